Context: an optimization exercise on an open-source flow, tuned for small area. The choices shown serve that exercise and are no tape-out recipe.
In this exercise RTL edits were held to simulation tests only and were not proved equivalent to the original.
Order is by start time. A run may have started before the one above it ended, and the first run may already hold edits.
The series may have gaps, and a smaller design here may also do less where the tests do not look.
The clock cells of runs 11 to 18 come from the design's own scripts or RTL, not from TritonCTS.
The flow treats the clock pin as an ideal source. Dropping or thinning the clock tree relies on that and would not hold on a real chip.
No activity file was given, so power comes from the tool's default toggle rates.

==> design/flow/design.v <==
`timescale 1ns / 1ps
module UART_RX #(
parameter  Baud_rate = 115200,  
parameter  clk_frq = 100000000,   
parameter  data_depth = 36   
) 
(
    input  wire clk,              
    input  wire rst,             
    input  wire [3:0] data_bits,  
    input  wire [1:0] stop_bits,  
    input  wire [1:0] parity,     
    output reg  [data_depth*8-1:0] receive_data,  
	 output reg  [data_depth*8-1:0] receive_data_,  
    output reg  [5:0] receive_data_bytes,        
    output reg  [data_depth-1:0] receive_data_check,  
	 output reg  receive_data_check_all,  
    output reg  RX_interrupt,               
    input  wire RX_interrupt_clear,         
    input  wire RX                           
    ); 
    localparam  Baud_rate_division_factor = clk_frq/Baud_rate; 
    localparam  Baud_rate_division_factor_2 = clk_frq/Baud_rate/2;   
    localparam  RX_complete = 3; 
    reg  [3:0] sig_rx;
    always @ (posedge clk )  
    begin  
        if(~rst) sig_rx <= 4'b1111;
        else sig_rx <= {sig_rx[2:0],RX};
    end
    reg [6:0] sig_maoci;
    always @ (posedge clk)  
    begin
        if(~rst) sig_maoci <= 7'b1111111;
        else sig_maoci <= {sig_maoci[5:0],sig_rx[3]};
    end
    wire [2:0] sig_maoci_sum;
    assign sig_maoci_sum = sig_maoci[0] + sig_maoci[1] + sig_maoci[2] +sig_maoci[3]+sig_maoci[4]+sig_maoci[5]+sig_maoci[6];
    wire RX_signal;
    assign RX_signal = (sig_maoci_sum >= 4)? 1'b1:1'b0;
    reg [15:0] counter; 
    reg [5:0]  RX_data_bytes_counter;
    reg [3:0]  RX_data_bits_counter; 
    reg [3:0]  RX_stop_bits_counter; 
    reg        RX_busy;
	 reg        RX_interrupt_;
     reg [2:0] RX_state;
    localparam                     RX_IDLE               = 0, 
                                   RX_START_BIT_DETECTED = 1, 
                                   RX_START_BIT          = 2, 
                                   RX_DATA_BITS          = 3,  
                                   RX_PARITY_BIT         = 4,  
                                   RX_STOP_BIT           = 5; 
    reg [7:0] RX_once_data;
    reg       RX_once_parity_bit;
    wire check_bit; 
    assign check_bit = RX_once_data[0] + RX_once_data[1] + RX_once_data[2] + RX_once_data[3] + RX_once_data[4] + RX_once_data[5] + RX_once_data[6] + RX_once_data[7];
    always @ (posedge clk ) 
    begin
        if(~rst)
        begin
            counter <= 0;
            RX_data_bytes_counter <= 0;
            RX_data_bits_counter  <= 0;
            RX_stop_bits_counter  <= 0;
            RX_state <= RX_IDLE;
            RX_busy <= 0;
            receive_data <= 0;
				receive_data_ <= 0;
            receive_data_bytes <= 0;
            receive_data_check <= 0;
				receive_data_check_all <= 1;
            RX_interrupt <= 0;
				RX_interrupt_ <=0;
        end
        else  if(RX_busy)
        begin
            if(counter == Baud_rate_division_factor - 1)
                counter <= 0;
            else
                counter <= counter + 1;
            if(counter == Baud_rate_division_factor_2-1)
            begin
                if(RX_state == RX_START_BIT_DETECTED) 
                    RX_state <= RX_START_BIT;
                else if(RX_state == RX_START_BIT)
                begin
                    RX_data_bits_counter <= 0; 
                    RX_data_bytes_counter <= RX_data_bytes_counter+1; 
                    RX_state <= RX_DATA_BITS;
                end
                else if(RX_state == RX_DATA_BITS)
                begin
                    if(RX_data_bits_counter == data_bits - 1) 
                    begin
                        RX_data_bits_counter <= 0;
                        if( parity == 2'b01 || parity == 2'b10 )  
                            RX_state <= RX_PARITY_BIT;
                        else
                        begin
                            RX_state <= RX_STOP_BIT;
                            RX_stop_bits_counter  <= 0;
                        end
                    end
                    else
                    begin
                        RX_data_bits_counter <= RX_data_bits_counter + 1; 
                        RX_state <= RX_DATA_BITS;
                    end
                end
                else if(RX_state == RX_PARITY_BIT)
                begin
                    RX_state <= RX_STOP_BIT;
                    RX_stop_bits_counter  <= 0;
                end
                else if(RX_state == RX_STOP_BIT)
                begin
                   RX_stop_bits_counter <= RX_stop_bits_counter + 1;
                   if(RX_stop_bits_counter == RX_complete) 
                   begin
                        RX_busy <= 1'b0; 
                        RX_state <= RX_IDLE; 
								receive_data_ <= receive_data << (data_depth - receive_data_bytes)*8; 
                        RX_interrupt_ <= 1'b1;
                   end
                end
            end
            else  if(counter == Baud_rate_division_factor_2)
            begin
                if(RX_state == RX_DATA_BITS) 
                begin
                    RX_once_data[RX_data_bits_counter] <= RX_signal; 
                end
                else if(RX_state == RX_PARITY_BIT)
                begin
                    RX_once_parity_bit <= RX_signal;
                end
                else if(RX_state == RX_STOP_BIT && RX_stop_bits_counter == 0)
                begin
                    receive_data <= {receive_data[data_depth*8-9 : 0],RX_once_data[7:0]};  
                    receive_data_bytes <= RX_data_bytes_counter;
                    if(parity == 2'b00 || (parity == 2'b01 && RX_once_parity_bit == check_bit) || (parity == 2'b10 && RX_once_parity_bit == ~check_bit) )  
						  begin
                        receive_data_check <= {receive_data_check[data_depth-2 : 0],1'b1};
								receive_data_check_all <= receive_data_check_all && 1'b1;
						  end
                    else                                                                                                                                  
						  begin
                        receive_data_check <= {receive_data_check[data_depth-2 : 0],1'b0};
								receive_data_check_all <= receive_data_check_all && 1'b0;
						  end
                end
            end
            if(RX_state == RX_STOP_BIT) 
            begin
                if(RX_signal == 1'b0)
                begin
                    counter <= 0;
                    RX_state <= RX_START_BIT_DETECTED;
                end
            end
        end
        else  
        begin
            if(RX_state == RX_IDLE && RX_signal == 1'b0) 
            begin
                RX_busy <= 1'b1; 
                RX_data_bytes_counter <= 0;
                RX_data_bits_counter  <= 0;
                receive_data <= 0; 
					 receive_data_ <= 0;
                receive_data_bytes <= 0;
                receive_data_check <= 0;
					 receive_data_check_all <= 1;
                RX_once_data <= 0;  
                RX_once_parity_bit <= 0;  
                counter <= 0;
                RX_state <= RX_START_BIT_DETECTED;
                RX_interrupt <= 0;
					 RX_interrupt_ <= 0;
            end
            else
            begin
					 if(RX_interrupt_ == 1)
					 begin
						RX_interrupt <= 1;
						RX_interrupt_ <= 0;
					 end
					 else
					 begin
						 if(RX_interrupt_clear == 1) 
							  RX_interrupt <= 0;
						 else 
							  RX_interrupt <= RX_interrupt;
					 end
            end
        end
    end
endmodule
`timescale 1ns / 1ps
`timescale 1ns / 1ps
module UART_TX #(
parameter  Baud_rate = 115200,  
parameter  clk_frq = 100000000,   
parameter  data_depth = 36   
) 
(
    input  wire clk,              
    input  wire rst,             
    input  wire [3:0] data_bits,  
    input  wire [1:0] stop_bits,  
    input  wire [1:0] parity,     
    input  wire [data_depth*8-1:0] send_data,  
    input  wire [5:0] send_data_bytes,         
    output wire  TX_ready,                    
    input  wire start_TX,                    
    output reg  TX                          
    ); 
    localparam  Baud_rate_division_factor = clk_frq/Baud_rate;
    localparam  Baud_rate_division_factor_2 = clk_frq/Baud_rate/2;
    reg [15:0] counter;  
    reg [5:0]  send_data_bytes_counter;
    reg [3:0]  send_data_bits_counter; 
    reg [3:0]  send_stop_bits_counter; 
    reg        TX_busy;
    assign TX_ready = ~TX_busy;
    reg [2:0] send_state;
    localparam                     SEND_IDLE       = 0, 
                                   SEND_START_BIT  = 1, 
                                   SEND_DATA_BITS  = 2,  
                                   SEND_PARITY_BIT = 3,  
                                   SEND_STOP_BIT   = 4; 
    always @ (posedge clk) 
    begin
        if(~rst) 
        begin
            counter <= 0;
            send_data_bytes_counter <= 0;
            send_data_bits_counter  <= 0;
            send_stop_bits_counter  <= 0;
            send_state <= SEND_IDLE;
            TX_busy <= 0;
        end
        else  if(TX_busy)
        begin
            if(counter == Baud_rate_division_factor - 1)
                counter <= 0;
            else
                counter <= counter + 1;
            if(counter == 1)
            begin
                if(send_state == SEND_IDLE) 
                    send_state <= SEND_START_BIT;
                else if(send_state == SEND_START_BIT)
                begin
                    send_data_bits_counter <= 0; 
                    send_state <= SEND_DATA_BITS;
                end
                else if(send_state == SEND_DATA_BITS)
                begin
                    if(send_data_bits_counter == data_bits - 1) 
                    begin
                        send_data_bits_counter <= 0;
                        if( parity == 2'b01 || parity == 2'b10 ) 
                            send_state <= SEND_PARITY_BIT;
                        else
                        begin
                            send_state <= SEND_STOP_BIT;
                            send_stop_bits_counter  <= 0;
                        end
                    end
                    else
                    begin
                        send_data_bits_counter <= send_data_bits_counter + 1; 
                        send_state <= SEND_DATA_BITS;
                    end
                end
                else if(send_state == SEND_PARITY_BIT)
                begin
                    send_state <= SEND_STOP_BIT;
                    send_stop_bits_counter  <= 0;
                end
                else if(send_state == SEND_STOP_BIT)
                begin
                    if(stop_bits == 2'b00) 
                    begin
                        if(send_data_bytes_counter == send_data_bytes - 1)
                        begin
                            send_data_bytes_counter <= 0;
                            send_state <= SEND_IDLE;
                            TX_busy <= 1'b0;  
                        end
                        else
                        begin
                            send_data_bytes_counter <= send_data_bytes_counter + 1;
                            send_state <= SEND_START_BIT;
                        end
                    end
                    else if(stop_bits == 2'b01) 
                    begin
                        send_stop_bits_counter <= send_stop_bits_counter + 1;
                    end
                    else if(stop_bits == 2'b10) 
                    begin
                        if(send_stop_bits_counter == 1)
                        begin
                            if(send_data_bytes_counter == send_data_bytes - 1)
                            begin
                                send_data_bytes_counter <= 0;
                                send_state <= SEND_IDLE;
                                TX_busy <= 1'b0;  
                            end
                            else
                            begin
                                send_data_bytes_counter <= send_data_bytes_counter + 1;
                                send_state <= SEND_START_BIT;
                            end
                        end
                        else 
                            send_stop_bits_counter <= send_stop_bits_counter + 1;
                    end
                end
            end
            else if (counter == Baud_rate_division_factor_2 && stop_bits == 2'b01 && send_stop_bits_counter == 1)  
            begin
                counter <= 0;
                send_stop_bits_counter <= 0;
                if(send_data_bytes_counter == send_data_bytes - 1)
                begin
                    send_data_bytes_counter <= 0;
                    send_state <= SEND_IDLE;
                    TX_busy <= 1'b0;  
                end
                else
                begin
                    send_data_bytes_counter <= send_data_bytes_counter + 1;
                    send_state <= SEND_IDLE;
                end
            end
        end
        else  
        begin
            if(start_TX == 1'b1)
            begin
                TX_busy <= 1'b1; 
                send_data_bytes_counter <= 0;
                send_data_bits_counter  <= 0;
                counter <= 0;
                send_state <= SEND_IDLE;
            end
        end
    end
    wire [9:0] send_start_once_addr;
    assign send_start_once_addr = {send_data_bytes - send_data_bytes_counter - 1,3'b000};
    reg check_bit;
    always @(*) 
    begin
      case(data_bits)
      4'h5:check_bit = send_data[send_start_once_addr] + send_data[send_start_once_addr + 1] + send_data[send_start_once_addr + 2] +send_data[send_start_once_addr + 3]
    + send_data[send_start_once_addr + 4] ;
      4'h6:check_bit = send_data[send_start_once_addr] + send_data[send_start_once_addr + 1] + send_data[send_start_once_addr + 2] +send_data[send_start_once_addr + 3]
    + send_data[send_start_once_addr + 4] + send_data[send_start_once_addr + 5] ;
      4'h7:check_bit = send_data[send_start_once_addr] + send_data[send_start_once_addr + 1] + send_data[send_start_once_addr + 2] +send_data[send_start_once_addr + 3]
    + send_data[send_start_once_addr + 4] + send_data[send_start_once_addr + 5] +send_data[send_start_once_addr + 6];
      4'h8:check_bit = send_data[send_start_once_addr] + send_data[send_start_once_addr + 1] + send_data[send_start_once_addr + 2] +send_data[send_start_once_addr + 3]
    + send_data[send_start_once_addr + 4] + send_data[send_start_once_addr + 5] +send_data[send_start_once_addr + 6] +send_data[send_start_once_addr + 7];
      default: check_bit = send_data[send_start_once_addr] + send_data[send_start_once_addr + 1] + send_data[send_start_once_addr + 2] +send_data[send_start_once_addr + 3]
    + send_data[send_start_once_addr + 4] + send_data[send_start_once_addr + 5] +send_data[send_start_once_addr + 6] +send_data[send_start_once_addr + 7];
      endcase
    end
    always @ (*)  
    begin
        if(~rst)
        begin
            TX = 1;
        end
        else 
        case(send_state)
            SEND_IDLE: begin                 
                TX = 1;
            end
            SEND_START_BIT: begin            
                TX = 0;  
            end
            SEND_DATA_BITS: begin           
                TX = send_data[send_start_once_addr + send_data_bits_counter];
            end
            SEND_PARITY_BIT:begin           
                if(parity == 2'b01)  
                    TX = check_bit;
                else                
                    TX = ~check_bit;
            end
            SEND_STOP_BIT: begin            
                TX = 1;  
            end
            default: begin
                TX = 1;
            end
        endcase
    end
endmodule
`timescale 1ns / 1ps
module process
#(
    parameter uart_data_depth = 12
)
(
	input clk,
	input rst_n,
    input tx_ready,
	output reg start_tx,
	output reg [uart_data_depth*8-1:0] send_data,
	output reg [5:0] send_data_bytes,
	input [uart_data_depth*8-1:0] receive_data,
	input RX_interrupt,
	output reg RX_interrupt_clear,
    input spi_ready,
    output reg spi_dir,
    output reg spi_start,
    output reg [23:0] spi_data_tx,
    output reg [7:0] spi_data_depth
);
localparam              PROCESS_RESET    = 0, 
                        UART_DEBUG       = 1;
wire [7:0] rx_byte [uart_data_depth-1:0];
genvar i;
generate 
    for(i=1;i<=uart_data_depth;i=i+1) 
    begin: rx_byte_gen
        assign rx_byte[i-1][7:0]=receive_data[i*8-1-:8];
    end
endgenerate
reg [1:0] process_state;
reg spi_wait;
always @(posedge clk)
if(!rst_n)
begin
    process_state<=PROCESS_RESET;
    RX_interrupt_clear<=0;
    spi_start<=0;
    start_tx<=0;
    spi_wait<=0;
end
else
case(process_state)
PROCESS_RESET:
begin
    RX_interrupt_clear<=0;
    spi_start<=0;
    spi_wait<=0;
    if(rst_n)
        process_state<=UART_DEBUG;   
end
UART_DEBUG:
begin
    if(RX_interrupt)
    begin
        if((rx_byte[10] == 8'h55) && (rx_byte[9] == 8'h5D) 
        && (rx_byte[1] == 8'h0D) && (rx_byte[0] == 8'h0A))  
        begin
            case(rx_byte[8])
            8'h01:  
            if(spi_ready)  
            begin
                spi_dir<=0;
                spi_data_depth<=14;
                spi_data_tx<={rx_byte[7],rx_byte[6]};
                spi_start<=1;   
            end
            8'h02:  
            if(spi_ready)  
            begin
                spi_dir<=0;
                spi_data_depth<=23;
                spi_data_tx<={rx_byte[7],rx_byte[6],rx_byte[5]};
                spi_start<=1;   
            end
            8'hAA: 
            if(tx_ready)  
            begin
                send_data<= 80'h45504741204F4B210D0A; 
                send_data_bytes<=10;
                start_tx<=1;
            end
            endcase
        end
        else if(tx_ready)  
        begin
            send_data<= 64'h6572726F72210D0A;  
            send_data_bytes<=8;
            start_tx<=1;
        end
        RX_interrupt_clear<=1;
    end
    else
    begin
        spi_start<=0;
        RX_interrupt_clear<=0;
        start_tx<=0;
    end 
    if(spi_wait&&spi_ready)  
    begin
        spi_wait<=0;
        spi_start<=1;
    end   
end
endcase
endmodule
`timescale 1ns / 1ps
module spi_master_modify #(
    parameter clk_div=10,
    parameter data_depth=32,
    parameter rx_head_depth=6
)
(
    input clk,
    input rst_n,
    input spi_start,
    input spi_dir,  
    input [7:0] spi_data_depth,
    input spi_miso,
    input [data_depth-1:0] spi_data_tx,
    output reg [data_depth-1:0] spi_data_rx,
    output reg spi_ready,
    output reg spi_sclk,
    output reg spi_read_finish, 
    output reg spi_mosi,
    output reg spi_le
);
reg spi_dir_reg;
reg [data_depth-1:0] spi_data_tx_reg;
reg [2:0] spi_state;
reg [7:0] spi_bit_cnt;
reg [15:0] clk_div_cnt;
reg [1:0] spi_ssc_cnt;
localparam                  SPI_IDLE        = 0, 
                            SPI_SSC         = 1,
                            SPI_WRITE_CLOCK_HIGH  = 2, 
                            SPI_WRITE_CLOCK_LOW  = 3, 
                            SPI_READ_CLOCK_HIGH  = 4, 
                            SPI_READ_CLOCK_LOW  = 5;
always @(posedge clk)
begin
    if(!rst_n)
    begin
        spi_le<=1;
        spi_sclk<=0;
        spi_mosi<=0;
        spi_state<=SPI_IDLE;
        spi_ready<=1;
        spi_read_finish<=0;
        spi_bit_cnt<=0;
        spi_ssc_cnt<=2'd0;
        clk_div_cnt<=0;
    end
    else if(spi_ready) 
    begin
        if(spi_start)
        begin
            spi_ready<=0;
            spi_le<=0;
            spi_dir_reg<=spi_dir;
            spi_data_tx_reg<=spi_data_tx;
            spi_ssc_cnt<=2'd0;
            spi_state<=SPI_SSC;
        end
    end
    else 
    begin
        if(clk_div_cnt!=clk_div-1)
            clk_div_cnt<=clk_div_cnt+1'b1;
        else
        begin
            clk_div_cnt<=0;
            case(spi_state)
            SPI_IDLE:
            begin
                spi_ready<=1;
                spi_le<=1;
                spi_read_finish<=0;
                spi_bit_cnt<=0;
                spi_sclk<=0;
                spi_mosi<=0;
                spi_state<=SPI_IDLE;
            end
            SPI_SSC:
            begin
                spi_sclk<=0;
                if(spi_ssc_cnt==2'd3)
                begin
                    spi_mosi <= 1'd0;
                    spi_ssc_cnt <= 2'd0;      
                    spi_state<=SPI_WRITE_CLOCK_HIGH;          
                end
                else
                if(spi_ssc_cnt==2'd2)
                begin
                    spi_mosi <= 1'd0;
                    spi_ssc_cnt <= spi_ssc_cnt+1'd1;     
                    spi_state<=SPI_SSC;            
                end
                else
                begin
                    spi_mosi <= 1'd1;
                    spi_ssc_cnt <= spi_ssc_cnt+1'd1;     
                    spi_state<=SPI_SSC;              
                end
            end
            SPI_WRITE_CLOCK_HIGH:
            begin
                spi_sclk<=1;
                spi_mosi<=spi_data_tx_reg[spi_data_depth-spi_bit_cnt-1];
                spi_state<=SPI_WRITE_CLOCK_LOW;
            end
            SPI_WRITE_CLOCK_LOW:
            begin
                spi_bit_cnt<=spi_bit_cnt+1'b1;
                spi_sclk<=1'b0;
                if(spi_dir_reg) 
                    if(spi_bit_cnt==rx_head_depth-1)
                        spi_state<=SPI_READ_CLOCK_HIGH;
                    else
                        spi_state<=SPI_WRITE_CLOCK_HIGH;
                else 
                    if(spi_bit_cnt==spi_data_depth-1) 
                    begin
                        spi_state<=SPI_IDLE;
                    end
                    else
                        spi_state<=SPI_WRITE_CLOCK_HIGH;
            end
            SPI_READ_CLOCK_HIGH:
            begin
                spi_sclk<=1;
                spi_state<=SPI_READ_CLOCK_LOW;
            end
            SPI_READ_CLOCK_LOW:
            begin
                spi_bit_cnt<=spi_bit_cnt+1'b1;
                spi_sclk<=1'b0;
                spi_data_rx[spi_data_depth-spi_bit_cnt-1]<=spi_miso;
                if(spi_bit_cnt==spi_data_depth-1) 
                begin
                    spi_state<=SPI_IDLE;
                    spi_read_finish<=1;
                end
                else
                    spi_state<=SPI_READ_CLOCK_HIGH;
            end
            endcase
        end
    end
end
endmodule
`timescale 1ns / 1ps
module uart2rffe_top
(
    input clk,
    input rst_n,
    input  FPGA_RX,
	output FPGA_TX,
    output spi_clk_rffe,
    output spi_sdo_rffe,
    output spi_le_rffe
);
parameter spi_data_depth_max = 24;  
parameter spi_clk_div = 5;   
wire spi_start;
wire spi_ready;
wire spi_dir;
wire [7:0] spi_data_depth;
wire [spi_data_depth_max-1:0] spi_data_tx;
spi_master_modify #(
    .clk_div(spi_clk_div),
    .data_depth(spi_data_depth_max)
)
rffe_spi(
    .clk(clk),
    .rst_n(rst_n),
    .spi_start(spi_start),
    .spi_dir(spi_dir),
    .spi_data_depth(spi_data_depth),
    .spi_miso(1'b0),
    .spi_data_tx(spi_data_tx),
    .spi_data_rx(),
    .spi_ready(spi_ready),
    .spi_sclk(spi_clk_rffe),
    .spi_read_finish(),
    .spi_mosi(spi_sdo_rffe),
    .spi_le(spi_le_rffe)
);
parameter  Baud_rate = 115200;
parameter  clk_frq = 50000000;  
parameter  data_depth = 12;   
parameter  data_bits = 8;
parameter  stop_bits = 2'b00;
parameter  parity = 2'b00;
wire [data_depth*8-1:0] send_data;
wire [5:0] send_data_bytes;
wire TX_ready;
wire start_TX;
UART_TX #(
    .Baud_rate(Baud_rate),
    .clk_frq(clk_frq),
    .data_depth(data_depth)
)
TX (
    .clk(clk),
    .rst(rst_n),
    .data_bits(data_bits),
    .stop_bits(stop_bits),
    .parity(parity),
    .send_data(send_data),
    .send_data_bytes(send_data_bytes),
    .TX_ready(TX_ready),
    .start_TX(start_TX),
    .TX(FPGA_TX)
);
wire [data_depth*8-1:0] receive_data;
wire [data_depth*8-1:0] receive_data_;
wire [5:0] receive_data_bytes;
wire [data_depth-1:0] receive_data_check;
wire receive_data_check_all;
wire RX_interrupt;
wire RX_interrupt_clear;
UART_RX #(
    .Baud_rate(Baud_rate),
    .clk_frq(clk_frq),
    .data_depth(data_depth)
)
RX(
    .clk(clk),
    .rst(rst_n),
    .data_bits(data_bits),
    .stop_bits(stop_bits),
    .parity(parity),
    .receive_data(receive_data),
    .receive_data_(receive_data_),
    .receive_data_bytes(receive_data_bytes),
    .receive_data_check(receive_data_check),
    .receive_data_check_all(receive_data_check_all),
    .RX_interrupt(RX_interrupt),
    .RX_interrupt_clear(RX_interrupt_clear),
    .RX(FPGA_RX)
);
process process(
    .clk(clk),
    .rst_n(rst_n),
    .tx_ready(TX_ready),
    .start_tx(start_TX),
    .send_data(send_data),
    .send_data_bytes(send_data_bytes),
    .RX_interrupt(RX_interrupt),
    .RX_interrupt_clear(RX_interrupt_clear),
    .receive_data(receive_data),
    .spi_ready(spi_ready),
    .spi_dir(spi_dir),
    .spi_start(spi_start),
    .spi_data_tx(spi_data_tx),
    .spi_data_depth(spi_data_depth)
);
endmodule
==> design/flow/run.sh <==
#!/bin/bash
# synth_recipe.tcl (not shown) runs the flow's synth.tcl, then flattens the netlist and writes it again
# the make line also repeats each setting of config.mk as NAME=value (left out here)
make -C /OpenROAD-flow-scripts/flow DESIGN_CONFIG=/design/flow/config.mk WORK_HOME=/design/flow/orfs CLKGATE_MAP_FILE= SYNTH_SCRIPT=/design/flow/synth_recipe.tcl finish
==> design/flow/config.mk <==
export PLATFORM = sky130hd
export DESIGN_NAME = uart2rffe_top
export DESIGN_NICKNAME = uart2rffe_top
export VERILOG_FILES = /design/flow/design.v
export SDC_FILE = /design/flow/constraint.sdc
export NUM_CORES = 4
export LEC_CHECK = 0
export CAP_MARGIN = 20
export CORE_MARGIN = 2
export CORE_UTILIZATION = 40
export PLACE_DENSITY = 0.6
export SLEW_MARGIN = 20
==> design/flow/constraint.sdc <==
create_clock -name core_clock -period 20.0 [get_ports {clk}]
set_input_delay 4.0000 -clock core_clock [delete_from_list [all_inputs] [get_ports {clk}]]
set_output_delay 4.0000 -clock core_clock [all_outputs]
set_load 0.01 [all_outputs]
==> run notes, run 1 <==
----------------------------------------------------
[Floorplanning]
  Horizontal extent of the die ... 181.6 microns
  Count of pins on the block boundary ... 7
  Core Region ... 0.03131 sq mm
  Effective utilization at floorplan ... 40.28%
  DIE AREA ... 0.03297 sq mm
  Number of cell rows ... 65
  Die height ... 181.6 microns

[Detailed routing]
  Residual DRC count ... 0
  Wire length per cell after detailed routing ... 14.01 microns
  Vias ... 9601
  Via density per instance ... 5.406
  Remaining number of nets flagged by the antenna check after routing ... 0
  Initial drt markers ... 592
  Final WL ... 24.89 mm
  First-pass DRT Iterations ... 5

[Layout]
  Most common cell after layout, fill and taps aside ... sky130_fd_sc_hd__dfxtp_1
  Total inserted antenna cells ... 0
  Most frequent cells in the layout ... sky130_fd_sc_hd__dfxtp_1, sky130_fd_sc_hd__nand2_1, sky130_fd_sc_hd__nor2b_1
  Design area ... 0.01384 sq mm
  Post-layout net count ... 1391
  Growth of design area from synthesis to finish ... 9.712%
  Number of flip-flops in the largest register ... 88
  Final-layout fill cell count ... 3014
  Layout cells sized above 1 ... 5.822%

[Global route]
  Maximum number of pins on one net before global-route repair ... 114
  Overall Global Routing Usage ... 15.02%
  Via count of the first global-routing pass ... 8988
  Antenna violations before repair ... 0
  Wire length of the first global-routing pass ... 43.07 mm
  Aggregate global routing overflow ... 0

[Power]
  Clock Power Share ... 48.1%
  Switching power ... 0.2280 mW
  Internal power ... 0.8558 mW
  Worst IR drop on VDD ... 0.05762 mV
  Leak Pwr ... 4.895 nW
  Logic gate share of total power ... 2.8%
  Proportion of total power due to net switching ... 21.04%
  Pwr per Cell Area ... 78.32 mW/mm^2
  Sequential Power Share ... 49.0%

[Clock network]
  # clock sinks ... 256
  Number of buffers on the longest clock path ... 3
  Clock Latency Late Sink ... 550 ps
  CTS tree ... yes
  Cell at the root of the clock tree ... sky130_fd_sc_hd__clkbuf_16
  Count of H-tree levels built during CTS ... 1
  Post-CTS setup repair buffer count ... 0
  Post-CTS Resized ... 0
  # hold bufs at CTS ... 0
  Number of buffers created by CTS ... 29
  Worst-path clk slew ... 60 ps

[Timing]
  Final Hold Violating Endpoints ... 0
  Minimum hold slack ... 411.4 ps
  Number of max-slew violations in the final report ... 0
  Final-report setup violation count ... 0
  Upper clock frequency limit ... 107.2 MHz
  Final critical path time including I/O delays and setup ... 9327 ps
  Final period utilization ... 46.64%
  Unrepaired setup endpoints after global routing ... no
  Final TNS setup ... 0 ps
  Slew @ Worst Pin ... 1054 ps
  Post-layout worst setup margin ... 10670 ps
  Worst clock skew on the final layout ... 27.04 ps
  Rel. slew slack ... 29.29%

[Synth]
  Post-synthesis net count ... 1433
  Unique masters post-synth ... 82
  EDFF count, synth ... 60
  Synthesized netlist cell count ... 1393
  Leading register cell type out of synthesis ... sky130_fd_sc_hd__dfxtp_1
  Post-synthesis async set-or-reset flop share ... 0%
  Synth warnings ... 6
  Syn avg cell area ... 9.055 sq um
  Portion of the post-synthesis area used by sequential elements ... 45.39%
  Cell Area, Synth ... 0.01261 sq mm
  Register bit total from synthesis ... 256

[Critical path]
  Highest net fanout along the worst path ... 62
  Family with the most delay on the worst path ... buffers and inverters
  Worst Path Arrival ... 5330 ps
  Critical-path cell with the highest stage delay ... sky130_fd_sc_hd__buf_4
  Critical path launch point type ... primary input
  Endpoint type of the worst setup path ... primary output
  Chain of cells forming the critical path ... buf_4, nor2b_1, o221ai_1, clkdlybuf4s50_1
  Largest stage delay on the critical path ... 500 ps
  CP Class ... primary input to primary output
  Critical path data required time ... 16000 ps
  Crit path buf inv count ... 2

[Status]
  Status ... no timing/DRC/antenna violations

[Place]
  Placed instance area ... 0.01289 sq mm
  Worst slack at placement ... 10650 ps
  Routability congestion estimate from global placement ... 0.8034
  Dpl hpwl ... 16.10 mm
  Quantity of I/O buffers inserted on ports ... 6

[Job]
  Number of max-cap violations ... 0

[Min path]
  Class of the most critical hold timing path ... flop to flop

----------------------------------------------------
[layer usage]
layer	routed length, microns	vias to the layer above	GRT usage, %
met5	0	-	0
met4	439	0	3.935
met3	747	37	1.966
met2	11790	122	25.58
met1	11920	4530	20.16
li1	-	4912	-
[cells in the mapped netlist, types with 4 or more instances]
| library cell | instances | area (sq um) |
|---|---|---|
| sky130_fd_sc_hd__a21boi_0 | 11 | 82.58 |
| sky130_fd_sc_hd__a21o_1 | 7 | 52.55 |
| sky130_fd_sc_hd__a21oi_1 | 59 | 295.3 |
| sky130_fd_sc_hd__a22oi_1 | 88 | 660.6 |
| sky130_fd_sc_hd__a22oi_2 | 4 | 50.05 |
| sky130_fd_sc_hd__a31oi_1 | 10 | 62.56 |
| sky130_fd_sc_hd__and2_1 | 13 | 81.33 |
| sky130_fd_sc_hd__and3_1 | 19 | 118.9 |
| sky130_fd_sc_hd__and4_1 | 6 | 52.55 |
| sky130_fd_sc_hd__buf_1 | 5 | 18.77 |
| sky130_fd_sc_hd__buf_2 | 5 | 25.02 |
| sky130_fd_sc_hd__clkbuf_1 | 73 | 274.0 |
| sky130_fd_sc_hd__dfxtp_1 | 196 | 3924 |
| sky130_fd_sc_hd__edfxtp_1 | 60 | 1802 |
| sky130_fd_sc_hd__ha_1 | 35 | 437.9 |
| sky130_fd_sc_hd__inv_1 | 43 | 161.4 |
| sky130_fd_sc_hd__mux2i_1 | 14 | 140.1 |
| sky130_fd_sc_hd__nand2_1 | 146 | 548.0 |
| sky130_fd_sc_hd__nand2b_1 | 20 | 125.1 |
| sky130_fd_sc_hd__nand3_1 | 59 | 295.3 |
| sky130_fd_sc_hd__nand3b_1 | 12 | 90.09 |
| sky130_fd_sc_hd__nand4_1 | 22 | 137.6 |
| sky130_fd_sc_hd__nand4b_1 | 6 | 52.55 |
| sky130_fd_sc_hd__nor2_1 | 92 | 345.3 |
| sky130_fd_sc_hd__nor2b_1 | 114 | 713.2 |
| sky130_fd_sc_hd__nor3_1 | 35 | 175.2 |
| sky130_fd_sc_hd__nor3b_1 | 4 | 30.03 |
| sky130_fd_sc_hd__nor4_1 | 9 | 56.30 |
| sky130_fd_sc_hd__nor4b_1 | 9 | 78.83 |
| sky130_fd_sc_hd__nor4bb_1 | 4 | 40.04 |
| sky130_fd_sc_hd__o211a_1 | 13 | 130.1 |
| sky130_fd_sc_hd__o211ai_1 | 8 | 60.06 |
| sky130_fd_sc_hd__o21a_1 | 5 | 37.54 |
| sky130_fd_sc_hd__o21ai_0 | 58 | 290.3 |
| sky130_fd_sc_hd__o31ai_1 | 4 | 30.03 |
| sky130_fd_sc_hd__or2_2 | 5 | 31.28 |
| sky130_fd_sc_hd__or3_1 | 10 | 62.56 |
| sky130_fd_sc_hd__xnor2_1 | 23 | 201.4 |
| sky130_fd_sc_hd__xor2_1 | 19 | 166.4 |
[cell families after synthesis]
family	share of synthesized area, %
AND/OR/NAND/NOR	25.14
AO/OA/AOI/OAI	16.83
flip-flops	45.39
buffers and inverters	4.156
XOR/XNOR	3.224
adder cells (fa/ha/maj)	3.789
multiplexers	1.468
[power groups by stage]
stage / Clock (mW) / Combinational, mW / Sequential (mW)
after floorplan: 0 / 0.0254 / 0.541
after global placement: 0 / 0.0307 / 0.543
after detailed placement: 0 / 0.0312 / 0.543
after CTS: 0.536 / 0.0312 / 0.531
after global routing: 0.556 / 0.0347 / 0.531
final: 0.522 / 0.0308 / 0.531
[worst register-to-register path: stages, from the launching register on]
cell and delay, ps:
sky130_fd_sc_hd__dfxtp_1 310, sky130_fd_sc_hd__ha_1 280, sky130_fd_sc_hd__inv_1 60, sky130_fd_sc_hd__fa_1 420
sky130_fd_sc_hd__fa_1 370, sky130_fd_sc_hd__inv_1 60, sky130_fd_sc_hd__ha_1 210, sky130_fd_sc_hd__and3b_1 170
sky130_fd_sc_hd__or3_1 320, sky130_fd_sc_hd__and2_1 260, sky130_fd_sc_hd__nor3_1 430, sky130_fd_sc_hd__a21oi_1 120
sky130_fd_sc_hd__nor2b_1 570
[per-stage QoR]
stage                     util (%)  power, mW  std cells
after global placement       41.12     0.5733       1720
final                        44.20      1.084       1776
after detailed placement     41.17     0.5738       1722
after global routing         44.20      1.122       1776
after floorplan                  -     0.5666       1393
after CTS                    44.20      1.099       1776
[path summary, 6_finish.rpt]
kind	start	endpoint	slack [ps]	cells after the start
worst max-delay path	rst_n	FPGA_TX	10670	4
worst min-delay path	RX.sig_rx[0]$_SDFF_PN1_	RX.sig_rx[1]$_SDFF_PN1_	410	1
worst max register to register	RX.sig_maoci[0]$_SDFF_PN1_	RX.RX_once_data[2]$_SDFFCE_PN0P_	16040	12
worst min register to register	RX.sig_rx[0]$_SDFF_PN1_	RX.sig_rx[1]$_SDFF_PN1_	410	1
[area by class of cell]
type | instances | area [sq um] | share of cell area, %
flip-flops and latches | 256 | 5725 | 41.37
well taps | 402 | 503.0 | 3.635
repair buffers | 14 | 117.6 | 0.8499
clock inverters | 13 | 146.4 | 1.058
clock buffers | 41 | 800.8 | 5.787
multi-input cells | 1006 | 6380 | 46.10
inverters | 44 | 165.2 | 1.193
==> run 2, diff against run 1 <==
==> design/flow/design.v (replaced) <==
`timescale 1ns / 1ps
module uart2rffe_top
(
    input  clk,
    input  rst_n,
    input  FPGA_RX,
    output FPGA_TX,
    output spi_clk_rffe,
    output spi_sdo_rffe,
    output spi_le_rffe
);
reg [10:0] rxs;
always @(posedge clk)
    if (!rst_n) rxs <= 11'h7ff;
    else        rxs <= {rxs[9:0], FPGA_RX};
wire [2:0] ones = rxs[4] + rxs[5] + rxs[6] + rxs[7] + rxs[8] + rxs[9] + rxs[10];
wire rxd = (ones >= 3'd4);
localparam R_S3 = 4'd3, R_IDLE = 4'd4, R_LOCK = 4'd5, R_SBD = 4'd6, R_START = 4'd7, R_D0 = 4'd8;
reg [3:0] pos;
reg [8:0] rc;        
reg [1:0] ist;       
reg [3:0] n;         
reg [63:0] F;        
reg [2:0] z;         
reg P;               
wire rtick  = (rc == 9'd433);            
wire rsamp  = (rc == 9'd0);              
wire ridle  = (pos[3:1] == 3'b010);      
wire instop = (pos[3:2] == 2'b00);
wire rstart = (pos == R_IDLE) && !rxd;
wire done   = rtick && (pos == R_S3);
always @(posedge clk) begin
    if (!rst_n) begin
        pos <= R_IDLE;
        ist <= 2'd0;
        n   <= 4'd0;
    end else begin
        if (!rxd && (instop || pos == R_IDLE))
            pos <= (done) ? R_LOCK : R_SBD;
        else if (rtick && !ridle)
            pos <= pos + 4'd1;
        if (rstart)
            n <= 4'd0;
        else if (rtick && pos == R_START && n != 4'd11)
            n <= n + 4'd1;
        if (rstart)            ist <= 2'd0;
        else if (done)         ist <= 2'd1;
        else if (ist == 2'd1)  ist <= 2'd2;
        else if (ist == 2'd2)  ist <= 2'd3;
        else                   ist <= 2'd0;
    end
end
always @(posedge clk)
    if (!rxd && (instop || pos == R_IDLE)) rc <= 9'd217;
    else if (rtick)                        rc <= 9'd0;
    else                                   rc <= rc + 9'd1;
wire [7:0] b7 = F[7:0];
always @(posedge clk)
    if (rsamp && pos[3]) begin
        F <= {rxd, F[63:1]};
        if (pos == R_D0) begin
            P <= (z == 3'd5);
            z <= (b7 == 8'h01) ? 3'd1 :
                 (b7 == 8'h02) ? 3'd2 :
                 (b7 == 8'hAA) ? 3'd3 :
                 (b7 == 8'h55) ? 3'd4 :
                 (b7 == 8'h5D && z == 3'd4) ? 3'd5 : 3'd0;
        end
    end
wire act   = ist[1];
wire valid = (n == 4'd11) && P && (F[63:56] == 8'h0A) && (F[55:48] == 8'h0D);
wire [1:0] cmd = z[2] ? 2'd0 : z[1:0];
reg sbusy, spend;
reg [2:0] pres;
reg [5:0] d;         
wire m23 = (cmd == 2'd2);
wire spi_go = act && valid && (cmd == 2'd1 || cmd == 2'd2) && !sbusy;
always @(posedge clk) begin
    if (!rst_n) begin
        sbusy <= 1'b0;
        spend <= 1'b0;
    end else begin
        spend <= spi_go;
        if (!sbusy) begin
            if (spend) sbusy <= 1'b1;
        end else if (pres == 3'd4 && d == (m23 ? 6'd0 : 6'd16))
            sbusy <= 1'b0;
    end
    pres <= (sbusy && pres != 3'd4) ? pres + 3'd1 : 3'd0;
    if (!sbusy) d <= m23 ? 6'd50 : 6'd48;
    else if (pres == 3'd4) d <= d - 6'd1;
end
wire [22:0] W = {F[6:0], F[15:8], F[23:16]};
wire wbit  = W[d[5:1]];
wire ssc12 = m23 ? (d == 6'd49 || d == 6'd48) : (d == 6'd47 || d == 6'd46);
wire datap = m23 ? (d <= 6'd45) : (d <= 6'd43);
assign spi_le_rffe  = !sbusy;
assign spi_clk_rffe = sbusy && datap && d[0];
assign spi_sdo_rffe = sbusy && (ssc12 || (datap && wbit));
localparam T_STOP = 4'd0, T_IDLE = 4'd1, T_PEND = 4'd2, T_PRE = 4'd6, T_START = 4'd7;
reg [3:0] q;
reg [3:0] p;         
reg [8:0] tc;        
wire ttick = (tc == 9'd433);
wire tx_ready = (q == T_IDLE) || (q == T_PEND);
wire tx_go = act && tx_ready && (!valid || cmd == 2'd3);
always @(posedge clk) begin
    if (!rst_n)
        q <= T_IDLE;
    else if (q == T_IDLE) begin
        if (tx_go) q <= T_PEND;
    end else if (q == T_PEND)
        q <= T_PRE;
    else if (ttick) begin
        if (q == T_STOP) q <= (p == 4'd0) ? T_IDLE : T_START;
        else             q <= q + 4'd1;
    end
    if (tx_go)
        p <= valid ? 4'd14 : 4'd7;
    else if (ttick && q == T_STOP)
        p <= (p == 4'd8) ? 4'd2 : p - 4'd1;
    if (q == T_PEND)  tc <= 9'd432;
    else if (ttick)   tc <= 9'd0;
    else              tc <= tc + 9'd1;
end
reg [7:0] ch;
always @(*)
    case (p)
    4'd0:  ch = 8'h0A;
    4'd1:  ch = 8'h0D;
    4'd2:  ch = 8'h21;
    4'd3:  ch = 8'h72;
    4'd4:  ch = 8'h6F;
    4'd5:  ch = 8'h72;
    4'd6:  ch = 8'h72;
    4'd7:  ch = 8'h65;
    4'd8:  ch = 8'h4B;
    4'd9:  ch = 8'h4F;
    4'd10: ch = 8'h20;
    4'd11: ch = 8'h41;
    4'd12: ch = 8'h47;
    4'd13: ch = 8'h50;
    4'd14: ch = 8'h45;
    default: ch = 8'hxx;
    endcase
wire txb = (q == T_START) ? 1'b0 : q[3] ? ch[q[2:0]] : 1'b1;
assign FPGA_TX = !rst_n || txb;
endmodule
==> run notes, run 2 <==
----------------------------------------------------
[Status]
  Status ... no timing/DRC/antenna violations

[Synth]
  Leading post-synthesis cells by instance count ... sky130_fd_sc_hd__edfxtp_1, sky130_fd_sc_hd__dfxtp_1, sky130_fd_sc_hd__nor2_1, sky130_fd_sc_hd__inv_1, sky130_fd_sc_hd__nand2_1
  Cell taking the most area after synthesis ... sky130_fd_sc_hd__edfxtp_1
  Syn avg cell area ... 12.24 sq um (+35%)
  Cell Area, Synth ... 0.005827 sq mm (-54%)
  Synth warnings ... 1 (-5)
  Leading register cell type out of synthesis ... sky130_fd_sc_hd__edfxtp_1
  Cell types with the largest area share after synthesis ... sky130_fd_sc_hd__edfxtp_1, sky130_fd_sc_hd__dfxtp_1, sky130_fd_sc_hd__ha_1
  Portion of the post-synthesis area used by sequential elements ... 59.09% (+14 points)
  Library cell with the highest instance count after synthesis ... sky130_fd_sc_hd__edfxtp_1
  Post-synthesis net count ... 512 (-64%)
  Unique masters post-synth ... 61 (-26%)
  Synthesized netlist cell count ... 476 (-66%)
  Register bit total from synthesis ... 133 (-48%)
  EDFF count, synth ... 78 (+30%)
  Post-synthesis async set-or-reset flop share ... 0% (unchanged)
  Area share of the largest cell type after synthesis ... 40.20% (+9.1 points)

[Layout]
  Most flop-heavy register ... F
  Final-layout fill cell count ... 1268 (-58%)
  Total inserted antenna cells ... 0 (unchanged)
  Number of flip-flops in the largest register ... 64 (-27%)
  Layout cells sized above 1 ... 9.581% (+3.8 points)
  Post-layout net count ... 525 (-62%)
  Growth of design area from synthesis to finish ... 14.60%
  Most frequent cells in the layout ... sky130_fd_sc_hd__edfxtp_1, sky130_fd_sc_hd__dfxtp_1, sky130_fd_sc_hd__nor2_1
  Final cell utilization of the core ... 46.47% (+2.3 points)
  Largest registers ranked by flip-flop count ... F: 64 flops, rxs: 11 flops
  Most common cell after layout, fill and taps aside ... sky130_fd_sc_hd__edfxtp_1

[Detailed routing]
  Via density per instance ... 5.108 (-5.5%)
  Wire length per cell after detailed routing ... 13.85 microns (-1.2%)
  Vias ... 3499 (-64%)
  First-pass DRT Iterations ... 4 (-1)
  Final WL ... 9.485 mm (-62%)
  Initial drt markers ... 319 (-46%)
  Remaining number of nets flagged by the antenna check after routing ... 0 (unchanged)
  Residual DRC count ... 0 (unchanged)

[Floorplanning]
  Effective utilization at floorplan ... 40.55% (+0.27 points)
  Core Region ... 0.01437 sq mm (-54%)
  Die height ... 124.7 microns (-31%)
  Count of pins on the block boundary ... 7 (unchanged)
  DIE AREA ... 0.01555 sq mm (-53%)
  Number of cell rows ... 44 (-32%)
  Horizontal extent of the die ... 124.7 microns (-31%)

[Timing]
  Worst clock skew on the final layout ... 6.035 ps (-21.00 ps)
  Upper clock frequency limit ... 104.4 MHz (-2.6%)
  Final period utilization ... 47.88% (+1.2 points)
  Number of max-slew violations in the final report ... 0 (unchanged)
  Final Hold Violating Endpoints ... 0 (unchanged)
  Final TNS setup ... 0 ps (unchanged)
  Unrepaired setup endpoints after global routing ... no
  Slew @ Worst Pin ... 802.7 ps (-250.9 ps)
  Final critical path time including I/O delays and setup ... 9577 ps (+249.5 ps)
  Rel. slew slack ... 46.03% (+17 points)
  Final-report setup violation count ... 0 (unchanged)

[Power]
  Sum of internal, switching and leakage power ... 0.6498 mW (-40%)
  Pwr per Cell Area ... 97.31 mW/mm^2 (+24%)
  Worst IR drop on VDD ... 0.05393 mV (-6.4%)
  Leak Pwr ... 2.534 nW (-48%)

[Global route]
  Via count of the first global-routing pass ... 3551 (-60%)
  Overall Global Routing Usage ... 13.32% (-1.7 points)
  Wire length of the first global-routing pass ... 16.75 mm (-61%)
  Antenna violations before repair ... 0 (unchanged)
  Aggregate global routing overflow ... 0 (unchanged)
  Maximum number of pins on one net before global-route repair ... 66 (-42%)

[Critical path]
  Highest net fanout along the worst path ... 23 (-63%)
  Chain of cells forming the critical path ... clkdlybuf4s50_1, nand2_1, clkdlybuf4s50_1
  Critical path launch point type ... primary input
  CP Class ... primary input to primary output
  Endpoint of the most critical register-to-register path ... n[3]$_SDFFE_PP0P_
  Beginning of the critical path ... rst_n
  Largest stage delay on the critical path ... 960 ps (+460 ps)
  Endpoint of the most critical setup path ... FPGA_TX
  Length in cells of the worst reg-to-reg path ... 9 (-3)
  Critical path data required time ... 16000 ps (about the same)
  Reg-to-Reg Start ... rxs[4]$_SDFF_PN1_
  Endpoint type of the worst setup path ... primary output
  Reg2Reg Setup Slack ... 16960 ps (+920 ps)
  Most repeated library cell on the critical path ... sky130_fd_sc_hd__clkdlybuf4s50_1
  Worst Path Arrival ... 5580 ps (+250 ps)
  Critical-path cell with the highest stage delay ... sky130_fd_sc_hd__clkdlybuf4s50_1

[Clock network]
  Number of buffers on the longest clock path ... 2 (-1)
  Clock Latency Late Sink ... 410 ps (-140 ps)
  CTS tree ... yes
  # clock sinks ... 133 (-48%)
  Worst-path clk slew ... 60 ps (about the same)
  Number of buffers created by CTS ... 17 (-41%)
  Cell at the root of the clock tree ... sky130_fd_sc_hd__clkbuf_16
  Post-CTS Resized ... 0 (unchanged)
  Post-CTS setup repair buffer count ... 0 (unchanged)
  # hold bufs at CTS ... 0 (unchanged)
  Count of H-tree levels built during CTS ... 4 (+3)

[Place]
  Routability congestion estimate from global placement ... 0.7911 (-1.5%)
  Dpl hpwl ... 6.277 mm (-61%)
  Quantity of I/O buffers inserted on ports ... 6 (unchanged)

[Min path]
  Class of the most critical hold timing path ... flop to flop
  Hold Path Depth ... 1 (unchanged)

[Job]
  Number of max-cap violations ... 0 (unchanged)

----------------------------------------------------
==> run 2: layer usage <==
metal,track usage [%],routed length (microns)
met2,20.35,4395
met5,0,0
met3,4.467,258
met4,5.684,146
met1,17.34,4684
==> run 2: power by group <==
part / total [mW] / switching [mW] / internal, mW / leakage [nW]
Combinational: 0.0233 / 0.0111 / 0.0122 / 1.14
Sequential: 0.307 / 0.0106 / 0.297 / 1.11
Clock: 0.319 / 0.112 / 0.207 / 0.289
Total: 0.650 / 0.134 / 0.516 / 2.53
==> run 2: how the worst min path moves through the flow <==
stage	startpoint	end	slack [ps]
2_1_floorplan	rxs[0]$_SDFF_PN1_	rxs[1]$_SDFF_PN1_	390
3_3_place_gp	rxs[3]$_SDFF_PN1_	rxs[4]$_SDFF_PN1_	390
3_5_place_dp	rxs[1]$_SDFF_PN1_	rxs[2]$_SDFF_PN1_	390
4_1_cts	rxs[1]$_SDFF_PN1_	rxs[2]$_SDFF_PN1_	410
5_1_grt	F[42]$_DFFE_PP_	F[41]$_DFFE_PP_	420
6_report	rxs[1]$_SDFF_PN1_	rxs[2]$_SDFF_PN1_	400
==> run 2: final cells by class <==
cell class	instances	area [sq um]	share of cell area [%]
multi-input combinational	297	2202	32.98
timing repair buffer	7	67.56	1.012
sequential	133	3443	51.56
clock inverter	13	181.4	2.717
inverter	33	123.9	1.855
tap	184	230.2	3.448
clock buffer	18	429.2	6.427
==> run 2: critical path, delay by kind of cell <==
kind / cells / cell delay (ps)
buf+inv: 2 / 1470
simple gates: 1 / 110
==> run 2: logic make-up (layout without fill, tap and decap cells) <==
logic type | Yosys count | after routing | share of synthesized area (%)
xor+xnor | 24 | 24 | 3.608
simple gates | 151 | 151 | 13.91
fa+ha+maj | 33 | 33 | 7.344
mux | 18 | 18 | 4.681
compound gates | 71 | 71 | 8.224
flops | 133 | 133 | 59.09
buf+inv | 46 | 71 | 3.135
==> run 2: per-stage QoR <==
| step | hold WS (ps) | std cells | setup WS, ps | cell area [sq um] |
|---|---|---|---|---|
| floorplan | 386.3 | 476 | 11650 | 5827 |
| global placement | 392.1 | 654 | 10420 | 6067 |
| detailed placement | 393.2 | 654 | 10380 | 6067 |
| CTS | 406.7 | 685 | 10380 | 6678 |
| global route | 417.0 | 685 | 10300 | 6678 |
| finish | 404.7 | 685 | 10420 | 6678 |
==> run 3, diff against run 2 <==
--- a/design/flow/config.mk
+++ b/design/flow/config.mk
@@ -10,2 +10,5 @@
 export CORE_UTILIZATION = 40
+export CTS_BUF_LIST = sky130_fd_sc_hd__clkbuf_4
+export CTS_CLUSTER_DIAMETER = 200
+export CTS_CLUSTER_SIZE = 50
 export PLACE_DENSITY = 0.6
==> run notes, run 3 <==
----------------------------------------------------
[Critical path]
  Worst Path Arrival ... 5580 ps (about the same)
  Levels on crit path ... 3 (unchanged)
  Endpoint type of the worst setup path ... primary output
  Length in cells of the worst reg-to-reg path ... 9 (unchanged)
  Most repeated library cell on the critical path ... sky130_fd_sc_hd__clkdlybuf4s50_1
  Critical path launch point type ... primary input
  Largest stage delay on the critical path ... 960 ps (about the same)
  Critical-path cell with the highest stage delay ... sky130_fd_sc_hd__clkdlybuf4s50_1
  Family with the most delay on the worst path ... buffers and inverters
  Critical path data required time ... 16000 ps (about the same)
  Chain of cells forming the critical path ... clkdlybuf4s50_1, nand2_1, clkdlybuf4s50_1
  Highest net fanout along the worst path ... 23 (unchanged)
  Crit path buf inv count ... 2 (unchanged)
  CP Class ... primary input to primary output

[Clock network]
  Post-CTS Resized ... 0 (unchanged)
  Number of buffers created by CTS ... 17 (unchanged)
  Number of buffers on the longest clock path ... 2 (unchanged)
  Cell at the root of the clock tree ... sky130_fd_sc_hd__clkbuf_4
  Count of H-tree levels built during CTS ... 4 (unchanged)
  # clock sinks ... 133 (unchanged)
  CTS tree ... yes
  Worst-path clk slew ... 110 ps (+50 ps)
  Post-CTS setup repair buffer count ... 0 (unchanged)
  Clock Latency Late Sink ... 510 ps (+100 ps)
  # hold bufs at CTS ... 0 (unchanged)

[Floorplanning]
  DIE AREA ... 0.01555 sq mm (unchanged)
  Horizontal extent of the die ... 124.7 microns (unchanged)
  Die height ... 124.7 microns (unchanged)
  Core Region ... 0.01437 sq mm (unchanged)
  Effective utilization at floorplan ... 40.55% (unchanged)
  Number of cell rows ... 44 (unchanged)
  Count of pins on the block boundary ... 7 (unchanged)

[Layout]
  Most frequent cells in the layout ... sky130_fd_sc_hd__edfxtp_1, sky130_fd_sc_hd__dfxtp_1, sky130_fd_sc_hd__nor2_1
  Design area ... 0.006384 sq mm (-4.4%)
  Post-layout net count ... 525 (unchanged)
  Growth of design area from synthesis to finish ... 9.555%
  Total inserted antenna cells ... 0 (unchanged)
  Final-layout fill cell count ... 1312 (+3.5%)
  Multi-input combinational cell area ... 0.002202 sq mm (unchanged)
  Largest registers ranked by flip-flop count ... F: 64 flops, rxs: 11 flops
  Layout cells sized above 1 ... 9.780% (+0.20 points)
  Most flop-heavy register ... F
  Sequential cell area ... 0.003443 sq mm (unchanged)
  Number of flip-flops in the largest register ... 64 (unchanged)
  Most common cell after layout, fill and taps aside ... sky130_fd_sc_hd__edfxtp_1

[Detailed routing]
  Vias ... 3472 (-0.77%)
  Initial drt markers ... 273 (-14%)
  Via density per instance ... 5.069 (-0.77%)
  Residual DRC count ... 0 (unchanged)
  First-pass DRT Iterations ... 6 (+2)
  Remaining number of nets flagged by the antenna check after routing ... 0 (unchanged)
  Wire length per cell after detailed routing ... 13.72 microns (-0.89%)
  Final WL ... 9.401 mm (-0.89%)

[Timing]
  Upper clock frequency limit ... 104.4 MHz (about the same)
  Post-layout worst setup margin ... 10420 ps (-3.200 ps)
  Final Hold Violating Endpoints ... 0 (unchanged)
  Number of max-slew violations in the final report ... 0 (unchanged)
  Minimum hold slack ... 418.0 ps (+13.28 ps)
  Worst clock skew on the final layout ... 22.20 ps (+16.16 ps)
  Final-report setup violation count ... 0 (unchanged)
  Rel. slew slack ... 46.53% (+0.50 points)
  Unrepaired setup endpoints after global routing ... no
  Final TNS setup ... 0 ps (unchanged)
  Slew @ Worst Pin ... 795.2 ps (-7.498 ps)
  Final critical path time including I/O delays and setup ... 9580 ps (+3.200 ps)
  Final period utilization ... 47.90% (about the same)

[Synth]
  EDFF count, synth ... 78 (unchanged)
  Portion of the post-synthesis area used by sequential elements ... 59.09% (unchanged)
  Cell Area, Synth ... 0.005827 sq mm (unchanged)
  Cell taking the most area after synthesis ... sky130_fd_sc_hd__edfxtp_1
  Synthesized netlist cell count ... 476 (unchanged)
  Post-synthesis async set-or-reset flop share ... 0% (unchanged)
  Leading register cell type out of synthesis ... sky130_fd_sc_hd__edfxtp_1
  Leading post-synthesis cells by instance count ... sky130_fd_sc_hd__edfxtp_1, sky130_fd_sc_hd__dfxtp_1, sky130_fd_sc_hd__nor2_1, sky130_fd_sc_hd__inv_1, sky130_fd_sc_hd__nand2_1
  Unique masters post-synth ... 61 (unchanged)
  Syn avg cell area ... 12.24 sq um (unchanged)
  Area share of the largest cell type after synthesis ... 40.20% (unchanged)
  Cell types with the largest area share after synthesis ... sky130_fd_sc_hd__edfxtp_1, sky130_fd_sc_hd__dfxtp_1, sky130_fd_sc_hd__ha_1
  Register bit total from synthesis ... 133 (unchanged)
  Post-synthesis net count ... 512 (unchanged)
  Synth warnings ... 1 (unchanged)
  Library cell with the highest instance count after synthesis ... sky130_fd_sc_hd__edfxtp_1

[Power]
  Leak Pwr ... 2.406 nW (-5.0%)
  Pwr per Cell Area ... 82.45 mW/mm^2 (-15%)
  Sum of internal, switching and leakage power ... 0.5263 mW (-19%)
  Worst IR drop on VDD ... 0.02760 mV (-49%)

[Global route]
  Aggregate global routing overflow ... 0 (unchanged)
  Via count of the first global-routing pass ... 3507 (-1.2%)
  Antenna violations before repair ... 0 (unchanged)
  Overall Global Routing Usage ... 13.22% (-0.10 points)
  Maximum number of pins on one net before global-route repair ... 66 (unchanged)
  Wire length of the first global-routing pass ... 16.68 mm (-0.45%)

[Status]
  Status ... no timing/DRC/antenna violations

[Place]
  Routability congestion estimate from global placement ... 0.7911 (unchanged)
  Dpl hpwl ... 6.277 mm (unchanged)
  Placed instance area ... 0.006067 sq mm (unchanged)
  Worst slack at placement ... 10380 ps (unchanged)
  Quantity of I/O buffers inserted on ports ... 6 (unchanged)

[Job]
  Number of max-cap violations ... 0 (unchanged)

[Min path]
  Class of the most critical hold timing path ... flop to flop
  Hold Path Depth ... 1 (unchanged)

----------------------------------------------------
## run 3: cell types whose count changed in the layout (fill, tap and decap cells not counted)
cell,before,now
sky130_fd_sc_hd__clkbuf_4,0,18
sky130_fd_sc_hd__clkbuf_1,1,0
sky130_fd_sc_hd__clkbuf_16,17,0
## run 3: stage by stage
stage	util [%]	cells
global placement	42.22	654
finish	44.43	685
detailed placement	42.22	654
CTS	44.43	685
floorplan	-	476
global route	44.43	685
## run 3: area by class of cell
class                           count  area share [%]
Timing Repair Buffer                7           1.058
Multi-Input combinational cell    297           34.50
Clock buffer                       18           2.117
Sequential cell                   133           53.94
Tap cell                          184           3.606
Clock inverter                     13           2.842
Inverter                           33           1.940
## run 3: power by group
| group | leakage, nW | internal [mW] | total (mW) | switching (mW) |
|---|---|---|---|---|
| logic | 1.14 | 0.0122 | 0.0234 | 0.0112 |
| clock network | 0.161 | 0.0996 | 0.196 | 0.0965 |
| registers | 1.11 | 0.296 | 0.307 | 0.0108 |
| total | 2.41 | 0.408 | 0.526 | 0.118 |
## run 3: cell families after synthesis
kind of cell	count (synthesis)	share of synthesized area, %
buf+inv	46	3.135
xor+xnor	24	3.608
compound gates	71	8.224
simple gates	151	13.91
fa+ha+maj	33	7.344
mux	18	4.681
flops	133	59.09
## run 3: final timing paths
check / from / endpoint / slack, ps
max: rst_n / FPGA_TX / 10420
min reg2reg: rxs[1]$_SDFF_PN1_ / rxs[2]$_SDFF_PN1_ / 420
max reg2reg: rxs[4]$_SDFF_PN1_ / n[0]$_SDFFE_PP0P_ / 16960
min: rxs[1]$_SDFF_PN1_ / rxs[2]$_SDFF_PN1_ / 420
## run 3: routing by layer
layer	part of all wire (%)	vias up	track usage (%)
met5	0	-	0
met4	1.4	0	4.296
met3	2.9	12	4.811
met2	46	38	20.15
met1	50	1676	17.57
li1	-	1746	-
==> run 4, diff against run 3 <==
--- a/design/flow/config.mk
+++ b/design/flow/config.mk
@@ -9,7 +9,7 @@
 export CORE_MARGIN = 2
-export CORE_UTILIZATION = 40
-export CTS_BUF_LIST = sky130_fd_sc_hd__clkbuf_4
-export CTS_CLUSTER_DIAMETER = 200
-export CTS_CLUSTER_SIZE = 50
-export PLACE_DENSITY = 0.6
+export CORE_UTILIZATION = 60
+export CTS_BUF_LIST = sky130_fd_sc_hd__clkbuf_8
+export CTS_CLUSTER_DIAMETER = 100
+export CTS_CLUSTER_SIZE = 30
+export PLACE_DENSITY = 0.7
 export SLEW_MARGIN = 20
==> run notes, run 4 <==
----------------------------------------------------
[Status]
  Status ... no timing/DRC/antenna violations

[Global route]
  Maximum number of pins on one net before global-route repair ... 66 (unchanged)
  Antenna violations before repair ... 0 (unchanged)
  Aggregate global routing overflow ... 0 (unchanged)
  Via count of the first global-routing pass ... 3413 (-2.7%)
  Overall Global Routing Usage ... 19.89% (+6.7 points)
  Wire length of the first global-routing pass ... 16.01 mm (-4.0%)

[Detailed routing]
  Final WL ... 9.241 mm (-1.7%)
  Wire length per cell after detailed routing ... 14.65 microns (+6.7%)
  Remaining number of nets flagged by the antenna check after routing ... 0 (unchanged)
  Vias ... 3513 (+1.2%)
  First-pass DRT Iterations ... 5 (-1)
  Residual DRC count ... 0 (unchanged)
  Initial drt markers ... 220 (-19%)
  Via density per instance ... 5.567 (+9.8%)

[Synth]
  Post-synthesis net count ... 512 (unchanged)
  Unique masters post-synth ... 61 (unchanged)
  Leading register cell type out of synthesis ... sky130_fd_sc_hd__edfxtp_1
  Area share of the largest cell type after synthesis ... 40.20% (unchanged)
  EDFF count, synth ... 78 (unchanged)
  Register bit total from synthesis ... 133 (unchanged)
  Portion of the post-synthesis area used by sequential elements ... 59.09% (unchanged)
  Synthesized netlist cell count ... 476 (unchanged)
  Leading post-synthesis cells by instance count ... sky130_fd_sc_hd__edfxtp_1, sky130_fd_sc_hd__dfxtp_1, sky130_fd_sc_hd__nor2_1, sky130_fd_sc_hd__inv_1, sky130_fd_sc_hd__nand2_1
  Cell Area, Synth ... 0.005827 sq mm (unchanged)
  Synth warnings ... 1 (unchanged)
  Library cell with the highest instance count after synthesis ... sky130_fd_sc_hd__edfxtp_1
  Syn avg cell area ... 12.24 sq um (unchanged)
  Cell types with the largest area share after synthesis ... sky130_fd_sc_hd__edfxtp_1, sky130_fd_sc_hd__dfxtp_1, sky130_fd_sc_hd__ha_1
  Cell taking the most area after synthesis ... sky130_fd_sc_hd__edfxtp_1
  Post-synthesis async set-or-reset flop share ... 0% (unchanged)

[Timing]
  Rel. slew slack ... 48.79% (+2.3 points)
  Final TNS setup ... 0 ps (unchanged)
  Worst clock skew on the final layout ... 9.109 ps (-13.09 ps)
  Final critical path time including I/O delays and setup ... 9587 ps (+7.000 ps)
  Final Hold Violating Endpoints ... 0 (unchanged)
  Upper clock frequency limit ... 104.3 MHz (about the same)
  Final period utilization ... 47.93% (about the same)
  Number of max-slew violations in the final report ... 0 (unchanged)
  Unrepaired setup endpoints after global routing ... no
  Post-layout worst setup margin ... 10410 ps (-7.000 ps)
  Minimum hold slack ... 416.4 ps (-1.587 ps)
  Slew @ Worst Pin ... 761.7 ps (-33.55 ps)
  Final-report setup violation count ... 0 (unchanged)

[Job]
  Number of max-cap violations ... 0 (unchanged)

[Place]
  Placed instance area ... 0.005998 sq mm (-1.1%)
  Cell total after placement ... 599 (-8.4%)
  Dpl hpwl ... 6.166 mm (-1.8%)
  Quantity of I/O buffers inserted on ports ... 6 (unchanged)
  Worst slack at placement ... 10430 ps (+53.60 ps)
  Routability congestion estimate from global placement ... 0.8313 (+5.1%)

[Layout]
  Most frequent cells in the layout ... sky130_fd_sc_hd__edfxtp_1, sky130_fd_sc_hd__dfxtp_1, sky130_fd_sc_hd__nor2_1
  Most common cell after layout, fill and taps aside ... sky130_fd_sc_hd__edfxtp_1
  Growth of design area from synthesis to finish ... 9.019%
  Final-layout fill cell count ... 695 (-47%)
  Layout cells sized above 1 ... 10.16% (+0.38 points)
  Number of flip-flops in the largest register ... 64 (unchanged)
  Most flop-heavy register ... F
  Design area ... 0.006352 sq mm (-0.49%)
  Total inserted antenna cells ... 0 (unchanged)
  Largest registers ranked by flip-flop count ... F: 64 flops, rxs: 11 flops
  Non-filler cells in the finished layout ... 631 (-7.9%)
  Post-layout net count ... 525 (unchanged)

[Critical path]
  Highest net fanout along the worst path ... 23 (unchanged)
  Chain of cells forming the critical path ... clkdlybuf4s50_1, nand2_1, clkdlybuf4s50_1
  Length in cells of the worst reg-to-reg path ... 9 (unchanged)
  Critical-path cell with the highest stage delay ... sky130_fd_sc_hd__clkdlybuf4s50_1
  Endpoint type of the worst setup path ... primary output
  Critical path launch point type ... primary input
  CP Class ... primary input to primary output
  Reg2Reg Setup Slack ... 17000 ps (+40 ps)
  Critical path data required time ... 16000 ps (about the same)
  Worst Path Arrival ... 5590 ps (about the same)
  Endpoint of the most critical register-to-register path ... n[2]$_SDFFE_PP0P_
  Reg-to-Reg Start ... rxs[4]$_SDFF_PN1_
  Largest stage delay on the critical path ... 960 ps (about the same)
  Most repeated library cell on the critical path ... sky130_fd_sc_hd__clkdlybuf4s50_1

[Min path]
  Origin of the worst min-delay path ... rxs[2]$_SDFF_PN1_
  Hold Path Depth ... 1 (unchanged)
  Class of the most critical hold timing path ... flop to flop
  Worst hold path endpoint ... rxs[3]$_SDFF_PN1_

[Clock network]
  Post-CTS Resized ... 0 (unchanged)
  Worst-path clk slew ... 80 ps (-30 ps)
  # clock sinks ... 133 (unchanged)
  # hold bufs at CTS ... 0 (unchanged)
  CTS tree ... yes
  Number of buffers on the longest clock path ... 2 (unchanged)
  Cell at the root of the clock tree ... sky130_fd_sc_hd__clkbuf_8
  Count of H-tree levels built during CTS ... 4 (unchanged)
  Post-CTS setup repair buffer count ... 0 (unchanged)
  Clock Latency Late Sink ... 430 ps (-80 ps)
  Number of buffers created by CTS ... 17 (unchanged)

[Floorplanning]
  Count of pins on the block boundary ... 7 (unchanged)
  Die height ... 102.5 microns (-18%)
  Effective utilization at floorplan ... 62.47% (+22 points)
  Number of cell rows ... 35 (-20%)
  DIE AREA ... 0.01052 sq mm (-32%)
  Core Region ... 0.009328 sq mm (-35%)
  Horizontal extent of the die ... 102.5 microns (-18%)

[Power]
  Worst IR drop on VDD ... 0.08948 mV (+220%)
  Pwr per Cell Area ... 83.26 mW/mm^2 (+0.99%)
  Leak Pwr ... 2.421 nW (+0.60%)

----------------------------------------------------
-- run 4: through the flow --
stage	utilization [%]	total power, mW
after floorplan	-	0.3295
after global placement	64.31	0.3341
after detailed placement	64.31	0.3364
after CTS	68.10	0.5347
after global routing	68.10	0.5510
final	68.10	0.5289
-- run 4: logic make-up (layout without fill, tap and decap cells) --
logic type	after synthesis	after routing	share of synthesized area, %
compound gates	71	71	8.224
xor+xnor	24	24	3.608
fa+ha+maj	33	33	7.344
buf+inv	46	72	3.135
flops	133	133	59.09
mux	18	18	4.681
simple gates	151	151	13.91
-- run 4: area by class of cell --
class	count	area [sq um]	share of cell area, %
multi-input combinational	297	2202	34.67
clock inverter	15	120.1	1.891
timing repair buffer	7	67.56	1.064
sequential	133	3443	54.21
tap	129	161.4	2.541
clock buffer	17	234.0	3.683
inverter	33	123.9	1.950
-- run 4: critical path, delay by kind of cell --
family,cells,cell delay (ps)
and+or+nand+nor,1,110
buffers and inverters,2,1480
-- run 4: metal layers --
metal	share of wire (%)	track usage (%)	up-vias
met2	47	30.77	64
li1	-	-	1739
met4	1.1	7.385	0
met1	49	27.25	1702
met3	3.5	5.288	8
met5	0	0	-
-- run 4: how the worst max path moves through the flow --
stage,startpoint,endpoint
3_3_place_gp,rst_n,FPGA_TX
3_5_place_dp,rst_n,FPGA_TX
6_report,rst_n,FPGA_TX
5_1_grt,rst_n,FPGA_TX
2_1_floorplan,rst_n,FPGA_TX
4_1_cts,rst_n,FPGA_TX
-- run 4: power by group --
group          internal, mW  switching (mW)
registers             0.296          0.0107
logic                0.0124          0.0111
clock network        0.0886           0.110
total                 0.397           0.132
==> run 5, diff against run 4 <==
--- a/design/flow/design.v
+++ b/design/flow/design.v
@@ -25,4 +25,8 @@
 reg P;               
-wire rtick  = (rc == 9'd433);            
-wire rsamp  = (rc == 9'd0);              
+localparam [8:0] U0 = 9'h055, U217 = 9'h0fa, U432 = 9'h115, U433 = 9'h02a;
+function [8:0] lfsr(input [8:0] s);
+    lfsr = {s[7:0], s[8] ^ s[4]};
+endfunction
+wire rtick  = (rc == U433);              
+wire rsamp  = (rc == U0);                
 wire ridle  = (pos[3:1] == 3'b010);      
@@ -53,5 +57,5 @@
 always @(posedge clk)
-    if (!rxd && (instop || pos == R_IDLE)) rc <= 9'd217;
-    else if (rtick)                        rc <= 9'd0;
-    else                                   rc <= rc + 9'd1;
+    if (!rxd && (instop || pos == R_IDLE)) rc <= U217;
+    else if (rtick)                        rc <= U0;
+    else                                   rc <= lfsr(rc);
 wire [7:0] b7 = F[7:0];
@@ -103,3 +107,3 @@
 reg [8:0] tc;        
-wire ttick = (tc == 9'd433);
+wire ttick = (tc == U433);
 wire tx_ready = (q == T_IDLE) || (q == T_PEND);
@@ -121,5 +125,5 @@
         p <= (p == 4'd8) ? 4'd2 : p - 4'd1;
-    if (q == T_PEND)  tc <= 9'd432;
-    else if (ttick)   tc <= 9'd0;
-    else              tc <= tc + 9'd1;
+    if (q == T_PEND)  tc <= U432;
+    else if (ttick)   tc <= U0;
+    else              tc <= lfsr(tc);
 end
==> design/flow/flow/run.sh (new file) <==
#!/bin/bash
# The standard layout, with clock tree synthesis told not to add dummy loads
# for balancing. Make's full output goes to standard_flow.log; ORFS keeps each
# step's own log under orfs/logs/.
set -euo pipefail
export CTS_ARGS="-sink_clustering_enable -repair_clock_nets -sink_clustering_size 50 -sink_clustering_max_diameter 200 -buf_list sky130_fd_sc_hd__clkbuf_4 -dont_use_dummy_load"
bash standard.sh > standard_flow.log 2>&1
==> design/flow/standard.sh (new file) <==
#!/bin/bash
# synth_recipe.tcl (not shown) runs the flow's synth.tcl, then flattens the netlist and writes it again
# the make line also repeats each setting of config.mk as NAME=value (left out here)
make -C /OpenROAD-flow-scripts/flow DESIGN_CONFIG=/design/flow/config.mk WORK_HOME=/design/flow/orfs CLKGATE_MAP_FILE= SYNTH_SCRIPT=/design/flow/synth_recipe.tcl "${@:-finish}"
--- a/design/flow/config.mk
+++ b/design/flow/config.mk
@@ -9,7 +9,7 @@
 export CORE_MARGIN = 2
-export CORE_UTILIZATION = 60
-export CTS_BUF_LIST = sky130_fd_sc_hd__clkbuf_8
-export CTS_CLUSTER_DIAMETER = 100
-export CTS_CLUSTER_SIZE = 30
-export PLACE_DENSITY = 0.7
+export CORE_UTILIZATION = 40
+export CTS_BUF_LIST = sky130_fd_sc_hd__clkbuf_4
+export CTS_CLUSTER_DIAMETER = 200
+export CTS_CLUSTER_SIZE = 50
+export PLACE_DENSITY = 0.6
 export SLEW_MARGIN = 20
removed: design/flow/run.sh
==> run notes, run 5 <==
----------------------------------------------------
[Status]
  Status ... no timing/DRC/antenna violations

[Layout]
  Multi-input combinational cell area ... 0.001969 sq mm (-11%)
  Growth of design area from synthesis to finish ... 6.761%
  Total inserted antenna cells ... 0 (unchanged)
  Largest registers ranked by flip-flop count ... F: 64 flops, rxs: 11 flops
  Sequential cell area ... 0.003443 sq mm (unchanged)
  Post-layout net count ... 480 (-8.6%)
  Final-layout fill cell count ... 1294 (+86%)
  Number of flip-flops in the largest register ... 64 (unchanged)
  Layout cells sized above 1 ... 11.63% (+1.5 points)
  Most frequent cells in the layout ... sky130_fd_sc_hd__edfxtp_1, sky130_fd_sc_hd__dfxtp_1, sky130_fd_sc_hd__nor2_1
  Most flop-heavy register ... F
  Most common cell after layout, fill and taps aside ... sky130_fd_sc_hd__edfxtp_1

[Synth]
  Cell types with the largest area share after synthesis ... sky130_fd_sc_hd__edfxtp_1, sky130_fd_sc_hd__dfxtp_1, sky130_fd_sc_hd__ha_1
  Register bit total from synthesis ... 133 (unchanged)
  Unique masters post-synth ... 64 (+4.9%)
  Library cell with the highest instance count after synthesis ... sky130_fd_sc_hd__edfxtp_1
  Leading register cell type out of synthesis ... sky130_fd_sc_hd__edfxtp_1
  Area share of the largest cell type after synthesis ... 42.05% (+1.9 points)
  EDFF count, synth ... 78 (unchanged)
  Portion of the post-synthesis area used by sequential elements ... 61.81% (+2.7 points)
  Syn avg cell area ... 12.86 sq um (+5.1%)
  Post-synthesis net count ... 464 (-9.4%)
  Post-synthesis async set-or-reset flop share ... 0% (unchanged)
  Cell Area, Synth ... 0.005570 sq mm (-4.4%)
  Cell taking the most area after synthesis ... sky130_fd_sc_hd__edfxtp_1
  Leading post-synthesis cells by instance count ... sky130_fd_sc_hd__edfxtp_1, sky130_fd_sc_hd__dfxtp_1, sky130_fd_sc_hd__nor2_1, sky130_fd_sc_hd__inv_1, sky130_fd_sc_hd__ha_1
  Synth warnings ... 1 (unchanged)
  Synthesized netlist cell count ... 433 (-9.0%)

[Timing]
  Final period utilization ... 47.72% (-0.22 points)
  Final-report setup violation count ... 0 (unchanged)
  Number of max-slew violations in the final report ... 0 (unchanged)
  Rel. slew slack ... 46.91% (-1.9 points)
  Upper clock frequency limit ... 104.8 MHz (+0.46%)
  Final Hold Violating Endpoints ... 0 (unchanged)
  Final TNS setup ... 0 ps (unchanged)
  Slew @ Worst Pin ... 796.3 ps (+34.68 ps)
  Final critical path time including I/O delays and setup ... 9543 ps (-43.70 ps)
  Unrepaired setup endpoints after global routing ... no
  Worst clock skew on the final layout ... 33.90 ps (+24.79 ps)

[Min path]
  Class of the most critical hold timing path ... flop to flop

[Clock network]
  # clock sinks ... 133 (unchanged)
  Post-CTS Resized ... 0 (unchanged)
  Cell at the root of the clock tree ... sky130_fd_sc_hd__clkbuf_4
  Number of buffers on the longest clock path ... 2 (unchanged)
  Number of buffers created by CTS ... 17 (unchanged)
  # hold bufs at CTS ... 0 (unchanged)
  CTS tree ... yes
  Count of H-tree levels built during CTS ... 4 (unchanged)
  Post-CTS setup repair buffer count ... 0 (unchanged)
  Worst-path clk slew ... 100 ps (+20 ps)
  Clock Latency Late Sink ... 520 ps (+90 ps)

[Power]
  Pwr per Cell Area ... 73.40 mW/mm^2 (-12%)
  Sum of internal, switching and leakage power ... 0.4365 mW (-17%)
  Worst IR drop on VDD ... 0.05595 mV (-37%)
  Leak Pwr ... 2.103 nW (-13%)

[Critical path]
  Reg2Reg Setup Slack ... 16890 ps (-110 ps)
  Critical path data required time ... 16000 ps (about the same)
  Length in cells of the worst reg-to-reg path ... 11 (+2)
  Endpoint of the most critical register-to-register path ... pos[0]$_SDFFE_PN0P_
  Endpoint of the most critical setup path ... FPGA_TX
  Highest net fanout along the worst path ... 17 (-26%)
  Critical path launch point type ... primary input
  Worst Path Arrival ... 5540 ps (-50 ps)
  Endpoint type of the worst setup path ... primary output
  Reg-to-Reg Start ... rxs[4]$_SDFF_PN1_
  Beginning of the critical path ... rst_n
  CP Class ... primary input to primary output

[Floorplanning]
  Count of pins on the block boundary ... 7 (unchanged)
  Horizontal extent of the die ... 122.0 microns (+19%)
  Effective utilization at floorplan ... 40.60% (-22 points)
  Die height ... 122.0 microns (+19%)
  DIE AREA ... 0.01489 sq mm (+42%)
  Core Region ... 0.01372 sq mm (+47%)
  Number of cell rows ... 43 (+23%)

[Global route]
  Overall Global Routing Usage ... 13.20% (-6.7 points)
  Maximum number of pins on one net before global-route repair ... 66 (unchanged)
  Via count of the first global-routing pass ... 3176 (-6.9%)
  Aggregate global routing overflow ... 0 (unchanged)
  Wire length of the first global-routing pass ... 15.14 mm (-5.4%)
  Antenna violations before repair ... 0 (unchanged)

[Detailed routing]
  First-pass DRT Iterations ... 4 (-1)
  Final WL ... 8.782 mm (-5.0%)
  Remaining number of nets flagged by the antenna check after routing ... 0 (unchanged)
  Residual DRC count ... 0 (unchanged)
  Wire length per cell after detailed routing ... 14.01 microns (-4.4%)
  Vias ... 3202 (-8.9%)
  Initial drt markers ... 289 (+31%)
  Via density per instance ... 5.107 (-8.3%)

[Place]
  Dpl hpwl ... 5.855 mm (-5.0%)
  Routability congestion estimate from global placement ... 0.8170 (-1.7%)
  Quantity of I/O buffers inserted on ports ... 6 (unchanged)

[Job]
  Number of max-cap violations ... 0 (unchanged)

----------------------------------------------------
==> run 5: changes by cell type in the layout (fill, tap and decap cells not counted), moves of 6 or more <==
cell / change
sky130_fd_sc_hd__clkbuf_4: +17
sky130_fd_sc_hd__clkbuf_8: -17
sky130_fd_sc_hd__or2_2: +10
sky130_fd_sc_hd__nand2_1: -8
sky130_fd_sc_hd__inv_6: -7
sky130_fd_sc_hd__nor3_1: +7
sky130_fd_sc_hd__o21ai_0: -7
sky130_fd_sc_hd__inv_1: -6
sky130_fd_sc_hd__nand3_1: -6
sky130_fd_sc_hd__nor2_1: -6
sky130_fd_sc_hd__xnor2_1: -6
==> run 5: per-layer routing <==
metal,GRT usage [%],up-vias,routed length [microns]
li1,-,1583,-
met1,18.19,1564,4411
met2,18.96,46,3900
met3,4.775,9,365
met4,5.172,0,105
met5,0,-,0
==> run 5: through the flow <==
stage          hold slack [ps]  util, %  setup WS [ps]  instances  area (sq um)
2_1_floorplan            386.3        -          11550        433          5570
3_3_place_gp             392.6    42.38          10500        609          5814
3_5_place_dp             396.1    42.42          10430        610          5819
4_1_cts                  399.3    43.35          10400        627          5947
5_1_grt                  414.1    43.35          10310        627          5947
6_report                 398.0    43.35          10460        627          5947
==> run 5: final cells by class <==
| cell class | count | share of cell area [%] |
|---|---|---|
| clock buffers | 17 | 2.146 |
| inverters | 29 | 1.830 |
| multi-input cells | 260 | 33.12 |
| flip-flops and latches | 133 | 57.90 |
| well taps | 180 | 3.787 |
| repair buffers | 8 | 1.220 |
==> run 5: critical path, cell delays in order <==
cell and delay [ps]:
sky130_fd_sc_hd__clkdlybuf4s50_1 810, sky130_fd_sc_hd__o21ai_0 210, sky130_fd_sc_hd__clkdlybuf4s50_1 520
==> run 5: cells by family after synthesis <==
kind of cell | after synthesis | share of synthesized area [%]
and+or+nand+nor | 144 | 14.69
muxes | 19 | 5.144
buffers and inverters | 40 | 2.942
AOI/OAI and AO/OA | 55 | 6.649
xor gates and xnor gates | 14 | 2.201
adders and majority gates | 28 | 6.559
DFF | 133 | 61.82
==> run 5: worst min-delay path by stage <==
stage / start / to / slack, ps / cells after the start
2_1_floorplan: rxs[0]$_SDFF_PN1_ / rxs[1]$_SDFF_PN1_ / 390 / 1
3_3_place_gp: rxs[3]$_SDFF_PN1_ / rxs[4]$_SDFF_PN1_ / 390 / 1
3_5_place_dp: rxs[3]$_SDFF_PN1_ / rxs[4]$_SDFF_PN1_ / 400 / 1
4_1_cts: rxs[3]$_SDFF_PN1_ / rxs[4]$_SDFF_PN1_ / 400 / 1
5_1_grt: rxs[3]$_SDFF_PN1_ / rxs[4]$_SDFF_PN1_ / 410 / 1
6_report: rxs[3]$_SDFF_PN1_ / rxs[4]$_SDFF_PN1_ / 400 / 1
==> run 5: power breakdown <==
part	leakage [nW]	total, mW	switching [mW]	internal [mW]
clock network	0.0782	0.117	0.0783	0.0389
registers	1.12	0.305	0.00809	0.296
logic	0.903	0.0148	0.00489	0.00990
total	2.10	0.436	0.0913	0.345
==> run 6, diff against run 5 <==
==> design/flow/flow/run.sh (replaced) <==
#!/bin/bash
# The standard layout, with clock tree synthesis told not to add dummy loads
# for balancing. Make's full output goes to standard_flow.log; ORFS keeps each
# step's own log under orfs/logs/.
set -euo pipefail
export CTS_ARGS="-sink_clustering_enable -repair_clock_nets -sink_clustering_size 50 -sink_clustering_max_diameter 200 -buf_list sky130_fd_sc_hd__clkbuf_8 -dont_use_dummy_load"
bash standard.sh > standard_flow.log 2>&1
--- a/design/flow/config.mk
+++ b/design/flow/config.mk
@@ -10,3 +10,3 @@
 export CORE_UTILIZATION = 40
-export CTS_BUF_LIST = sky130_fd_sc_hd__clkbuf_4
+export CTS_BUF_LIST = sky130_fd_sc_hd__clkbuf_8
 export CTS_CLUSTER_DIAMETER = 200
==> run notes, run 6 <==
----------------------------------------------------
[Status]
  Status ... no timing/DRC/antenna violations

[Detailed routing]
  Wire length per cell after detailed routing ... 14.02 microns (about the same)
  Via density per instance ... 5.086 (-0.41%)
  M1 WL ... 4.308 mm (-2.3%)
  Initial drt markers ... 316 (+9.3%)
  Met2 WL ... 3.995 mm (+2.4%)
  Residual DRC count ... 0 (unchanged)
  Final WL ... 8.788 mm (about the same)
  First-pass DRT Iterations ... 4 (unchanged)
  Vias ... 3189 (-0.41%)
  Met3 wire length ... 384 microns (+5.2%)
  Highest routed metal layer ... met4
  Remaining number of nets flagged by the antenna check after routing ... 0 (unchanged)

[Layout]
  Layout cells sized above 1 ... 11.63% (unchanged)
  Post-layout net count ... 480 (unchanged)
  Design area ... 0.006053 sq mm (+1.8%)
  Most frequent cells in the layout ... sky130_fd_sc_hd__edfxtp_1, sky130_fd_sc_hd__dfxtp_1, sky130_fd_sc_hd__nor2_1
  Most common cell after layout, fill and taps aside ... sky130_fd_sc_hd__edfxtp_1
  Non-filler cells in the finished layout ... 627 (unchanged)
  Final cell utilization of the core ... 44.12% (+0.78 points)
  Number of flip-flops in the largest register ... 64 (unchanged)
  Most flop-heavy register ... F
  Largest registers ranked by flip-flop count ... F: 64 flops, rxs: 11 flops
  Total inserted antenna cells ... 0 (unchanged)
  Final-layout fill cell count ... 1271 (-1.8%)
  Growth of design area from synthesis to finish ... 8.670%

[Synth]
  Portion of the post-synthesis area used by sequential elements ... 61.81% (unchanged)
  Area share of the largest cell type after synthesis ... 42.05% (unchanged)
  EDFF count, synth ... 78 (unchanged)
  Syn avg cell area ... 12.86 sq um (unchanged)
  Leading register cell type out of synthesis ... sky130_fd_sc_hd__edfxtp_1
  Synth warnings ... 1 (unchanged)
  Cell Area, Synth ... 0.005570 sq mm (unchanged)
  Cell taking the most area after synthesis ... sky130_fd_sc_hd__edfxtp_1
  Register bit total from synthesis ... 133 (unchanged)
  Post-synthesis async set-or-reset flop share ... 0% (unchanged)
  Synthesized netlist cell count ... 433 (unchanged)
  Post-synthesis net count ... 464 (unchanged)
  Leading post-synthesis cells by instance count ... sky130_fd_sc_hd__edfxtp_1, sky130_fd_sc_hd__dfxtp_1, sky130_fd_sc_hd__nor2_1, sky130_fd_sc_hd__inv_1, sky130_fd_sc_hd__ha_1
  Unique masters post-synth ... 64 (unchanged)
  Cell types with the largest area share after synthesis ... sky130_fd_sc_hd__edfxtp_1, sky130_fd_sc_hd__dfxtp_1, sky130_fd_sc_hd__ha_1
  Library cell with the highest instance count after synthesis ... sky130_fd_sc_hd__edfxtp_1

[Clock network]
  Worst-path clk slew ... 60 ps (-40 ps)
  Count of H-tree levels built during CTS ... 4 (unchanged)
  Post-CTS setup repair buffer count ... 0 (unchanged)
  Clock Latency Late Sink ... 430 ps (-90 ps)
  Number of buffers created by CTS ... 17 (unchanged)
  CTS tree ... yes
  Post-CTS Resized ... 0 (unchanged)
  # clock sinks ... 133 (unchanged)
  Number of buffers on the longest clock path ... 2 (unchanged)
  # hold bufs at CTS ... 0 (unchanged)
  Cell at the root of the clock tree ... sky130_fd_sc_hd__clkbuf_8

[Timing]
  Unrepaired setup endpoints after global routing ... no
  Upper clock frequency limit ... 104.7 MHz (-0.13%)
  Final critical path time including I/O delays and setup ... 9555 ps (+12.20 ps)
  Slew @ Worst Pin ... 799.0 ps (+2.666 ps)
  Final Hold Violating Endpoints ... 0 (unchanged)
  Number of max-slew violations in the final report ... 0 (unchanged)
  Final-report setup violation count ... 0 (unchanged)
  Final period utilization ... 47.78% (+0.061 points)
  Worst clock skew on the final layout ... 18.86 ps (-15.04 ps)
  Final TNS setup ... 0 ps (unchanged)
  Rel. slew slack ... 46.73% (-0.18 points)

[Global route]
  Via count of the first global-routing pass ... 3182 (+0.19%)
  Wire length of the first global-routing pass ... 15.20 mm (+0.41%)
  Antenna violations before repair ... 0 (unchanged)
  Aggregate global routing overflow ... 0 (unchanged)
  Overall Global Routing Usage ... 13.30% (+0.10 points)
  Maximum number of pins on one net before global-route repair ... 66 (unchanged)

[Critical path]
  Most repeated library cell on the critical path ... sky130_fd_sc_hd__clkdlybuf4s50_1
  Worst Path Arrival ... 5560 ps (+20 ps)
  Critical path launch point type ... primary input
  CP Class ... primary input to primary output
  Highest net fanout along the worst path ... 17 (unchanged)
  Critical path data required time ... 16000 ps (about the same)
  Reg2Reg Setup Slack ... 16880 ps (about the same)
  Critical-path cell with the highest stage delay ... sky130_fd_sc_hd__clkdlybuf4s50_1
  Endpoint type of the worst setup path ... primary output
  Largest stage delay on the critical path ... 820 ps (about the same)
  Chain of cells forming the critical path ... clkdlybuf4s50_1, o21ai_0, clkdlybuf4s50_1

[Place]
  Placed instance area ... 0.005819 sq mm (unchanged)
  Routability congestion estimate from global placement ... 0.8170 (unchanged)
  Dpl hpwl ... 5.855 mm (unchanged)
  Quantity of I/O buffers inserted on ports ... 6 (unchanged)
  Cell total after placement ... 610 (unchanged)

[Job]
  Number of max-cap violations ... 0 (unchanged)

[Floorplanning]
  Core Region ... 0.01372 sq mm (unchanged)
  Effective utilization at floorplan ... 40.60% (unchanged)
  Die height ... 122.0 microns (unchanged)
  Number of cell rows ... 43 (unchanged)
  Count of pins on the block boundary ... 7 (unchanged)
  Horizontal extent of the die ... 122.0 microns (unchanged)
  DIE AREA ... 0.01489 sq mm (unchanged)

[Power]
  Worst IR drop on VDD ... 0.06666 mV (+19%)
  Pwr per Cell Area ... 79.05 mW/mm^2 (+7.7%)
  Leak Pwr ... 2.147 nW (+2.1%)

[Min path]
  Class of the most critical hold timing path ... flop to flop

----------------------------------------------------
## run 6: changes by cell type in the layout (fill, tap and decap cells not counted)
cell                       previous run  this run
sky130_fd_sc_hd__clkbuf_4            17         0
sky130_fd_sc_hd__clkbuf_8             0        17
## run 6: layout make-up
type / instances / area, sq um / share of cell area, %
sequential: 133 / 3443 / 56.88
multi-input combinational: 260 / 1969 / 32.53
clock buffer: 17 / 234.0 / 3.865
tap: 180 / 225.2 / 3.721
inverter: 29 / 108.9 / 1.798
timing repair buffer: 8 / 72.57 / 1.199
## run 6: cells by family (layout without fill, tap and decap cells)
group / Yosys count / count (layout) / share of synthesized area (%)
adders and majority gates: 28 / 28 / 6.559
DFF: 133 / 133 / 61.82
AOI/OAI and AO/OA: 55 / 55 / 6.649
xor gates and xnor gates: 14 / 14 / 2.201
muxes: 19 / 19 / 5.144
and+or+nand+nor: 144 / 144 / 14.69
buffers and inverters: 40 / 54 / 2.942
## run 6: path summary, 6_finish.rpt
| kind | start | cells past startpoint | to |
|---|---|---|---|
| min | rxs[3]$_SDFF_PN1_ | 1 | rxs[4]$_SDFF_PN1_ |
| min reg2reg | rxs[3]$_SDFF_PN1_ | 1 | rxs[4]$_SDFF_PN1_ |
| max reg2reg | rxs[4]$_SDFF_PN1_ | 11 | pos[0]$_SDFFE_PN0P_ |
| max | rst_n | 3 | FPGA_TX |
## run 6: per-layer routing
layer	vias to the layer above	track usage [%]
li1	1579	-
met1	1557	18.22
met2	46	19.17
met3	7	4.775
met4	0	5.388
met5	-	0
## run 6: power by group
| group | internal [mW] | switching, mW |
|---|---|---|
| sequential | 0.297 | 0.00818 |
| combinational | 0.00990 | 0.00483 |
| clock | 0.0746 | 0.0840 |
## run 6: worst max-delay path, delay by kind of cell
kind,cells,cell delay [ps]
AOI/OAI and AO/OA,1,210
buffers and inverters,2,1340
## run 6: per-stage QoR
stage | setup slack (ps) | hold slack, ps | power, mW
after floorplan | 11550 | 386.3 | 0.3209
after global placement | 10500 | 392.6 | 0.3247
after detailed placement | 10430 | 396.1 | 0.3259
after CTS | 10400 | 400.1 | 0.4854
after global routing | 10310 | 412.1 | 0.4977
final | 10440 | 396.1 | 0.4785
==> run 7, diff against run 6 <==
==> design/flow/flow/run.sh (replaced) <==
#!/bin/bash
# The standard layout, with clock tree synthesis told not to add dummy loads
# for balancing. Make's full output goes to standard_flow.log; ORFS keeps each
# step's own log under orfs/logs/.
set -euo pipefail
export CTS_ARGS='-sink_clustering_enable -repair_clock_nets -sink_clustering_size 50 -sink_clustering_max_diameter 200 -buf_list {sky130_fd_sc_hd__clkbuf_4 sky130_fd_sc_hd__clkbuf_8} -dont_use_dummy_load'
bash standard.sh > standard_flow.log 2>&1
==> run notes, run 7 <==
----------------------------------------------------
[Status]
  Status ... no timing/DRC/antenna violations

[Detailed routing]
  Initial drt markers ... 316 (unchanged)
  Vias ... 3189 (unchanged)
  Remaining number of nets flagged by the antenna check after routing ... 0 (unchanged)
  Via density per instance ... 5.086 (unchanged)
  Wire length per cell after detailed routing ... 14.02 microns (unchanged)
  First-pass DRT Iterations ... 4 (unchanged)
  Final WL ... 8.788 mm (unchanged)
  Residual DRC count ... 0 (unchanged)

[Clock network]
  Clock Latency Late Sink ... 430 ps (about the same)
  Worst-path clk slew ... 60 ps (about the same)
  Post-CTS Resized ... 0 (unchanged)
  # clock sinks ... 133 (unchanged)
  Number of buffers on the longest clock path ... 2 (unchanged)
  Post-CTS setup repair buffer count ... 0 (unchanged)
  Number of buffers created by CTS ... 17 (unchanged)
  Cell at the root of the clock tree ... sky130_fd_sc_hd__clkbuf_8
  Count of H-tree levels built during CTS ... 4 (unchanged)
  # hold bufs at CTS ... 0 (unchanged)
  CTS tree ... yes

[Floorplanning]
  DIE AREA ... 0.01489 sq mm (unchanged)
  Die height ... 122.0 microns (unchanged)
  Effective utilization at floorplan ... 40.60% (unchanged)
  Horizontal extent of the die ... 122.0 microns (unchanged)
  Count of pins on the block boundary ... 7 (unchanged)
  Core Region ... 0.01372 sq mm (unchanged)
  Number of cell rows ... 43 (unchanged)

[Timing]
  Minimum hold slack ... 396.1 ps (unchanged)
  Final critical path time including I/O delays and setup ... 9555 ps (unchanged)
  Number of max-slew violations in the final report ... 0 (unchanged)
  Upper clock frequency limit ... 104.7 MHz (unchanged)
  Unrepaired setup endpoints after global routing ... no
  Slew @ Worst Pin ... 799.0 ps (unchanged)
  Final TNS setup ... 0 ps (unchanged)
  Final-report setup violation count ... 0 (unchanged)
  Rel. slew slack ... 46.73% (unchanged)
  Final Hold Violating Endpoints ... 0 (unchanged)
  Worst clock skew on the final layout ... 18.86 ps (unchanged)
  Final period utilization ... 47.78% (unchanged)

[Layout]
  Layout cells sized above 1 ... 11.63% (unchanged)
  Most frequent cells in the layout ... sky130_fd_sc_hd__edfxtp_1, sky130_fd_sc_hd__dfxtp_1, sky130_fd_sc_hd__nor2_1
  Most flop-heavy register ... F
  Non-filler cells in the finished layout ... 627 (unchanged)
  Total inserted antenna cells ... 0 (unchanged)
  Most common cell after layout, fill and taps aside ... sky130_fd_sc_hd__edfxtp_1
  Post-layout net count ... 480 (unchanged)
  Number of flip-flops in the largest register ... 64 (unchanged)
  Final cell utilization of the core ... 44.12% (unchanged)
  Growth of design area from synthesis to finish ... 8.670% (unchanged)
  Largest registers ranked by flip-flop count ... F: 64 flops, rxs: 11 flops

[Critical path]
  Reg2Reg Setup Slack ... 16880 ps (about the same)
  Highest net fanout along the worst path ... 17 (unchanged)
  CP Class ... primary input to primary output
  Endpoint of the most critical register-to-register path ... pos[0]$_SDFFE_PN0P_
  Worst Path Arrival ... 5560 ps (about the same)
  Endpoint type of the worst setup path ... primary output
  Critical path data required time ... 16000 ps (about the same)
  Length in cells of the worst reg-to-reg path ... 11 (unchanged)
  Reg-to-Reg Start ... rxs[4]$_SDFF_PN1_
  Critical path launch point type ... primary input

[Place]
  Dpl hpwl ... 5.855 mm (unchanged)
  Cell total after placement ... 610 (unchanged)
  Routability congestion estimate from global placement ... 0.8170 (unchanged)
  Quantity of I/O buffers inserted on ports ... 6 (unchanged)

[Global route]
  Aggregate global routing overflow ... 0 (unchanged)
  Antenna violations before repair ... 0 (unchanged)
  Maximum number of pins on one net before global-route repair ... 66 (unchanged)
  Overall Global Routing Usage ... 13.30% (unchanged)
  Wire length of the first global-routing pass ... 15.20 mm (unchanged)
  Via count of the first global-routing pass ... 3182 (unchanged)

[Synth]
  EDFF count, synth ... 78 (unchanged)
  Post-synthesis net count ... 464 (unchanged)
  Synth warnings ... 1 (unchanged)
  Cell types with the largest area share after synthesis ... sky130_fd_sc_hd__edfxtp_1, sky130_fd_sc_hd__dfxtp_1, sky130_fd_sc_hd__ha_1
  Unique masters post-synth ... 64 (unchanged)
  Register bit total from synthesis ... 133 (unchanged)
  Portion of the post-synthesis area used by sequential elements ... 61.81% (unchanged)
  Post-synthesis async set-or-reset flop share ... 0% (unchanged)
  Syn avg cell area ... 12.86 sq um (unchanged)
  Synthesized netlist cell count ... 433 (unchanged)
  Leading register cell type out of synthesis ... sky130_fd_sc_hd__edfxtp_1
  Cell Area, Synth ... 0.005570 sq mm (unchanged)
  Leading post-synthesis cells by instance count ... sky130_fd_sc_hd__edfxtp_1, sky130_fd_sc_hd__dfxtp_1, sky130_fd_sc_hd__nor2_1, sky130_fd_sc_hd__inv_1, sky130_fd_sc_hd__ha_1
  Cell taking the most area after synthesis ... sky130_fd_sc_hd__edfxtp_1
  Area share of the largest cell type after synthesis ... 42.05% (unchanged)
  Library cell with the highest instance count after synthesis ... sky130_fd_sc_hd__edfxtp_1

[Min path]
  Origin of the worst min-delay path ... rxs[3]$_SDFF_PN1_
  Class of the most critical hold timing path ... flop to flop
  Worst hold path endpoint ... rxs[4]$_SDFF_PN1_
  Hold Path Depth ... 1 (unchanged)

[Power]
  Leak Pwr ... 2.147 nW (unchanged)
  Pwr per Cell Area ... 79.05 mW/mm^2 (unchanged)
  Worst IR drop on VDD ... 0.06666 mV (unchanged)

[Job]
  Number of max-cap violations ... 0 (unchanged)

----------------------------------------------------
## run 7: cell counts after synthesis
Identical to the previous run, type by type.
## run 7: area by class of cell
type / instances / area, sq um
timing repair buffer: 8 / 72.57
tap: 180 / 225.2
fill: 1271 / 7666
inverter: 29 / 108.9
clock buffer: 17 / 234.0
sequential: 133 / 3443
multi-input combinational: 260 / 1969
## run 7: kinds of logic after synthesis
| logic type | after synthesis | share of synthesized area, % |
|---|---|---|
| AOI/OAI and AO/OA | 55 | 6.649 |
| muxes | 19 | 5.144 |
| DFF | 133 | 61.82 |
| xor gates and xnor gates | 14 | 2.201 |
| and+or+nand+nor | 144 | 14.69 |
| buffers and inverters | 40 | 2.942 |
| adders and majority gates | 28 | 6.559 |
## run 7: per-layer routing
metal | share of wire, % | wire length (microns) | vias to the layer above | GRT usage, %
met5 | 0 | 0 | - | 0
met4 | 1.1 | 99 | 0 | 5.388
met3 | 4.4 | 384 | 7 | 4.775
met2 | 45 | 3995 | 46 | 19.17
met1 | 49 | 4308 | 1557 | 18.22
li1 | - | - | 1579 | -
## run 7: worst max-delay path by stage
stage          startpoint  endpoint  cells past startpoint
2_1_floorplan       rst_n   FPGA_TX                      2
3_3_place_gp        rst_n   FPGA_TX                      3
3_5_place_dp        rst_n   FPGA_TX                      3
4_1_cts             rst_n   FPGA_TX                      3
5_1_grt             rst_n   FPGA_TX                      3
6_report            rst_n   FPGA_TX                      3
## run 7: stage by stage
stage | worst slack [ps] | cell area [sq um] | total power, mW
6_report | 10440 | 6053 | 0.4785
5_1_grt | 10310 | 6053 | 0.4977
4_1_cts | 10400 | 6053 | 0.4854
3_5_place_dp | 10430 | 5819 | 0.3259
3_3_place_gp | 10500 | 5814 | 0.3247
2_1_floorplan | 11550 | 5570 | 0.3209
## run 7: worst max-delay path, stage by stage
cell and delay, ps:
sky130_fd_sc_hd__clkdlybuf4s50_1 820, sky130_fd_sc_hd__o21ai_0 210, sky130_fd_sc_hd__clkdlybuf4s50_1 520
## run 7: report_power, final
part	switching, mW	leakage [nW]	internal, mW
Sequential	0.00818	1.12	0.297
Clock	0.0840	0.122	0.0746
Combinational	0.00483	0.903	0.00990
==> run 8, diff against run 7 <==
==> design/flow/flow/run.sh (replaced) <==
#!/bin/bash
# The standard layout, with clock tree synthesis told not to add dummy loads
# for balancing. Make's full output goes to standard_flow.log; ORFS keeps each
# step's own log under orfs/logs/.
set -euo pipefail
export CTS_ARGS='-sink_clustering_enable -repair_clock_nets -sink_clustering_size 50 -sink_clustering_max_diameter 200 -root_buf sky130_fd_sc_hd__clkbuf_16 -buf_list sky130_fd_sc_hd__clkbuf_4 -dont_use_dummy_load'
bash standard.sh > standard_flow.log 2>&1
--- a/design/flow/config.mk
+++ b/design/flow/config.mk
@@ -10,3 +10,3 @@
 export CORE_UTILIZATION = 40
-export CTS_BUF_LIST = sky130_fd_sc_hd__clkbuf_8
+export CTS_BUF_LIST = sky130_fd_sc_hd__clkbuf_4
 export CTS_CLUSTER_DIAMETER = 200
==> run notes, run 8 <==
----------------------------------------------------
[Synth]
  Cell taking the most area after synthesis ... sky130_fd_sc_hd__edfxtp_1
  Area share of the largest cell type after synthesis ... 42.05% (unchanged)
  Cell Area, Synth ... 0.005570 sq mm (unchanged)
  Register bit total from synthesis ... 133 (unchanged)
  Syn avg cell area ... 12.86 sq um (unchanged)
  Post-synthesis net count ... 464 (unchanged)
  Leading post-synthesis cells by instance count ... sky130_fd_sc_hd__edfxtp_1, sky130_fd_sc_hd__dfxtp_1, sky130_fd_sc_hd__nor2_1, sky130_fd_sc_hd__inv_1, sky130_fd_sc_hd__ha_1
  Leading register cell type out of synthesis ... sky130_fd_sc_hd__edfxtp_1
  Cell types with the largest area share after synthesis ... sky130_fd_sc_hd__edfxtp_1, sky130_fd_sc_hd__dfxtp_1, sky130_fd_sc_hd__ha_1
  Synthesized netlist cell count ... 433 (unchanged)
  Post-synthesis async set-or-reset flop share ... 0% (unchanged)
  Synth warnings ... 1 (unchanged)
  EDFF count, synth ... 78 (unchanged)
  Unique masters post-synth ... 64 (unchanged)
  Library cell with the highest instance count after synthesis ... sky130_fd_sc_hd__edfxtp_1
  Portion of the post-synthesis area used by sequential elements ... 61.81% (unchanged)

[Timing]
  Final-report setup violation count ... 0 (unchanged)
  Final TNS setup ... 0 ps (unchanged)
  Final Hold Violating Endpoints ... 0 (unchanged)
  Worst clock skew on the final layout ... 32.02 ps (+13.15 ps)
  Rel. slew slack ... 46.25% (-0.48 points)
  Unrepaired setup endpoints after global routing ... no
  Post-layout worst setup margin ... 10460 ps (+10.60 ps)
  Final critical path time including I/O delays and setup ... 9545 ps (-10.60 ps)
  Slew @ Worst Pin ... 806.2 ps (+7.220 ps)
  Number of max-slew violations in the final report ... 0 (unchanged)
  Final period utilization ... 47.72% (-0.053 points)
  Upper clock frequency limit ... 104.8 MHz (+0.11%)

[Floorplanning]
  DIE AREA ... 0.01489 sq mm (unchanged)
  Horizontal extent of the die ... 122.0 microns (unchanged)
  Core Region ... 0.01372 sq mm (unchanged)
  Number of cell rows ... 43 (unchanged)
  Effective utilization at floorplan ... 40.60% (unchanged)
  Count of pins on the block boundary ... 7 (unchanged)
  Die height ... 122.0 microns (unchanged)

[Layout]
  Post-layout net count ... 480 (unchanged)
  Largest registers ranked by flip-flop count ... F: 64 flops, rxs: 11 flops
  Most frequent cells in the layout ... sky130_fd_sc_hd__edfxtp_1, sky130_fd_sc_hd__dfxtp_1, sky130_fd_sc_hd__nor2_1
  Growth of design area from synthesis to finish ... 7.075%
  Layout cells sized above 1 ... 11.63% (unchanged)
  Most flop-heavy register ... F
  Final-layout fill cell count ... 1294 (+1.8%)
  Total inserted antenna cells ... 0 (unchanged)
  Most common cell after layout, fill and taps aside ... sky130_fd_sc_hd__edfxtp_1
  Number of flip-flops in the largest register ... 64 (unchanged)

[Power]
  Logic gate share of total power ... 3.3% (+0.2 points)
  Switching power ... 0.09098 mW (-6.2%)
  Clock Power Share ... 28.0% (-5.2 points)
  Leak Pwr ... 2.111 nW (-1.7%)
  Worst IR drop on VDD ... 0.05611 mV (-16%)
  Proportion of total power due to net switching ... 20.50% (+0.23 points)
  Pwr per Cell Area ... 74.41 mW/mm^2 (-5.9%)
  Internal power ... 0.3528 mW (-7.5%)
  Sequential Power Share ... 68.6% (+4.8 points)

[Min path]
  Worst hold path endpoint ... rxs[4]$_SDFF_PN1_
  Class of the most critical hold timing path ... flop to flop
  Hold Path Depth ... 1 (unchanged)
  Origin of the worst min-delay path ... rxs[3]$_SDFF_PN1_

[Place]
  Quantity of I/O buffers inserted on ports ... 6 (unchanged)
  Worst slack at placement ... 10430 ps (unchanged)
  Dpl hpwl ... 5.855 mm (unchanged)
  Routability congestion estimate from global placement ... 0.8170 (unchanged)

[Detailed routing]
  Final WL ... 8.785 mm (about the same)
  Remaining number of nets flagged by the antenna check after routing ... 0 (unchanged)
  Vias ... 3199 (+0.31%)
  Residual DRC count ... 0 (unchanged)
  Wire length per cell after detailed routing ... 14.01 microns (about the same)
  Via density per instance ... 5.102 (+0.31%)
  Initial drt markers ... 346 (+9.5%)
  First-pass DRT Iterations ... 4 (unchanged)

[Clock network]
  # clock sinks ... 133 (unchanged)
  Post-CTS setup repair buffer count ... 0 (unchanged)
  Worst-path clk slew ... 100 ps (+40 ps)
  Clock Latency Late Sink ... 360 ps (-70 ps)
  Post-CTS Resized ... 0 (unchanged)
  # hold bufs at CTS ... 0 (unchanged)
  CTS tree ... yes
  Count of H-tree levels built during CTS ... 4 (unchanged)
  Cell at the root of the clock tree ... sky130_fd_sc_hd__clkbuf_16
  Number of buffers created by CTS ... 17 (unchanged)
  Number of buffers on the longest clock path ... 2 (unchanged)

[Critical path]
  Reg2Reg Setup Slack ... 16880 ps (about the same)
  CP Class ... primary input to primary output
  Critical path data required time ... 16000 ps (about the same)
  Endpoint of the most critical register-to-register path ... pos[0]$_SDFFE_PN0P_
  Worst Path Arrival ... 5540 ps (-20 ps)
  Beginning of the critical path ... rst_n
  Critical path launch point type ... primary input
  Reg-to-Reg Start ... rxs[4]$_SDFF_PN1_
  Endpoint type of the worst setup path ... primary output
  Length in cells of the worst reg-to-reg path ... 11 (unchanged)
  Highest net fanout along the worst path ... 17 (unchanged)

[Status]
  Status ... no timing/DRC/antenna violations

[Global route]
  Overall Global Routing Usage ... 13.18% (-0.12 points)
  Maximum number of pins on one net before global-route repair ... 66 (unchanged)
  Via count of the first global-routing pass ... 3172 (-0.31%)
  Wire length of the first global-routing pass ... 15.14 mm (-0.41%)
  Antenna violations before repair ... 0 (unchanged)
  Aggregate global routing overflow ... 0 (unchanged)

[Job]
  Number of max-cap violations ... 0 (unchanged)

----------------------------------------------------
==> run 8: cell type report <==
cell class                 count  area (sq um)  area share (%)
sequential                   133          3443           57.73
multi-input combinational    260          1969           33.02
tap                          180         225.2           3.776
clock buffer                  17         145.1           2.433
inverter                      29         108.9           1.825
timing repair buffer           8         72.57           1.217
==> run 8: logic make-up after synthesis <==
family,after synthesis,share of synthesized area [%]
AOI/OAI and AO/OA,55,6.649
DFF,133,61.82
muxes,19,5.144
and+or+nand+nor,144,14.69
buffers and inverters,40,2.942
xor gates and xnor gates,14,2.201
adders and majority gates,28,6.559
==> run 8: power groups by stage <==
stage,logic [mW],clock network [mW],registers (mW)
3_5_place_dp,0.0148,0,0.311
5_1_grt,0.0166,0.141,0.306
4_1_cts,0.0150,0.132,0.305
2_1_floorplan,0.0126,0,0.308
6_report,0.0148,0.124,0.305
3_3_place_gp,0.0144,0,0.310
==> run 8: through the flow <==
| step | util (%) | instances | hold slack, ps | area (sq um) | power, mW |
|---|---|---|---|---|---|
| finish | 43.47 | 627 | 397.8 | 5964 | 0.4438 |
| detailed placement | 42.42 | 610 | 396.1 | 5819 | 0.3259 |
| global placement | 42.38 | 609 | 392.6 | 5814 | 0.3247 |
| global route | 43.47 | 627 | 413.6 | 5964 | 0.4636 |
| CTS | 43.47 | 627 | 398.8 | 5964 | 0.4514 |
| floorplan | - | 433 | 386.3 | 5570 | 0.3209 |
==> run 8: worst max-delay path by stage <==
| stage | slack, ps | end | cells after the start |
|---|---|---|---|
| after floorplan | 11550 | FPGA_TX | 2 |
| after global routing | 10310 | FPGA_TX | 3 |
| final | 10460 | FPGA_TX | 3 |
| after detailed placement | 10430 | FPGA_TX | 3 |
| after CTS | 10400 | FPGA_TX | 3 |
| after global placement | 10500 | FPGA_TX | 3 |
==> run 8: critical path, stage by stage <==
cell and delay [ps]:
sky130_fd_sc_hd__clkdlybuf4s50_1 810, sky130_fd_sc_hd__o21ai_0 210, sky130_fd_sc_hd__clkdlybuf4s50_1 520
==> run 8: per-layer routing <==
layer | wire [microns] | global-route usage [%] | share of wire, % | up-vias
li1 | - | - | - | 1583
met4 | 59 | 5.172 | 0.67 | 0
met3 | 333 | 4.635 | 3.8 | 5
met1 | 4442 | 18.22 | 51 | 1565
met5 | 0 | 0 | 0 | -
met2 | 3950 | 18.96 | 45 | 46
==> run 9, diff against run 8 <==
==> design/flow/flow/run.sh (replaced) <==
#!/bin/bash
# The standard layout, with clock tree synthesis told not to add dummy loads
# for balancing. Make's full output goes to standard_flow.log; ORFS keeps each
# step's own log under orfs/logs/.
set -euo pipefail
export CTS_ARGS='-sink_clustering_enable -repair_clock_nets -sink_clustering_size 50 -sink_clustering_max_diameter 200 -root_buf sky130_fd_sc_hd__clkbuf_8 -buf_list sky130_fd_sc_hd__clkbuf_4 -dont_use_dummy_load'
bash standard.sh > standard_flow.log 2>&1
==> run notes, run 9 <==
----------------------------------------------------
[Critical path]
  Worst Path Arrival ... 5550 ps (about the same)
  Reg-to-Reg Start ... rxs[4]$_SDFF_PN1_
  Reg2Reg Setup Slack ... 16880 ps (about the same)
  Beginning of the critical path ... rst_n
  Endpoint of the most critical setup path ... FPGA_TX
  Endpoint of the most critical register-to-register path ... pos[0]$_SDFFE_PN0P_
  Critical path data required time ... 16000 ps (about the same)
  Highest net fanout along the worst path ... 17 (unchanged)
  Length in cells of the worst reg-to-reg path ... 11 (unchanged)
  CP Class ... primary input to primary output
  Critical path launch point type ... primary input
  Endpoint type of the worst setup path ... primary output

[Synth]
  Portion of the post-synthesis area used by sequential elements ... 61.81% (unchanged)
  Post-synthesis async set-or-reset flop share ... 0% (unchanged)
  Unique masters post-synth ... 64 (unchanged)
  Cell taking the most area after synthesis ... sky130_fd_sc_hd__edfxtp_1
  Leading post-synthesis cells by instance count ... sky130_fd_sc_hd__edfxtp_1, sky130_fd_sc_hd__dfxtp_1, sky130_fd_sc_hd__nor2_1, sky130_fd_sc_hd__inv_1, sky130_fd_sc_hd__ha_1
  Syn avg cell area ... 12.86 sq um (unchanged)
  Cell Area, Synth ... 0.005570 sq mm (unchanged)
  Leading register cell type out of synthesis ... sky130_fd_sc_hd__edfxtp_1
  Synth warnings ... 1 (unchanged)
  Post-synthesis net count ... 464 (unchanged)
  Area share of the largest cell type after synthesis ... 42.05% (unchanged)
  Synthesized netlist cell count ... 433 (unchanged)
  Library cell with the highest instance count after synthesis ... sky130_fd_sc_hd__edfxtp_1
  Register bit total from synthesis ... 133 (unchanged)
  Cell types with the largest area share after synthesis ... sky130_fd_sc_hd__edfxtp_1, sky130_fd_sc_hd__dfxtp_1, sky130_fd_sc_hd__ha_1
  EDFF count, synth ... 78 (unchanged)

[Detailed routing]
  Via density per instance ... 5.100 (about the same)
  First-pass DRT Iterations ... 4 (unchanged)
  Residual DRC count ... 0 (unchanged)
  Remaining number of nets flagged by the antenna check after routing ... 0 (unchanged)
  Vias ... 3198 (-0.031%)
  Final WL ... 8.774 mm (-0.13%)
  Wire length per cell after detailed routing ... 13.99 microns (-0.13%)
  Initial drt markers ... 343 (-0.87%)

[Layout]
  Final cell utilization of the core ... 43.39% (-0.082 points)
  Total inserted antenna cells ... 0 (unchanged)
  Growth of design area from synthesis to finish ... 6.873%
  Most frequent cells in the layout ... sky130_fd_sc_hd__edfxtp_1, sky130_fd_sc_hd__dfxtp_1, sky130_fd_sc_hd__nor2_1
  Most common cell after layout, fill and taps aside ... sky130_fd_sc_hd__edfxtp_1
  Most flop-heavy register ... F
  Design area ... 0.005953 sq mm (-0.19%)
  Largest registers ranked by flip-flop count ... F: 64 flops, rxs: 11 flops
  Number of flip-flops in the largest register ... 64 (unchanged)
  Layout cells sized above 1 ... 11.63% (unchanged)
  Post-layout net count ... 480 (unchanged)

[Clock network]
  Clock Latency Late Sink ... 410 ps (+50 ps)
  Count of H-tree levels built during CTS ... 4 (unchanged)
  Worst-path clk slew ... 100 ps (about the same)
  # hold bufs at CTS ... 0 (unchanged)
  # clock sinks ... 133 (unchanged)
  Number of buffers on the longest clock path ... 2 (unchanged)
  Number of buffers created by CTS ... 17 (unchanged)
  Cell at the root of the clock tree ... sky130_fd_sc_hd__clkbuf_8
  CTS tree ... yes
  Post-CTS setup repair buffer count ... 0 (unchanged)
  Post-CTS Resized ... 0 (unchanged)

[Timing]
  Final Hold Violating Endpoints ... 0 (unchanged)
  Final critical path time including I/O delays and setup ... 9546 ps (+1.300 ps)
  Final-report setup violation count ... 0 (unchanged)
  Upper clock frequency limit ... 104.8 MHz (about the same)
  Worst clock skew on the final layout ... 33.16 ps (+1.143 ps)
  Final TNS setup ... 0 ps (unchanged)
  Rel. slew slack ... 46.28% (about the same)
  Final period utilization ... 47.73% (about the same)
  Number of max-slew violations in the final report ... 0 (unchanged)
  Slew @ Worst Pin ... 805.8 ps (-0.4697 ps)
  Unrepaired setup endpoints after global routing ... no

[Global route]
  Maximum number of pins on one net before global-route repair ... 66 (unchanged)
  Antenna violations before repair ... 0 (unchanged)
  Wire length of the first global-routing pass ... 15.14 mm (unchanged)
  Via count of the first global-routing pass ... 3172 (unchanged)
  Overall Global Routing Usage ... 13.18% (unchanged)
  Aggregate global routing overflow ... 0 (unchanged)

[Place]
  Placed instance area ... 0.005819 sq mm (unchanged)
  Dpl hpwl ... 5.855 mm (unchanged)
  Quantity of I/O buffers inserted on ports ... 6 (unchanged)
  Routability congestion estimate from global placement ... 0.8170 (unchanged)

[Min path]
  Class of the most critical hold timing path ... flop to flop
  Hold Path Depth ... 1 (unchanged)

[Floorplanning]
  DIE AREA ... 0.01489 sq mm (unchanged)
  Count of pins on the block boundary ... 7 (unchanged)
  Core Region ... 0.01372 sq mm (unchanged)
  Number of cell rows ... 43 (unchanged)
  Effective utilization at floorplan ... 40.60% (unchanged)
  Die height ... 122.0 microns (unchanged)
  Horizontal extent of the die ... 122.0 microns (unchanged)

[Power]
  Pwr per Cell Area ... 73.78 mW/mm^2 (-0.85%)
  Worst IR drop on VDD ... 0.05605 mV (about the same)
  Leak Pwr ... 2.106 nW (-0.24%)

[Status]
  Status ... no timing/DRC/antenna violations

[Job]
  Number of max-cap violations ... 0 (unchanged)

----------------------------------------------------
-- run 9: cell counts after synthesis --
No cell type changed its count.
-- run 9: final cells by class --
| cell class | instances | area, sq um |
|---|---|---|
| fill | 1294 | 7766 |
| sequential | 133 | 3443 |
| multi-input combinational | 260 | 1969 |
| tap | 180 | 225.2 |
| clock buffer | 17 | 133.9 |
| inverter | 29 | 108.9 |
| timing repair buffer | 8 | 72.57 |
-- run 9: how the worst min path moves through the flow --
stage,startpoint,to,slack (ps)
global placement,rxs[3]$_SDFF_PN1_,rxs[4]$_SDFF_PN1_,390
CTS,rxs[3]$_SDFF_PN1_,rxs[4]$_SDFF_PN1_,400
global route,rxs[3]$_SDFF_PN1_,rxs[4]$_SDFF_PN1_,410
finish,rxs[3]$_SDFF_PN1_,rxs[4]$_SDFF_PN1_,400
detailed placement,rxs[3]$_SDFF_PN1_,rxs[4]$_SDFF_PN1_,400
floorplan,rxs[0]$_SDFF_PN1_,rxs[1]$_SDFF_PN1_,390
-- run 9: through the flow --
| stage | power (mW) | instances | setup slack, ps | hold slack, ps |
|---|---|---|---|---|
| after CTS | 0.4463 | 627 | 10400 | 399.0 |
| after floorplan | 0.3209 | 433 | 11550 | 386.3 |
| after detailed placement | 0.3259 | 610 | 10430 | 396.1 |
| after global placement | 0.3247 | 609 | 10500 | 392.6 |
| final | 0.4392 | 627 | 10450 | 398.0 |
| after global routing | 0.4585 | 627 | 10310 | 413.7 |
-- run 9: cells by family (layout without fill, tap and decap cells) --
logic type | after synthesis | count (layout) | share of synthesized area, %
adder cells (fa/ha/maj) | 28 | 28 | 6.559
XOR/XNOR | 14 | 14 | 2.201
flip-flops | 133 | 133 | 61.82
AO/OA/AOI/OAI | 55 | 55 | 6.649
AND/OR/NAND/NOR | 144 | 144 | 14.69
multiplexers | 19 | 19 | 5.144
buffers and inverters | 40 | 54 | 2.942
-- run 9: routing by layer --
metal	vias to the layer above	routed length [microns]	global-route usage [%]
met5	-	0	0
met4	0	106	5.172
met3	9	351	4.635
met2	43	3890	18.96
met1	1563	4425	18.22
li1	1583	-	-
-- run 9: power breakdown --
group,internal [mW],switching (mW),total [mW]
clock network,0.0417,0.0781,0.120
logic,0.00990,0.00489,0.0148
registers,0.296,0.00810,0.305
total,0.348,0.0911,0.439
-- run 9: critical path, stage by stage --
cell and delay (ps):
sky130_fd_sc_hd__clkdlybuf4s50_1 810, sky130_fd_sc_hd__o21ai_0 210, sky130_fd_sc_hd__clkdlybuf4s50_1 520
==> run 10, diff against run 9 <==
==> design/flow/flow/run.sh (replaced) <==
#!/bin/bash
# The standard layout, with clock tree synthesis told not to add dummy loads
# for balancing. Make's full output goes to standard_flow.log; ORFS keeps each
# step's own log under orfs/logs/.
set -euo pipefail
export CTS_ARGS='-sink_clustering_enable -repair_clock_nets -sink_clustering_size 40 -sink_clustering_max_diameter 300 -sink_clustering_levels 1 -buf_list sky130_fd_sc_hd__clkbuf_8 -dont_use_dummy_load'
bash standard.sh > standard_flow.log 2>&1
==> run notes, run 10 <==
----------------------------------------------------
[Synth]
  Leading post-synthesis cells by instance count ... sky130_fd_sc_hd__edfxtp_1, sky130_fd_sc_hd__dfxtp_1, sky130_fd_sc_hd__nor2_1, sky130_fd_sc_hd__inv_1, sky130_fd_sc_hd__ha_1
  Cell types with the largest area share after synthesis ... sky130_fd_sc_hd__edfxtp_1, sky130_fd_sc_hd__dfxtp_1, sky130_fd_sc_hd__ha_1
  Unique masters post-synth ... 64 (unchanged)
  Post-synthesis async set-or-reset flop share ... 0% (unchanged)
  Cell Area, Synth ... 0.005570 sq mm (unchanged)
  Synthesized netlist cell count ... 433 (unchanged)
  Portion of the post-synthesis area used by sequential elements ... 61.81% (unchanged)
  Register bit total from synthesis ... 133 (unchanged)
  Cell taking the most area after synthesis ... sky130_fd_sc_hd__edfxtp_1
  Leading register cell type out of synthesis ... sky130_fd_sc_hd__edfxtp_1
  Library cell with the highest instance count after synthesis ... sky130_fd_sc_hd__edfxtp_1
  Syn avg cell area ... 12.86 sq um (unchanged)
  Post-synthesis net count ... 464 (unchanged)
  Synth warnings ... 1 (unchanged)
  Area share of the largest cell type after synthesis ... 42.05% (unchanged)
  EDFF count, synth ... 78 (unchanged)

[Global route]
  Maximum number of pins on one net before global-route repair ... 66 (unchanged)
  Antenna violations before repair ... 0 (unchanged)
  Wire length of the first global-routing pass ... 15.20 mm (+0.41%)
  Via count of the first global-routing pass ... 3182 (+0.32%)
  Overall Global Routing Usage ... 13.30% (+0.12 points)
  Aggregate global routing overflow ... 0 (unchanged)

[Critical path]
  Critical path launch point type ... primary input
  CP Class ... primary input to primary output
  Critical-path cell with the highest stage delay ... sky130_fd_sc_hd__clkdlybuf4s50_1
  Chain of cells forming the critical path ... clkdlybuf4s50_1, o21ai_0, clkdlybuf4s50_1
  Critical path data required time ... 16000 ps (about the same)
  Most repeated library cell on the critical path ... sky130_fd_sc_hd__clkdlybuf4s50_1
  Crit path buf inv count ... 2 (unchanged)
  Largest stage delay on the critical path ... 820 ps (about the same)
  Worst Path Arrival ... 5560 ps (about the same)
  Highest net fanout along the worst path ... 17 (unchanged)
  Endpoint type of the worst setup path ... primary output
  Family with the most delay on the worst path ... buffers and inverters

[Clock network]
  Number of buffers on the longest clock path ... 2 (unchanged)
  Count of H-tree levels built during CTS ... 4 (unchanged)
  # clock sinks ... 133 (unchanged)
  Post-CTS setup repair buffer count ... 0 (unchanged)
  Worst-path clk slew ... 60 ps (-40 ps)
  # hold bufs at CTS ... 0 (unchanged)
  Clock Latency Late Sink ... 430 ps (+20 ps)
  Cell at the root of the clock tree ... sky130_fd_sc_hd__clkbuf_8
  CTS tree ... yes
  Number of buffers created by CTS ... 17 (unchanged)
  Post-CTS Resized ... 0 (unchanged)

[Layout]
  Non-filler cells in the finished layout ... 627 (unchanged)
  Largest registers ranked by flip-flop count ... F: 64 flops, rxs: 11 flops
  Most common cell after layout, fill and taps aside ... sky130_fd_sc_hd__edfxtp_1
  Post-layout net count ... 480 (unchanged)
  Most flop-heavy register ... F
  Final cell utilization of the core ... 44.12% (+0.73 points)
  Layout cells sized above 1 ... 11.63% (unchanged)
  Growth of design area from synthesis to finish ... 8.670%
  Number of flip-flops in the largest register ... 64 (unchanged)
  Most frequent cells in the layout ... sky130_fd_sc_hd__edfxtp_1, sky130_fd_sc_hd__dfxtp_1, sky130_fd_sc_hd__nor2_1
  Design area ... 0.006053 sq mm (+1.7%)
  Total inserted antenna cells ... 0 (unchanged)

[Timing]
  Worst clock skew on the final layout ... 18.86 ps (-14.30 ps)
  Minimum hold slack ... 396.1 ps (-1.824 ps)
  Upper clock frequency limit ... 104.7 MHz (about the same)
  Unrepaired setup endpoints after global routing ... no
  Number of max-slew violations in the final report ... 0 (unchanged)
  Post-layout worst setup margin ... 10440 ps (-9.300 ps)
  Final Hold Violating Endpoints ... 0 (unchanged)
  Final period utilization ... 47.78% (about the same)
  Rel. slew slack ... 46.73% (+0.45 points)
  Final critical path time including I/O delays and setup ... 9555 ps (+9.300 ps)
  Slew @ Worst Pin ... 799.0 ps (-6.750 ps)
  Final-report setup violation count ... 0 (unchanged)
  Final TNS setup ... 0 ps (unchanged)

[Place]
  Routability congestion estimate from global placement ... 0.8170 (unchanged)
  Cell total after placement ... 610 (unchanged)
  Placed instance area ... 0.005819 sq mm (unchanged)
  Dpl hpwl ... 5.855 mm (unchanged)
  Worst slack at placement ... 10430 ps (unchanged)
  Quantity of I/O buffers inserted on ports ... 6 (unchanged)

[Floorplanning]
  Effective utilization at floorplan ... 40.60% (unchanged)
  Count of pins on the block boundary ... 7 (unchanged)
  Number of cell rows ... 43 (unchanged)
  Die height ... 122.0 microns (unchanged)
  Horizontal extent of the die ... 122.0 microns (unchanged)
  DIE AREA ... 0.01489 sq mm (unchanged)
  Core Region ... 0.01372 sq mm (unchanged)

[Detailed routing]
  Final WL ... 8.788 mm (+0.16%)
  First-pass DRT Iterations ... 4 (unchanged)
  Wire length per cell after detailed routing ... 14.02 microns (+0.16%)
  Residual DRC count ... 0 (unchanged)
  Vias ... 3189 (-0.28%)
  Via density per instance ... 5.086 (-0.28%)
  Remaining number of nets flagged by the antenna check after routing ... 0 (unchanged)
  Initial drt markers ... 316 (-7.9%)

[Status]
  Status ... no timing/DRC/antenna violations

[Job]
  Number of max-cap violations ... 0 (unchanged)

[Min path]
  Class of the most critical hold timing path ... flop to flop

[Power]
  Leak Pwr ... 2.147 nW (+2.0%)
  Sum of internal, switching and leakage power ... 0.4785 mW (+8.9%)
  Pwr per Cell Area ... 79.05 mW/mm^2 (+7.1%)
  Worst IR drop on VDD ... 0.06666 mV (+19%)

----------------------------------------------------
## run 10: cell type report
cell class	instances	area, sq um
timing repair buffer	8	72.57
fill	1271	7666
sequential	133	3443
tap	180	225.2
clock buffer	17	234.0
inverter	29	108.9
multi-input combinational	260	1969
## run 10: path summary, 6_finish.rpt
check / from / end / slack (ps) / depth (start not counted)
min reg2reg: rxs[3]$_SDFF_PN1_ / rxs[4]$_SDFF_PN1_ / 400 / 1
min: rxs[3]$_SDFF_PN1_ / rxs[4]$_SDFF_PN1_ / 400 / 1
max reg2reg: rxs[4]$_SDFF_PN1_ / pos[0]$_SDFFE_PN0P_ / 16880 / 11
max: rst_n / FPGA_TX / 10440 / 3
## run 10: cells by family after synthesis
group | synth area share [%]
DFF | 61.82
muxes | 5.144
AOI/OAI and AO/OA | 6.649
adders and majority gates | 6.559
and+or+nand+nor | 14.69
buffers and inverters | 2.942
xor gates and xnor gates | 2.201
## run 10: power breakdown
| group | total, mW | internal (mW) | switching (mW) |
|---|---|---|---|
| clock | 0.159 | 0.0746 | 0.0840 |
| combinational | 0.0147 | 0.00990 | 0.00483 |
| sequential | 0.305 | 0.297 | 0.00818 |
| total | 0.479 | 0.382 | 0.0970 |
## run 10: metal layers
| layer | global-route usage [%] | up-vias | share of wire [%] |
|---|---|---|---|
| met4 | 5.388 | 0 | 1.1 |
| met5 | 0 | - | 0 |
| met2 | 19.17 | 46 | 45 |
| met1 | 18.22 | 1557 | 49 |
| li1 | - | 1579 | - |
| met3 | 4.775 | 7 | 4.4 |
==> run 11, diff against run 10 <==
==> design/flow/flow/run.sh (replaced) <==
#!/bin/bash
# The standard layout, except the clock tree: after ORFS's clock tree synthesis,
# flow/clock_tree.tcl replaces its tree with a smaller one (a root buffer and one
# buffer per group of nearby flip-flops). Make's full output goes to
# standard_flow.log; ORFS keeps each step's log under orfs/logs/.
set -euo pipefail
export POST_CTS_TCL="$PWD/flow/clock_tree.tcl"
export CTS_TREE_GROUPS="${CTS_TREE_GROUPS:-8}"
export CTS_LEAF_BUF="${CTS_LEAF_BUF:-sky130_fd_sc_hd__clkbuf_8}"
bash standard.sh > standard_flow.log 2>&1
==> design/flow/flow/clock_tree.tcl (new file) <==
# Replace the clock tree that clock_tree_synthesis built with a two-level tree:
# clk -> one root buffer -> one leaf buffer per group of flip-flops, the groups
# made by splitting the flip-flops in halves by position, alternating x and y.
set db [ord::get_db]
set block [[$db getChip] getBlock]
set root_master [$db findMaster sky130_fd_sc_hd__clkbuf_4]
set leaf_master [$db findMaster $::env(CTS_LEAF_BUF)]
set ngroups $::env(CTS_TREE_GROUPS)

set clk_net [$block findNet clk]
set sinks {}
set old_insts {}
set old_nets {}
set todo [list $clk_net]
while {[llength $todo] > 0} {
  set net [lindex $todo 0]
  set todo [lrange $todo 1 end]
  foreach it [$net getITerms] {
    if {[$it isOutputSignal]} { continue }
    set inst [$it getInst]
    set mname [[$inst getMaster] getName]
    if {[string match "sky130_fd_sc_hd__clkbuf_*" $mname] || [string match "sky130_fd_sc_hd__clkinv*" $mname] || [string match "clkload*" [$inst getName]]} {
      lappend old_insts $inst
      foreach o [$inst getITerms] {
        if {[$o isOutputSignal] && [$o getNet] != "NULL"} {
          lappend old_nets [$o getNet]
          lappend todo [$o getNet]
        }
      }
    } else {
      lappend sinks $it
    }
  }
}
puts "clock_tree.tcl: [llength $sinks] sinks, removing [llength $old_insts] buffers"
foreach it $sinks { $it disconnect }
foreach inst $old_insts { odb::dbInst_destroy $inst }
foreach net $old_nets { odb::dbNet_destroy $net }

proc sink_xy {it} {
  set b [[$it getInst] getBBox]
  return [list [expr {([$b xMin] + [$b xMax]) / 2}] [expr {([$b yMin] + [$b yMax]) / 2}]]
}
proc split_groups {items n axis} {
  if {$n <= 1} { return [list $items] }
  set keyed {}
  foreach it $items { lappend keyed [list [lindex [sink_xy $it] $axis] $it] }
  set sorted {}
  foreach k [lsort -integer -index 0 $keyed] { lappend sorted [lindex $k 1] }
  set h [expr {[llength $sorted] / 2}]
  set a [lrange $sorted 0 [expr {$h - 1}]]
  set b [lrange $sorted $h end]
  set nax [expr {1 - $axis}]
  return [concat [split_groups $a [expr {$n / 2}] $nax] [split_groups $b [expr {$n / 2}] $nax]]
}
proc place_at {inst x y} {
  $inst setLocation [expr {int($x)}] [expr {int($y)}]
  $inst setPlacementStatus PLACED
}

set groups [split_groups $sinks $ngroups 0]
set root [odb::dbInst_create $block $root_master clktree_root]
[$root findITerm A] connect $clk_net
set root_net [odb::dbNet_create $block clktree_root_net]
$root_net setSigType CLOCK
[$root findITerm X] connect $root_net
set sx 0; set sy 0; set sn 0
set i 0
foreach g $groups {
  set leaf [odb::dbInst_create $block $leaf_master clktree_leaf_$i]
  set net [odb::dbNet_create $block clktree_leaf_net_$i]
  $net setSigType CLOCK
  [$leaf findITerm A] connect $root_net
  [$leaf findITerm X] connect $net
  set gx 0; set gy 0
  foreach it $g {
    $it connect $net
    lassign [sink_xy $it] x y
    set gx [expr {$gx + $x}]; set gy [expr {$gy + $y}]
  }
  set gx [expr {$gx / [llength $g]}]; set gy [expr {$gy / [llength $g]}]
  place_at $leaf $gx $gy
  set sx [expr {$sx + $gx}]; set sy [expr {$sy + $gy}]; incr sn
  puts "clock_tree.tcl: leaf $i drives [llength $g] flip-flops at ($gx, $gy)"
  incr i
}
place_at $root [expr {$sx / $sn}] [expr {$sy / $sn}]
$clk_net setSigType CLOCK

detailed_placement
check_placement -verbose
estimate_parasitics -placement
report_clock_skew
repair_timing -hold -hold_margin 0.1
detailed_placement
check_placement -verbose
estimate_parasitics -placement
report_clock_skew
report_worst_slack -min
report_worst_slack -max
--- a/design/flow/config.mk
+++ b/design/flow/config.mk
@@ -10,5 +10,2 @@
 export CORE_UTILIZATION = 40
-export CTS_BUF_LIST = sky130_fd_sc_hd__clkbuf_4
-export CTS_CLUSTER_DIAMETER = 200
-export CTS_CLUSTER_SIZE = 50
 export PLACE_DENSITY = 0.6
==> run notes, run 11 <==
----------------------------------------------------
[Power]
  Logic gate share of total power ... 3.4% (+0.3 points)
  Switching power ... 0.08743 mW (-9.9%)
  Worst IR drop on VDD ... 0.05504 mV (-17%)
  Clock Power Share ... 26.1% (-7.1 points)
  Pwr per Cell Area ... 72.74 mW/mm^2 (-8.0%)
  Sum of internal, switching and leakage power ... 0.4319 mW (-9.7%)
  Leak Pwr ... 2.087 nW (-2.8%)
  Internal power ... 0.3444 mW (-9.7%)
  Proportion of total power due to net switching ... 20.25% (-0.026 points)
  Sequential Power Share ... 70.5% (+6.7 points)

[Global route]
  Wire length of the first global-routing pass ... 15.03 mm (-1.1%)
  Antenna violations before repair ... 0 (unchanged)
  Maximum number of pins on one net before global-route repair ... 66 (unchanged)
  Via count of the first global-routing pass ... 3122 (-1.9%)
  Overall Global Routing Usage ... 12.28% (-1.0 points)
  Aggregate global routing overflow ... 0 (unchanged)

[Min path]
  Class of the most critical hold timing path ... flop to flop

[Synth]
  Synth warnings ... 1 (unchanged)
  Library cell with the highest instance count after synthesis ... sky130_fd_sc_hd__edfxtp_1
  Portion of the post-synthesis area used by sequential elements ... 61.81% (unchanged)
  Cell taking the most area after synthesis ... sky130_fd_sc_hd__edfxtp_1
  Syn avg cell area ... 12.86 sq um (unchanged)
  Leading post-synthesis cells by instance count ... sky130_fd_sc_hd__edfxtp_1, sky130_fd_sc_hd__dfxtp_1, sky130_fd_sc_hd__nor2_1, sky130_fd_sc_hd__inv_1, sky130_fd_sc_hd__ha_1
  Leading register cell type out of synthesis ... sky130_fd_sc_hd__edfxtp_1
  Cell types with the largest area share after synthesis ... sky130_fd_sc_hd__edfxtp_1, sky130_fd_sc_hd__dfxtp_1, sky130_fd_sc_hd__ha_1
  Register bit total from synthesis ... 133 (unchanged)
  Area share of the largest cell type after synthesis ... 42.05% (unchanged)
  Unique masters post-synth ... 64 (unchanged)
  Post-synthesis async set-or-reset flop share ... 0% (unchanged)
  EDFF count, synth ... 78 (unchanged)
  Cell Area, Synth ... 0.005570 sq mm (unchanged)
  Post-synthesis net count ... 464 (unchanged)
  Synthesized netlist cell count ... 433 (unchanged)

[Floorplanning]
  Number of cell rows ... 43 (unchanged)
  Core Region ... 0.01372 sq mm (unchanged)
  Horizontal extent of the die ... 122.0 microns (unchanged)
  Die height ... 122.0 microns (unchanged)
  DIE AREA ... 0.01489 sq mm (unchanged)
  Count of pins on the block boundary ... 7 (unchanged)
  Effective utilization at floorplan ... 40.60% (unchanged)

[Layout]
  Design area ... 0.005937 sq mm (-1.9%)
  Number of flip-flops in the largest register ... 64 (unchanged)
  Growth of design area from synthesis to finish ... 6.581%
  Post-layout net count ... 472 (-1.7%)
  Most flop-heavy register ... F
  Sequential cell area ... 0.003443 sq mm (unchanged)
  Final-layout fill cell count ... 1274 (+0.24%)
  Final cell utilization of the core ... 43.27% (-0.85 points)
  Largest registers ranked by flip-flop count ... F: 64 flops, rxs: 11 flops
  Most frequent cells in the layout ... sky130_fd_sc_hd__edfxtp_1, sky130_fd_sc_hd__dfxtp_1, sky130_fd_sc_hd__nor2_1
  Multi-input combinational cell area ... 0.001969 sq mm (unchanged)
  Layout cells sized above 1 ... 10.02% (-1.6 points)
  Most common cell after layout, fill and taps aside ... sky130_fd_sc_hd__edfxtp_1
  Total inserted antenna cells ... 0 (unchanged)

[Timing]
  Unrepaired setup endpoints after global routing ... no
  Final-report setup violation count ... 0 (unchanged)
  Number of max-slew violations in the final report ... 0 (unchanged)
  Final TNS setup ... 0 ps (unchanged)
  Final critical path time including I/O delays and setup ... 9546 ps (-9.500 ps)
  Rel. slew slack ... 47.00% (+0.27 points)
  Worst clock skew on the final layout ... 14.39 ps (-4.469 ps)
  Upper clock frequency limit ... 104.8 MHz (+0.10%)
  Slew @ Worst Pin ... 795.0 ps (-4.046 ps)
  Final Hold Violating Endpoints ... 0 (unchanged)
  Final period utilization ... 47.73% (about the same)

[Clock network]
  Clock Latency Late Sink ... 480 ps (+50 ps)
  Worst-path clk slew ... 90 ps (+30 ps)
  # clock sinks ... 133 (unchanged)

[Critical path]
  Critical path data required time ... 16000 ps (about the same)
  CP Class ... primary input to primary output
  Worst Path Arrival ... 5550 ps (about the same)
  Critical path launch point type ... primary input
  Endpoint type of the worst setup path ... primary output
  Highest net fanout along the worst path ... 17 (unchanged)

[Detailed routing]
  Initial drt markers ... 280 (-11%)
  Final WL ... 8.736 mm (-0.59%)
  Remaining number of nets flagged by the antenna check after routing ... 0 (unchanged)
  Vias ... 3139 (-1.6%)
  Residual DRC count ... 0 (unchanged)
  Via density per instance ... 5.071 (-0.30%)
  First-pass DRT Iterations ... 5 (+1)
  Wire length per cell after detailed routing ... 14.11 microns (+0.69%)

[Place]
  Dpl hpwl ... 5.855 mm (unchanged)
  Quantity of I/O buffers inserted on ports ... 6 (unchanged)
  Placed instance area ... 0.005819 sq mm (unchanged)
  Routability congestion estimate from global placement ... 0.8170 (unchanged)

[Status]
  Status ... no timing/DRC/antenna violations

[Job]
  Number of max-cap violations ... 0 (unchanged)

----------------------------------------------------
## run 11: cell count changes in the layout (fill, tap and decap cells not counted), sizes merged
cell / previous run / this run
clkbuf: 17 / 9
## run 11: kinds of logic after synthesis
group | synth area share, %
AO/OA/AOI/OAI | 6.649
multiplexers | 5.144
adder cells (fa/ha/maj) | 6.559
flip-flops | 61.82
XOR/XNOR | 2.201
buffers and inverters | 2.942
AND/OR/NAND/NOR | 14.69
## run 11: cell type report
type	count	area share, %
Buffer	9	1.981
Inverter	29	1.834
Multi-Input combinational cell	260	33.17
Sequential cell	133	58.00
Tap cell	180	3.793
Timing Repair Buffer	8	1.222
## run 11: final timing paths
| check | slack [ps] | cells after the start | end | from |
|---|---|---|---|---|
| max | 10450 | 3 | FPGA_TX | rst_n |
| min | 420 | 1 | rxs[4]$_SDFF_PN1_ | rxs[3]$_SDFF_PN1_ |
| max reg2reg | 16880 | 11 | pos[0]$_SDFFE_PN0P_ | rxs[4]$_SDFF_PN1_ |
| min reg2reg | 420 | 1 | rxs[4]$_SDFF_PN1_ | rxs[3]$_SDFF_PN1_ |
## run 11: per-layer routing
layer  up-vias  share of wire [%]  track usage, %
met5         -                  0               0
met4         0                1.1           2.299
met3         5                3.9           2.247
met2        37                 46           19.66
met1      1530                 49           17.64
li1       1567                  -               -
## run 11: power by group through the flow
| stage | clock, mW | combinational [mW] | sequential [mW] |
|---|---|---|---|
| floorplan | 0 | 0.0126 | 0.308 |
| global placement | 0 | 0.0144 | 0.310 |
| detailed placement | 0 | 0.0148 | 0.311 |
| global route | 0.127 | 0.0165 | 0.306 |
| finish | 0.113 | 0.0147 | 0.304 |
## run 11: metrics by stage
step                      hold slack, ps  instances  setup slack [ps]
final                              417.0        619             10450
after global routing               434.2        619             10310
after detailed placement           396.1        610             10430
after global placement             392.6        609             10500
after floorplan                    386.3        433             11550
## run 11: critical path: stages
cell and delay, ps:
sky130_fd_sc_hd__clkdlybuf4s50_1 820, sky130_fd_sc_hd__o21ai_0 210, sky130_fd_sc_hd__clkdlybuf4s50_1 520
==> run 12, diff against run 11 <==
--- a/design/flow/flow/run.sh
+++ b/design/flow/flow/run.sh
@@ -7,4 +7,4 @@
 export POST_CTS_TCL="$PWD/flow/clock_tree.tcl"
-export CTS_TREE_GROUPS="${CTS_TREE_GROUPS:-8}"
-export CTS_LEAF_BUF="${CTS_LEAF_BUF:-sky130_fd_sc_hd__clkbuf_8}"
+export CTS_TREE_GROUPS="${CTS_TREE_GROUPS:-4}"
+export CTS_LEAF_BUF="${CTS_LEAF_BUF:-sky130_fd_sc_hd__clkbuf_16}"
 bash standard.sh > standard_flow.log 2>&1
==> run notes, run 12 <==
----------------------------------------------------
[Power]
  Pwr per Cell Area ... 72.99 mW/mm^2 (+0.33%)
  Internal power ... 0.3453 mW (+0.25%)
  Sequential Power Share ... 70.4% (about the same)
  Sum of internal, switching and leakage power ... 0.4326 mW (+0.17%)
  Proportion of total power due to net switching ... 20.18% (-0.064 points)
  Switching power ... 0.08730 mW (-0.15%)
  Worst IR drop on VDD ... 0.05288 mV (-3.9%)
  Leak Pwr ... 2.079 nW (-0.39%)
  Logic gate share of total power ... 3.4% (about the same)
  Clock Power Share ... 26.2% (about the same)

[Critical path]
  Largest stage delay on the critical path ... 810 ps (about the same)
  Critical-path cell with the highest stage delay ... sky130_fd_sc_hd__clkdlybuf4s50_1
  Family with the most delay on the worst path ... buffers and inverters
  Highest net fanout along the worst path ... 17 (unchanged)
  Worst Path Arrival ... 5540 ps (about the same)
  CP Class ... primary input to primary output
  Endpoint of the most critical register-to-register path ... pos[0]$_SDFFE_PN0P_
  Reg-to-Reg Start ... rxs[4]$_SDFF_PN1_
  Reg2Reg Setup Slack ... 16870 ps (about the same)
  Endpoint type of the worst setup path ... primary output
  Beginning of the critical path ... rst_n
  Critical path launch point type ... primary input
  Length in cells of the worst reg-to-reg path ... 11 (unchanged)
  Chain of cells forming the critical path ... clkdlybuf4s50_1, o21ai_0, clkdlybuf4s50_1
  Crit path buf inv count ... 2 (unchanged)
  Critical path data required time ... 16000 ps (about the same)
  Most repeated library cell on the critical path ... sky130_fd_sc_hd__clkdlybuf4s50_1

[Timing]
  Final TNS setup ... 0 ps (unchanged)
  Final-report setup violation count ... 0 (unchanged)
  Upper clock frequency limit ... 104.8 MHz (about the same)
  Minimum hold slack ... 423.7 ps (+6.739 ps)
  Final critical path time including I/O delays and setup ... 9542 ps (-3.900 ps)
  Unrepaired setup endpoints after global routing ... no
  Rel. slew slack ... 47.31% (+0.31 points)
  Slew @ Worst Pin ... 790.3 ps (-4.658 ps)
  Final period utilization ... 47.71% (about the same)
  Post-layout worst setup margin ... 10460 ps (+3.900 ps)
  Final Hold Violating Endpoints ... 0 (unchanged)
  Number of max-slew violations in the final report ... 0 (unchanged)
  Worst clock skew on the final layout ... 11.37 ps (-3.024 ps)

[Synth]
  Area share of the largest cell type after synthesis ... 42.05% (unchanged)
  EDFF count, synth ... 78 (unchanged)
  Cell types with the largest area share after synthesis ... sky130_fd_sc_hd__edfxtp_1, sky130_fd_sc_hd__dfxtp_1, sky130_fd_sc_hd__ha_1
  Share of the synthesized netlist area taken by xor and xnor gates ... 2.201% (unchanged)
  Simple-gate portion of the synthesized area ... 14.69% (unchanged)
  Cell taking the most area after synthesis ... sky130_fd_sc_hd__edfxtp_1
  Post-synthesis adder-cell area fraction ... 6.559% (unchanged)
  Synth warnings ... 1 (unchanged)
  Register bit total from synthesis ... 133 (unchanged)
  Post-synthesis net count ... 464 (unchanged)
  Leading post-synthesis cells by instance count ... sky130_fd_sc_hd__edfxtp_1, sky130_fd_sc_hd__dfxtp_1, sky130_fd_sc_hd__nor2_1, sky130_fd_sc_hd__inv_1, sky130_fd_sc_hd__ha_1
  Area fraction in compound gates after synthesis ... 6.649% (unchanged)
  Multiplexer share of the synthesized area ... 5.144% (unchanged)
  Portion of the post-synthesis area used by sequential elements ... 61.81% (unchanged)
  Combinational family with the most area after synthesis ... simple AND/OR/NAND/NOR gates
  Leading register cell type out of synthesis ... sky130_fd_sc_hd__edfxtp_1
  Syn avg cell area ... 12.86 sq um (unchanged)
  Post-synthesis async set-or-reset flop share ... 0% (unchanged)
  Unique masters post-synth ... 64 (unchanged)
  Library cell with the highest instance count after synthesis ... sky130_fd_sc_hd__edfxtp_1
  Cell Area, Synth ... 0.005570 sq mm (unchanged)
  Synthesized netlist cell count ... 433 (unchanged)

[Floorplanning]
  Horizontal extent of the die ... 122.0 microns (unchanged)
  Count of pins on the block boundary ... 7 (unchanged)
  Effective utilization at floorplan ... 40.60% (unchanged)
  Number of cell rows ... 43 (unchanged)
  Die height ... 122.0 microns (unchanged)
  Core Region ... 0.01372 sq mm (unchanged)
  DIE AREA ... 0.01489 sq mm (unchanged)

[Min path]
  Origin of the worst min-delay path ... rxs[3]$_SDFF_PN1_
  Hold Path Depth ... 1 (unchanged)
  Class of the most critical hold timing path ... flop to flop
  Worst hold path endpoint ... rxs[4]$_SDFF_PN1_

[Detailed routing]
  Wire length per cell after detailed routing ... 14.21 microns (+0.68%)
  Remaining number of nets flagged by the antenna check after routing ... 0 (unchanged)
  First-pass DRT Iterations ... 4 (-1)
  Via density per instance ... 5.098 (+0.52%)
  Residual DRC count ... 0 (unchanged)
  Initial drt markers ... 294 (+5.0%)
  Vias ... 3135 (-0.13%)
  Final WL ... 8.739 mm (about the same)

[Layout]
  Number of flip-flops in the largest register ... 64 (unchanged)
  Multi-input combinational cell area ... 0.001969 sq mm (unchanged)
  Most common cell after layout, fill and taps aside ... sky130_fd_sc_hd__edfxtp_1
  Largest registers ranked by flip-flop count ... F: 64 flops, rxs: 11 flops
  Total inserted antenna cells ... 0 (unchanged)
  Final-layout fill cell count ... 1268 (-0.47%)
  Post-layout net count ... 468 (-0.85%)
  Most frequent cells in the layout ... sky130_fd_sc_hd__edfxtp_1, sky130_fd_sc_hd__dfxtp_1, sky130_fd_sc_hd__nor2_1
  Most flop-heavy register ... F
  Sequential cell area ... 0.003443 sq mm (unchanged)
  Growth of design area from synthesis to finish ... 6.402%
  Layout cells sized above 1 ... 9.195% (-0.83 points)

[Clock network]
  # clock sinks ... 133 (unchanged)
  Clock Latency Late Sink ... 450 ps (-30 ps)
  Worst-path clk slew ... 120 ps (+30 ps)

[Global route]
  Wire length of the first global-routing pass ... 15.01 mm (about the same)
  Maximum number of pins on one net before global-route repair ... 66 (unchanged)
  Overall Global Routing Usage ... 12.26% (-0.020 points)
  Aggregate global routing overflow ... 0 (unchanged)
  Antenna violations before repair ... 0 (unchanged)
  Via count of the first global-routing pass ... 3093 (-0.93%)

[Job]
  Number of max-cap violations ... 0 (unchanged)

[Place]
  Worst slack at placement ... 10430 ps (unchanged)
  Quantity of I/O buffers inserted on ports ... 6 (unchanged)
  Routability congestion estimate from global placement ... 0.8170 (unchanged)
  Dpl hpwl ... 5.855 mm (unchanged)

[Status]
  Status ... no timing/DRC/antenna violations

----------------------------------------------------
[run 12: worst max path at each step]
stage,slack (ps),to,cells after the start
after global placement,10500,FPGA_TX,3
after detailed placement,10430,FPGA_TX,3
after floorplan,11550,FPGA_TX,2
after global routing,10310,FPGA_TX,3
final,10460,FPGA_TX,3
[run 12: routing by layer]
layer	vias to the layer above	share of wire (%)	wire length, microns	global-route usage, %
met3	8	2.4	211	1.498
met2	30	46	3998	19.31
met5	-	0	0	0
li1	1556	-	-	-
met4	0	1.6	139	2.586
met1	1541	50	4390	18.25
[run 12: cells by family (layout without fill, tap and decap cells)]
family	after synthesis	in the layout
and+or+nand+nor	144	144
DFF	133	133
AOI/OAI and AO/OA	55	55
buffers and inverters	40	42
adders and majority gates	28	28
muxes	19	19
xor gates and xnor gates	14	14
[run 12: cell type report]
type                       count  share of cell area [%]
sequential                   133                   58.10
multi-input combinational    260                   33.23
tap                          180                   3.800
inverter                      29                   1.837
buffer                         5                   1.815
timing repair buffer           8                   1.224
[run 12: power groups by stage]
stage	clock, mW	sequential (mW)	combinational [mW]
final	0.113	0.305	0.0146
after global routing	0.127	0.306	0.0165
after detailed placement	0	0.311	0.0148
after global placement	0	0.310	0.0144
after floorplan	0	0.308	0.0126
[run 12: through the flow]
stage,std cells,instance area [sq um],util [%]
2_1_floorplan,433,5570,-
3_3_place_gp,609,5814,42.38
3_5_place_dp,610,5819,42.42
5_1_grt,615,5927,43.20
6_report,615,5927,43.20
==> run 13, diff against run 12 <==
--- a/design/flow/flow/run.sh
+++ b/design/flow/flow/run.sh
@@ -7,4 +7,4 @@
 export POST_CTS_TCL="$PWD/flow/clock_tree.tcl"
-export CTS_TREE_GROUPS="${CTS_TREE_GROUPS:-4}"
-export CTS_LEAF_BUF="${CTS_LEAF_BUF:-sky130_fd_sc_hd__clkbuf_16}"
+export CTS_TREE_GROUPS="${CTS_TREE_GROUPS:-8}"
+export CTS_LEAF_BUF="${CTS_LEAF_BUF:-sky130_fd_sc_hd__clkbuf_8}"
 bash standard.sh > standard_flow.log 2>&1
--- a/design/flow/config.mk
+++ b/design/flow/config.mk
@@ -9,4 +9,4 @@
 export CORE_MARGIN = 2
-export CORE_UTILIZATION = 40
-export PLACE_DENSITY = 0.6
+export CORE_UTILIZATION = 65
+export PLACE_DENSITY = 0.8
 export SLEW_MARGIN = 20
==> run notes, run 13 <==
----------------------------------------------------
[Timing]
  Upper clock frequency limit ... 104.0 MHz (-0.76%)
  Slew @ Worst Pin ... 781.1 ps (-9.162 ps)
  Final TNS setup ... 0 ps (unchanged)
  Final Hold Violating Endpoints ... 0 (unchanged)
  Rel. slew slack ... 47.92% (+0.61 points)
  Final period utilization ... 48.07% (+0.36 points)
  Number of max-slew violations in the final report ... 0 (unchanged)
  Worst clock skew on the final layout ... 14.62 ps (+3.252 ps)
  Unrepaired setup endpoints after global routing ... no
  Final-report setup violation count ... 0 (unchanged)
  Final critical path time including I/O delays and setup ... 9615 ps (+72.90 ps)

[Critical path]
  Highest net fanout along the worst path ... 17 (unchanged)
  Chain of cells forming the critical path ... clkdlybuf4s50_1, o21ai_0, clkdlybuf4s50_1
  Reg2Reg Setup Slack ... 16790 ps (-80 ps)
  Most repeated library cell on the critical path ... sky130_fd_sc_hd__clkdlybuf4s50_1
  Length in cells of the worst reg-to-reg path ... 11 (unchanged)
  Endpoint type of the worst setup path ... primary output
  Endpoint of the most critical register-to-register path ... pos[0]$_SDFFE_PN0P_
  Critical path launch point type ... primary input
  Reg-to-Reg Start ... rxs[4]$_SDFF_PN1_
  Largest stage delay on the critical path ... 850 ps (+40 ps)
  Worst Path Arrival ... 5610 ps (+70 ps)
  Critical path data required time ... 16000 ps (about the same)
  CP Class ... primary input to primary output
  Critical-path cell with the highest stage delay ... sky130_fd_sc_hd__clkdlybuf4s50_1

[Synth]
  Post-synthesis async set-or-reset flop share ... 0% (unchanged)
  Multiplexer share of the synthesized area ... 5.144% (unchanged)
  Post-synthesis net count ... 464 (unchanged)
  Synthesized netlist cell count ... 433 (unchanged)
  Post-synthesis adder-cell area fraction ... 6.559% (unchanged)
  Simple-gate portion of the synthesized area ... 14.69% (unchanged)
  Unique masters post-synth ... 64 (unchanged)
  Share of the synthesized netlist area taken by xor and xnor gates ... 2.201% (unchanged)
  Cell types with the largest area share after synthesis ... sky130_fd_sc_hd__edfxtp_1, sky130_fd_sc_hd__dfxtp_1, sky130_fd_sc_hd__ha_1
  Leading register cell type out of synthesis ... sky130_fd_sc_hd__edfxtp_1
  Cell taking the most area after synthesis ... sky130_fd_sc_hd__edfxtp_1
  Combinational family with the most area after synthesis ... simple AND/OR/NAND/NOR gates
  Area share of the largest cell type after synthesis ... 42.05% (unchanged)
  Library cell with the highest instance count after synthesis ... sky130_fd_sc_hd__edfxtp_1
  Register bit total from synthesis ... 133 (unchanged)
  Area fraction in compound gates after synthesis ... 6.649% (unchanged)
  Cell Area, Synth ... 0.005570 sq mm (unchanged)
  Synth warnings ... 1 (unchanged)
  EDFF count, synth ... 78 (unchanged)
  Leading post-synthesis cells by instance count ... sky130_fd_sc_hd__edfxtp_1, sky130_fd_sc_hd__dfxtp_1, sky130_fd_sc_hd__nor2_1, sky130_fd_sc_hd__inv_1, sky130_fd_sc_hd__ha_1
  Syn avg cell area ... 12.86 sq um (unchanged)
  Portion of the post-synthesis area used by sequential elements ... 61.81% (unchanged)

[Layout]
  Layout cells sized above 1 ... 10.05% (+0.85 points)
  Final cell utilization of the core ... 70.76% (+28 points)
  Most common cell after layout, fill and taps aside ... sky130_fd_sc_hd__edfxtp_1
  Most flop-heavy register ... F
  Multi-input combinational cell area ... 0.001974 sq mm (+0.25%)
  Sequential cell area ... 0.003443 sq mm (unchanged)
  Largest registers ranked by flip-flop count ... F: 64 flops, rxs: 11 flops
  Final-layout fill cell count ... 566 (-55%)
  Most frequent cells in the layout ... sky130_fd_sc_hd__edfxtp_1, sky130_fd_sc_hd__dfxtp_1, sky130_fd_sc_hd__nor2_1
  Post-layout net count ... 471 (+0.64%)
  Growth of design area from synthesis to finish ... 4.897%
  Number of flip-flops in the largest register ... 64 (unchanged)
  Total inserted antenna cells ... 0 (unchanged)

[Floorplanning]
  Number of cell rows ... 33 (-23%)
  Die height ... 96.57 microns (-21%)
  Horizontal extent of the die ... 96.57 microns (-21%)
  Count of pins on the block boundary ... 7 (unchanged)
  Effective utilization at floorplan ... 67.45% (+27 points)
  Core Region ... 0.008258 sq mm (-40%)
  DIE AREA ... 0.009326 sq mm (-37%)

[Min path]
  Hold Path Depth ... 0 (-1)
  Worst hold path endpoint ... F[29]$_DFFE_PP_
  Class of the most critical hold timing path ... flop to flop
  Origin of the worst min-delay path ... F[30]$_DFFE_PP_

[Global route]
  Via count of the first global-routing pass ... 3124 (+1.0%)
  Aggregate global routing overflow ... 0 (unchanged)
  Overall Global Routing Usage ... 20.54% (+8.3 points)
  Antenna violations before repair ... 0 (unchanged)
  Maximum number of pins on one net before global-route repair ... 66 (unchanged)
  Wire length of the first global-routing pass ... 14.80 mm (-1.4%)

[Detailed routing]
  First-pass DRT Iterations ... 4 (unchanged)
  Residual DRC count ... 0 (unchanged)
  Vias ... 3189 (+1.7%)
  Wire length per cell after detailed routing ... 16.91 microns (+19%)
  Remaining number of nets flagged by the antenna check after routing ... 0 (unchanged)
  Final WL ... 9.181 mm (+5.1%)
  Initial drt markers ... 173 (-41%)
  Via density per instance ... 5.873 (+15%)

[Power]
  Worst IR drop on VDD ... 0.07487 mV (+42%)
  Pwr per Cell Area ... 73.84 mW/mm^2 (+1.2%)
  Sum of internal, switching and leakage power ... 0.4315 mW (-0.25%)
  Leak Pwr ... 2.083 nW (+0.19%)

[Place]
  Routability congestion estimate from global placement ... 0.7706 (-5.7%)
  Dpl hpwl ... 5.737 mm (-2.0%)
  Quantity of I/O buffers inserted on ports ... 6 (unchanged)

[Clock network]
  # clock sinks ... 133 (unchanged)
  Worst-path clk slew ... 100 ps (-20 ps)
  Clock Latency Late Sink ... 460 ps (about the same)

[Job]
  Number of max-cap violations ... 0 (unchanged)

[Status]
  Status ... no timing/DRC/antenna violations

----------------------------------------------------
run 13: critical path, delay by kind of cell:
| kind | cells | cell delay (ps) |
|---|---|---|
| AOI/OAI and AO/OA | 1 | 230 |
| buffers and inverters | 2 | 1380 |
run 13: logic make-up after synthesis:
kind of cell	after synthesis
xor+xnor	14
mux	19
fa+ha+maj	28
flops	133
buf+inv	40
compound gates	55
simple gates	144
run 13: worst max path at each step:
stage	start	end	slack, ps	cells after the start
6_report	rst_n	FPGA_TX	10390	3
5_1_grt	rst_n	FPGA_TX	10280	3
3_5_place_dp	rst_n	FPGA_TX	10400	3
3_3_place_gp	rst_n	FPGA_TX	10450	3
2_1_floorplan	rst_n	FPGA_TX	11550	2
run 13: metal layers:
metal	global-route usage (%)	up-vias	part of all wire [%]
met3	3.646	13	4.0
li1	-	1554	-
met5	0	-	0
met4	4.812	0	1.3
met1	28.13	1559	46
met2	34.55	63	49
run 13: power by group:
part           switching (mW)  internal (mW)  total (mW)
Clock                  0.0740         0.0381       0.112
Sequential            0.00828          0.297       0.305
Combinational         0.00469        0.00989      0.0146
Total                  0.0870          0.344       0.431
run 13: area by class of cell:
class / instances / share of cell area (%)
plain buffers: 9 / 2.013
inverters: 29 / 1.863
multi-input cells: 260 / 33.79
flip-flops and latches: 133 / 58.93
well taps: 105 / 2.248
repair buffers: 7 / 1.156
run 13: stage by stage:
stage	hold slack (ps)	area, sq um	instances	setup slack [ps]
final	412.9	5843	543	10390
after global routing	423.3	5843	543	10280
after detailed placement	404.0	5720	534	10400
after floorplan	386.3	5570	433	11550
after global placement	390.7	5720	534	10450
==> run 14, diff against run 13 <==
--- a/design/flow/design.v
+++ b/design/flow/design.v
@@ -129,23 +129,6 @@
 end
-reg [7:0] ch;
-always @(*)
-    case (p)
-    4'd0:  ch = 8'h0A;
-    4'd1:  ch = 8'h0D;
-    4'd2:  ch = 8'h21;
-    4'd3:  ch = 8'h72;
-    4'd4:  ch = 8'h6F;
-    4'd5:  ch = 8'h72;
-    4'd6:  ch = 8'h72;
-    4'd7:  ch = 8'h65;
-    4'd8:  ch = 8'h4B;
-    4'd9:  ch = 8'h4F;
-    4'd10: ch = 8'h20;
-    4'd11: ch = 8'h41;
-    4'd12: ch = 8'h47;
-    4'd13: ch = 8'h50;
-    4'd14: ch = 8'h45;
-    default: ch = 8'hxx;
-    endcase
-wire txb = (q == T_START) ? 1'b0 : q[3] ? ch[q[2:0]] : 1'b1;
+localparam [127:0] CHARS = 128'h0045504741204F4B6572726F72210D0A;
+wire [6:0] tbit = {p, q[2:0]};
+wire cbit = CHARS[tbit];
+wire txb = (q == T_START) ? 1'b0 : q[3] ? cbit : 1'b1;
 assign FPGA_TX = !rst_n || txb;
--- a/design/flow/flow/run.sh
+++ b/design/flow/flow/run.sh
@@ -8,2 +8,3 @@
 export CTS_TREE_GROUPS="${CTS_TREE_GROUPS:-8}"
+export CTS_ROOT_BUF="${CTS_ROOT_BUF:-sky130_fd_sc_hd__clkbuf_4}"
 export CTS_LEAF_BUF="${CTS_LEAF_BUF:-sky130_fd_sc_hd__clkbuf_8}"
--- a/design/flow/flow/clock_tree.tcl
+++ b/design/flow/flow/clock_tree.tcl
@@ -5,3 +5,3 @@
 set block [[$db getChip] getBlock]
-set root_master [$db findMaster sky130_fd_sc_hd__clkbuf_4]
+set root_master [$db findMaster $::env(CTS_ROOT_BUF)]
 set leaf_master [$db findMaster $::env(CTS_LEAF_BUF)]
--- a/design/flow/config.mk
+++ b/design/flow/config.mk
@@ -9,4 +9,4 @@
 export CORE_MARGIN = 2
-export CORE_UTILIZATION = 65
-export PLACE_DENSITY = 0.8
+export CORE_UTILIZATION = 40
+export PLACE_DENSITY = 0.6
 export SLEW_MARGIN = 20
==> run notes, run 14 <==
----------------------------------------------------
[Power]
  Leak Pwr ... 2.002 nW (-3.9%)
  Worst IR drop on VDD ... 0.04725 mV (-37%)
  Proportion of total power due to net switching ... 21.47% (+1.3 points)
  Sum of internal, switching and leakage power ... 0.4417 mW (+2.4%)
  Pwr per Cell Area ... 77.55 mW/mm^2 (+5.0%)
  Internal power ... 0.3469 mW (+0.69%)
  Sequential Power Share ... 68.8% (-1.8 points)
  Switching power ... 0.09482 mW (+9.0%)
  Clock Power Share ... 25.3% (-0.7 points)
  Logic gate share of total power ... 5.9% (+2.5 points)

[Layout]
  Non-filler cells in the finished layout ... 605 (+11%)
  Total inserted antenna cells ... 0 (unchanged)
  Most flop-heavy register ... F
  Final-layout fill cell count ... 1226 (+120%)
  Sequential cell area ... 0.003303 sq mm (-4.1%)
  Final cell utilization of the core ... 43.35% (-27 points)
  Number of flip-flops in the largest register ... 64 (unchanged)
  Design area ... 0.005695 sq mm (-2.5%)
  Most common cell after layout, fill and taps aside ... sky130_fd_sc_hd__edfxtp_1
  Multi-input combinational cell area ... 0.001893 sq mm (-4.1%)
  Layout cells sized above 1 ... 6.527% (-3.5 points)
  Growth of design area from synthesis to finish ... 6.529%
  Largest registers ranked by flip-flop count ... F: 64 flops, rxs: 11 flops
  Post-layout net count ... 457 (-3.0%)
  Most frequent cells in the layout ... sky130_fd_sc_hd__edfxtp_1, sky130_fd_sc_hd__dfxtp_1, sky130_fd_sc_hd__nor2_1

[Timing]
  Final Hold Violating Endpoints ... 0 (unchanged)
  Worst clock skew on the final layout ... 10.53 ps (-4.092 ps)
  Upper clock frequency limit ... 101.6 MHz (-2.3%)
  Final critical path time including I/O delays and setup ... 9841 ps (+226.3 ps)
  Final-report setup violation count ... 0 (unchanged)
  Rel. slew slack ... 36.71% (-11 points)
  Unrepaired setup endpoints after global routing ... no
  Post-layout worst setup margin ... 10160 ps (-226.3 ps)
  Final TNS setup ... 0 ps (unchanged)
  Slew @ Worst Pin ... 947.5 ps (+166.4 ps)
  Final period utilization ... 49.21% (+1.1 points)
  Minimum hold slack ... 417.6 ps (+4.635 ps)
  Number of max-slew violations in the final report ... 0 (unchanged)

[Synth]
  Synthesized netlist cell count ... 429 (-0.92%)
  Syn avg cell area ... 12.46 sq um (-3.1%)
  EDFF count, synth ... 78 (unchanged)
  Cell taking the most area after synthesis ... sky130_fd_sc_hd__edfxtp_1
  Post-synthesis net count ... 455 (-1.9%)
  Leading post-synthesis cells by instance count ... sky130_fd_sc_hd__edfxtp_1, sky130_fd_sc_hd__dfxtp_1, sky130_fd_sc_hd__nor2_1, sky130_fd_sc_hd__nand2_1, sky130_fd_sc_hd__inv_1
  Portion of the post-synthesis area used by sequential elements ... 61.78% (about the same)
  Cell types with the largest area share after synthesis ... sky130_fd_sc_hd__edfxtp_1, sky130_fd_sc_hd__dfxtp_1, sky130_fd_sc_hd__ha_1
  Library cell with the highest instance count after synthesis ... sky130_fd_sc_hd__edfxtp_1
  Unique masters post-synth ... 64 (unchanged)
  Cell Area, Synth ... 0.005346 sq mm (-4.0%)
  Post-synthesis async set-or-reset flop share ... 0% (unchanged)
  Area share of the largest cell type after synthesis ... 43.81% (+1.8 points)
  Leading register cell type out of synthesis ... sky130_fd_sc_hd__edfxtp_1
  Synth warnings ... 1 (unchanged)
  Register bit total from synthesis ... 126 (-5.3%)

[Clock network]
  # clock sinks ... 126 (-5.3%)
  Clock Latency Late Sink ... 490 ps (+30 ps)
  Worst-path clk slew ... 90 ps (about the same)

[Detailed routing]
  Remaining number of nets flagged by the antenna check after routing ... 0 (unchanged)
  Wire length per cell after detailed routing ... 14.38 microns (-15%)
  Via density per instance ... 5.210 (-11%)
  Initial drt markers ... 260 (+50%)
  Vias ... 3152 (-1.2%)
  Residual DRC count ... 0 (unchanged)
  First-pass DRT Iterations ... 4 (unchanged)
  Final WL ... 8.701 mm (-5.2%)

[Status]
  Status ... no timing/DRC/antenna violations

[Critical path]
  Highest net fanout along the worst path ... 24 (+7)
  Critical-path cell with the highest stage delay ... sky130_fd_sc_hd__clkdlybuf4s50_1
  CP Class ... primary input to primary output
  Chain of cells forming the critical path ... clkdlybuf4s50_1, buf_4, o2111ai_1, a41oi_1, o311ai_0, and4_1, clkdlybuf4s50_1
  Critical path data required time ... 16000 ps (about the same)
  Family with the most delay on the worst path ... buffers and inverters
  Worst Path Arrival ... 5840 ps (+230 ps)
  Crit path buf inv count ... 3 (+1)
  Endpoint type of the worst setup path ... primary output
  Critical path launch point type ... primary input
  Largest stage delay on the critical path ... 470 ps (-380 ps)
  Most repeated library cell on the critical path ... sky130_fd_sc_hd__clkdlybuf4s50_1

[Global route]
  Via count of the first global-routing pass ... 3013 (-3.6%)
  Met2 usage ... 19.07% (-15 points)
  Overall Global Routing Usage ... 12.33% (-8.2 points)
  M1 GR Usage ... 18.08% (-10 points)
  Antenna violations before repair ... 0 (unchanged)
  Wire length of the first global-routing pass ... 14.77 mm (-0.23%)
  Busiest grt layer ... met2
  Maximum number of pins on one net before global-route repair ... 66 (unchanged)
  Fraction of met3 tracks used by global routing ... 2.709% (-0.94 points)
  Aggregate global routing overflow ... 0 (unchanged)

[Floorplanning]
  Count of pins on the block boundary ... 7 (unchanged)
  DIE AREA ... 0.01431 sq mm (+53%)
  Core Region ... 0.01314 sq mm (+59%)
  Number of cell rows ... 42 (+27%)
  Effective utilization at floorplan ... 40.70% (-27 points)
  Die height ... 119.6 microns (+24%)
  Horizontal extent of the die ... 119.6 microns (+24%)

[Place]
  Dpl hpwl ... 5.672 mm (-1.1%)
  Placed instance area ... 0.005578 sq mm (-2.5%)
  Routability congestion estimate from global placement ... 0.7963 (+3.3%)
  Quantity of I/O buffers inserted on ports ... 6 (unchanged)
  Worst slack at placement ... 10160 ps (-235.5 ps)
  Cell total after placement ... 596 (+12%)

[Min path]
  Class of the most critical hold timing path ... flop to flop

[Job]
  Number of max-cap violations ... 0 (unchanged)

----------------------------------------------------
## run 14: changes by cell type in the layout (fill, tap and decap cells not counted), moves of 4 or more
cell	change
sky130_fd_sc_hd__nor3_1	-5
sky130_fd_sc_hd__ha_1	-5
sky130_fd_sc_hd__or2_2	-7
sky130_fd_sc_hd__inv_1	-6
sky130_fd_sc_hd__dfxtp_1	-7
sky130_fd_sc_hd__nand3_1	+4
sky130_fd_sc_hd__nand2b_1	+5
sky130_fd_sc_hd__and3_1	+4
sky130_fd_sc_hd__mux2i_1	-5
## run 14: worst paths after layout
path | end | start | cells after the start | slack [ps]
hold reg to reg | rxs[4]$_SDFF_PN1_ | rxs[3]$_SDFF_PN1_ | 1 | 420
setup reg to reg | pos[0]$_SDFFE_PN0P_ | rxs[4]$_SDFF_PN1_ | 9 | 16800
hold / removal | rxs[4]$_SDFF_PN1_ | rxs[3]$_SDFF_PN1_ | 1 | 420
setup / recovery | FPGA_TX | rst_n | 7 | 10160
## run 14: area by class of cell
type / count / area share (%)
well taps: 176 / 3.866
multi-input cells: 263 / 33.24
repair buffers: 8 / 1.318
flip-flops and latches: 126 / 58.00
inverters: 23 / 1.516
plain buffers: 9 / 2.065
## run 14: cell families (layout without fill, tap and decap cells)
group	Yosys count	count (layout)	synth area share, %
buf+inv	40	40	2.949
xor+xnor	14	14	2.294
fa+ha+maj	23	23	5.663
mux	9	9	2.879
simple gates	151	151	15.98
flops	126	126	61.78
compound gates	66	66	8.449
## run 14: power by group through the flow
stage | Sequential [mW] | Clock, mW | Combinational, mW
2_1_floorplan | 0.306 | 0 | 0.0223
6_report | 0.304 | 0.112 | 0.0260
3_5_place_dp | 0.310 | 0 | 0.0263
3_3_place_gp | 0.309 | 0 | 0.0256
5_1_grt | 0.307 | 0.125 | 0.0296
## run 14: routing by layer
metal | share of wire, % | routed length, microns | vias to the layer above
met5 | 0 | 0 | -
met2 | 45 | 3877 | 45
met1 | 50 | 4379 | 1532
met3 | 3.8 | 331 | 12
li1 | - | - | 1563
met4 | 1.3 | 112 | 0
==> run 15, diff against run 14 <==
--- a/design/flow/design.v
+++ b/design/flow/design.v
@@ -76,3 +76,2 @@
 wire [1:0] cmd = z[2] ? 2'd0 : z[1:0];
-reg sbusy, spend;
 reg [2:0] pres;
@@ -80,17 +79,14 @@
 wire m23 = (cmd == 2'd2);
-wire spi_go = act && valid && (cmd == 2'd1 || cmd == 2'd2) && !sbusy;
+wire sidle = (d[5:1] == 5'b11111);
+wire spi_go = act && valid && (cmd == 2'd1 || cmd == 2'd2);
 always @(posedge clk) begin
-    if (!rst_n) begin
-        sbusy <= 1'b0;
-        spend <= 1'b0;
-    end else begin
-        spend <= spi_go;
-        if (!sbusy) begin
-            if (spend) sbusy <= 1'b1;
-        end else if (pres == 3'd4 && d == (m23 ? 6'd0 : 6'd16))
-            sbusy <= 1'b0;
-    end
-    pres <= (sbusy && pres != 3'd4) ? pres + 3'd1 : 3'd0;
-    if (!sbusy) d <= m23 ? 6'd50 : 6'd48;
-    else if (pres == 3'd4) d <= d - 6'd1;
+    if (!rst_n)
+        d <= 6'd63;
+    else if (d == 6'd63) begin
+        if (spi_go) d <= 6'd62;
+    end else if (d == 6'd62)
+        d <= m23 ? 6'd50 : 6'd48;
+    else if (pres == 3'd4)
+        d <= (d == (m23 ? 6'd0 : 6'd16)) ? 6'd63 : d - 6'd1;
+    pres <= (!sidle && pres != 3'd4) ? pres + 3'd1 : 3'd0;
 end
@@ -100,5 +96,5 @@
 wire datap = m23 ? (d <= 6'd45) : (d <= 6'd43);
-assign spi_le_rffe  = !sbusy;
-assign spi_clk_rffe = sbusy && datap && d[0];
-assign spi_sdo_rffe = sbusy && (ssc12 || (datap && wbit));
+assign spi_le_rffe  = sidle;
+assign spi_clk_rffe = datap && d[0];
+assign spi_sdo_rffe = ssc12 || (datap && wbit);
 localparam T_STOP = 4'd0, T_IDLE = 4'd1, T_PEND = 4'd2, T_PRE = 4'd6, T_START = 4'd7;
==> run notes, run 15 <==
----------------------------------------------------
[Status]
  Status ... no timing/DRC/antenna violations

[Synth]
  Library cell with the highest instance count after synthesis ... sky130_fd_sc_hd__edfxtp_1
  Synthesized netlist cell count ... 462 (+7.7%)
  Portion of the post-synthesis area used by sequential elements ... 58.73% (-3.1 points)
  Post-synthesis net count ... 489 (+7.5%)
  Register bit total from synthesis ... 124 (-1.6%)
  Leading post-synthesis cells by instance count ... sky130_fd_sc_hd__edfxtp_1, sky130_fd_sc_hd__dfxtp_1, sky130_fd_sc_hd__nand2_1, sky130_fd_sc_hd__nor2_1, sky130_fd_sc_hd__inv_1
  Area share of the largest cell type after synthesis ... 39.64% (-4.2 points)
  EDFF count, synth ... 72 (-7.7%)
  Cell types with the largest area share after synthesis ... sky130_fd_sc_hd__edfxtp_1, sky130_fd_sc_hd__dfxtp_1, sky130_fd_sc_hd__ha_1
  Leading register cell type out of synthesis ... sky130_fd_sc_hd__edfxtp_1
  Syn avg cell area ... 11.81 sq um (-5.3%)
  Unique masters post-synth ... 67 (+4.7%)
  Post-synthesis async set-or-reset flop share ... 0% (unchanged)
  Cell Area, Synth ... 0.005454 sq mm (+2.0%)
  Cell taking the most area after synthesis ... sky130_fd_sc_hd__edfxtp_1
  Synth warnings ... 1 (unchanged)

[Timing]
  Rel. slew slack ... 48.40% (+12 points)
  Upper clock frequency limit ... 105.8 MHz (+4.1%)
  Final period utilization ... 47.27% (-1.9 points)
  Slew @ Worst Pin ... 774.0 ps (-173.6 ps)
  Worst clock skew on the final layout ... 10.03 ps (-0.5038 ps)
  Final critical path time including I/O delays and setup ... 9454 ps (-386.8 ps)
  Number of max-slew violations in the final report ... 0 (unchanged)
  Unrepaired setup endpoints after global routing ... no
  Final Hold Violating Endpoints ... 0 (unchanged)
  Final TNS setup ... 0 ps (unchanged)
  Final-report setup violation count ... 0 (unchanged)

[Critical path]
  Critical path data required time ... 16000 ps (about the same)
  Largest stage delay on the critical path ... 520 ps (+50 ps)
  Worst Path Arrival ... 5450 ps (-390 ps)
  Endpoint type of the worst setup path ... primary output
  Most repeated library cell on the critical path ... sky130_fd_sc_hd__clkdlybuf4s50_1
  Critical path launch point type ... primary input
  Critical-path cell with the highest stage delay ... sky130_fd_sc_hd__clkdlybuf4s50_1
  Highest net fanout along the worst path ... 26 (+8.3%)
  CP Class ... primary input to primary output
  Chain of cells forming the critical path ... clkdlybuf4s50_1, buf_4, o311ai_0, clkdlybuf4s50_1

[Layout]
  Final-layout fill cell count ... 1221 (-0.41%)
  Layout cells sized above 1 ... 7.158% (+0.63 points)
  Largest registers ranked by flip-flop count ... F: 64 flops, rxs: 11 flops
  Post-layout net count ... 490 (+7.2%)
  Most flop-heavy register ... F
  Multi-input combinational cell area ... 0.002088 sq mm (+10%)
  Most frequent cells in the layout ... sky130_fd_sc_hd__edfxtp_1, sky130_fd_sc_hd__dfxtp_1, sky130_fd_sc_hd__nand2_1, sky130_fd_sc_hd__nor2_1, sky130_fd_sc_hd__inv_1
  Most common cell after layout, fill and taps aside ... sky130_fd_sc_hd__edfxtp_1
  Total inserted antenna cells ... 0 (unchanged)
  Design area ... 0.005809 sq mm (+2.0%)
  Number of flip-flops in the largest register ... 64 (unchanged)
  Sequential cell area ... 0.003203 sq mm (-3.0%)
  Growth of design area from synthesis to finish ... 6.515% (about the same)

[Detailed routing]
  Vias ... 3394 (+7.7%)
  First-pass DRT Iterations ... 4 (unchanged)
  Via density per instance ... 5.328 (+2.3%)
  Initial drt markers ... 288 (+11%)
  Final WL ... 9.318 mm (+7.1%)
  Residual DRC count ... 0 (unchanged)
  Wire length per cell after detailed routing ... 14.63 microns (+1.7%)
  Remaining number of nets flagged by the antenna check after routing ... 0 (unchanged)

[Floorplanning]
  Count of pins on the block boundary ... 7 (unchanged)
  Core Region ... 0.01330 sq mm (+1.2%)
  Die height ... 120.8 microns (+0.97%)
  Horizontal extent of the die ... 120.8 microns (+0.97%)
  Effective utilization at floorplan ... 41.02% (+0.33 points)
  Number of cell rows ... 42 (unchanged)
  DIE AREA ... 0.01459 sq mm (+1.9%)

[Global route]
  Wire length of the first global-routing pass ... 15.90 mm (+7.7%)
  Aggregate global routing overflow ... 0 (unchanged)
  Maximum number of pins on one net before global-route repair ... 66 (unchanged)
  Via count of the first global-routing pass ... 3270 (+8.5%)
  Overall Global Routing Usage ... 13.10% (+0.77 points)
  Antenna violations before repair ... 0 (unchanged)

[Place]
  Placed instance area ... 0.005687 sq mm (+2.0%)
  Routability congestion estimate from global placement ... 0.8445 (+6.1%)
  Dpl hpwl ... 6.150 mm (+8.4%)
  Quantity of I/O buffers inserted on ports ... 6 (unchanged)

[Power]
  Leak Pwr ... 2.122 nW (+6.0%)
  Worst IR drop on VDD ... 0.03728 mV (-21%)
  Switching power ... 0.08452 mW (-11%)
  Internal power ... 0.3251 mW (-6.3%)
  Clock Power Share ... 26.4% (+1.1 points)
  Pwr per Cell Area ... 70.51 mW/mm^2 (-9.1%)
  Proportion of total power due to net switching ... 20.64% (-0.83 points)
  Sequential Power Share ... 69.6% (+0.8 points)
  Logic gate share of total power ... 4.0% (-1.9 points)

[Min path]
  Class of the most critical hold timing path ... flop to flop

[Clock network]
  # clock sinks ... 124 (-1.6%)
  Clock Latency Late Sink ... 470 ps (-20 ps)
  Worst-path clk slew ... 90 ps (about the same)

[Job]
  Number of max-cap violations ... 0 (unchanged)

----------------------------------------------------
[run 15: cell count changes after synthesis, sizes merged, moves of 5 or more]
| cell | change |
|---|---|
| edfxtp | -6 |
| nand2 | +6 |
| mux2i | +6 |
| nor3 | +5 |
| inv | +6 |
| nand3 | +9 |
[run 15: logic make-up after synthesis]
logic type | synth area share, %
AOI/OAI and AO/OA | 9.039
xor gates and xnor gates | 1.767
adders and majority gates | 5.781
buffers and inverters | 3.189
DFF | 58.73
muxes | 3.510
and+or+nand+nor | 17.99
[run 15: critical path: cells and delay by family]
family,cells,cell delay (ps)
buffers and inverters,3,1250
AOI/OAI and AO/OA,1,200
[run 15: cell type report]
| class | instances | area share, % |
|---|---|---|
| multi-input cells | 292 | 35.95 |
| inverters | 28 | 1.809 |
| plain buffers | 9 | 2.025 |
| repair buffers | 8 | 1.292 |
| well taps | 176 | 3.791 |
| flip-flops and latches | 124 | 55.14 |
[run 15: power groups by stage]
| stage | sequential [mW] | clock (mW) | combinational (mW) |
|---|---|---|---|
| after floorplan | 0.289 | 0 | 0.0137 |
| after global placement | 0.291 | 0 | 0.0158 |
| after detailed placement | 0.291 | 0 | 0.0161 |
| after global routing | 0.287 | 0.125 | 0.0180 |
| final | 0.285 | 0.108 | 0.0162 |
[run 15: final timing paths]
kind	start	end	slack, ps	cells past startpoint
max	rst_n	FPGA_TX	10550	4
min reg2reg	rxs[3]$_SDFF_PN1_	rxs[4]$_SDFF_PN1_	420	1
max reg2reg	rxs[4]$_SDFF_PN1_	pos[0]$_SDFFE_PN0P_	16710	11
min	rxs[3]$_SDFF_PN1_	rxs[4]$_SDFF_PN1_	420	1
[run 15: metal layers]
layer | track usage (%) | vias up | wire length [microns]
met2 | 21.12 | 51 | 4205
met1 | 18.51 | 1654 | 4606
met5 | 0 | - | 0
li1 | - | 1677 | -
met4 | 2.326 | 0 | 113
met3 | 2.689 | 12 | 391
[run 15: metrics by stage]
step | power (mW) | worst slack, ps | utilization (%) | std cells | hold slack, ps
final | 0.4096 | 10550 | 43.69 | 637 | 417.8
after global routing | 0.4294 | 10480 | 43.69 | 637 | 427.0
after detailed placement | 0.3074 | 10550 | 42.77 | 628 | 395.6
after global placement | 0.3068 | 10580 | 42.77 | 628 | 392.8
after floorplan | 0.3026 | 11510 | - | 462 | 386.3
==> run 16, diff against run 15 <==
--- a/design/flow/flow/run.sh
+++ b/design/flow/flow/run.sh
@@ -3,3 +3,4 @@
 # flow/clock_tree.tcl replaces its tree with a smaller one (a root buffer and one
-# buffer per group of nearby flip-flops). Make's full output goes to
+# buffer per group of nearby flip-flops), and gives the ports the smallest
+# buffer. Make's full output goes to
 # standard_flow.log; ORFS keeps each step's log under orfs/logs/.
@@ -9,2 +10,3 @@
 export CTS_ROOT_BUF="${CTS_ROOT_BUF:-sky130_fd_sc_hd__clkbuf_4}"
+export PORT_BUF="${PORT_BUF:-sky130_fd_sc_hd__buf_1}"
 export CTS_LEAF_BUF="${CTS_LEAF_BUF:-sky130_fd_sc_hd__clkbuf_8}"
--- a/design/flow/flow/clock_tree.tcl
+++ b/design/flow/flow/clock_tree.tcl
@@ -8,2 +8,12 @@
 set ngroups $::env(CTS_TREE_GROUPS)
+
+# The port buffers ORFS chose (clkdlybuf4s50_1) are larger than the ports need:
+# use the smallest buffer instead.
+foreach inst [$block getInsts] {
+  set name [$inst getName]
+  if {[regexp {^(input|output)[0-9]+$} $name] && [[$inst getMaster] getName] != $::env(PORT_BUF)} {
+    puts "clock_tree.tcl: port buffer $name -> $::env(PORT_BUF)"
+    replace_cell $name $::env(PORT_BUF)
+  }
+}
 
==> run notes, run 16 <==
----------------------------------------------------
[Status]
  Status ... no timing/DRC/antenna violations

[Floorplanning]
  Die height ... 120.8 microns (unchanged)
  DIE AREA ... 0.01459 sq mm (unchanged)
  Number of cell rows ... 42 (unchanged)
  Core Region ... 0.01330 sq mm (unchanged)
  Horizontal extent of the die ... 120.8 microns (unchanged)
  Count of pins on the block boundary ... 7 (unchanged)
  Effective utilization at floorplan ... 41.02% (unchanged)

[Synth]
  Synth warnings ... 1 (unchanged)
  Synthesized netlist cell count ... 462 (unchanged)
  Cell taking the most area after synthesis ... sky130_fd_sc_hd__edfxtp_1
  Share of the synthesized netlist area taken by xor and xnor gates ... 1.766% (unchanged)
  Cell Area, Synth ... 0.005454 sq mm (unchanged)
  EDFF count, synth ... 72 (unchanged)
  Multiplexer share of the synthesized area ... 3.510% (unchanged)
  Post-synthesis adder-cell area fraction ... 5.781% (unchanged)
  Leading register cell type out of synthesis ... sky130_fd_sc_hd__edfxtp_1
  Cell types with the largest area share after synthesis ... sky130_fd_sc_hd__edfxtp_1, sky130_fd_sc_hd__dfxtp_1, sky130_fd_sc_hd__ha_1
  Library cell with the highest instance count after synthesis ... sky130_fd_sc_hd__edfxtp_1
  Combinational family with the most area after synthesis ... simple AND/OR/NAND/NOR gates
  Leading post-synthesis cells by instance count ... sky130_fd_sc_hd__edfxtp_1, sky130_fd_sc_hd__dfxtp_1, sky130_fd_sc_hd__nand2_1, sky130_fd_sc_hd__nor2_1, sky130_fd_sc_hd__inv_1
  Area fraction in compound gates after synthesis ... 9.039% (unchanged)
  Post-synthesis async set-or-reset flop share ... 0% (unchanged)
  Syn avg cell area ... 11.81 sq um (unchanged)
  Post-synthesis net count ... 489 (unchanged)
  Unique masters post-synth ... 67 (unchanged)
  Register bit total from synthesis ... 124 (unchanged)
  Area share of the largest cell type after synthesis ... 39.64% (unchanged)
  Portion of the post-synthesis area used by sequential elements ... 58.73% (unchanged)
  Simple-gate portion of the synthesized area ... 17.99% (unchanged)

[Global route]
  Via count of the first global-routing pass ... 3266 (-0.12%)
  Antenna violations before repair ... 0 (unchanged)
  Aggregate global routing overflow ... 0 (unchanged)
  Maximum number of pins on one net before global-route repair ... 66 (unchanged)
  Wire length of the first global-routing pass ... 15.88 mm (about the same)
  Overall Global Routing Usage ... 13.09% (about the same)

[Timing]
  Unrepaired setup endpoints after global routing ... no
  Final period utilization ... 43.50% (-3.8 points)
  Final critical path time including I/O delays and setup ... 8701 ps (-753.5 ps)
  Worst clock skew on the final layout ... 9.823 ps (-0.2025 ps)
  Final-report setup violation count ... 0 (unchanged)
  Slew @ Worst Pin ... 775.7 ps (+1.709 ps)
  Final Hold Violating Endpoints ... 0 (unchanged)
  Final TNS setup ... 0 ps (unchanged)
  Minimum hold slack ... 417.8 ps (+0.001000 ps)
  Rel. slew slack ... 48.29% (-0.11 points)
  Number of max-slew violations in the final report ... 0 (unchanged)
  Upper clock frequency limit ... 114.9 MHz (+8.7%)

[Layout]
  Most common cell after layout, fill and taps aside ... sky130_fd_sc_hd__edfxtp_1
  Number of flip-flops in the largest register ... 64 (unchanged)
  Design area ... 0.005772 sq mm (-0.65%)
  Final-layout fill cell count ... 1227 (+0.49%)
  Most flop-heavy register ... F
  Most frequent cells in the layout ... sky130_fd_sc_hd__edfxtp_1, sky130_fd_sc_hd__dfxtp_1, sky130_fd_sc_hd__nand2_1, sky130_fd_sc_hd__nor2_1, sky130_fd_sc_hd__inv_1
  Total inserted antenna cells ... 0 (unchanged)
  Layout cells sized above 1 ... 7.158% (unchanged)
  Growth of design area from synthesis to finish ... 5.827%
  Largest registers ranked by flip-flop count ... F: 64 flops, rxs: 11 flops
  Post-layout net count ... 490 (unchanged)

[Critical path]
  Worst Path Arrival ... 4700 ps (-750 ps)
  Family with the most delay on the worst path ... buffers and inverters
  Critical path data required time ... 16000 ps (about the same)
  Chain of cells forming the critical path ... buf_1, buf_4, o311ai_0, buf_1
  Critical-path cell with the highest stage delay ... sky130_fd_sc_hd__buf_4
  CP Class ... primary input to primary output
  Highest net fanout along the worst path ... 26 (unchanged)
  Reg2Reg Setup Slack ... 16710 ps (about the same)
  Most repeated library cell on the critical path ... sky130_fd_sc_hd__buf_1
  Endpoint type of the worst setup path ... primary output
  Largest stage delay on the critical path ... 270 ps (-250 ps)
  Critical path launch point type ... primary input
  Crit path buf inv count ... 3 (unchanged)

[Clock network]
  Clock Latency Late Sink ... 470 ps (about the same)
  Worst-path clk slew ... 90 ps (about the same)
  # clock sinks ... 124 (unchanged)

[Place]
  Routability congestion estimate from global placement ... 0.8445 (unchanged)
  Dpl hpwl ... 6.150 mm (unchanged)
  Quantity of I/O buffers inserted on ports ... 6 (unchanged)
  Placed instance area ... 0.005687 sq mm (unchanged)

[Power]
  Worst IR drop on VDD ... 0.03729 mV (about the same)
  Proportion of total power due to net switching ... 20.64% (about the same)
  Pwr per Cell Area ... 70.91 mW/mm^2 (+0.57%)
  Sequential Power Share ... 69.7% (about the same)
  Switching power ... 0.08447 mW (about the same)
  Internal power ... 0.3248 mW (about the same)
  Leak Pwr ... 2.106 nW (-0.77%)
  Sum of internal, switching and leakage power ... 0.4093 mW (about the same)
  Logic gate share of total power ... 3.9% (about the same)
  Clock Power Share ... 26.4% (about the same)

[Job]
  Number of max-cap violations ... 0 (unchanged)

[Detailed routing]
  First-pass DRT Iterations ... 4 (unchanged)
  Via density per instance ... 5.347 (+0.35%)
  Final WL ... 9.277 mm (-0.44%)
  Remaining number of nets flagged by the antenna check after routing ... 0 (unchanged)
  Vias ... 3406 (+0.35%)
  Wire length per cell after detailed routing ... 14.56 microns (-0.44%)
  Initial drt markers ... 324 (+13%)
  Residual DRC count ... 0 (unchanged)

[Min path]
  Class of the most critical hold timing path ... flop to flop

----------------------------------------------------
[run 16: cell count changes in the layout (fill, tap and decap cells not counted), sizes merged]
| cell | change |
|---|---|
| buf | +6 |
| clkdlybuf4s50 | -6 |
[run 16: worst paths after layout]
kind,startpoint,endpoint,cells past startpoint
worst min-delay path,rxs[3]$_SDFF_PN1_,rxs[4]$_SDFF_PN1_,1
worst min register to register,rxs[3]$_SDFF_PN1_,rxs[4]$_SDFF_PN1_,1
worst max register to register,rxs[4]$_SDFF_PN1_,pos[0]$_SDFFE_PN0P_,11
worst max-delay path,rst_n,FPGA_TX,4
[run 16: per-stage QoR]
step                std cells  util [%]  setup WS [ps]
global placement          628     42.77          10580
finish                    637     43.41          11300
global route              637     43.41          11230
floorplan                 462         -          11510
detailed placement        628     42.77          10550
[run 16: per-layer routing]
metal	wire, microns	track usage, %
met5	0	0
met4	121	2.326
met3	416	2.689
met1	4571	18.48
met2	4168	21.12
[run 16: final cells by class]
type	instances	area, sq um	share of cell area (%)
timing repair buffer	8	37.54	0.6503
tap	176	220.2	3.815
multi-input combinational	292	2088	36.18
buffer	9	117.6	2.038
inverter	28	105.1	1.821
sequential	124	3203	55.50
[run 16: logic make-up after synthesis]
kind of cell | Yosys count
XOR/XNOR | 11
adder cells (fa/ha/maj) | 24
multiplexers | 14
flip-flops | 124
buffers and inverters | 46
AO/OA/AOI/OAI | 70
AND/OR/NAND/NOR | 173
[run 16: power groups by stage]
stage / sequential (mW) / clock (mW) / combinational [mW]
after floorplan: 0.289 / 0 / 0.0137
after global placement: 0.291 / 0 / 0.0158
after detailed placement: 0.291 / 0 / 0.0161
after global routing: 0.287 / 0.125 / 0.0177
final: 0.285 / 0.108 / 0.0159
[run 16: worst register-to-register path, stage by stage, from the launching register on]
cell	delay, ps
sky130_fd_sc_hd__dfxtp_1	340
sky130_fd_sc_hd__fa_1	530
sky130_fd_sc_hd__inv_1	50
sky130_fd_sc_hd__fa_1	480
sky130_fd_sc_hd__inv_1	40
sky130_fd_sc_hd__ha_1	270
sky130_fd_sc_hd__a21o_1	160
sky130_fd_sc_hd__a21oi_1	280
sky130_fd_sc_hd__inv_1	140
sky130_fd_sc_hd__nor3_2	570
sky130_fd_sc_hd__or2b_2	250
sky130_fd_sc_hd__o21ai_0	80
==> run 17, diff against run 16 <==
--- a/design/flow/design.v
+++ b/design/flow/design.v
@@ -76,2 +76,3 @@
 wire [1:0] cmd = z[2] ? 2'd0 : z[1:0];
+reg sbusy, spend;
 reg [2:0] pres;
@@ -79,14 +80,17 @@
 wire m23 = (cmd == 2'd2);
-wire sidle = (d[5:1] == 5'b11111);
-wire spi_go = act && valid && (cmd == 2'd1 || cmd == 2'd2);
+wire spi_go = act && valid && (cmd == 2'd1 || cmd == 2'd2) && !sbusy;
 always @(posedge clk) begin
-    if (!rst_n)
-        d <= 6'd63;
-    else if (d == 6'd63) begin
-        if (spi_go) d <= 6'd62;
-    end else if (d == 6'd62)
-        d <= m23 ? 6'd50 : 6'd48;
-    else if (pres == 3'd4)
-        d <= (d == (m23 ? 6'd0 : 6'd16)) ? 6'd63 : d - 6'd1;
-    pres <= (!sidle && pres != 3'd4) ? pres + 3'd1 : 3'd0;
+    if (!rst_n) begin
+        sbusy <= 1'b0;
+        spend <= 1'b0;
+    end else begin
+        spend <= spi_go;
+        if (!sbusy) begin
+            if (spend) sbusy <= 1'b1;
+        end else if (pres == 3'd4 && d == (m23 ? 6'd0 : 6'd16))
+            sbusy <= 1'b0;
+    end
+    pres <= (sbusy && pres != 3'd4) ? pres + 3'd1 : 3'd0;
+    if (!sbusy) d <= m23 ? 6'd50 : 6'd48;
+    else if (pres == 3'd4) d <= d - 6'd1;
 end
@@ -96,5 +100,5 @@
 wire datap = m23 ? (d <= 6'd45) : (d <= 6'd43);
-assign spi_le_rffe  = sidle;
-assign spi_clk_rffe = datap && d[0];
-assign spi_sdo_rffe = ssc12 || (datap && wbit);
+assign spi_le_rffe  = !sbusy;
+assign spi_clk_rffe = sbusy && datap && d[0];
+assign spi_sdo_rffe = sbusy && (ssc12 || (datap && wbit));
 localparam T_STOP = 4'd0, T_IDLE = 4'd1, T_PEND = 4'd2, T_PRE = 4'd6, T_START = 4'd7;
==> run notes, run 17 <==
----------------------------------------------------
[Status]
  Status ... no timing/DRC/antenna violations

[Layout]
  Growth of design area from synthesis to finish ... 5.827% (about the same)
  Final-layout fill cell count ... 1228 (+0.081%)
  Post-layout net count ... 457 (-6.7%)
  Most frequent cells in the layout ... sky130_fd_sc_hd__edfxtp_1, sky130_fd_sc_hd__dfxtp_1, sky130_fd_sc_hd__nor2_1
  Total inserted antenna cells ... 0 (unchanged)
  Most flop-heavy register ... F
  Sequential cell area ... 0.003303 sq mm (+3.1%)
  Layout cells sized above 1 ... 6.527% (-0.63 points)
  Most common cell after layout, fill and taps aside ... sky130_fd_sc_hd__edfxtp_1
  Largest registers ranked by flip-flop count ... F: 64 flops, rxs: 11 flops
  Number of flip-flops in the largest register ... 64 (unchanged)
  Multi-input combinational cell area ... 0.001893 sq mm (-9.3%)

[Synth]
  Synth warnings ... 1 (unchanged)
  Area share of the largest cell type after synthesis ... 43.81% (+4.2 points)
  Leading post-synthesis cells by instance count ... sky130_fd_sc_hd__edfxtp_1, sky130_fd_sc_hd__dfxtp_1, sky130_fd_sc_hd__nor2_1, sky130_fd_sc_hd__nand2_1, sky130_fd_sc_hd__inv_1
  Syn avg cell area ... 12.46 sq um (+5.6%)
  Synthesized netlist cell count ... 429 (-7.1%)
  Cell taking the most area after synthesis ... sky130_fd_sc_hd__edfxtp_1
  Post-synthesis net count ... 455 (-7.0%)
  Cell types with the largest area share after synthesis ... sky130_fd_sc_hd__edfxtp_1, sky130_fd_sc_hd__dfxtp_1, sky130_fd_sc_hd__ha_1
  Unique masters post-synth ... 64 (-4.5%)
  Register bit total from synthesis ... 126 (+1.6%)
  Library cell with the highest instance count after synthesis ... sky130_fd_sc_hd__edfxtp_1
  Cell Area, Synth ... 0.005346 sq mm (-2.0%)
  Leading register cell type out of synthesis ... sky130_fd_sc_hd__edfxtp_1
  Portion of the post-synthesis area used by sequential elements ... 61.78% (+3.1 points)
  EDFF count, synth ... 78 (+8.3%)
  Post-synthesis async set-or-reset flop share ... 0% (unchanged)

[Timing]
  Minimum hold slack ... 417.6 ps (-0.2670 ps)
  Worst clock skew on the final layout ... 10.58 ps (+0.7574 ps)
  Upper clock frequency limit ... 109.5 MHz (-4.7%)
  Final period utilization ... 45.65% (+2.1 points)
  Rel. slew slack ... 36.71% (-12 points)
  Number of max-slew violations in the final report ... 0 (unchanged)
  Final critical path time including I/O delays and setup ... 9131 ps (+429.8 ps)
  Final Hold Violating Endpoints ... 0 (unchanged)
  Unrepaired setup endpoints after global routing ... no
  Final TNS setup ... 0 ps (unchanged)
  Final-report setup violation count ... 0 (unchanged)
  Slew @ Worst Pin ... 947.5 ps (+171.8 ps)

[Power]
  Worst IR drop on VDD ... 0.04724 mV (+27%)
  Sum of internal, switching and leakage power ... 0.4412 mW (+7.8%)
  Leak Pwr ... 1.986 nW (-5.7%)
  Pwr per Cell Area ... 77.98 mW/mm^2 (+10%)

[Critical path]
  Most repeated library cell on the critical path ... sky130_fd_sc_hd__buf_1
  Endpoint of the most critical setup path ... FPGA_TX
  Endpoint type of the worst setup path ... primary output
  Worst Path Arrival ... 5130 ps (+430 ps)
  Chain of cells forming the critical path ... buf_1, buf_4, o2111ai_1, a41oi_1, o311ai_0, and4_1, buf_1
  Beginning of the critical path ... rst_n
  Endpoint of the most critical register-to-register path ... pos[0]$_SDFFE_PN0P_
  Reg2Reg Setup Slack ... 16800 ps (+90 ps)
  Highest net fanout along the worst path ... 24 (-7.7%)
  Largest stage delay on the critical path ... 240 ps (-30 ps)
  Reg-to-Reg Start ... rxs[4]$_SDFF_PN1_
  Critical path launch point type ... primary input
  Critical path data required time ... 16000 ps (about the same)
  CP Class ... primary input to primary output
  Length in cells of the worst reg-to-reg path ... 9 (-2)
  Critical-path cell with the highest stage delay ... sky130_fd_sc_hd__buf_4

[Detailed routing]
  Initial drt markers ... 270 (-17%)
  Remaining number of nets flagged by the antenna check after routing ... 0 (unchanged)
  Vias ... 3146 (-7.6%)
  Final WL ... 8.674 mm (-6.5%)
  First-pass DRT Iterations ... 4 (unchanged)
  Via density per instance ... 5.200 (-2.7%)
  Residual DRC count ... 0 (unchanged)
  Wire length per cell after detailed routing ... 14.34 microns (-1.6%)

[Global route]
  Maximum number of pins on one net before global-route repair ... 66 (unchanged)
  Overall Global Routing Usage ... 12.36% (-0.73 points)
  Via count of the first global-routing pass ... 3022 (-7.5%)
  Wire length of the first global-routing pass ... 14.81 mm (-6.8%)
  Aggregate global routing overflow ... 0 (unchanged)
  Antenna violations before repair ... 0 (unchanged)

[Floorplanning]
  DIE AREA ... 0.01431 sq mm (-1.9%)
  Die height ... 119.6 microns (-0.96%)
  Horizontal extent of the die ... 119.6 microns (-0.96%)
  Effective utilization at floorplan ... 40.70% (-0.33 points)
  Core Region ... 0.01314 sq mm (-1.2%)
  Number of cell rows ... 42 (unchanged)
  Count of pins on the block boundary ... 7 (unchanged)

[Clock network]
  # clock sinks ... 126 (+1.6%)
  Worst-path clk slew ... 90 ps (about the same)
  Clock Latency Late Sink ... 490 ps (+20 ps)

[Job]
  Number of max-cap violations ... 0 (unchanged)

[Place]
  Quantity of I/O buffers inserted on ports ... 6 (unchanged)
  Dpl hpwl ... 5.672 mm (-7.8%)
  Routability congestion estimate from global placement ... 0.7963 (-5.7%)

[Min path]
  Hold Path Depth ... 1 (unchanged)
  Class of the most critical hold timing path ... flop to flop

----------------------------------------------------
run 17: cells by family (layout without fill, tap and decap cells):
logic type | after synthesis | after routing | synth area share, %
xor gates and xnor gates | 14 | 14 | 2.294
buffers and inverters | 40 | 40 | 2.949
DFF | 126 | 126 | 61.78
muxes | 9 | 9 | 2.879
and+or+nand+nor | 151 | 151 | 15.98
adders and majority gates | 23 | 23 | 5.663
AOI/OAI and AO/OA | 66 | 66 | 8.449
run 17: routing by layer:
metal | vias to the layer above | part of all wire [%] | track usage, %
met4 | 0 | 1.3 | 2.206
met5 | - | 0 | 0
li1 | 1560 | - | -
met3 | 12 | 4.0 | 2.709
met1 | 1528 | 50 | 18.18
met2 | 46 | 45 | 19.07
run 17: worst max-delay path: cells and delay by family:
family          cells  cell delay, ps
buf+inv             3             430
compound gates      3             500
simple gates        1             200
run 17: final cells by class:
cell class                 instances  area share (%)
buffer                             9           2.079
inverter                          23           1.526
multi-input combinational        263           33.46
sequential                       126           58.38
tap                              176           3.892
timing repair buffer               8          0.6634
run 17: report_power, final:
group | internal (mW) | switching (mW)
logic | 0.0162 | 0.00951
clock network | 0.0379 | 0.0736
registers | 0.292 | 0.0115
total | 0.347 | 0.0946
run 17: worst min path at each step:
stage,startpoint,end,slack [ps]
2_1_floorplan,rxs[0]$_SDFF_PN1_,rxs[1]$_SDFF_PN1_,390
3_3_place_gp,rxs[3]$_SDFF_PN1_,rxs[4]$_SDFF_PN1_,390
3_5_place_dp,rxs[2]$_SDFF_PN1_,rxs[3]$_SDFF_PN1_,400
5_1_grt,F[33]$_DFFE_PP_,F[32]$_DFFE_PP_,430
6_report,rxs[3]$_SDFF_PN1_,rxs[4]$_SDFF_PN1_,420
run 17: metrics by stage:
| step | worst slack (ps) | instance area [sq um] | utilization [%] | cells |
|---|---|---|---|---|
| after floorplan | 11440 | 5346 | - | 429 |
| after global placement | 10180 | 5578 | 42.46 | 596 |
| after detailed placement | 10160 | 5578 | 42.46 | 596 |
| after global routing | 10710 | 5658 | 43.07 | 605 |
| final | 10870 | 5658 | 43.07 | 605 |
==> run 18, diff against run 17 <==
--- a/design/flow/design.v
+++ b/design/flow/design.v
@@ -105,2 +105,3 @@
 reg [3:0] q;
+localparam [63:0] PNEXT = 64'h0a0b654d0948ec31;    
 reg [3:0] p;         
@@ -118,3 +119,3 @@
     else if (ttick) begin
-        if (q == T_STOP) q <= (p == 4'd0) ? T_IDLE : T_START;
+        if (q == T_STOP) q <= (p == 4'd13) ? T_IDLE : T_START;
         else             q <= q + 4'd1;
@@ -122,5 +123,5 @@
     if (tx_go)
-        p <= valid ? 4'd14 : 4'd7;
+        p <= valid ? 4'd7 : 4'd2;
     else if (ttick && q == T_STOP)
-        p <= (p == 4'd8) ? 4'd2 : p - 4'd1;
+        p <= PNEXT[4 * p +: 4];
     if (q == T_PEND)  tc <= U432;
@@ -129,3 +130,3 @@
 end
-localparam [127:0] CHARS = 128'h0045504741204F4B6572726F72210D0A;
+localparam [127:0] CHARS = 128'h00200a72724f720d456f4b2141654750;
 wire [6:0] tbit = {p, q[2:0]};
==> run notes, run 18 <==
----------------------------------------------------
[Status]
  Status ... no timing/DRC/antenna violations

[Synth]
  Post-synthesis async set-or-reset flop share ... 0% (unchanged)
  Cell taking the most area after synthesis ... sky130_fd_sc_hd__edfxtp_1
  Syn avg cell area ... 12.43 sq um (-0.23%)
  EDFF count, synth ... 78 (unchanged)
  Unique masters post-synth ... 70 (+9.4%)
  Area share of the largest cell type after synthesis ... 43.71% (-0.10 points)
  Synthesized netlist cell count ... 431 (+0.47%)
  Register bit total from synthesis ... 126 (unchanged)
  Cell types with the largest area share after synthesis ... sky130_fd_sc_hd__edfxtp_1, sky130_fd_sc_hd__dfxtp_1, sky130_fd_sc_hd__ha_1
  Leading register cell type out of synthesis ... sky130_fd_sc_hd__edfxtp_1
  Leading post-synthesis cells by instance count ... sky130_fd_sc_hd__edfxtp_1, sky130_fd_sc_hd__dfxtp_1, sky130_fd_sc_hd__nor2_1, sky130_fd_sc_hd__nand2b_1, sky130_fd_sc_hd__inv_1
  Synth warnings ... 1 (unchanged)
  Library cell with the highest instance count after synthesis ... sky130_fd_sc_hd__edfxtp_1
  Portion of the post-synthesis area used by sequential elements ... 61.64% (-0.14 points)
  Post-synthesis net count ... 455 (unchanged)
  Cell Area, Synth ... 0.005359 sq mm (+0.23%)

[Clock network]
  Clock Latency Late Sink ... 470 ps (-20 ps)
  Worst-path clk slew ... 90 ps (about the same)
  # clock sinks ... 126 (unchanged)

[Power]
  Sum of internal, switching and leakage power ... 0.4125 mW (-6.5%)
  Pwr per Cell Area ... 72.77 mW/mm^2 (-6.7%)
  Worst IR drop on VDD ... 0.06077 mV (+29%)
  Leak Pwr ... 1.898 nW (-4.4%)

[Layout]
  Growth of design area from synthesis to finish ... 5.767% (about the same)
  Post-layout net count ... 459 (+0.44%)
  Most common cell after layout, fill and taps aside ... sky130_fd_sc_hd__edfxtp_1
  Total inserted antenna cells ... 0 (unchanged)
  Most frequent cells in the layout ... sky130_fd_sc_hd__edfxtp_1, sky130_fd_sc_hd__dfxtp_1, sky130_fd_sc_hd__nor2_1
  Largest registers ranked by flip-flop count ... F: 64 flops, rxs: 11 flops
  Layout cells sized above 1 ... 6.005% (-0.52 points)
  Most flop-heavy register ... F
  Final-layout fill cell count ... 1243 (+1.2%)
  Number of flip-flops in the largest register ... 64 (unchanged)

[Timing]
  Final Hold Violating Endpoints ... 0 (unchanged)
  Rel. slew slack ... 28.49% (-8.2 points)
  Final TNS setup ... 0 ps (unchanged)
  Number of max-slew violations in the final report ... 0 (unchanged)
  Minimum hold slack ... 411.1 ps (-6.455 ps)
  Final-report setup violation count ... 0 (unchanged)
  Slew @ Worst Pin ... 1073 ps (+125.2 ps)
  Unrepaired setup endpoints after global routing ... no
  Final critical path time including I/O delays and setup ... 9550 ps (+419.0 ps)
  Final period utilization ... 47.75% (+2.1 points)
  Worst clock skew on the final layout ... 15.35 ps (+4.774 ps)
  Upper clock frequency limit ... 104.7 MHz (-4.4%)

[Critical path]
  Highest net fanout along the worst path ... 25 (+4.2%)
  Length in cells of the worst reg-to-reg path ... 10 (+1)
  Endpoint of the most critical register-to-register path ... n[0]$_SDFFE_PP0P_
  Reg-to-Reg Start ... rxs[4]$_SDFF_PN1_
  Endpoint type of the worst setup path ... primary output
  Worst Path Arrival ... 5550 ps (+420 ps)
  Critical path launch point type ... primary input
  CP Class ... primary input to primary output
  Reg2Reg Setup Slack ... 16900 ps (+100 ps)
  Critical path data required time ... 16000 ps (about the same)

[Detailed routing]
  Remaining number of nets flagged by the antenna check after routing ... 0 (unchanged)
  Wire length per cell after detailed routing ... 14.46 microns (+0.87%)
  Final WL ... 8.807 mm (+1.5%)
  Highest routed metal layer ... met4
  Initial drt markers ... 232 (-14%)
  Met2 WL ... 4.209 mm (+8.0%)
  Vias ... 3201 (+1.7%)
  M1 WL ... 4.129 mm (-4.3%)
  Met3 wire length ... 361 microns (+3.1%)
  Residual DRC count ... 0 (unchanged)
  First-pass DRT Iterations ... 4 (unchanged)
  Via density per instance ... 5.256 (+1.1%)

[Place]
  Dpl hpwl ... 5.749 mm (+1.4%)
  Routability congestion estimate from global placement ... 0.8064 (+1.3%)
  Quantity of I/O buffers inserted on ports ... 6 (unchanged)

[Min path]
  Origin of the worst min-delay path ... rxs[3]$_SDFF_PN1_
  Worst hold path endpoint ... rxs[4]$_SDFF_PN1_
  Class of the most critical hold timing path ... flop to flop
  Hold Path Depth ... 1 (unchanged)

[Global route]
  Via count of the first global-routing pass ... 3089 (+2.2%)
  Overall Global Routing Usage ... 12.37% (about the same)
  Maximum number of pins on one net before global-route repair ... 66 (unchanged)
  Aggregate global routing overflow ... 0 (unchanged)
  Wire length of the first global-routing pass ... 14.77 mm (-0.28%)
  Antenna violations before repair ... 0 (unchanged)

[Floorplanning]
  Count of pins on the block boundary ... 7 (unchanged)
  Core Region ... 0.01314 sq mm (unchanged)
  DIE AREA ... 0.01434 sq mm (+0.23%)
  Effective utilization at floorplan ... 40.79% (+0.095 points)
  Number of cell rows ... 42 (unchanged)
  Horizontal extent of the die ... 119.7 microns (+0.11%)
  Die height ... 119.7 microns (+0.11%)

[Job]
  Number of max-cap violations ... 0 (unchanged)

----------------------------------------------------
## run 18: per-stage QoR
| stage | instances | worst slack (ps) | utilization (%) | instance area (sq um) |
|---|---|---|---|---|
| after floorplan | 431 | 11460 | - | 5359 |
| after global placement | 600 | 9885 | 42.53 | 5588 |
| after detailed placement | 600 | 9811 | 42.53 | 5588 |
| after global routing | 609 | 10220 | 43.14 | 5668 |
| final | 609 | 10450 | 43.14 | 5668 |
## run 18: power by group
part | leakage, nW | total [mW] | internal, mW | switching (mW)
Combinational | 0.781 | 0.0148 | 0.00874 | 0.00606
Sequential | 1.05 | 0.289 | 0.283 | 0.00638
Clock | 0.0621 | 0.109 | 0.0380 | 0.0707
## run 18: routing by layer
| metal | up-vias | track usage, % |
|---|---|---|
| li1 | 1570 | - |
| met1 | 1571 | 17.26 |
| met2 | 52 | 20.18 |
| met3 | 8 | 2.281 |
| met4 | 0 | 2.794 |
| met5 | - | 0 |
## run 18: cells by family after synthesis
family,after synthesis,share of synthesized area [%]
and+or+nand+nor,150,15.95
DFF,126,61.64
AOI/OAI and AO/OA,68,8.896
buffers and inverters,41,3.012
adders and majority gates,21,5.183
muxes,13,3.362
xor gates and xnor gates,12,1.961
## run 18: worst max-delay path: stages
cell                        delay, ps
sky130_fd_sc_hd__buf_1            770
sky130_fd_sc_hd__nand3_1          200
sky130_fd_sc_hd__a2111oi_0        340
sky130_fd_sc_hd__a311oi_1         100
sky130_fd_sc_hd__buf_1            140
## run 18: cell type report
| class | instances | area [sq um] | share of cell area (%) |
|---|---|---|---|
| flip-flops and latches | 126 | 3303 | 58.28 |
| multi-input cells | 264 | 1896 | 33.44 |
| well taps | 176 | 220.2 | 3.885 |
| plain buffers | 9 | 117.6 | 2.075 |
| inverters | 27 | 101.3 | 1.788 |
| repair buffers | 7 | 30.03 | 0.5298 |
## run 18: how the worst max path moves through the flow
stage,startpoint,end,slack [ps],cells past startpoint
global placement,rst_n,FPGA_TX,9890,5
floorplan,rst_n,FPGA_TX,11460,3
global route,rst_n,FPGA_TX,10220,5
detailed placement,rst_n,FPGA_TX,9810,5
finish,rst_n,FPGA_TX,10450,5

## static timing again, ports no longer ideal
In the flow no input, the clock included, has a driving cell. The finished layouts below were timed again as built, in two steps. Step 1 (the two cells are an assumption about what drives the block):
set clk [get_ports {clk}]
set_driving_cell -lib_cell sky130_fd_sc_hd__clkbuf_16 $clk
set_driving_cell -lib_cell sky130_fd_sc_hd__buf_2 [delete_from_list [all_inputs] $clk]
Step 2 adds t to the input delays and takes it off the output delays; t is the mean of the earliest and latest rising clock arrival at the registers after step 1. Input paths then give back, and output paths get back, about the clock's delay inside the block. Three values: no drivers, after step 1, after step 2; two values: the first two.
run	t (ns)	setup WS [ns]	hold WS [ns]	cell pins on the clock port's net
run 1	0.583	10.673 / 10.648 / 10.648	0.411 / 0.411 / 0.411	1
run 2	0.443	10.423 / 10.401 / 10.401	0.405 / 0.405 / 0.405	1
run 3	0.535	10.420 / 10.398 / 10.398	0.418 / 0.418 / 0.418	1
run 4	0.457	10.413 / 10.391 / 10.391	0.416 / 0.416 / 0.416	1
run 5	0.538	10.457 / 10.435 / 10.435	0.398 / 0.398 / 0.398	1
run 6	0.462	10.445 / 10.423 / 10.423	0.396 / 0.396 / 0.396	1
run 7	0.462	10.445 / 10.423 / 10.423	0.396 / 0.396 / 0.396	1
run 8	0.387	10.455 / 10.433 / 10.433	0.398 / 0.398 / 0.398	1
run 9	0.432	10.454 / 10.432 / 10.432	0.398 / 0.398 / 0.398	1
run 10	0.462	10.445 / 10.423 / 10.423	0.396 / 0.396 / 0.396	1
run 11	0.505	10.454 / 10.432 / 10.432	0.417 / 0.417 / 0.417	1
run 12	0.484	10.458 / 10.436 / 10.436	0.424 / 0.424 / 0.424	1
run 13	0.487	10.385 / 10.363 / 10.363	0.413 / 0.413 / 0.413	1
run 14	0.519	10.159 / 10.136 / 10.136	0.418 / 0.418 / 0.418	1
run 15	0.504	10.546 / 10.523 / 10.523	0.418 / 0.418 / 0.418	1
run 16	0.504	11.299 / 11.277 / 11.277	0.418 / 0.418 / 0.418	1
run 17	0.520	10.869 / 10.846 / 10.846	0.418 / 0.418 / 0.418	1
run 18	0.489	10.450 / 10.422 / 10.422	0.411 / 0.411 / 0.411	1
After both steps every run listed still meets setup and hold. The setup slack of run 18, which loses most, moves by -0.028 ns with the drivers and by -0.028 ns with both steps.
